What follows belongs to an exercise in optimizing a design on an open flow for a short achievable clock period and few clock cycles; a production flow would make more cautious choices. In this exercise RTL edits were held to simulation tests only and were not proved equivalent to the original. The runs stand in the order in which they began. Some may have run side by side, so a run need not build on the results above it, and the first need not be the original design. Not every run is shown, and edits may drop behaviour that the tests do not exercise. No activity file was given, so power comes from the tool's default toggle rates.

**flow/run.sh**
```bash
#!/bin/bash
# synth_recipe.tcl (not shown) runs the flow's synth.tcl, then flattens the netlist and writes it again
# the make line also repeats each setting of config.mk as NAME=value (left out here)
make -C /OpenROAD-flow-scripts/flow DESIGN_CONFIG=/design/flow/config.mk WORK_HOME=/design/flow/orfs CLKGATE_MAP_FILE= SYNTH_SCRIPT=/design/flow/synth_recipe.tcl finish
```
**flow/constraint.sdc**
```tcl
create_clock -name core_clock -period 6.0 [get_ports {CLK}]
set_input_delay 1.2000 -clock core_clock [delete_from_list [all_inputs] [get_ports {CLK}]]
set_output_delay 1.2000 -clock core_clock [all_outputs]
set_load 0.01 [all_outputs]
```
**flow/design.v**
```verilog
`timescale 1ns / 1ps
module rat_6_arch(
    input [7:0]IN_PORT,
    input CLK,
    output IO_STRB,
    input RESET,
    output [7:0]PORT_ID,
    output [7:0]OUT_PORT,
    output [9:0]PROG_ADDR,
    input [17:0]PROG_IR
    );
    logic C;
    logic Z;
    logic INT;
    logic [4:0]OPCODE_HI_5;
    logic [1:0]OPCODE_LO_2;
    logic RST;
    logic I_SET;
    logic I_CLR;
            logic PC_LD;
            logic PC_INC;
            logic [1:0]PC_MUX_SEL;
            logic [9:0]PC_DIN;
            logic [9:0]PC_COUNT;
            logic ALU_OPY_SEL;
            logic [3:0]ALU_SEL;
            logic [7:0]ALU_DIN;
            logic ALU_C;
            logic ALU_Z;
            logic [7:0]RESULT;
            logic RF_WR;
            logic [1:0]RF_WR_SEL;
            logic [7:0]RF_DIN;
            logic [7:0]DX_OUT;
            logic [7:0]DY_OUT;
            logic SP_LD;
            logic SP_INCR;
            logic SP_DECR;
            logic SCR_WE;
            logic [1:0]SCR_ADDR_SEL;
            logic SCR_DATA_SEL;
    logic FLG_C_SET;
    logic FLG_C_CLR;
    logic FLG_C_LD;
    logic FLG_Z_LD;
    logic FLG_LD_SEL;
    logic FLG_SHAD_LD;
    logic [9:0]STACK;
    logic [7:0]B;
    logic [17:0]IR;
    assign OPCODE_HI_5=IR[17:13];
    assign OPCODE_LO_2=IR[1:0];
    assign OUT_PORT=DX_OUT;
    assign PORT_ID=IR[7:0];
    assign INT=1'b0;
    assign STACK=10'h000;
    assign B=8'h00;
    ProgramCounter pc0(
        .PC_LD(PC_LD),
        .PC_INC(PC_INC),
        .PC_DIN(PC_DIN),
        .RST(RST),
        .CLK(CLK),
        .PC_COUNT(PC_COUNT)
        );
        comb_PC_Mux pc1(
            .FROM_IMMED(IR[12:3]),
            .FROM_STACK(STACK),
            .PC_MUX_SEL(PC_MUX_SEL),
            .MUX_O(PC_DIN)
            ); 
    assign PROG_ADDR=PC_COUNT;
    assign IR=PROG_IR;
    REG_FILE rf0(
        .DIN(RF_DIN),
        .ADRX(IR[12:8]),
        .ADRY(IR[7:3]),
        .RF_WR(RF_WR),
        .CLK(CLK),
        .DX_OUT(DX_OUT),
        .DY_OUT(DY_OUT)
        );
        comb_RF_Mux rf1(
            .RF_WR_SEL(RF_WR_SEL),
            .RESULT(RESULT),
            .SCR_DATA_OUT(STACK[7:0]),
            .B(B),
            .IN_PORT(IN_PORT),
            .DIN(RF_DIN)
            );   
    ALU alu0(
        .SEL(ALU_SEL),
        .A(DX_OUT),
        .B(ALU_DIN),
        .CIN(C),
        .RESULT(RESULT),
        .C(ALU_C),
        .Z(ALU_Z)
        );
        comb_ALU_Mux alu1(
            .ALU_OPY_SEL(ALU_OPY_SEL),
            .DY_OUT(DY_OUT),
            .IR(IR[7:0]),
            .DIN(ALU_DIN)
            );
    Flags fl0(
        .FLG_CLK(CLK),
        .FLG_C_SET(FLG_C_SET),
        .FLG_C_CLR(FLG_C_CLR),
        .FLG_C_LD(FLG_C_LD),
        .FLG_Z_LD(FLG_Z_LD),
        .FLG_LD_SEL(FLG_LD_SEL),
        .FLG_SHAD_LD(FLG_SHAD_LD),
        .FLG_CIN(ALU_C),
        .FLG_ZIN(ALU_Z),
        .FLG_COUT(C),
        .FLG_ZOUT(Z)
        );
    ControlUnit cu0(
        .CLK(CLK),
        .C(C),
        .Z(Z),
        .INT(INT),
        .RESET(RESET),
        .OPCODE_HI_5(OPCODE_HI_5),
        .OPCODE_LO_2(OPCODE_LO_2),
        .I_SET(I_SET),
        .I_CLR(I_CLR),
        .PC_LD(PC_LD),
        .PC_INC(PC_INC),
        .PC_MUX_SEL(PC_MUX_SEL),
        .ALU_OPY_SEL(ALU_OPY_SEL),
        .ALU_SEL(ALU_SEL),
        .RF_WR(RF_WR),
        .RF_WR_SEL(RF_WR_SEL),
        .SP_LD(SP_LD),
        .SP_INCR(SP_INCR),
        .SP_DECR(SP_DECR),
        .SCR_WE(SCR_WE),
        .SCR_ADDR_SEL(SCR_ADDR_SEL),
        .SCR_DATA_SEL(SCR_DATA_SEL),
        .FLG_C_SET(FLG_C_SET),
        .FLG_C_CLR(FLG_C_CLR),
        .FLG_C_LD(FLG_C_LD),
        .FLG_Z_LD(FLG_Z_LD),
        .FLG_LD_SEL(FLG_LD_SEL),
        .FLG_SHAD_LD(FLG_SHAD_LD),
        .RST(RST),
        .IO_STRB(IO_STRB)
    );
endmodule
module comb_PC_Mux(
    input [9:0]FROM_IMMED,
    input [9:0]FROM_STACK,
    input [1:0]PC_MUX_SEL,
    output [9:0]MUX_O
    );
    logic [9:0]T_MUX_O;
    always_comb
    begin
        case (PC_MUX_SEL)
            2'b00:  T_MUX_O <= FROM_IMMED;
            2'b01:  T_MUX_O <= FROM_STACK;
            2'b10:  T_MUX_O <= 10'h3FF;
            default:  T_MUX_O<=10'h000;
        endcase
    end 
    assign MUX_O=T_MUX_O;
endmodule
module comb_RF_Mux(
    input [1:0]RF_WR_SEL,
    input [7:0]RESULT,
    input [7:0]SCR_DATA_OUT,
    input [7:0]B,
    input [7:0]IN_PORT,
    output [7:0]DIN
    );
    logic [7:0]T_DIN;
    always_comb
    begin
        case (RF_WR_SEL)
        2'b00:  T_DIN<=RESULT;
        2'b01:  T_DIN<=SCR_DATA_OUT;
        2'b10:  T_DIN<=B;
        2'b11:  T_DIN<=IN_PORT;
        endcase
    end
    assign DIN=T_DIN;
endmodule
module comb_ALU_Mux(
    input ALU_OPY_SEL,
    input [7:0]DY_OUT,
    input [7:0]IR,
    output [7:0]DIN
    );
    logic [7:0]T_DIN;
    always_comb
    begin
        case (ALU_OPY_SEL)
        1'b0:  T_DIN<=DY_OUT;
        1'b1:  T_DIN<=IR;
        endcase
    end
    assign DIN=T_DIN;
endmodule
module ALU(
    input [3:0]SEL,
    input [7:0]A,
    input [7:0]B,
    input CIN,
    output [7:0]RESULT,
    output C,
    output Z
    );
    logic [8:0]X;
    logic [7:0]T_RESULT;
    logic T_C;
    logic T_Z;
    always_comb
    begin
        case (SEL)
        4'b0000:         
            X<=A+B;
        4'b0001:         
            X<=A+B+CIN;
        4'b0010:         
            X<=A-B;
        4'b0011:         
            X<=A-B-CIN;
        4'b0100:         
            X<=A-B;
        4'b0101:         
            X<=A&B;
        4'b0110:         
            X<=A|B;
        4'b0111:         
            X<=A^B;
        4'b1000:         
            X<=A&B;
        4'b1001:         
            X<={A[7:0],CIN};
        4'b1010:         
            X<={A[0],CIN,A[7:1]};
        4'b1011:         
            X<={A[7],A[6:0],A[7]};
        4'b1100:         
            X<={A[0],A[0],A[7:1]};
        4'b1101:         
            X<={A[0],A[7],A[7:1]};
        4'b1110:         
            X<={CIN,B[7:0]};
        4'b1111:         
            begin 
            X<=8'b0;
            end 
        endcase
            T_RESULT<=X[7:0];          
            T_C<=X[8];
            T_Z<=(X==8'b0); 
    end
    assign RESULT = T_RESULT;
    assign C = T_C;
    assign Z = T_Z;
endmodule
module ProgramCounter(
    input PC_LD,
    input PC_INC,
    input [9:0]PC_DIN,
    input RST,
    input CLK,
    output [9:0]PC_COUNT
    );
    logic [9:0]PC_T_COUNT;
    always_ff @(posedge CLK)
    begin
    if (RST == 1)
        begin
        PC_T_COUNT <= 10'b0;
        end
    else
        begin
        if (PC_LD == 1)
            begin
            PC_T_COUNT <= PC_DIN;
            end
        else if (PC_INC == 1)
            begin
            PC_T_COUNT<=PC_T_COUNT+1'b1;
            end
        end
    end
    assign PC_COUNT = PC_T_COUNT;
endmodule
module REG_FILE(
    input [7:0]DIN,
    input [4:0]ADRX,
    input [4:0]ADRY,
    input RF_WR,
    input CLK,
    output [7:0]DX_OUT,
    output [7:0]DY_OUT
    );
    logic [7:0]ram[0:31];
    always @(posedge CLK)
    begin
        if (RF_WR)
            begin
            ram[ADRX] <= DIN;
            end
    end
        assign DX_OUT = ram[ADRX];
        assign DY_OUT = ram[ADRY];
endmodule
module ControlUnit(
  input CLK,
  input C,
  input Z,
  input INT,
  input RESET,
  input [4:0]OPCODE_HI_5,
  input [1:0]OPCODE_LO_2,
  output logic I_SET,
  output logic I_CLR,
  output logic PC_LD,
  output logic PC_INC,
  output logic [1:0]PC_MUX_SEL,
  output logic ALU_OPY_SEL,
  output logic [3:0]ALU_SEL,
  output logic RF_WR,
  output logic [1:0]RF_WR_SEL,
  output logic SP_LD,
  output logic SP_INCR,
  output logic SP_DECR,
  output logic SCR_WE,
  output logic [1:0]SCR_ADDR_SEL,
  output logic SCR_DATA_SEL,
  output logic FLG_C_SET,
  output logic FLG_C_CLR,
  output logic FLG_C_LD,
  output logic FLG_Z_LD,
  output logic FLG_LD_SEL,
  output logic FLG_SHAD_LD,
  output logic RST,
  output logic IO_STRB
  );
  typedef enum {ST_FETCH, ST_EXEC, ST_INIT} STATES; 
  STATES NS, PS;
  logic [6:0] s_opcode;
  assign s_opcode = {OPCODE_HI_5,OPCODE_LO_2};
  always_ff @ (posedge CLK)
    begin
      if (RESET == 1'b1)
        PS <= ST_INIT;
      else
        PS <= NS;
    end
  always_comb
    begin
        I_SET<=1'b0;
        I_CLR<=1'b0;
        PC_LD<=1'b0;
        PC_INC<=1'b0;
        PC_MUX_SEL<=2'b00;
        ALU_OPY_SEL<=1'b0;
        ALU_SEL<=4'h0;
        RF_WR<=1'b0;
        RF_WR_SEL<=2'b00;
        SP_LD<=1'b0;
        SP_INCR<=1'b0;
        SP_DECR<=1'b0;
        SCR_WE<=1'b0;
        SCR_ADDR_SEL<=2'b00;
        SCR_DATA_SEL<=1'b0;
        FLG_C_SET<=1'b0;
        FLG_C_CLR<=1'b0;
        FLG_C_LD<=1'b0;
        FLG_Z_LD<=1'b0;
        FLG_LD_SEL<=1'b0;
        FLG_SHAD_LD<=1'b0;
        RST<=1'b0;
        IO_STRB<=1'b0;
      case (PS)
        ST_INIT: begin       
          NS     <= ST_FETCH;
          RST	 <= 1'b1;
        end
        ST_FETCH: begin     
            NS <= ST_EXEC;   
            PC_INC<=1'b1;   
        end
        ST_EXEC: begin       
            NS <= ST_FETCH;
          case (s_opcode)
            7'b0000100:
            begin
            RF_WR<=1'b1;
            ALU_SEL<=4'b0000;
            FLG_C_LD<=1'b1;
            FLG_Z_LD<=1'b1;
            end
            7'b1010000,7'b1010001,7'b1010010,7'b1010011:
            begin
            RF_WR<=1'b1;
            ALU_SEL<=4'b0000;
            ALU_OPY_SEL<=1'b1;
            FLG_C_LD<=1'b1;
            FLG_Z_LD<=1'b1;
            end
            7'b0000101:
            begin
            RF_WR<=1'b1;
            ALU_SEL<=4'b0001;
            FLG_C_LD<=1'b1;
            FLG_Z_LD<=1'b1;
            end
            7'b1010100,7'b1010101,7'b1010110,7'b1010111:
            begin
            RF_WR<=1'b1;
            ALU_SEL<=4'b0001;
            ALU_OPY_SEL<=1'b1;
            FLG_C_LD<=1'b1;
            FLG_Z_LD<=1'b1;
            end
            7'b0000000:
            begin
            RF_WR<=1'b1;
            ALU_SEL<=4'b0101;
            FLG_C_LD<=1'b1;
            FLG_Z_LD<=1'b1;
            end
            7'b1000000,7'b1000001,7'b1000010,7'b1000011:
            begin
            RF_WR<=1'b1;
            ALU_SEL<=4'b0101;
            ALU_OPY_SEL<=1'b1;
            FLG_C_LD<=1'b1;
            FLG_Z_LD<=1'b1;
            end
            7'b0100100:
            begin
            RF_WR<=1'b1;
            ALU_SEL<=4'b1101;
            FLG_C_LD<=1'b1;
            FLG_Z_LD<=1'b1;
            end
            7'b0010101:
            begin
            if (C==1'b0)
                begin
                PC_LD<=1'b1;
                end
            end
            7'b0010100:
            begin
            if (C==1'b1)
                begin
                PC_LD<=1'b1;
                end
            end
            7'b0010010:
            begin
            if (Z==1'b1)
                begin
                PC_LD<=1'b1;
                end
            end
            7'b0010000:
            begin
            PC_LD<=1'b1;
            end
            7'b0010011:
            begin
            if (Z==1'b0)
                begin
                PC_LD<=1'b1;
                end
            end
			7'b0110000:
			begin
			FLG_C_CLR<=1'b1;
			end
			7'b0001000:
			begin
			ALU_SEL<=4'b0100;
			FLG_C_LD<=1'b1;
            FLG_Z_LD<=1'b1;
			end
			7'b1100000,7'b1100001,7'b1100010,7'b1100011:
			begin
            ALU_SEL<=4'b0100;
            ALU_OPY_SEL<=1'b1;
            FLG_C_LD<=1'b1;
            FLG_Z_LD<=1'b1;
            end
			7'b0000010:
            begin
            RF_WR<=1'b1;
            ALU_SEL<=4'b0111;
            FLG_C_CLR<=1'b1;
            FLG_Z_LD<=1'b1;
            end
            7'b1001000,7'b1001001,7'b1001010,7'b1001011:
            begin
		    RF_WR<=1'b1;
            ALU_SEL<=4'b0111;
            ALU_OPY_SEL<=1'b1;
            FLG_C_LD<=1'b1;
            FLG_Z_LD<=1'b1;
			end
			7'b1100100,7'b1100101,7'b1100110,7'b1100111:
			begin
			RF_WR<=1'b1;
			RF_WR_SEL<=2'b11;
			end
			7'b0100000:
			begin
			RF_WR<=1'b1;
			ALU_SEL<=4'b1001;
			FLG_C_LD<=1'b1;
            FLG_Z_LD<=1'b1;
			end
			7'b0100001:
			begin
			RF_WR<=1'b1;
            ALU_SEL<=4'b1010;
            FLG_C_LD<=1'b1;
            FLG_Z_LD<=1'b1;
           end
			7'b0001001:
			begin
            RF_WR<=1'b1;
            ALU_SEL<=4'b1110;
			end
            7'b1101100,7'b1101101,7'b1101110,7'b1101111:
            begin
            RF_WR<=1'b1;
            ALU_SEL<=4'b1110;
            ALU_OPY_SEL<=1'b1;
            end
            7'b0000001:
            begin
            RF_WR<=1'b1;
            ALU_SEL<=4'b0110;
            FLG_C_LD<=1'b1;
            FLG_Z_LD<=1'b1;
            end
            7'b1000100,7'b1000101,7'b1000110,7'b1000111:
            begin
            RF_WR<=1'b1;
            ALU_SEL<=4'b0110;
            ALU_OPY_SEL<=1'b1;
            FLG_C_LD<=1'b1;
            FLG_Z_LD<=1'b1;
            end
            7'b1101000,7'b1101001,7'b1101010,7'b1101011:
            begin
            IO_STRB<=1'b1;
            end
            7'b0100010:
            begin
            RF_WR<=1'b1;
            ALU_SEL<=4'b1011;
            FLG_C_LD<=1'b1;
            FLG_Z_LD<=1'b1;
            end
            7'b0100011:
            begin
            RF_WR<=1'b1;
            ALU_SEL<=4'b1100;
            FLG_C_LD<=1'b1;
            FLG_Z_LD<=1'b1;
            end
            7'b0110001:
            begin
            FLG_C_SET<=1'b1;
            end
            7'b0000110:
            begin
            RF_WR<=1'b1;
            ALU_SEL<=4'b0010;
            FLG_C_LD<=1'b1;
            FLG_Z_LD<=1'b1;
            end
            7'b1011000,7'b1011001,7'b1011010,7'b1011011:
            begin
            RF_WR<=1'b1;
            ALU_SEL<=4'b0010;
            ALU_OPY_SEL<=1'b1;
            FLG_C_LD<=1'b1;
            FLG_Z_LD<=1'b1;
            end
            7'b0000111:
            begin
            RF_WR<=1'b1;
            ALU_SEL<=4'b0011;
            FLG_C_LD<=1'b1;
            FLG_Z_LD<=1'b1;
            end
            7'b1011100,7'b1011101,7'b1011110,7'b1011111:
            begin
            RF_WR<=1'b1;
            ALU_SEL<=4'b0011;
            ALU_OPY_SEL<=1'b1;
            FLG_C_LD<=1'b1;
            FLG_Z_LD<=1'b1;
            end
            7'b0000011:
            begin
            ALU_SEL<=4'b1000;
            FLG_C_LD<=1'b1;
            FLG_Z_LD<=1'b1;
            end
            7'b1001100,7'b1001101,7'b1001110,7'b1001111:
            begin
            ALU_SEL<=4'b1000;
            ALU_OPY_SEL<=1'b1;
            FLG_C_LD<=1'b1;
            FLG_Z_LD<=1'b1;
            end
            default:           
              begin
              RST <= 1'b0;
              end
          endcase
        end
        default:           
          NS <= ST_INIT;
      endcase
    end
endmodule
module Flags(
		input FLG_CLK,
		input FLG_C_SET,
		input FLG_C_CLR,
		input FLG_C_LD,
		input FLG_Z_LD,
		input FLG_LD_SEL,
		input FLG_SHAD_LD,
		input FLG_CIN,
		input FLG_ZIN,
		output FLG_COUT,
		output FLG_ZOUT);
	logic s_cin, s_zin, r_cout, r_zout, r_c_shad, r_z_shad;
	always_comb
	begin
		if (FLG_LD_SEL == 1'b0) 
			s_zin = FLG_ZIN;
		else
			s_zin = r_z_shad;
	end
	always_comb
	begin
		if (FLG_LD_SEL == 1'b0) 
			s_cin = FLG_CIN;
		else
			s_cin = r_c_shad;
	end
	always_ff @ (posedge FLG_CLK)
	begin
		if (FLG_Z_LD == 1'b1)
			r_zout <= s_zin;
	end
	always_ff @ (posedge FLG_CLK)
	begin
		if (FLG_C_CLR == 1'b1)
			r_cout <= 1'b0;
		else if (FLG_C_SET == 1'b1)
			r_cout <= 1'b1;
		else if (FLG_C_LD == 1'b1)
			r_cout <= s_cin;
	end
	always_ff @ (posedge FLG_CLK)
	begin
		if (FLG_SHAD_LD == 1'b1)
			r_z_shad <= r_zout;
	end
	always_ff @ (posedge FLG_CLK)
	begin
		if (FLG_SHAD_LD == 1'b1)
			r_c_shad <= r_cout;
	end
	assign FLG_COUT = r_cout;
	assign FLG_ZOUT = r_zout;
endmodule
```
**flow/config.mk**
```make
export PLATFORM = sky130hd
export DESIGN_NAME = rat_6_arch
export DESIGN_NICKNAME = rat_6_arch
export VERILOG_FILES = /design/flow/design.v
export SDC_FILE = /design/flow/constraint.sdc
export NUM_CORES = 4
export LEC_CHECK = 0
export CAP_MARGIN = 20
export CORE_MARGIN = 2
export CORE_UTILIZATION = 40
export SLEW_MARGIN = 20
```
==> impl_metrics.py, run 1 <==
metrics = {
    "status": {
        "outcome": "timing/DRC/antenna clean",
    },
    "worst_setup_path": {
        "cpMaxStageDelayCell": "mux4_2",
        "regToRegSetupSlack_ns": 0.91,
        "path_cells": "buf_4 -> buf_12 -> buf_4 -> mux4_2 -> mux4_2 -> mux2i_2 -> o21ai_0 -> inv_1 -> ha_1 -> o21ai_0 -> a21oi_1 -> o31a_1 -> nor3_1 -> nand2_1 -> or3_1 -> nand2_1 -> o22ai_1 -> or3_1 -> mux2_2 -> buf_12",
        "path_class": "input port to flip-flop",
        "crit_start": "PROG_IR[3]",
        "crit_family": "multiplexers",
        "cp_max_fo": 32,
        "critPathLaunchType": "input port",
        "required_ns": 6.27,
        "r2r_end": "rf0.ram[3][7]",
        "path_buf_inv": 5,
        "reg2reg_depth": 20,
        "worst_ep_arrival_time_ns": 6.04,
        "cp_slowest_stage_delay_ns": 0.57,
        "r2r_start": "rf0.ram[21][0]",
        "worstSetupEndpointType": "flip-flop",
    },
    "global_routing": {
        "grt_use_total_pct": 27.5,
        "antenna_found_initial": 0,
        "grt_pass1_wl_um": 82000,
        "grt_max_degree": 33,
        "grt_pass1_vias": 12127,
        "grt_overflow_total": 0,
    },
    "hold_path": {
        "hold_path_class": "flip-flop to flip-flop",
        "min_path_cells": 2,
        "hold_start": "pc0.PC_T_COUNT[3]",
        "min_to": "pc0.PC_T_COUNT[3]",
    },
    "timing": {
        "rsz0062_at_grt": "false",
        "setup_slack_ns": 0.234,
        "clock.fmax_mhz": 173,
        "period_needed_ns": 5.77,
        "final_hold_viol_count": 0,
        "skew_ns": 0.0313,
        "worstMarginPinSlew_ns": 0.909,
        "final.period_utilization_pct": 96.1,
        "final-max-slew-violation-count": 0,
        "slew_headroom_pct": 39.2,
        "setup_viol": 0,
    },
    "placed_design": {
        "gp_congestion": 1.01,
        "placed_cell_area_mm2": 0.0188,
        "dp_hpwl_um": 42900,
        "io_buffers": 54,
        "dp_slack_ns": -0.369,
    },
    "synthesis": {
        "syn_area_mm2": 0.0156,
        "synth-async-reset-ratio_pct": 0,
        "synth_cell_types": 75,
        "synth_compound_area_share_pct": 10.2,
        "avgSynthCellArea_um2": 12.4,
        "synth-seq-area-share_pct": 51.1,
        "yosys.area_share.simple_pct": 11.9,
        "netlist_instances": 1259,
        "yosys_register_bits": 270,
        "netlist_top_cells_area": "edfxtp_1, mux4_2, mux2i_1",
        "synth_xor_area_share_pct": 1.18,
        "ys.flop_type": "edfxtp_1",
        "yosys.area_share.adder_pct": 2.58,
        "synth_top_cell_by_area": "edfxtp_1",
        "synth_edf_count": 257,
        "synth_top_family_by_area": "multiplexers",
        "synthTopCellsByCount": "edfxtp_1, mux2i_1, nor2_1",
        "synth_top_area_share_pct": 49.5,
        "synthMuxAreaShare_pct": 19.4,
        "synth.most_common_cell": "edfxtp_1",
        "yosys_warnings": 8,
    },
    "run": {
        "cap_violations": 0,
    },
    "clock_network": {
        "hold_buffers": 0,
        "clock_latency_ns": 0.56,
        "cts_setup_buffers": 0,
        "htreeDepth": 1,
        "cts_buffers": 28,
        "clk_pin_slew_ns": 0.06,
        "cts.repair.resized": 0,
        "clockBufferDepth": 3,
        "cts_root_buffer": "clkbuf_16",
        "cts_tree": "done",
        "clock-sinks": 270,
    },
    "routing": {
        "ant_nets": 0,
        "vias_per_cell": 6.08,
        "wl_per_cell_um": 27.2,
        "drc_errors": 0,
        "drtIter0Drc": 1470,
        "first_pass_iters": 7,
        "drt_wl_total_um": 56600,
        "dr_total_vias": 12641,
    },
    "pwr": {
        "peakVddDrop_v": 0.000259,
        "pwr_density_cell_mw_per_mm2": 293,
        "p_leak_nw": 7.30,
        "p_int_mw": 4.09,
        "clkPwrFrac_pct": 31.3,
        "sw_frac_of_total_pct": 29.3,
        "pwr-share-comb_pct": 28.3,
        "p_sw_mw": 1.70,
        "p_seq_share_pct": 40.3,
    },
    "floorplan": {
        "num_rows": 72,
        "die_w_um": 201,
        "dieArea_mm2": 0.0406,
        "core_mm2": 0.0386,
        "io_pins": 55,
        "initial_utilization_pct": 40.5,
        "die_y_um": 201,
    },
    "finish": {
        "drive_above_1_share_pct": 28.4,
        "fin_area_mm2": 0.0197,
        "nets": 1600,
        "diodes": 0,
        "nFillCells": 3476,
        "area_growth_syn_to_layout_pct": 26.5,
    },
}
[layout by cell type, fill, tap and decap left out, drive strengths merged, types with 7 or more instances in the layout]
cell type | synthesis | layout
nand2 | 74 | 74
dfxtp | 13 | 13
xnor2 | 13 | 13
a22oi | 9 | 9
or3 | 10 | 10
a31oi | 14 | 14
inv | 38 | 39
nand2b | 7 | 7
clkinv | 1 | 12
nand4 | 13 | 13
mux4 | 70 | 70
nand3 | 29 | 29
nor3 | 25 | 25
xor2 | 8 | 8
a211oi | 12 | 12
nand3b | 9 | 9
o22ai | 83 | 83
buf | 42 | 296
or3b | 7 | 7
nor2b | 14 | 14
and3 | 8 | 8
ha | 29 | 29
clkdlybuf4s50 | 0 | 50
a21oi | 33 | 33
nor2 | 85 | 85
mux2 | 9 | 9
edfxtp | 257 | 257
mux2i | 134 | 134
nor4 | 27 | 27
clkbuf | 52 | 33
o21ai | 40 | 40
[worst register-to-register path, delay by kind of cell (launching register included)]
| family | cells | cell delay [ns] |
|---|---|---|
| AOI/OAI and AO/OA | 4 | 0.60 |
| adders and majority gates | 2 | 0.46 |
| buffers and inverters | 3 | 0.38 |
| DFF | 1 | 0.38 |
| muxes | 3 | 1.44 |
| and+or+nand+nor | 8 | 1.54 |
[worst max path at each step]
stage                      to  slack [ns]  cells past startpoint
5_1_grt         rf0.ram[3][7]        0.01                     19
3_3_place_gp   rf0.ram[11][7]       -0.37                     20
6_report        rf0.ram[3][7]        0.23                     20
4_1_cts         rf0.ram[3][7]        0.19                     20
3_5_place_dp   rf0.ram[11][6]       -0.37                     19
2_1_floorplan   rf0.ram[0][4]        0.04                     17
[stage by stage]
stage | power [mW] | std cells | hold slack (ns) | utilization, % | setup TNS, ns
finish | 5.79 | 2080 | 0.519 | 51.2 | 0
global route | 5.99 | 2080 | 0.540 | 51.2 | 0
CTS | 5.78 | 2080 | 0.516 | 51.2 | 0
detailed placement | 4.00 | 2029 | 0.506 | 48.7 | -42.67
global placement | 3.98 | 2029 | 0.503 | 48.7 | -42.71
floorplan | 3.13 | 1259 | 0.512 | - | 0
[state kept, by name, indices dropped and copies added (netlist names)]
signal	count
fl0.r_cout	1
pc0.PC_T_COUNT	10
cu0.PS	2
fl0.r_zout	1
rf0.ram	256
[metal layers]
layer	GRT usage (%)	up-vias	share of wire, %
met4	9.24	0	3.7
met5	0	-	0
met2	45.9	673	48
met3	3.58	101	8.4
li1	-	5563	-
met1	37.0	6304	40
[area by class of cell]
class | instances | area (µm²) | share of cell area (%)
tap | 518 | 648 | 3.28
sequential | 270 | 7980 | 40.4
clock inverter | 18 | 234 | 1.19
multi-input combinational | 856 | 7070 | 35.8
timing repair buffer | 346 | 2930 | 14.9
clock buffer | 33 | 719 | 3.65
inverter | 39 | 146 | 0.742
[power groups by stage]
| stage | logic (mW) | clock network [mW] | registers, mW |
|---|---|---|---|
| 5_1_grt | 1.75 | 1.90 | 2.33 |
| 2_1_floorplan | 0.753 | 0 | 2.38 |
| 3_3_place_gp | 1.61 | 0 | 2.37 |
| 3_5_place_dp | 1.63 | 0 | 2.37 |
| 4_1_cts | 1.63 | 1.82 | 2.33 |
| 6_report | 1.64 | 1.81 | 2.33 |
[cell families (layout without fill, tap and decap cells)]
family | Yosys count | count (layout)
multiplexers | 213 | 213
adder cells (fa/ha/maj) | 31 | 31
XOR/XNOR | 21 | 21
AND/OR/NAND/NOR | 349 | 349
buffers and inverters | 133 | 436
AO/OA/AOI/OAI | 242 | 242
flip-flops | 270 | 270
Testbench counts, summed over its fixed seeds: cycles 20,620.
==> inputs of run 2 (changes only) <==
==> flow/design.v (replaced) <==
`timescale 1ns / 1ps
module rat_6_arch(
    input [7:0]IN_PORT,
    input CLK,
    output IO_STRB,
    input RESET,
    output [7:0]PORT_ID,
    output [7:0]OUT_PORT,
    output [9:0]PROG_ADDR,
    input [17:0]PROG_IR
    );
    logic [9:0] pc;           
    logic       dv;           
    logic [7:0] rf [0:31];    
    logic       C, Z;         
    logic       e_wr;         
    logic [4:0] e_rd;
    logic [7:0] e_a, e_b;     
    logic       e_arith;      
    logic       e_sub;        
    logic       e_cin1, e_cinc, e_cinn;    
    logic       e_and, e_or, e_xor, e_movb, e_in;
    logic       e_lsl, e_lsr, e_rol, e_ror, e_asr;
    logic       e_ldc, e_ldz, e_clc, e_sec;
    logic       strb_q;
    logic [7:0] port_q, out_q;
    assign PROG_ADDR = pc;
    assign IO_STRB   = strb_q;
    assign PORT_ID   = port_q;
    assign OUT_PORT  = out_q;
    logic       cin, co;
    logic [7:0] sum;
    logic [7:0] w;            
    logic       x8;           
    logic       zx;           
    logic       c_nx, z_nx;
    always_comb begin
        cin = e_cin1 | (e_cinc & C) | (e_cinn & ~C);
        {co, sum} = {1'b0, e_a} + {1'b0, e_b} + {8'h00, cin};
        w  = ({8{e_arith}} & sum)
           | ({8{e_and}}   & (e_a & e_b))
           | ({8{e_or}}    & (e_a | e_b))
           | ({8{e_xor}}   & (e_a ^ e_b))
           | ({8{e_movb}}  & e_b)
           | ({8{e_in}}    & IN_PORT)
           | ({8{e_lsl}}   & {e_a[6:0], C})
           | ({8{e_lsr}}   & {C, e_a[7:1]})
           | ({8{e_rol}}   & {e_a[6:0], e_a[7]})
           | ({8{e_ror}}   & {e_a[0], e_a[7:1]})
           | ({8{e_asr}}   & {e_a[7], e_a[7:1]});
        x8 = (e_arith & (co ^ e_sub))
           | (e_lsl & e_a[7])
           | ((e_lsr | e_ror | e_asr) & e_a[0])
           | (e_rol & e_a[7]);
        zx = (w == 8'h00) & ~x8;
        c_nx = e_clc ? 1'b0 : e_sec ? 1'b1 : e_ldc ? x8 : C;
        z_nx = e_ldz ? zx : Z;
    end
    always_ff @(posedge CLK) begin
        C <= c_nx;
        Z <= z_nx;
        if (e_wr) rf[e_rd] <= w;
    end
    logic [4:0] hi;
    logic [1:0] lo;
    logic [4:0] rx, ry;
    logic [7:0] imm;
    assign hi  = PROG_IR[17:13];
    assign lo  = PROG_IR[1:0];
    assign rx  = PROG_IR[12:8];
    assign ry  = PROG_IR[7:3];
    assign imm = PROG_IR[7:0];
    logic rr_lg, rr_ar, rr_cmp, rr_mov;        
    logic im, im_lg, im_ar, im_cmp, im_mov, im_in, im_out;
    logic [2:0] f;                             
    logic sh, sh_lsl, sh_lsr, sh_rol, sh_ror, sh_asr;
    logic br, br_n, br_eq, br_ne, br_cs, br_cc;
    logic op_clc, op_sec;
    logic alu2, is_cmp, is_mov;
    always_comb begin
        im     = hi[4];
        rr_lg  = (hi == 5'b00000);
        rr_ar  = (hi == 5'b00001);
        rr_cmp = (hi == 5'b00010) & (lo == 2'b00);
        rr_mov = (hi == 5'b00010) & (lo == 2'b01);
        im_lg  = (hi[4:2] == 3'b100);
        im_ar  = (hi[4:2] == 3'b101);
        im_cmp = (hi == 5'b11000);
        im_in  = (hi == 5'b11001);
        im_out = (hi == 5'b11010);
        im_mov = (hi == 5'b11011);
        f      = im ? hi[2:0] : {hi[0], lo};
        alu2   = rr_lg | rr_ar | im_lg | im_ar;   
        is_cmp = rr_cmp | im_cmp;
        is_mov = rr_mov | im_mov;
        sh     = (hi == 5'b01000) | ((hi == 5'b01001) & (lo == 2'b00));
        sh_lsl = (hi == 5'b01000) & (lo == 2'b00);
        sh_lsr = (hi == 5'b01000) & (lo == 2'b01);
        sh_rol = (hi == 5'b01000) & (lo == 2'b10);
        sh_ror = (hi == 5'b01000) & (lo == 2'b11);
        sh_asr = (hi == 5'b01001) & (lo == 2'b00);
        br_n   = (hi == 5'b00100) & (lo == 2'b00);
        br_eq  = (hi == 5'b00100) & (lo == 2'b10);
        br_ne  = (hi == 5'b00100) & (lo == 2'b11);
        br_cs  = (hi == 5'b00101) & (lo == 2'b00);
        br_cc  = (hi == 5'b00101) & (lo == 2'b01);
        op_clc = (hi == 5'b01100) & (lo == 2'b00);
        op_sec = (hi == 5'b01100) & (lo == 2'b01);
    end
    logic [7:0] a_nx, b_nx;
    logic       inv_b;
    always_comb begin
        a_nx = (e_wr && e_rd == rx) ? w : rf[rx];
        b_nx = im ? imm : ((e_wr && e_rd == ry) ? w : rf[ry]);
        inv_b = ((alu2 & f[2] & f[1]) | is_cmp);    
    end
    logic take;
    always_comb begin
        take = dv & (br_n | (br_eq & z_nx) | (br_ne & ~z_nx) | (br_cs & c_nx) | (br_cc & ~c_nx));
    end
    always_ff @(posedge CLK) begin
        if (RESET) begin
            pc <= 10'd0;
            dv <= 1'b0;
        end else begin
            pc <= take ? PROG_IR[12:3] : pc + 10'd1;
            dv <= ~take;
        end
    end
    always_ff @(posedge CLK) begin
        e_a <= a_nx;
        e_b <= b_nx ^ {8{inv_b}};
        e_rd <= rx;
        e_arith <= (alu2 & f[2]) | is_cmp;
        e_sub   <= (alu2 & f[2] & f[1]) | is_cmp;
        e_cin1  <= ((alu2 & f[2] & f[1] & ~f[0]) | is_cmp);    
        e_cinc  <= (alu2 & f[2] & ~f[1] & f[0]);               
        e_cinn  <= (alu2 & f[2] & f[1] & f[0]);                
        e_and   <= alu2 & (f == 3'b000 || f == 3'b011);
        e_or    <= alu2 & (f == 3'b001);
        e_xor   <= alu2 & (f == 3'b010);
        e_movb  <= is_mov;
        e_in    <= im_in;
        e_lsl   <= sh_lsl;
        e_lsr   <= sh_lsr;
        e_rol   <= sh_rol;
        e_ror   <= sh_ror;
        e_asr   <= sh_asr;
        if (RESET || !dv) begin
            e_wr  <= 1'b0;
            e_ldc <= 1'b0;
            e_ldz <= 1'b0;
            e_clc <= 1'b0;
            e_sec <= 1'b0;
        end else begin
            e_wr  <= (alu2 & (f != 3'b011)) | is_mov | im_in | sh;
            e_ldc <= alu2 | is_cmp | sh;
            e_ldz <= alu2 | is_cmp | sh;
            e_clc <= op_clc;
            e_sec <= op_sec;
        end
    end
    always_ff @(posedge CLK) begin
        strb_q <= ~RESET & dv & im_out;
        port_q <= imm;
        out_q  <= a_nx;
    end
endmodule
==> run 2 against run 1 <==
  * Combinational power fell by 55%
  * Global-route usage fell by 4.1 points
  * First-iteration DRC count fell by 34%
  * Non-clock buffer count fell by 257
  * Sequential power rose by 8%
  * Synthesized cell count fell by 15%
  * Worst setup slack improved by 0.072 ns
  * Fmax rose by 1.3%
  * Clock power rose by 17%
  * Critical path type is now flip-flop to flip-flop
  * Highest routed layer unchanged
==> impl_metrics.py, run 2 <==
metrics = {
    "status": {
        "outcome": "timing/DRC/antenna clean",
    },
    "routing": {
        "first_pass_iters": 5,
        "drc_errors": 0,
        "drtIter0Drc": 963,
        "wl_per_cell_um": 27.6,
        "drt_wl_total_um": 45600,
        "ant_nets": 0,
        "dr_total_vias": 9935,
        "vias_per_cell": 6.02,
    },
    "synthesis": {
        "synth.most_common_cell": "edfxtp_1",
        "avgSynthCellArea_um2": 14.4,
        "synth-async-reset-ratio_pct": 0,
        "yosys_register_bits": 310,
        "synth_edf_count": 256,
        "synth_cell_types": 60,
        "synth-seq-area-share_pct": 57.1,
        "synthTopCellsByCount": "edfxtp_1, mux2i_1, mux4_2",
        "netlist_top_cells_area": "edfxtp_1, mux4_2, mux2i_1",
        "synth_top_cell_by_area": "edfxtp_1",
        "ys.flop_type": "edfxtp_1",
        "yosys_warnings": 1,
        "netlist_instances": 1067,
        "synth_top_area_share_pct": 50.0,
        "syn_area_mm2": 0.0154,
    },
    "timing": {
        "slew_headroom_pct": 32.7,
        "setup_tns_ns": 0,
        "setup_slack_ns": 0.306,
        "period_needed_ns": 5.69,
        "final-max-slew-violation-count": 0,
        "clock.fmax_mhz": 176,
        "final.period_utilization_pct": 94.9,
        "skew_ns": 0.0316,
        "rsz0062_at_grt": "false",
        "hold_ws_ns": 0.410,
        "worstMarginPinSlew_ns": 1.01,
        "setup_viol": 0,
        "final_hold_viol_count": 0,
    },
    "placed_design": {
        "dp_slack_ns": 0.397,
        "io_buffers": 54,
        "dp_hpwl_um": 32200,
        "dp.cells": 1587,
        "gp_congestion": 0.956,
    },
    "worst_setup_path": {
        "path_class": "flip-flop to flip-flop",
        "critPathLaunchType": "flip-flop",
        "worstSetupEndpointType": "flip-flop",
        "cpMaxStageDelayCell": "dfxtp_1",
        "cp_max_fo": 25,
        "path_cells": "or4b_2 -> o22ai_1 -> nor4_2 -> nand2_1 -> inv_1 -> fa_1 -> fa_1 -> nor2b_1 -> o2111ai_1 -> a31oi_1 -> mux2i_1 -> nor4_1 -> nand4_1 -> or4_4 -> nor4_2 -> a2111oi_4 -> buf_4 -> mux2_4",
        "regToRegSetupSlack_ns": 0.31,
        "cp_slowest_stage_delay_ns": 0.86,
        "required_ns": 6.40,
        "worst_ep_arrival_time_ns": 6.09,
    },
    "global_routing": {
        "grt_use_total_pct": 23.3,
        "grt_max_degree": 47,
        "grt_overflow_total": 0,
        "grt_pass1_wl_um": 66200,
        "antenna_found_initial": 0,
        "grt_pass1_vias": 9712,
    },
    "floorplan": {
        "initial_utilization_pct": 40.7,
        "die_y_um": 200,
        "io_pins": 55,
        "core_mm2": 0.0378,
        "dieArea_mm2": 0.0400,
        "die_w_um": 200,
        "num_rows": 71,
    },
    "pwr": {
        "pwr_density_cell_mw_per_mm2": 305,
        "peakVddDrop_v": 0.000200,
        "finalPower_mw": 5.38,
        "p_leak_nw": 6.19,
    },
    "finish": {
        "nets": 1161,
        "drive_above_1_share_pct": 18.6,
        "multi_input_area_mm2": 0.00611,
        "largest_reg_flops": 256,
        "layout_commonest_cell": "edfxtp_1",
        "regMostFlops": "rf",
        "top_regs": "rf x256, pc x10",
        "area_growth_syn_to_layout_pct": 14.7,
        "regArea_mm2": 0.00877,
        "final_cell_mix": "edfxtp_1, mux2i_1, mux4_2",
        "nFillCells": 3343,
        "layout.cells.non_filler": 1651,
    },
    "clock_network": {
        "hold_buffers": 0,
        "cts_tree": "done",
        "cts_setup_buffers": 0,
        "cts_buffers": 35,
        "cts.repair.resized": 0,
        "cts_root_buffer": "clkbuf_16",
        "clock_latency_ns": 0.53,
        "clockBufferDepth": 3,
        "clock-sinks": 310,
        "htreeDepth": 2,
        "clk_pin_slew_ns": 0.06,
    },
    "run": {
        "cap_violations": 0,
    },
    "hold_path": {
        "hold_path_class": "flip-flop to flip-flop",
    },
}
==> run 2: final cells by class <==
| class | count | area share (%) |
|---|---|---|
| diodes | 1 | 0.0142 |
| flip-flops and latches | 310 | 49.8 |
| well taps | 511 | 3.63 |
| clock buffers | 45 | 5.67 |
| clock inverters | 17 | 0.816 |
| repair buffers | 89 | 4.91 |
| inverters | 25 | 0.532 |
| multi-input cells | 653 | 34.7 |
==> run 2: kinds of logic (layout without fill, tap and decap cells) <==
group	count (synthesis)	count (layout)	synth area share, %
adders and majority gates	19	19	1.64
DFF	310	310	57.1
and+or+nand+nor	223	223	8.10
muxes	227	227	21.6
other	0	1	0
AOI/OAI and AO/OA	158	158	6.64
buffers and inverters	104	176	3.50
xor gates and xnor gates	26	26	1.48
==> run 2: stage by stage <==
step / utilization (%) / area [µm²]
after floorplan: - / 15400
after global placement: 43.6 / 16500
after detailed placement: 43.6 / 16500
after CTS: 46.6 / 17600
after global routing: 46.7 / 17600
final: 46.7 / 17600
==> run 2: final timing paths <==
path	startpoint	to	depth (start not counted)
max reg2reg	e_rd[3]	pc[2]	18
min reg2reg	e_clc	C	1
min	e_clc	C	1
max	e_rd[3]	pc[2]	18
==> run 2: metal layers <==
layer / up-vias / routed length [µm] / GRT usage, %
met5: - / 0 / 0
met4: 0 / 1530 / 8.31
met3: 87 / 3750 / 4.47
met2: 451 / 21600 / 37.5
met1: 5069 / 18700 / 31.7
li1: 4328 / - / -
==> run 2: critical path, delay by kind of cell, from the launching register on <==
family / cells / cell delay (ns)
adders and majority gates: 2 / 0.89
DFF: 1 / 0.86
and+or+nand+nor: 8 / 2.40
AOI/OAI and AO/OA: 4 / 0.68
muxes: 2 / 0.43
buffers and inverters: 2 / 0.29
==> run 2: power breakdown <==
| group | total, mW | internal (mW) | switching, mW |
|---|---|---|---|
| Sequential | 2.52 | 2.48 | 0.0329 |
| Clock | 2.12 | 1.27 | 0.855 |
| Combinational | 0.746 | 0.266 | 0.479 |
Testbench counts for the RTL of run 2, summed over its fixed seeds: cycles 11,731.
==> inputs of run 3 (changes only) <==
--- a/flow/design.v
+++ b/flow/design.v
@@ -11,7 +11,7 @@
     );
     logic [9:0] pc;           
     logic       dv;           
-    logic [7:0] rf [0:31];    
+    logic [31:0][7:0] rf;     
     logic       C, Z;         
     logic       e_wr;         
     logic [4:0] e_rd;
@@ -34,13 +34,37 @@
     logic       x8;           
     logic       zx;           
     logic       c_nx, z_nx;
+    logic [7:0] p, g, k;       
+    logic [8:0] cy;            
+    logic [7:0] gg, pp;        
     always_comb begin
         cin = e_cin1 | (e_cinc & C) | (e_cinn & ~C);
-        {co, sum} = {1'b0, e_a} + {1'b0, e_b} + {8'h00, cin};
+        p = e_a ^ e_b;
+        g = e_a & e_b;
+        k = e_a | e_b;
+        begin : ks
+            logic [7:0] g1, p1, g2, p2;
+            for (int i = 0; i < 8; i++) begin
+                g1[i] = (i >= 1) ? (g[i] | (p[i] & g[i-1])) : g[i];
+                p1[i] = (i >= 1) ? (p[i] & p[i-1]) : p[i];
+            end
+            for (int i = 0; i < 8; i++) begin
+                g2[i] = (i >= 2) ? (g1[i] | (p1[i] & g1[i-2])) : g1[i];
+                p2[i] = (i >= 2) ? (p1[i] & p1[i-2]) : p1[i];
+            end
+            for (int i = 0; i < 8; i++) begin
+                gg[i] = (i >= 4) ? (g2[i] | (p2[i] & g2[i-4])) : g2[i];
+                pp[i] = (i >= 4) ? (p2[i] & p2[i-4]) : p2[i];
+            end
+        end
+        cy[0] = cin;
+        for (int i = 0; i < 8; i++) cy[i+1] = gg[i] | (pp[i] & cin);
+        co  = cy[8];
+        sum = p ^ cy[7:0];
         w  = ({8{e_arith}} & sum)
-           | ({8{e_and}}   & (e_a & e_b))
-           | ({8{e_or}}    & (e_a | e_b))
-           | ({8{e_xor}}   & (e_a ^ e_b))
+           | ({8{e_and}}   & g)
+           | ({8{e_or}}    & k)
+           | ({8{e_xor}}   & p)
            | ({8{e_movb}}  & e_b)
            | ({8{e_in}}    & IN_PORT)
            | ({8{e_lsl}}   & {e_a[6:0], C})
@@ -52,14 +76,20 @@
            | (e_lsl & e_a[7])
            | ((e_lsr | e_ror | e_asr) & e_a[0])
            | (e_rol & e_a[7]);
-        zx = (w == 8'h00) & ~x8;
+        zx = (e_arith & (p[0] == cin) & (p[7:1] == k[6:0]) & (k[7] == e_sub))
+           | (e_and & (g == 8'h00))
+           | (e_or  & (k == 8'h00))
+           | (e_xor & (p == 8'h00))
+           | ((e_lsl | e_lsr) & (e_a == 8'h00) & ~C)
+           | ((e_rol | e_ror | e_asr) & (e_a == 8'h00));
         c_nx = e_clc ? 1'b0 : e_sec ? 1'b1 : e_ldc ? x8 : C;
         z_nx = e_ldz ? zx : Z;
     end
     always_ff @(posedge CLK) begin
         C <= c_nx;
         Z <= z_nx;
-        if (e_wr) rf[e_rd] <= w;
+        for (int i = 0; i < 32; i++)
+            if (e_wr && e_rd == i) rf[i] <= w;
     end
     logic [4:0] hi;
     logic [1:0] lo;
--- a/flow/config.mk
+++ b/flow/config.mk
@@ -5,7 +5,9 @@
 export SDC_FILE = /design/flow/constraint.sdc
 export NUM_CORES = 4
 export LEC_CHECK = 0
+export ABC_CLOCK_PERIOD_IN_PS = 1500
 export CAP_MARGIN = 20
 export CORE_MARGIN = 2
 export CORE_UTILIZATION = 40
+export SETUP_SLACK_MARGIN = 4
 export SLEW_MARGIN = 20
==> run 3 against run 2 <==
  * Sequential power about the same
  * Area after synthesis increased by 2.4%
  * Largest cell class unchanged
  * Routed wire length is 13% higher
  * Largest power group unchanged
  * Total power rose by 9.4%
  * Global-route usage rose by 1.2 points
  * Sequential cell count up 8
  * Register-to-register slack gained 2.9 ns
  * Critical path depth fell by 5
  * Core utilization up 7.1 points
  * Non-clock buffer count is 106 higher
  * Clock-buffer cell count up 9
  * Worst hold slack better by 0.14 ns
==> impl_metrics.py, run 3 <==
metrics = {
    "synthesis": {
        "syn_area_mm2": 0.0157,
        "synth.most_common_cell": "edfxtp_1",
        "synth-seq-area-share_pct": 56.8,
        "synthTopCellsByCount": "edfxtp_1, mux4_2, nor2_1",
        "ys.flop_type": "edfxtp_1",
        "yosys_register_bits": 318,
        "synth_top_area_share_pct": 48.9,
        "synth_edf_count": 256,
        "netlist_top_cells_area": "edfxtp_1, mux4_2, dfxtp_1",
        "netlist_instances": 1025,
        "synth-async-reset-ratio_pct": 0,
        "avgSynthCellArea_um2": 15.3,
        "yosys_warnings": 1,
        "synth_cell_types": 63,
        "synth_top_cell_by_area": "edfxtp_1",
    },
    "worst_setup_path": {
        "path_class": "input port to flip-flop",
        "reg2reg_depth": 8,
        "regToRegSetupSlack_ns": 3.17,
        "cpMaxStageDelayCell": "mux4_2",
        "path_buf_inv": 6,
        "crit_family": "buffers and inverters",
        "required_ns": 6.38,
        "cp_slowest_stage_delay_ns": 0.42,
        "crit_start": "PROG_IR[3]",
        "cp_max_fo": 5,
        "path_cells": "buf_16 -> buf_12 -> buf_12 -> buf_16 -> buf_8 -> buf_4 -> mux4_2 -> a22oi_2 -> nand3_1 -> o21ai_2 -> nor4_1 -> nor2_1 -> o2111ai_1",
        "endpoint": "e_b[5]",
        "r2r_end": "pc[8]",
        "r2r_start": "e_b[2]",
        "worst_ep_arrival_time_ns": 3.23,
        "worstSetupEndpointType": "flip-flop",
        "cp.depth": 13,
        "critPathLaunchType": "input port",
    },
    "timing": {
        "period_needed_ns": 2.85,
        "clock.fmax_mhz": 351,
        "slew_headroom_pct": 36.5,
        "final_hold_viol_count": 0,
        "final-max-slew-violation-count": 0,
        "rsz0062_at_grt": "true",
        "setup_viol": 0,
        "setup_tns_ns": 0,
        "skew_ns": 0.0275,
        "worstMarginPinSlew_ns": 0.949,
        "final.period_utilization_pct": 47.5,
    },
    "clock_network": {
        "clk_pin_slew_ns": 0.06,
        "cts_tree": "done",
        "htreeDepth": 2,
        "clockBufferDepth": 3,
        "cts_buffers": 35,
        "clock_latency_ns": 0.54,
        "cts_root_buffer": "clkbuf_16",
        "hold_buffers": 0,
        "clock-sinks": 318,
    },
    "routing": {
        "drc_errors": 0,
        "vias_per_cell": 6.24,
        "ant_nets": 0,
        "drtIter0Drc": 1321,
        "drt_wl_total_um": 51700,
        "dr_total_vias": 10832,
        "first_pass_iters": 8,
        "wl_per_cell_um": 29.8,
    },
    "pwr": {
        "peakVddDrop_v": 0.000195,
        "pwr_density_cell_mw_per_mm2": 283,
        "finalPower_mw": 5.89,
        "p_leak_nw": 7.18,
    },
    "global_routing": {
        "grt_max_degree": 35,
        "grt_pass1_vias": 10493,
        "grt_pass1_wl_um": 72600,
        "antenna_found_initial": 4,
        "grt_use_total_pct": 24.6,
        "grt_overflow_total": 0,
    },
    "floorplan": {
        "die_w_um": 202,
        "initial_utilization_pct": 40.6,
        "num_rows": 72,
        "die_y_um": 202,
        "dieArea_mm2": 0.0409,
        "core_mm2": 0.0387,
        "io_pins": 55,
    },
    "placed_design": {
        "gp_congestion": 0.901,
        "placed_cell_area_mm2": 0.0169,
        "dp.cells": 1529,
        "io_buffers": 54,
        "dp_hpwl_um": 27800,
    },
    "finish": {
        "regMostFlops": "rf",
        "nets": 1236,
        "area_growth_syn_to_layout_pct": 32.3,
        "largest_reg_flops": 256,
        "drive_above_1_share_pct": 47.5,
        "nFillCells": 3109,
        "top_regs": "rf x256, pc x10",
        "layout.cells.non_filler": 1736,
        "fin_area_mm2": 0.0208,
        "final_cell_mix": "edfxtp_1, mux4_2, buf_6",
        "fin_util_pct": 53.7,
        "layout_commonest_cell": "edfxtp_1",
    },
    "hold_path": {
        "hold_path_class": "flip-flop to flip-flop",
    },
    "run": {
        "cap_violations": 0,
    },
    "status": {
        "outcome": "timing/DRC/antenna clean",
    },
}
[run 3: cell types whose count changed in the layout (fill, tap and decap cells not counted), moves of 17 or more]
| cell | previous run | this run |
|---|---|---|
| nor2_2 | 0 | 21 |
| o22ai_1 | 67 | 1 |
| buf_4 | 31 | 59 |
| nor2_4 | 0 | 17 |
| mux2i_1 | 137 | 7 |
| nor4_1 | 23 | 6 |
| mux4_2 | 80 | 154 |
| buf_16 | 1 | 21 |
| dfxtp_1 | 53 | 33 |
| nor2_1 | 65 | 38 |
| buf_6 | 0 | 63 |
| clkdlybuf4s50_1 | 52 | 6 |
[run 3: what timing repair did]
| action | in CTS | in global routing |
|---|---|---|
| setup buffers | 71 | 35 |
| resized for setup | 392 | 107 |
| hold endpoints to repair | 0 | 0 |
| pin swaps | 45 | 41 |
| gates cloned | 31 | 4 |
| endpoints found under the setup margin | 511 | 510 |
[run 3: cell type report]
class	count	area [µm²]	area share, %
flip-flops and latches	318	9000	43.3
inverters	30	119	0.571
clock buffers	54	1040	4.99
clock inverters	10	90.1	0.433
diodes	2	5.00	0.0240
well taps	518	648	3.11
multi-input cells	608	7410	35.6
repair buffers	195	2490	12.0
repair inverters	1	7.51	0.0361
[run 3: worst min path at each step]
stage | start | end | cells past startpoint
6_report | dv | e_ldz | 2
5_1_grt | Z | Z | 2
4_1_cts | dv | e_ldz | 2
3_5_place_dp | Z | Z | 2
3_3_place_gp | Z | Z | 2
2_1_floorplan | Z | Z | 2
[run 3: metal layers]
layer / wire, µm / track usage [%] / vias to the layer above
met4: 1790 / 8.00 / 4
met1: 19900 / 32.9 / 5573
met5: 90 / 0 / -
met3: 5740 / 7.24 / 120
li1: - / - / 4499
met2: 24200 / 38.6 / 636
[run 3: through the flow]
step	setup WS, ns	hold WS [ns]
after detailed placement	1.77	0.518
after global routing	3.10	0.612
after floorplan	2.93	0.491
after CTS	3.18	0.555
final	3.15	0.553
after global placement	1.85	0.508
[run 3: cell families (layout without fill, tap and decap cells)]
group	after synthesis	after routing	synth area share, %
adder cells (fa/ha/maj)	19	19	1.56
XOR/XNOR	37	37	2.06
other	0	2	0
AND/OR/NAND/NOR	248	256	7.79
buffers and inverters	111	290	2.77
AO/OA/AOI/OAI	117	121	5.39
flip-flops	318	318	56.8
multiplexers	175	175	23.7
[run 3: report_power, final]
part / internal [mW] / leakage, nW / switching [mW]
logic: 0.564 / 3.76 / 0.660
registers: 2.50 / 2.87 / 0.0471
clock network: 1.24 / 0.560 / 0.872
[run 3: worst min-delay path, cell delays in order (launching register included)]
cell and delay, ns:
dfxtp_1 0.31, nand2b_1 0.14, a21oi_1 0.05
Testbench counts for the RTL of run 3, summed over its fixed seeds: cycles 11,731.
==> inputs of run 4 (changes only) <==
==> flow/design.v (replaced) <==
`timescale 1ns / 1ps
module rat_6_arch(
    input [7:0]IN_PORT,
    input CLK,
    output IO_STRB,
    input RESET,
    output [7:0]PORT_ID,
    output [7:0]OUT_PORT,
    output [9:0]PROG_ADDR,
    input [17:0]PROG_IR
    );
    logic [9:0]       pc;         
    logic             dv;         
    logic [31:0][7:0] rf;         
    logic             C, Z;       
    logic       e_wr;             
    logic [4:0] e_rd;
    logic [7:0] e_a, e_b;         
    logic [7:0] e_bs;             
    logic       e_arith, e_sub, e_cin;    
    logic       e_and, e_or, e_xor, e_movb, e_in;
    logic       e_lsl, e_lsr, e_rol, e_ror, e_asr;
    logic       e_ldc, e_ldz, e_clc, e_sec;
    logic       w_wr;
    logic [4:0] w_rd;
    logic [7:0] w_q;
    logic       strb_q;
    logic [7:0] port_q, out_q;
    assign PROG_ADDR = pc;
    assign IO_STRB   = strb_q;
    assign PORT_ID   = port_q;
    assign OUT_PORT  = out_q;
    logic [7:0] w;                
    logic       co, x8o, zl;      
    rat_alu alu (
        .a(e_a), .b(e_b), .bs(e_bs), .C(C), .in_port(IN_PORT),
        .arith(e_arith), .sub(e_sub), .cin(e_cin),
        .f_and(e_and), .f_or(e_or), .f_xor(e_xor), .movb(e_movb), .f_in(e_in),
        .lsl(e_lsl), .lsr(e_lsr), .rol(e_rol), .ror(e_ror), .asr(e_asr),
        .w(w), .co(co), .x8o(x8o), .zl(zl));
    always_ff @(posedge CLK) begin
        w_wr <= e_wr;
        w_rd <= e_rd;
        w_q  <= w;
        for (int i = 0; i < 32; i++)
            if (w_wr && w_rd == i) rf[i] <= w_q;
    end
    logic [4:0] hi;
    logic [1:0] lo;
    logic [4:0] rx, ry;
    logic [7:0] imm;
    assign hi  = PROG_IR[17:13];
    assign lo  = PROG_IR[1:0];
    assign rx  = PROG_IR[12:8];
    assign ry  = PROG_IR[7:3];
    assign imm = PROG_IR[7:0];
    logic rr_lg, rr_ar, rr_cmp, rr_mov;
    logic im, im_lg, im_ar, im_cmp, im_mov, im_in, im_out;
    logic [2:0] f;                
    logic sh, sh_lsl, sh_lsr, sh_rol, sh_ror, sh_asr;
    logic br_n, br_eq, br_ne, br_cs, br_cc;
    logic op_clc, op_sec;
    logic alu2, is_cmp, is_mov, inv_b;
    always_comb begin
        im     = hi[4];
        rr_lg  = (hi == 5'b00000);
        rr_ar  = (hi == 5'b00001);
        rr_cmp = (hi == 5'b00010) & (lo == 2'b00);
        rr_mov = (hi == 5'b00010) & (lo == 2'b01);
        im_lg  = (hi[4:2] == 3'b100);
        im_ar  = (hi[4:2] == 3'b101);
        im_cmp = (hi == 5'b11000);
        im_in  = (hi == 5'b11001);
        im_out = (hi == 5'b11010);
        im_mov = (hi == 5'b11011);
        f      = im ? hi[2:0] : {hi[0], lo};
        alu2   = rr_lg | rr_ar | im_lg | im_ar;
        is_cmp = rr_cmp | im_cmp;
        is_mov = rr_mov | im_mov;
        sh_lsl = (hi == 5'b01000) & (lo == 2'b00);
        sh_lsr = (hi == 5'b01000) & (lo == 2'b01);
        sh_rol = (hi == 5'b01000) & (lo == 2'b10);
        sh_ror = (hi == 5'b01000) & (lo == 2'b11);
        sh_asr = (hi == 5'b01001) & (lo == 2'b00);
        sh     = sh_lsl | sh_lsr | sh_rol | sh_ror | sh_asr;
        br_n   = (hi == 5'b00100) & (lo == 2'b00);
        br_eq  = (hi == 5'b00100) & (lo == 2'b10);
        br_ne  = (hi == 5'b00100) & (lo == 2'b11);
        br_cs  = (hi == 5'b00101) & (lo == 2'b00);
        br_cc  = (hi == 5'b00101) & (lo == 2'b01);
        op_clc = (hi == 5'b01100) & (lo == 2'b00);
        op_sec = (hi == 5'b01100) & (lo == 2'b01);
        inv_b  = (alu2 & f[2] & f[1]) | is_cmp;    
    end
    logic [7:0] a_rf, b_rf, a_nx, b_nx, bs_nx;
    logic       efx, efy;
    logic       wfx, wfy;
    rat_rdport rpa (.rf(rf), .adr(rx), .q(a_rf));
    rat_rdport rpb (.rf(rf), .adr(ry), .q(b_rf));
    always_comb begin
        efx = e_wr && (e_rd == rx);
        efy = e_wr && (e_rd == ry) && !im;
        wfx = w_wr && (w_rd == rx);
        wfy = w_wr && (w_rd == ry);
    end
    rat_bypass bpa (.sel_w(efx), .w(w), .sel_i(1'b0), .i(8'h00), .sel_q(wfx), .wq(w_q),
                    .r(a_rf), .inv(1'b0), .q(a_nx), .qs());
    rat_bypass bpb (.sel_w(efy), .w(w), .sel_i(im), .i(imm), .sel_q(wfy), .wq(w_q),
                    .r(b_rf), .inv(inv_b), .q(b_nx), .qs(bs_nx));
    logic [9:0] pc_nx, pc_inc;
    logic       dv_nx, c_nx, z_nx, cin_nx;
    assign pc_inc = pc + 10'd1;
    rat_brsel brs (
        .reset(RESET), .dv(dv),
        .br_n(br_n), .br_eq(br_eq), .br_ne(br_ne), .br_cs(br_cs), .br_cc(br_cc),
        .C(C), .Z(Z), .ldc(e_ldc), .ldz(e_ldz), .clc(e_clc), .sec(e_sec),
        .arith(e_arith), .sub(e_sub), .co(co), .x8o(x8o), .zl(zl),
        .cin1((alu2 & f[2] & f[1] & ~f[0]) | is_cmp),      
        .cinc(alu2 & f[2] & ~f[1] & f[0]),                 
        .cinn(alu2 & f[2] & f[1] & f[0]),                  
        .tgt(PROG_IR[12:3]), .inc(pc_inc),
        .pc_nx(pc_nx), .dv_nx(dv_nx), .c_nx(c_nx), .z_nx(z_nx), .cin_nx(cin_nx));
    always_ff @(posedge CLK) begin
        pc <= pc_nx;
        dv <= dv_nx;
        C  <= c_nx;
        Z  <= z_nx;
        e_cin <= cin_nx;
    end
    always_ff @(posedge CLK) begin
        e_a  <= a_nx;
        e_b  <= b_nx;
        e_bs <= bs_nx;
        e_rd <= rx;
        e_arith <= (alu2 & f[2]) | is_cmp;
        e_sub   <= inv_b;
        e_and   <= alu2 & (f == 3'b000 || f == 3'b011);
        e_or    <= alu2 & (f == 3'b001);
        e_xor   <= alu2 & (f == 3'b010);
        e_movb  <= is_mov;
        e_in    <= im_in;
        e_lsl   <= sh_lsl;
        e_lsr   <= sh_lsr;
        e_rol   <= sh_rol;
        e_ror   <= sh_ror;
        e_asr   <= sh_asr;
        if (RESET || !dv) begin
            e_wr  <= 1'b0;
            e_ldc <= 1'b0;
            e_ldz <= 1'b0;
            e_clc <= 1'b0;
            e_sec <= 1'b0;
        end else begin
            e_wr  <= (alu2 & (f != 3'b011)) | is_mov | im_in | sh;
            e_ldc <= alu2 | is_cmp | sh;
            e_ldz <= alu2 | is_cmp | sh;
            e_clc <= op_clc;
            e_sec <= op_sec;
        end
    end
    always_ff @(posedge CLK) begin
        strb_q <= ~RESET & dv & im_out;
        port_q <= imm;
        out_q  <= a_nx;
    end
endmodule
module rat_rdport (
    input  [31:0][7:0] rf,
    input  [4:0]       adr,
    output [7:0]       q
    );
    logic [3:0] s0;
    logic [7:0] s1;
    logic [7:0][7:0] grp;
    always_comb begin
        for (int j = 0; j < 4; j++) s0[j] = (adr[1:0] == j);
        for (int j = 0; j < 8; j++) s1[j] = (adr[4:2] == j);
    end
    for (genvar gi = 0; gi < 8; gi++) begin : g4
        rat_sel4 s4 (.d0(rf[4*gi]), .d1(rf[4*gi+1]), .d2(rf[4*gi+2]), .d3(rf[4*gi+3]),
                     .s(s0), .q(grp[gi]));
    end
    rat_sel8 s8 (.d(grp), .s(s1), .q(q));
endmodule
module rat_sel4 (
    input  [7:0] d0, d1, d2, d3,
    input  [3:0] s,
    output [7:0] q
    );
    assign q = ({8{s[0]}} & d0) | ({8{s[1]}} & d1) | ({8{s[2]}} & d2) | ({8{s[3]}} & d3);
endmodule
module rat_sel8 (
    input  [7:0][7:0] d,
    input  [7:0]      s,
    output logic [7:0] q
    );
    always_comb begin
        q = 8'h00;
        for (int j = 0; j < 8; j++) q = q | ({8{s[j]}} & d[j]);
    end
endmodule
module rat_bypass (
    input              sel_w,
    input  [7:0]       w,
    input              sel_i,
    input  [7:0]       i,
    input              sel_q,
    input  [7:0]       wq,
    input  [7:0]       r,
    input              inv,
    output [7:0]       q,
    output [7:0]       qs
    );
    logic [7:0] o, o_s, rs;
    logic       sel_o;
    rat_opmux om (.sel_w(sel_w), .w(w), .sel_i(sel_i), .i(i), .sel_q(sel_q), .wq(wq),
                  .inv(inv), .q(o), .qs(o_s), .sel(sel_o));
    rat_xor #(8) xr (.a(r), .b({8{inv}}), .y(rs));
    rat_mux2 m0 (.s(sel_o), .d1(o), .d0(r), .q(q));
    rat_mux2 m1 (.s(sel_o), .d1(o_s), .d0(rs), .q(qs));
endmodule
module rat_opmux (
    input              sel_w,
    input  [7:0]       w,
    input              sel_i,
    input  [7:0]       i,
    input              sel_q,
    input  [7:0]       wq,
    input              inv,
    output logic [7:0] q,
    output logic [7:0] qs,
    output logic       sel
    );
    always_comb begin
        q   = sel_i ? i : sel_w ? w : wq;
        qs  = q ^ {8{inv}};
        sel = sel_i | sel_w | sel_q;
    end
endmodule
module rat_mux2 (
    input        s,
    input  [7:0] d1,
    input  [7:0] d0,
    output [7:0] q
    );
    assign q = s ? d1 : d0;
endmodule
module rat_brsel (
    input              reset,
    input              dv,
    input              br_n, br_eq, br_ne, br_cs, br_cc,
    input              C, Z,
    input              ldc, ldz, clc, sec,
    input              arith, sub, co, x8o, zl,
    input              cin1, cinc, cinn,        
    input  [9:0]       tgt,
    input  [9:0]       inc,
    output [9:0]       pc_nx,
    output             dv_nx,
    output             c_nx,
    output             z_nx,
    output             cin_nx
    );
    logic       c1, c0, z1, z0, tc1, tc0, tz1, tz0, tz, k1, k0, d1, d0;
    logic [9:0] tgt_r, inc_r, pa1, pa0, pb;
    always_comb begin
        c1 = ~clc & (sec | (ldc ? (arith ? ~sub : x8o) : C));
        c0 = ~clc & (sec | (ldc ? (arith ?  sub : x8o) : C));
        z1 = ldz | Z;
        z0 = ~ldz & Z;
        tc1 = dv & ((br_cs & c1) | (br_cc & ~c1));
        tc0 = dv & ((br_cs & c0) | (br_cc & ~c0));
        tz1 = dv & (br_n | (br_eq & z1) | (br_ne & ~z1));
        tz0 = dv & (br_n | (br_eq & z0) | (br_ne & ~z0));
        k1 = cin1 | (cinc & c1) | (cinn & ~c1);
        k0 = cin1 | (cinc & c0) | (cinn & ~c0);
        d1 = ~reset & ~tc1;
        d0 = ~reset & ~tc0;
        tgt_r = reset ? 10'd0 : tgt;
        inc_r = reset ? 10'd0 : inc;
        pa1 = tc1 ? tgt_r : inc_r;
        pa0 = tc0 ? tgt_r : inc_r;
    end
    rat_mux #(1)  mc (.s(co), .d1(c1), .d0(c0), .q(c_nx));
    rat_mux #(1)  mz (.s(zl), .d1(z1), .d0(z0), .q(z_nx));
    rat_mux #(1)  mk (.s(co), .d1(k1), .d0(k0), .q(cin_nx));
    rat_mux #(1)  mt (.s(zl), .d1(tz1), .d0(tz0), .q(tz));
    rat_mux #(10) mp (.s(co), .d1(pa1), .d0(pa0), .q(pb));
    rat_mux #(10) mq (.s(tz), .d1(tgt_r), .d0(pb), .q(pc_nx));
    rat_dvsel     md (.tz(tz), .co(co), .d1(d1), .d0(d0), .reset(reset), .q(dv_nx));
endmodule
module rat_dvsel (
    input  tz, co, d1, d0, reset,
    output q
    );
    assign q = ~tz & (co ? d1 : d0) & ~reset;
endmodule
module rat_mux #(parameter int W = 1) (
    input          s,
    input  [W-1:0] d1,
    input  [W-1:0] d0,
    output [W-1:0] q
    );
    assign q = s ? d1 : d0;
endmodule
module rat_alu (
    input  [7:0]       a, b, bs,
    input              C,
    input  [7:0]       in_port,
    input              arith, sub, cin,
    input              f_and, f_or, f_xor, movb, f_in,
    input              lsl, lsr, rol, ror, asr,
    output [7:0]       w,
    output logic       co,       
    output logic       x8o,      
    output logic       zl        
    );
    logic       za;
    logic [7:0] p, g, k, sum, zt, zt_b, wo;
    logic [8:0] cy;
    logic       zo, xo;
    assign g = a & bs;
    assign k = a | bs;
    rat_xor #(8) x_p (.a(a), .b(bs), .y(p));
    rat_carry    cc  (.p(p), .g(g), .cin(cin), .cy(cy));
    rat_xor #(8) x_s (.a(p), .b(cy[7:0]), .y(sum));
    assign zt_b = ~{k[6:0], cin};
    rat_xor #(8) x_z (.a(p), .b(zt_b), .y(zt));
    rat_wother   wot (.a(a), .b(b), .p(p), .g(g), .k(k), .C(C), .in_port(in_port),
                      .f_and(f_and), .f_or(f_or), .f_xor(f_xor), .movb(movb), .f_in(f_in),
                      .lsl(lsl), .lsr(lsr), .rol(rol), .ror(ror), .asr(asr),
                      .w(wo), .x8(xo), .zx(zo));
    rat_wsel     wse (.arith(arith), .sum(sum), .wo(wo), .w(w));
    always_comb begin
        co = cy[8];
        za = arith & (&zt) & (sub ? k[7] : ~k[7]);
        x8o = xo;
        zl = za | zo;
    end
endmodule
module rat_carry (
    input  [7:0]       p, g,
    input              cin,
    output logic [8:0] cy
    );
    logic [7:0] g1, p1, g2, p2, gg, pp;
    always_comb begin
        for (int i = 0; i < 8; i++) begin
            g1[i] = (i >= 1) ? (g[i] | (p[i] & g[i-1])) : g[i];
            p1[i] = (i >= 1) ? (p[i] & p[i-1]) : p[i];
        end
        for (int i = 0; i < 8; i++) begin
            g2[i] = (i >= 2) ? (g1[i] | (p1[i] & g1[i-2])) : g1[i];
            p2[i] = (i >= 2) ? (p1[i] & p1[i-2]) : p1[i];
        end
        for (int i = 0; i < 8; i++) begin
            gg[i] = (i >= 4) ? (g2[i] | (p2[i] & g2[i-4])) : g2[i];
            pp[i] = (i >= 4) ? (p2[i] & p2[i-4]) : p2[i];
        end
        cy[0] = cin;
        for (int i = 0; i < 8; i++) cy[i+1] = gg[i] | (pp[i] & cin);
    end
endmodule
module rat_wother (
    input  [7:0]       a, b, p, g, k,
    input              C,
    input  [7:0]       in_port,
    input              f_and, f_or, f_xor, movb, f_in,
    input              lsl, lsr, rol, ror, asr,
    output logic [7:0] w,
    output logic       x8,
    output logic       zx
    );
    always_comb begin
        w  = ({8{f_and}} & g)
           | ({8{f_or}}  & k)
           | ({8{f_xor}} & p)
           | ({8{movb}}  & b)
           | ({8{f_in}}  & in_port)
           | ({8{lsl}}   & {a[6:0], C})
           | ({8{lsr}}   & {C, a[7:1]})
           | ({8{rol}}   & {a[6:0], a[7]})
           | ({8{ror}}   & {a[0], a[7:1]})
           | ({8{asr}}   & {a[7], a[7:1]});
        x8 = (lsl & a[7])
           | ((lsr | ror | asr) & a[0])
           | (rol & a[7]);
        zx = (f_and & (g == 8'h00))
           | (f_or  & (k == 8'h00))
           | (f_xor & (p == 8'h00))
           | ((lsl | lsr) & (a == 8'h00) & ~C)
           | ((rol | ror | asr) & (a == 8'h00));
    end
endmodule
module rat_wsel (
    input        arith,
    input  [7:0] sum,
    input  [7:0] wo,
    output [7:0] w
    );
    assign w = ({8{arith}} & sum) | wo;
endmodule
module rat_xor #(parameter int W = 8) (
    input  [W-1:0] a,
    input  [W-1:0] b,
    output [W-1:0] y
    );
    assign y = a ^ b;
endmodule
--- a/flow/config.mk
+++ b/flow/config.mk
@@ -11,3 +11,5 @@
 export CORE_UTILIZATION = 40
 export SETUP_SLACK_MARGIN = 4
 export SLEW_MARGIN = 20
+export SYNTH_HIERARCHICAL = 1
+export SYNTH_MINIMUM_KEEP_SIZE = 0
==> run 4 against run 3 <==
  * Still clean
  * Core utilization fell by 1.6 points
  * Critical path depth fell by 2
  * Die area rose by 14%
  * Area after synthesis rose by 14%
  * Worst setup slack improved by 0.12 ns
  * Register-to-register slack improved by 0.27 ns
  * Sequential power rose by 12%
  * Clock skew fell by 0.0065 ns
  * Non-clock buffer count rose by 43
  * Largest cell class unchanged
==> impl_metrics.py, run 4 <==
metrics = {
    "placed_design": {
        "io_buffers": 54,
        "dp_hpwl_um": 35200,
        "gp_congestion": 0.910,
    },
    "routing": {
        "drt_wl_total_um": 62400,
        "first_pass_iters": 10,
        "dr_total_vias": 13928,
        "wl_met2_um": 29400,
        "ant_nets": 0,
        "top_layer": "met4",
        "vias_per_cell": 6.16,
        "dr_wl_met3_um": 5400,
        "drtIter0Drc": 1682,
        "wl_met1_um": 24500,
        "drc_errors": 0,
        "wl_per_cell_um": 27.6,
    },
    "finish": {
        "fin_util_pct": 52.1,
        "largest_reg_flops": 256,
        "nets": 1666,
        "layout_commonest_cell": "edfxtp_1",
        "nFillCells": 3682,
        "drive_above_1_share_pct": 43.0,
        "area_growth_syn_to_layout_pct": 28.2,
        "final_cell_mix": "edfxtp_1, a22oi_2, nand2_1",
        "top_regs": "rf x256, pc x10",
        "regMostFlops": "rf",
    },
    "timing": {
        "worstMarginPinSlew_ns": 1.02,
        "skew_ns": 0.0210,
        "setup_viol": 0,
        "final_hold_viol_count": 0,
        "slew_headroom_pct": 31.9,
        "final-max-slew-violation-count": 0,
        "final.period_utilization_pct": 45.5,
        "period_needed_ns": 2.73,
        "rsz0062_at_grt": "true",
        "setup_tns_ns": 0,
        "clock.fmax_mhz": 366,
    },
    "global_routing": {
        "grt_max_degree": 35,
        "grt_pass1_vias": 13705,
        "grt_use_total_pct": 25.7,
        "antenna_found_initial": 1,
        "grt_pass1_wl_um": 89800,
        "grt_overflow_total": 0,
    },
    "worst_setup_path": {
        "cp_max_fo": 7,
        "worst_ep_arrival_time_ns": 3.18,
        "required_ns": 6.45,
        "reg2reg_depth": 11,
        "critPathLaunchType": "input port",
        "worstSetupEndpointType": "flip-flop",
        "path_class": "input port to flip-flop",
    },
    "clock_network": {
        "hold_buffers": 0,
        "clock_latency_ns": 0.57,
        "htreeDepth": 2,
        "clock-sinks": 338,
        "clk_pin_slew_ns": 0.06,
        "cts_root_buffer": "clkbuf_16",
        "cts_tree": "done",
        "clockBufferDepth": 3,
        "cts_buffers": 38,
    },
    "floorplan": {
        "die_y_um": 216,
        "num_rows": 77,
        "initial_utilization_pct": 40.6,
        "io_pins": 55,
        "die_w_um": 216,
        "core_mm2": 0.0443,
        "dieArea_mm2": 0.0467,
    },
    "pwr": {
        "sw_frac_of_total_pct": 29.0,
        "peakVddDrop_v": 0.000225,
        "p_seq_share_pct": 43.9,
        "p_sw_mw": 1.88,
        "pwr_density_cell_mw_per_mm2": 281,
        "pwr-share-comb_pct": 20.7,
        "p_leak_nw": 8.36,
        "p_int_mw": 4.60,
        "clkPwrFrac_pct": 35.3,
    },
    "hold_path": {
        "hold_path_class": "flip-flop to flip-flop",
        "min_path_cells": 0,
    },
    "status": {
        "outcome": "timing/DRC/antenna clean",
    },
    "synthesis": {
        "yosys_warnings": 14,
        "syn_area_mm2": 0.0180,
        "avgSynthCellArea_um2": 12.4,
        "netlist_instances": 1456,
    },
    "run": {
        "cap_violations": 0,
    },
}
[run 4: cell type report]
class                      instances  area [µm²]  share of cell area [%]
timing repair buffer             238        2870                    12.4
sequential                       338        9410                    40.8
tap                              592         741                    3.21
multi-input combinational        996        8770                    38.0
clock inverter                    20         171                   0.742
antenna                            1        2.50                  0.0108
clock buffer                      50        1030                    4.45
inverter                          25        96.3                   0.417
[run 4: what timing repair did]
| action | 4_1_cts | 5_1_grt |
|---|---|---|
| resized for setup | 534 | 73 |
| pin swaps | 126 | 79 |
| endpoints found under the setup margin | 285 | 261 |
| setup buffers | 110 | 18 |
| cloned | 25 | 5 |
[run 4: power by group through the flow]
stage	sequential, mW	combinational (mW)	clock [mW]
after floorplan	2.84	0.661	0
after CTS	2.84	1.26	2.31
after global placement	2.88	0.939	0
after global routing	2.86	1.40	2.40
final	2.85	1.34	2.29
after detailed placement	2.88	0.950	0
[run 4: worst max-delay path, cell delays in order]
cell       delay (ns)
buf_16           0.12
buf_12           0.14
xnor2_4          0.11
nand4_1          0.18
nor4b_4          0.33
buf_4            0.19
clkbuf_16        0.14
mux2i_1          0.18
o21ai_1          0.13
xor2_1           0.18
mux2_4           0.26
[run 4: metrics by stage]
| step | instances | power [mW] | setup WS (ns) | cell area [µm²] | hold WS [ns] |
|---|---|---|---|---|---|
| floorplan | 1471 | 3.50 | 3.06 | 18200 | 0.345 |
| detailed placement | 2031 | 3.83 | 1.43 | 18600 | 0.366 |
| finish | 2260 | 6.48 | 3.27 | 23100 | 0.415 |
| CTS | 2236 | 6.41 | 3.40 | 22500 | 0.400 |
| global route | 2259 | 6.66 | 3.19 | 23100 | 0.429 |
| global placement | 2029 | 3.82 | 1.49 | 18600 | 0.373 |
[run 4: worst paths after layout]
kind | startpoint | end | slack [ns]
setup reg to reg | e_a[0] | e_bs[6] | 3.44
setup / recovery | PROG_IR[4] | e_bs[4] | 3.27
hold / removal | e_rd[3] | w_rd[3] | 0.41
hold reg to reg | e_rd[3] | w_rd[3] | 0.41
[run 4: per-layer routing]
metal  GRT usage (%)  vias up
li1                -     5971
met1            32.4     7018
met2            41.8      740
met3            6.13      199
met4            12.4        0
met5               0        -
Testbench counts for the RTL of run 4, summed over its fixed seeds: cycles 11,731.
==> inputs of run 5 (changes only) <==
--- a/flow/design.v
+++ b/flow/design.v
@@ -15,8 +15,8 @@
     logic             C, Z;       
     logic       e_wr;             
     logic [4:0] e_rd;
-    logic [7:0] e_a, e_b;         
-    logic [7:0] e_bs;             
+    logic [7:0] e_an, e_bn;       
+    logic [7:0] e_bsn;            
     logic       e_arith, e_sub, e_cin;    
     logic       e_and, e_or, e_xor, e_movb, e_in;
     logic       e_lsl, e_lsr, e_rol, e_ror, e_asr;
@@ -25,15 +25,15 @@
     logic [4:0] w_rd;
     logic [7:0] w_q;
     logic       strb_q;
-    logic [7:0] port_q, out_q;
+    logic [7:0] port_q, out_qn;
     assign PROG_ADDR = pc;
     assign IO_STRB   = strb_q;
     assign PORT_ID   = port_q;
-    assign OUT_PORT  = out_q;
+    assign OUT_PORT  = ~out_qn;
     logic [7:0] w;                
     logic       co, x8o, zl;      
     rat_alu alu (
-        .a(e_a), .b(e_b), .bs(e_bs), .C(C), .in_port(IN_PORT),
+        .an(e_an), .bn(e_bn), .bsn(e_bsn), .C(C), .in_port(IN_PORT),
         .arith(e_arith), .sub(e_sub), .cin(e_cin),
         .f_and(e_and), .f_or(e_or), .f_xor(e_xor), .movb(e_movb), .f_in(e_in),
         .lsl(e_lsl), .lsr(e_lsr), .rol(e_rol), .ror(e_ror), .asr(e_asr),
@@ -58,7 +58,6 @@
     logic im, im_lg, im_ar, im_cmp, im_mov, im_in, im_out;
     logic [2:0] f;                
     logic sh, sh_lsl, sh_lsr, sh_rol, sh_ror, sh_asr;
-    logic br_n, br_eq, br_ne, br_cs, br_cc;
     logic op_clc, op_sec;
     logic alu2, is_cmp, is_mov, inv_b;
     always_comb begin
@@ -83,36 +82,28 @@
         sh_ror = (hi == 5'b01000) & (lo == 2'b11);
         sh_asr = (hi == 5'b01001) & (lo == 2'b00);
         sh     = sh_lsl | sh_lsr | sh_rol | sh_ror | sh_asr;
-        br_n   = (hi == 5'b00100) & (lo == 2'b00);
-        br_eq  = (hi == 5'b00100) & (lo == 2'b10);
-        br_ne  = (hi == 5'b00100) & (lo == 2'b11);
-        br_cs  = (hi == 5'b00101) & (lo == 2'b00);
-        br_cc  = (hi == 5'b00101) & (lo == 2'b01);
         op_clc = (hi == 5'b01100) & (lo == 2'b00);
         op_sec = (hi == 5'b01100) & (lo == 2'b01);
         inv_b  = (alu2 & f[2] & f[1]) | is_cmp;    
     end
-    logic [7:0] a_rf, b_rf, a_nx, b_nx, bs_nx;
+    logic [7:0] a_rf, b_rf, a_nxn, b_nxn, bs_nxn;
     logic       efx, efy;
     logic       wfx, wfy;
     rat_rdport rpa (.rf(rf), .adr(rx), .q(a_rf));
     rat_rdport rpb (.rf(rf), .adr(ry), .q(b_rf));
-    always_comb begin
-        efx = e_wr && (e_rd == rx);
-        efy = e_wr && (e_rd == ry) && !im;
-        wfx = w_wr && (w_rd == rx);
-        wfy = w_wr && (w_rd == ry);
-    end
-    rat_bypass bpa (.sel_w(efx), .w(w), .sel_i(1'b0), .i(8'h00), .sel_q(wfx), .wq(w_q),
-                    .r(a_rf), .inv(1'b0), .q(a_nx), .qs());
-    rat_bypass bpb (.sel_w(efy), .w(w), .sel_i(im), .i(imm), .sel_q(wfy), .wq(w_q),
-                    .r(b_rf), .inv(inv_b), .q(b_nx), .qs(bs_nx));
+    logic       sox, soy;
+    rat_fwd fwd (.rx(rx), .ry(ry), .hi4(hi[4]), .e_wr(e_wr), .e_rd(e_rd), .w_wr(w_wr), .w_rd(w_rd),
+                 .efx(efx), .efy(efy), .wfx(wfx), .wfy(wfy), .sox(sox), .soy(soy));
+    rat_bypass bpa (.sel_w(efx), .w(w), .sel_i(1'b0), .i(8'h00), .sel_q(wfx), .wq(w_q), .sel_o(sox),
+                    .r(a_rf), .inv(1'b0), .qn(a_nxn), .qsn());
+    rat_bypass bpb (.sel_w(efy), .w(w), .sel_i(im), .i(imm), .sel_q(wfy), .wq(w_q), .sel_o(soy),
+                    .r(b_rf), .inv(inv_b), .qn(b_nxn), .qsn(bs_nxn));
     logic [9:0] pc_nx, pc_inc;
     logic       dv_nx, c_nx, z_nx, cin_nx;
     assign pc_inc = pc + 10'd1;
     rat_brsel brs (
         .reset(RESET), .dv(dv),
-        .br_n(br_n), .br_eq(br_eq), .br_ne(br_ne), .br_cs(br_cs), .br_cc(br_cc),
+        .hi(hi), .lo(lo),
         .C(C), .Z(Z), .ldc(e_ldc), .ldz(e_ldz), .clc(e_clc), .sec(e_sec),
         .arith(e_arith), .sub(e_sub), .co(co), .x8o(x8o), .zl(zl),
         .cin1((alu2 & f[2] & f[1] & ~f[0]) | is_cmp),      
@@ -128,9 +119,9 @@
         e_cin <= cin_nx;
     end
     always_ff @(posedge CLK) begin
-        e_a  <= a_nx;
-        e_b  <= b_nx;
-        e_bs <= bs_nx;
+        e_an  <= a_nxn;
+        e_bn  <= b_nxn;
+        e_bsn <= bs_nxn;
         e_rd <= rx;
         e_arith <= (alu2 & f[2]) | is_cmp;
         e_sub   <= inv_b;
@@ -161,7 +152,7 @@
     always_ff @(posedge CLK) begin
         strb_q <= ~RESET & dv & im_out;
         port_q <= imm;
-        out_q  <= a_nx;
+        out_qn <= a_nxn;
     end
 endmodule
 module rat_rdport (
@@ -171,16 +162,16 @@
     );
     logic [3:0] s0;
     logic [7:0] s1;
-    logic [7:0][7:0] grp;
+    logic [3:0][7:0] grp;
     always_comb begin
         for (int j = 0; j < 4; j++) s0[j] = (adr[1:0] == j);
         for (int j = 0; j < 8; j++) s1[j] = (adr[4:2] == j);
     end
-    for (genvar gi = 0; gi < 8; gi++) begin : g4
-        rat_sel4 s4 (.d0(rf[4*gi]), .d1(rf[4*gi+1]), .d2(rf[4*gi+2]), .d3(rf[4*gi+3]),
-                     .s(s0), .q(grp[gi]));
+    for (genvar l = 0; l < 4; l++) begin : g8
+        rat_sel8 s8 (.d({rf[28+l], rf[24+l], rf[20+l], rf[16+l], rf[12+l], rf[8+l], rf[4+l], rf[l]}),
+                     .s(s1), .q(grp[l]));
     end
-    rat_sel8 s8 (.d(grp), .s(s1), .q(q));
+    rat_sel4 s4 (.d0(grp[0]), .d1(grp[1]), .d2(grp[2]), .d3(grp[3]), .s(s0), .q(q));
 endmodule
 module rat_sel4 (
     input  [7:0] d0, d1, d2, d3,
@@ -199,6 +190,24 @@
         for (int j = 0; j < 8; j++) q = q | ({8{s[j]}} & d[j]);
     end
 endmodule
+module rat_fwd (
+    input  [4:0] rx, ry,
+    input        hi4,             
+    input        e_wr,
+    input  [4:0] e_rd,
+    input        w_wr,
+    input  [4:0] w_rd,
+    output logic efx, efy, wfx, wfy, sox, soy
+    );
+    always_comb begin
+        efx = e_wr && (e_rd == rx);
+        efy = e_wr && (e_rd == ry) && !hi4;
+        wfx = w_wr && (w_rd == rx);
+        wfy = w_wr && (w_rd == ry);
+        sox = efx | wfx;
+        soy = efy | wfy | hi4;
+    end
+endmodule
 module rat_bypass (
     input              sel_w,
     input  [7:0]       w,
@@ -206,18 +215,18 @@
     input  [7:0]       i,
     input              sel_q,
     input  [7:0]       wq,
+    input              sel_o,    
     input  [7:0]       r,
     input              inv,
-    output [7:0]       q,
-    output [7:0]       qs
+    output [7:0]       qn,       
+    output [7:0]       qsn       
     );
     logic [7:0] o, o_s, rs;
-    logic       sel_o;
     rat_opmux om (.sel_w(sel_w), .w(w), .sel_i(sel_i), .i(i), .sel_q(sel_q), .wq(wq),
-                  .inv(inv), .q(o), .qs(o_s), .sel(sel_o));
+                  .inv(inv), .q(o), .qs(o_s));
     rat_xor #(8) xr (.a(r), .b({8{inv}}), .y(rs));
-    rat_mux2 m0 (.s(sel_o), .d1(o), .d0(r), .q(q));
-    rat_mux2 m1 (.s(sel_o), .d1(o_s), .d0(rs), .q(qs));
+    rat_mux2n m1 (.s(sel_o), .d1(o), .d0(r), .q(qn));
+    rat_mux2n m2 (.s(sel_o), .d1(o_s), .d0(rs), .q(qsn));
 endmodule
 module rat_opmux (
     input              sel_w,
@@ -228,15 +237,21 @@
     input  [7:0]       wq,
     input              inv,
     output logic [7:0] q,
-    output logic [7:0] qs,
-    output logic       sel
+    output logic [7:0] qs
     );
     always_comb begin
         q   = sel_i ? i : sel_w ? w : wq;
         qs  = q ^ {8{inv}};
-        sel = sel_i | sel_w | sel_q;
     end
 endmodule
+module rat_mux2n (
+    input        s,
+    input  [7:0] d1,
+    input  [7:0] d0,
+    output [7:0] q
+    );
+    assign q = ~(s ? d1 : d0);
+endmodule
 module rat_mux2 (
     input        s,
     input  [7:0] d1,
@@ -248,7 +263,8 @@
 module rat_brsel (
     input              reset,
     input              dv,
-    input              br_n, br_eq, br_ne, br_cs, br_cc,
+    input  [4:0]       hi,
+    input  [1:0]       lo,
     input              C, Z,
     input              ldc, ldz, clc, sec,
     input              arith, sub, co, x8o, zl,
@@ -263,7 +279,13 @@
     );
     logic       c1, c0, z1, z0, tc1, tc0, tz1, tz0, tz, k1, k0, d1, d0;
     logic [9:0] tgt_r, inc_r, pa1, pa0, pb;
+    logic       br_n, br_eq, br_ne, br_cs, br_cc;
     always_comb begin
+        br_n   = (hi == 5'b00100) & (lo == 2'b00);
+        br_eq  = (hi == 5'b00100) & (lo == 2'b10);
+        br_ne  = (hi == 5'b00100) & (lo == 2'b11);
+        br_cs  = (hi == 5'b00101) & (lo == 2'b00);
+        br_cc  = (hi == 5'b00101) & (lo == 2'b01);
         c1 = ~clc & (sec | (ldc ? (arith ? ~sub : x8o) : C));
         c0 = ~clc & (sec | (ldc ? (arith ?  sub : x8o) : C));
         z1 = ldz | Z;
@@ -304,7 +326,7 @@
     assign q = s ? d1 : d0;
 endmodule
 module rat_alu (
-    input  [7:0]       a, b, bs,
+    input  [7:0]       an, bn, bsn,      
     input              C,
     input  [7:0]       in_port,
     input              arith, sub, cin,
@@ -316,12 +338,14 @@
     output logic       zl        
     );
     logic       za;
-    logic [7:0] p, g, k, sum, zt, zt_b, wo;
+    logic [7:0] a, b, p, g, k, sum, zt, zt_b, wo;
     logic [8:0] cy;
     logic       zo, xo;
-    assign g = a & bs;
-    assign k = a | bs;
-    rat_xor #(8) x_p (.a(a), .b(bs), .y(p));
+    assign a = ~an;
+    assign b = ~bn;
+    assign g = ~(an | bsn);
+    assign k = ~(an & bsn);
+    rat_xor #(8) x_p (.a(an), .b(bsn), .y(p));
     rat_carry    cc  (.p(p), .g(g), .cin(cin), .cy(cy));
     rat_xor #(8) x_s (.a(p), .b(cy[7:0]), .y(sum));
     assign zt_b = ~{k[6:0], cin};
==> run 5 against run 4 <==
  * Still clean on timing, DRC and antenna
  * Critical path depth shrank 1
  * Cell area shrank 2.8%
  * Cell count shrank 5.8%
  * Combinational power is essentially flat
  * Area after synthesis shrank 5.3%
  * Sequential cell count is the same
==> impl_metrics.py, run 5 <==
metrics = {
    "status": {
        "outcome": "timing/DRC/antenna clean",
    },
    "finish": {
        "top_regs": "rf x256, pc x10",
        "nets": 1590,
        "largest_reg_flops": 256,
        "fin_util_pct": 53.4,
        "nFillCells": 3389,
        "multi_input_area_mm2": 0.00809,
        "area_growth_syn_to_layout_pct": 31.6,
        "regArea_mm2": 0.00941,
        "regMostFlops": "rf",
        "drive_above_1_share_pct": 40.5,
        "layout_commonest_cell": "edfxtp_1",
        "final_cell_mix": "edfxtp_1, a22oi_1, a22oi_2",
        "layout.cells.non_filler": 2129,
    },
    "worst_setup_path": {
        "cp_max_fo": 8,
        "cp_slowest_stage_delay_ns": 0.36,
        "worstSetupEndpointType": "flip-flop",
        "crit_top_cell": "buf_12",
        "path_buf_inv": 3,
        "reg2reg_depth": 9,
        "required_ns": 6.47,
        "path_class": "input port to flip-flop",
        "cp.depth": 10,
        "path_cells": "buf_16 -> nor3b_4 -> buf_12 -> buf_12 -> a22oi_1 -> nand4_1 -> a22oi_2 -> nand2_2 -> xor2_1 -> mux2i_1",
        "cpMaxStageDelayCell": "a22oi_2",
        "worst_ep_arrival_time_ns": 2.96,
        "crit_family": "simple AND/OR/NAND/NOR gates",
        "critPathLaunchType": "input port",
    },
    "floorplan": {
        "initial_utilization_pct": 40.6,
        "dieArea_mm2": 0.0443,
        "die_w_um": 210,
        "die_y_um": 210,
        "num_rows": 75,
        "core_mm2": 0.0420,
        "io_pins": 55,
    },
    "synthesis": {
        "syn_area_mm2": 0.0171,
        "avgSynthCellArea_um2": 12.5,
        "netlist_instances": 1365,
        "yosys_warnings": 15,
    },
    "timing": {
        "hold_ws_ns": 0.427,
        "clock.fmax_mhz": 401,
        "final-max-slew-violation-count": 0,
        "worstMarginPinSlew_ns": 0.750,
        "final.period_utilization_pct": 41.5,
        "period_needed_ns": 2.49,
        "final_hold_viol_count": 0,
        "slew_headroom_pct": 50.0,
        "setup_tns_ns": 0,
        "skew_ns": 0.0190,
        "setup_viol": 0,
        "rsz0062_at_grt": "true",
    },
    "global_routing": {
        "grt_pass1_wl_um": 87800,
        "grt_use_total_pct": 26.8,
        "grt_overflow_total": 0,
        "grt_max_degree": 35,
        "grt_pass1_vias": 13312,
        "antenna_found_initial": 1,
    },
    "placed_design": {
        "io_buffers": 54,
        "dp.cells": 1883,
        "gp_congestion": 0.924,
        "dp_hpwl_um": 32900,
    },
    "clock_network": {
        "clockBufferDepth": 3,
        "clock-sinks": 338,
        "clk_pin_slew_ns": 0.06,
        "htreeDepth": 2,
        "clock_latency_ns": 0.54,
        "cts_buffers": 37,
        "cts_tree": "done",
        "cts_root_buffer": "clkbuf_16",
    },
    "pwr": {
        "pwr_density_cell_mw_per_mm2": 289,
        "p_int_mw": 4.67,
        "pwr-share-comb_pct": 20.6,
        "peakVddDrop_v": 0.000156,
        "p_leak_nw": 8.07,
        "sw_frac_of_total_pct": 28.0,
        "clkPwrFrac_pct": 36.5,
        "p_seq_share_pct": 43.0,
        "p_sw_mw": 1.81,
    },
    "routing": {
        "wl_per_cell_um": 29.1,
        "dr_total_vias": 13771,
        "ant_nets": 0,
        "first_pass_iters": 8,
        "drc_errors": 0,
        "drt_wl_total_um": 61900,
        "vias_per_cell": 6.47,
        "drtIter0Drc": 1954,
    },
    "hold_path": {
        "hold_path_class": "flip-flop to flip-flop",
        "min_path_cells": 0,
    },
    "run": {
        "cap_violations": 0,
    },
}
[run 5: metrics by stage]
stage,total power [mW],instance area (µm²),worst slack [ns]
floorplan,3.40,17300,3.26
global placement,3.69,17700,1.71
detailed placement,3.71,17700,1.69
CTS,6.30,21300,3.58
global route,6.66,22400,3.49
finish,6.48,22400,3.51
[run 5: area by class of cell]
class | instances | share of cell area, %
Clock buffer | 42 | 4.21
Inverter | 48 | 0.825
Clock inverter | 25 | 1.32
Sequential cell | 338 | 41.9
Antenna cell | 1 | 0.0111
Tap cell | 539 | 3.00
Multi-Input combinational cell | 906 | 36.0
Timing Repair Buffer | 230 | 12.7
[run 5: power groups by stage]
stage	combinational (mW)	clock [mW]	sequential, mW
final	1.33	2.36	2.79
after global routing	1.39	2.48	2.79
after CTS	1.14	2.38	2.78
after detailed placement	0.896	0	2.81
after global placement	0.881	0	2.81
after floorplan	0.584	0	2.82
[run 5: per-layer routing]
layer	track usage (%)	part of all wire, %
met1	35.2	38
met2	41.8	45
met3	5.33	11
met4	15.2	6.3
met5	0	0
[run 5: final timing paths]
check                  end        from  slack (ns)
setup / recovery  e_bsn[2]  PROG_IR[7]        3.51
hold / removal     w_rd[1]     e_rd[1]        0.43
setup reg to reg     pc[4]       e_lsr        3.55
hold reg to reg    w_rd[1]     e_rd[1]        0.43
[run 5: what timing repair did]
action	CTS	global route
hold buffers	0	0
buffers inserted	80	59
gates cloned	35	4
endpoints found under the setup margin	292	219
gates resized for setup	520	140
pin swaps	113	102
Testbench counts for the RTL of run 5, summed over its fixed seeds: cycles 11,731.
==> inputs of run 6 (changes only) <==
--- a/flow/design.v
+++ b/flow/design.v
@@ -278,7 +278,7 @@
     output             cin_nx
     );
     logic       c1, c0, z1, z0, tc1, tc0, tz1, tz0, tz, k1, k0, d1, d0;
-    logic [9:0] tgt_r, inc_r, pa1, pa0, pb;
+    logic [9:0] tgt_r, inc_r;
     logic       br_n, br_eq, br_ne, br_cs, br_cc;
     always_comb begin
         br_n   = (hi == 5'b00100) & (lo == 2'b00);
@@ -300,22 +300,22 @@
         d0 = ~reset & ~tc0;
         tgt_r = reset ? 10'd0 : tgt;
         inc_r = reset ? 10'd0 : inc;
-        pa1 = tc1 ? tgt_r : inc_r;
-        pa0 = tc0 ? tgt_r : inc_r;
     end
     rat_mux #(1)  mc (.s(co), .d1(c1), .d0(c0), .q(c_nx));
     rat_mux #(1)  mz (.s(zl), .d1(z1), .d0(z0), .q(z_nx));
     rat_mux #(1)  mk (.s(co), .d1(k1), .d0(k0), .q(cin_nx));
     rat_mux #(1)  mt (.s(zl), .d1(tz1), .d0(tz0), .q(tz));
-    rat_mux #(10) mp (.s(co), .d1(pa1), .d0(pa0), .q(pb));
-    rat_mux #(10) mq (.s(tz), .d1(tgt_r), .d0(pb), .q(pc_nx));
-    rat_dvsel     md (.tz(tz), .co(co), .d1(d1), .d0(d0), .reset(reset), .q(dv_nx));
+    logic tc, take;
+    rat_mux #(1)  mtc (.s(co), .d1(tc1), .d0(tc0), .q(tc));
+    rat_or        mtk (.a(tz), .b(tc), .q(take));
+    rat_mux #(10) mq (.s(take), .d1(tgt_r), .d0(inc_r), .q(pc_nx));
+    assign dv_nx = ~take & ~reset;
 endmodule
-module rat_dvsel (
-    input  tz, co, d1, d0, reset,
+module rat_or (
+    input  a, b,
     output q
     );
-    assign q = ~tz & (co ? d1 : d0) & ~reset;
+    assign q = a | b;
 endmodule
 module rat_mux #(parameter int W = 1) (
     input          s,
==> run 6 against run 5 <==
  * Non-clock buffer count fell by 59
  * Largest cell class unchanged
  * Critical endpoint is now e_bsn[5]
  * First-iteration DRC count rose by 1.2%
  * Clock power fell by 2%
  * Fmax fell by 5.8%
==> impl_metrics.py, run 6 <==
metrics = {
    "status": {
        "outcome": "timing/DRC/antenna clean",
    },
    "placed_design": {
        "gp_congestion": 0.916,
        "dp.cells": 1838,
        "dp_slack_ns": 1.79,
        "placed_cell_area_mm2": 0.0173,
        "dp_hpwl_um": 31500,
        "io_buffers": 54,
    },
    "timing": {
        "final_hold_viol_count": 0,
        "period_needed_ns": 2.65,
        "worstMarginPinSlew_ns": 0.727,
        "setup_viol": 0,
        "slew_headroom_pct": 51.4,
        "setup_slack_ns": 3.35,
        "final.period_utilization_pct": 44.1,
        "skew_ns": 0.0271,
        "clock.fmax_mhz": 378,
        "rsz0062_at_grt": "true",
        "setup_tns_ns": 0,
        "hold_ws_ns": 0.385,
        "final-max-slew-violation-count": 0,
    },
    "synthesis": {
        "netlist_instances": 1322,
        "syn_area_mm2": 0.0166,
        "yosys_warnings": 15,
        "avgSynthCellArea_um2": 12.6,
    },
    "floorplan": {
        "dieArea_mm2": 0.0431,
        "die_y_um": 208,
        "die_w_um": 208,
        "num_rows": 74,
        "initial_utilization_pct": 40.6,
        "io_pins": 55,
        "core_mm2": 0.0409,
    },
    "routing": {
        "dr_total_vias": 12921,
        "ant_nets": 0,
        "first_pass_iters": 7,
        "drt_wl_total_um": 56300,
        "vias_per_cell": 6.39,
        "drc_errors": 0,
        "drtIter0Drc": 1978,
        "wl_per_cell_um": 27.9,
    },
    "finish": {
        "layout.cells.non_filler": 2021,
        "multi_input_area_mm2": 0.00756,
        "drive_above_1_share_pct": 36.9,
        "layout_commonest_cell": "edfxtp_1",
        "regArea_mm2": 0.00940,
        "fin_area_mm2": 0.0210,
        "diodes": 0,
        "area_growth_syn_to_layout_pct": 26.4,
        "regMostFlops": "rf",
        "top_regs": "rf x256, pc x10",
        "fin_util_pct": 51.2,
        "largest_reg_flops": 256,
        "nFillCells": 3430,
        "nets": 1488,
        "final_cell_mix": "edfxtp_1, a22oi_1, a22oi_2",
    },
    "worst_setup_path": {
        "r2r_start": "e_an[5]",
        "critPathLaunchType": "input port",
        "path_class": "input port to flip-flop",
        "required_ns": 6.45,
        "cp_max_fo": 8,
        "path_cells": "buf_12 -> buf_12 -> nor3b_4 -> buf_12 -> buf_12 -> a22oi_2 -> nand4_1 -> a22oi_2 -> nand2_2 -> xor2_1 -> mux2i_1",
        "worstSetupEndpointType": "flip-flop",
        "cpMaxStageDelayCell": "a22oi_2",
        "crit_top_cell": "buf_12",
        "path_buf_inv": 4,
        "cp_slowest_stage_delay_ns": 0.39,
        "crit_start": "PROG_IR[7]",
        "worst_ep_arrival_time_ns": 3.10,
        "crit_family": "buffers and inverters",
    },
    "global_routing": {
        "grt_max_degree": 40,
        "grt_pass1_vias": 12574,
        "antenna_found_initial": 1,
        "grt_use_total_pct": 25.2,
        "grt_pass1_wl_um": 82200,
        "grt_overflow_total": 0,
    },
    "pwr": {
        "peakVddDrop_v": 0.000235,
        "pwr_density_cell_mw_per_mm2": 295,
        "p_leak_nw": 7.22,
        "finalPower_mw": 6.19,
    },
    "run": {
        "cap_violations": 0,
    },
    "clock_network": {
        "cts_buffers": 38,
        "clockBufferDepth": 3,
        "clock_latency_ns": 0.54,
        "clock-sinks": 338,
        "cts_root_buffer": "clkbuf_16",
        "htreeDepth": 2,
        "cts_tree": "done",
        "clk_pin_slew_ns": 0.06,
    },
    "hold_path": {
        "hold_path_class": "flip-flop to flip-flop",
        "hold_start": "e_wr",
    },
}
## run 6: routing by layer
metal	share of wire, %	vias to the layer above	GRT usage (%)
li1	-	5492	-
met1	38	6263	33.1
met2	45	959	39.7
met3	11	205	5.34
met4	5.3	2	12.6
met5	0.023	-	0
## run 6: power breakdown
group / leakage (nW) / internal (mW) / switching, mW
Sequential: 3.03 / 2.67 / 0.0835
Combinational: 3.56 / 0.446 / 0.666
Clock: 0.620 / 1.37 / 0.953
## run 6: final cells by class
| cell class | count | area share, % |
|---|---|---|
| Timing Repair Buffer | 171 | 9.30 |
| Inverter | 38 | 0.716 |
| Tap cell | 532 | 3.17 |
| Clock inverter | 23 | 1.01 |
| Sequential cell | 338 | 44.8 |
| Clock buffer | 47 | 4.95 |
| Multi-Input combinational cell | 872 | 36.0 |
## run 6: path summary, 6_finish.rpt
kind / endpoint / slack (ns) / cells past startpoint
worst max-delay path: e_bsn[5] / 3.35 / 11
worst min-delay path: w_wr / 0.39 / 0
worst max register to register: pc[9] / 3.41 / 8
worst min register to register: w_wr / 0.39 / 0
## run 6: what timing repair did
| item | 4_1_cts | 5_1_grt |
|---|---|---|
| pin swaps | 105 | 42 |
| hold buffers | 0 | 0 |
| setup buffers | 69 | 18 |
| setup endpoints to repair | 284 | 192 |
| hold endpoints to repair | 0 | 0 |
| resized for setup | 515 | 93 |
| gates cloned | 26 | 0 |
## run 6: worst register-to-register path, stage by stage (launching register included)
cell and delay (ns):
dfxtp_4 0.37, inv_2 0.06, or4_4 0.53, a211o_1 0.29, nand4_1 0.08, a21o_1 0.19
mux2_4 0.33, or2_4 0.32, mux2_4 0.31
Testbench counts for the RTL of run 6, summed over its fixed seeds: cycles 11,731.
==> inputs of run 7 (changes only) <==
--- a/flow/design.v
+++ b/flow/design.v
@@ -98,9 +98,36 @@
                     .r(a_rf), .inv(1'b0), .qn(a_nxn), .qsn());
     rat_bypass bpb (.sel_w(efy), .w(w), .sel_i(im), .i(imm), .sel_q(wfy), .wq(w_q), .sel_o(soy),
                     .r(b_rf), .inv(inv_b), .qn(b_nxn), .qsn(bs_nxn));
-    logic [9:0] pc_nx, pc_inc;
-    logic       dv_nx, c_nx, z_nx, cin_nx;
+    logic [9:0] pc_nx, pc_inc, seq;
+    logic       dv_nx, c_nx, z_nx, cin_nx, take, hit, pr;
     assign pc_inc = pc + 10'd1;
+    logic       btb_v;
+    logic [9:0] btb_tag, btb_tgt;
+    logic       pred_d;             
+    logic [9:0] fall_d, addr_d;     
+    logic       u_take, u_pr;       
+    logic [9:0] u_addr, u_tgt;
+    assign hit = btb_v & (pc == btb_tag);
+    assign seq = hit ? btb_tgt : pc_inc;
+    assign pr  = dv & pred_d;
+    always_ff @(posedge CLK) begin
+        pred_d <= hit;
+        fall_d <= pc_inc;
+        addr_d <= pc;
+        u_take <= take;
+        u_pr   <= pr;
+        u_addr <= addr_d;
+        u_tgt  <= PROG_IR[12:3];
+        if (RESET) begin
+            btb_v <= 1'b0;
+        end else if (u_take & ~u_pr) begin
+            btb_v   <= 1'b1;
+            btb_tag <= u_addr;
+            btb_tgt <= u_tgt;
+        end else if (~u_take & u_pr) begin
+            btb_v <= 1'b0;
+        end
+    end
     rat_brsel brs (
         .reset(RESET), .dv(dv),
         .hi(hi), .lo(lo),
@@ -109,8 +136,8 @@
         .cin1((alu2 & f[2] & f[1] & ~f[0]) | is_cmp),      
         .cinc(alu2 & f[2] & ~f[1] & f[0]),                 
         .cinn(alu2 & f[2] & f[1] & f[0]),                  
-        .tgt(PROG_IR[12:3]), .inc(pc_inc),
-        .pc_nx(pc_nx), .dv_nx(dv_nx), .c_nx(c_nx), .z_nx(z_nx), .cin_nx(cin_nx));
+        .tgt(PROG_IR[12:3]), .seq(seq), .fall(fall_d), .pr(pr),
+        .pc_nx(pc_nx), .dv_nx(dv_nx), .take(take), .c_nx(c_nx), .z_nx(z_nx), .cin_nx(cin_nx));
     always_ff @(posedge CLK) begin
         pc <= pc_nx;
         dv <= dv_nx;
@@ -270,15 +297,18 @@
     input              arith, sub, co, x8o, zl,
     input              cin1, cinc, cinn,        
     input  [9:0]       tgt,
-    input  [9:0]       inc,
+    input  [9:0]       seq,                     
+    input  [9:0]       fall,                    
+    input              pr,                      
     output [9:0]       pc_nx,
     output             dv_nx,
+    output             take,
     output             c_nx,
     output             z_nx,
     output             cin_nx
     );
-    logic       c1, c0, z1, z0, tc1, tc0, tz1, tz0, tz, k1, k0, d1, d0;
-    logic [9:0] tgt_r, inc_r;
+    logic       c1, c0, z1, z0, tc1, tc0, tz1, tz0, tz, k1, k0, d1, d0, prr, nprr, tc;
+    logic [9:0] tgt_r, seq_r, fall_r, pt, pn;
     logic       br_n, br_eq, br_ne, br_cs, br_cc;
     always_comb begin
         br_n   = (hi == 5'b00100) & (lo == 2'b00);
@@ -296,20 +326,24 @@
         tz0 = dv & (br_n | (br_eq & z0) | (br_ne & ~z0));
         k1 = cin1 | (cinc & c1) | (cinn & ~c1);
         k0 = cin1 | (cinc & c0) | (cinn & ~c0);
-        d1 = ~reset & ~tc1;
-        d0 = ~reset & ~tc0;
-        tgt_r = reset ? 10'd0 : tgt;
-        inc_r = reset ? 10'd0 : inc;
+        prr  = ~reset & pr;
+        nprr = ~reset & ~pr;
+        d1 = tc1 ? prr : nprr;
+        d0 = tc0 ? prr : nprr;
+        tgt_r  = reset ? 10'd0 : tgt;
+        seq_r  = reset ? 10'd0 : seq;
+        fall_r = reset ? 10'd0 : fall;
+        pt = pr ? seq_r : tgt_r;        
+        pn = pr ? fall_r : seq_r;       
     end
     rat_mux #(1)  mc (.s(co), .d1(c1), .d0(c0), .q(c_nx));
     rat_mux #(1)  mz (.s(zl), .d1(z1), .d0(z0), .q(z_nx));
     rat_mux #(1)  mk (.s(co), .d1(k1), .d0(k0), .q(cin_nx));
     rat_mux #(1)  mt (.s(zl), .d1(tz1), .d0(tz0), .q(tz));
-    logic tc, take;
     rat_mux #(1)  mtc (.s(co), .d1(tc1), .d0(tc0), .q(tc));
     rat_or        mtk (.a(tz), .b(tc), .q(take));
-    rat_mux #(10) mq (.s(take), .d1(tgt_r), .d0(inc_r), .q(pc_nx));
-    assign dv_nx = ~take & ~reset;
+    rat_mux #(10) mq (.s(take), .d1(pt), .d0(pn), .q(pc_nx));
+    rat_mux #(1)  md (.s(take), .d1(prr), .d0(nprr), .q(dv_nx));
 endmodule
 module rat_or (
     input  a, b,
==> run 7 against run 6 <==
  * Still clean
  * Cell count increased by 12%
  * Worst setup slack better by 0.079 ns
  * Critical path depth fell by 3
  * Non-clock buffer count is 60 higher
  * Routed wire length grew 15%
==> impl_metrics.py, run 7 <==
metrics = {
    "placed_design": {
        "gp_congestion": 0.873,
        "dp.cells": 2022,
        "dp_hpwl_um": 33900,
        "io_buffers": 54,
        "dp_slack_ns": 1.66,
        "placed_cell_area_mm2": 0.0192,
    },
    "worst_setup_path": {
        "worstSetupEndpointType": "flip-flop",
        "regToRegSetupSlack_ns": 3.43,
        "cp_max_fo": 6,
        "worst_ep_arrival_time_ns": 3.01,
        "cpMaxStageDelayCell": "or4_4",
        "crit_family": "simple AND/OR/NAND/NOR gates",
        "r2r_start": "e_an[2]",
        "path_cells": "inv_2 -> or4_4 -> a211o_1 -> nand4_1 -> a21o_1 -> mux2_4 -> or2_4 -> mux2_4",
        "crit_top_cell": "mux2_4",
        "critPathLaunchType": "flip-flop",
        "r2r_end": "pc[2]",
        "path_class": "flip-flop to flip-flop",
        "reg2reg_depth": 8,
        "required_ns": 6.44,
        "path_buf_inv": 1,
        "cp_slowest_stage_delay_ns": 0.50,
    },
    "pwr": {
        "peakVddDrop_v": 0.000210,
        "sw_frac_of_total_pct": 27.5,
        "pwr_density_cell_mw_per_mm2": 291,
        "p_seq_share_pct": 45.5,
        "p_leak_nw": 8.33,
        "clkPwrFrac_pct": 36.3,
        "p_int_mw": 5.06,
        "pwr-share-comb_pct": 18.2,
        "p_sw_mw": 1.92,
    },
    "timing": {
        "final_hold_viol_count": 0,
        "rsz0062_at_grt": "true",
        "final.period_utilization_pct": 42.8,
        "hold_ws_ns": 0.321,
        "setup_tns_ns": 0,
        "slew_headroom_pct": 48.3,
        "setup_viol": 0,
        "worstMarginPinSlew_ns": 0.771,
        "skew_ns": 0.0236,
        "setup_slack_ns": 3.43,
        "final-max-slew-violation-count": 0,
        "clock.fmax_mhz": 390,
        "period_needed_ns": 2.57,
    },
    "floorplan": {
        "die_y_um": 218,
        "die_w_um": 218,
        "num_rows": 78,
        "dieArea_mm2": 0.0476,
        "core_mm2": 0.0454,
        "initial_utilization_pct": 40.4,
        "io_pins": 55,
    },
    "finish": {
        "diodes": 0,
        "layout_commonest_cell": "edfxtp_1",
        "fin_area_mm2": 0.0240,
        "regMostFlops": "rf",
        "drive_above_1_share_pct": 37.7,
        "final_cell_mix": "edfxtp_1, a22oi_1, a22oi_2",
        "nets": 1668,
        "area_growth_syn_to_layout_pct": 30.6,
        "layout.cells.non_filler": 2269,
        "largest_reg_flops": 256,
    },
    "status": {
        "outcome": "timing/DRC/antenna clean",
    },
    "clock_network": {
        "cts_tree": "done",
        "cts_buffers": 42,
        "clockBufferDepth": 3,
        "clock_latency_ns": 0.57,
        "clk_pin_slew_ns": 0.06,
        "cts_root_buffer": "clkbuf_16",
        "htreeDepth": 2,
        "clock-sinks": 392,
        "hold_buffers": 0,
    },
    "synthesis": {
        "netlist_instances": 1441,
        "yosys_warnings": 15,
        "syn_area_mm2": 0.0184,
        "avgSynthCellArea_um2": 12.7,
    },
    "routing": {
        "vias_per_cell": 6.34,
        "drt_wl_total_um": 64700,
        "drc_errors": 0,
        "drtIter0Drc": 2070,
        "wl_per_cell_um": 28.5,
        "ant_nets": 0,
        "dr_total_vias": 14390,
        "first_pass_iters": 8,
    },
    "hold_path": {
        "hold_path_class": "flip-flop to flip-flop",
        "hold_start": "addr_d[9]",
        "min_path_cells": 0,
        "min_to": "u_addr[9]",
    },
    "global_routing": {
        "grt_pass1_vias": 13745,
        "grt_overflow_total": 0,
        "grt_use_total_pct": 26.4,
        "grt_max_degree": 40,
        "grt_pass1_wl_um": 92400,
        "antenna_found_initial": 0,
    },
    "run": {
        "cap_violations": 0,
    },
}
-- run 7: power groups by stage --
stage	logic, mW	clock network (mW)	registers [mW]
2_1_floorplan	0.577	0	3.23
3_3_place_gp	0.897	0	3.21
3_5_place_dp	0.907	0	3.21
4_1_cts	1.13	2.55	3.16
5_1_grt	1.34	2.68	3.18
6_report	1.27	2.53	3.17
-- run 7: area by class of cell --
cell class | instances | area (µm²)
Multi-Input combinational cell | 933 | 8200
Clock buffer | 57 | 1170
Tap cell | 600 | 751
Inverter | 38 | 160
Fill cell | 3697 | 21400
Clock inverter | 18 | 150
Sequential cell | 392 | 10700
Timing Repair Buffer | 231 | 2830
-- run 7: repair_timing --
action / in CTS / in global routing
cloned: 32 / 3
pin swaps: 108 / 84
gates resized for setup: 554 / 95
setup buffers: 83 / 54
setup endpoints to repair: 331 / 266
endpoints found under the hold margin: 0 / 0
-- run 7: worst max-delay path by stage --
stage	from	to	slack (ns)	depth (start not counted)
finish	e_an[2]	pc[2]	3.43	8
global route	e_an[5]	pc[2]	3.37	9
CTS	e_lsr	dv	3.43	9
detailed placement	PROG_IR[7]	e_bsn[1]	1.66	9
global placement	PROG_IR[7]	e_bsn[1]	1.74	9
floorplan	PROG_IR[1]	pc[0]	3.32	8
-- run 7: metrics by stage --
stage	total power, mW	utilization [%]
finish	6.98	52.8
global route	7.19	52.8
CTS	6.85	50.6
detailed placement	4.11	42.3
global placement	4.10	42.3
floorplan	3.80	-
-- run 7: metal layers --
layer  global-route usage, %  wire (µm)  vias up
met5                       0          0        -
met4                    13.5       4100        0
met3                    6.35       7510      269
met2                    40.6      28600     1065
met1                    34.7      24400     7030
li1                        -          -     6026
-- run 7: worst reg2reg max path, stage by stage (launching register included) --
cell	delay (ns)
dfxtp_4	0.39
inv_2	0.07
or4_4	0.50
a211o_1	0.28
nand4_1	0.08
a21o_1	0.14
mux2_4	0.35
or2_4	0.34
mux2_4	0.32
Testbench counts for the RTL of run 7, summed over its fixed seeds: cycles 11,492.
==> inputs of run 8 (changes only) <==
==> flow/design.v: back to that of run 5 <==
--- a/flow/config.mk
+++ b/flow/config.mk
@@ -9,6 +9,8 @@
 export CAP_MARGIN = 20
 export CORE_MARGIN = 2
 export CORE_UTILIZATION = 40
+export GPL_ROUTABILITY_DRIVEN = 0
+export PLACE_DENSITY = 0.7
 export SETUP_SLACK_MARGIN = 4
 export SLEW_MARGIN = 20
 export SYNTH_HIERARCHICAL = 1
==> run 8 against run 7 <==
  * Sequential share of layout area down 0.40 points
  * Via count down 5.7%
  * Still clean on timing, DRC and antenna
  * Synthesized cell count down 5.3%
  * Sequential cell count down 54
  * Critical path type is now input port to flip-flop
  * Sequential power down 12%
  * Worst setup slack better by 0.032 ns
  * Area after synthesis down 7.1%
  * Routed wire length down 13%
  * Clock skew down 0.0059 ns
  * Die area down 7.0%
  * Cell area down 11%
  * Worst hold slack better by 0.087 ns
  * Largest power group unchanged
==> impl_metrics.py, run 8 <==
metrics = {
    "hold_path": {
        "min_path_cells": 0,
        "hold_start": "e_rd[4]",
        "hold_path_class": "flip-flop to flip-flop",
    },
    "finish": {
        "largest_reg_flops": 256,
        "fin_area_mm2": 0.0212,
        "diodes": 0,
        "final_cell_mix": "edfxtp_1, a22oi_1, a22oi_2",
        "top_regs": "rf x256, pc x10",
        "area_growth_syn_to_layout_pct": 24.6,
        "drive_above_1_share_pct": 35.5,
        "nets": 1535,
        "layout_commonest_cell": "edfxtp_1",
        "regMostFlops": "rf",
    },
    "routing": {
        "drt_wl_total_um": 56600,
        "vias_per_cell": 6.55,
        "drc_errors": 0,
        "ant_nets": 0,
        "dr_total_vias": 13576,
        "first_pass_iters": 9,
        "drtIter0Drc": 2315,
        "wl_per_cell_um": 27.3,
    },
    "synthesis": {
        "syn_area_mm2": 0.0171,
        "netlist_instances": 1365,
        "avgSynthCellArea_um2": 12.5,
        "yosys_warnings": 15,
    },
    "timing": {
        "worstMarginPinSlew_ns": 0.790,
        "setup_slack_ns": 3.46,
        "clock.fmax_mhz": 394,
        "final-max-slew-violation-count": 0,
        "setup_viol": 0,
        "final.period_utilization_pct": 42.3,
        "skew_ns": 0.0177,
        "slew_headroom_pct": 47.4,
        "setup_tns_ns": 0,
        "final_hold_viol_count": 0,
        "rsz0062_at_grt": "true",
        "period_needed_ns": 2.54,
    },
    "worst_setup_path": {
        "worst_ep_arrival_time_ns": 2.99,
        "required_ns": 6.46,
        "worstSetupEndpointType": "flip-flop",
        "cpMaxStageDelayCell": "nor4b_4",
        "path_cells": "buf_12 -> buf_12 -> xnor2_2 -> nand4_1 -> nor4b_4 -> buf_4 -> buf_6 -> mux2i_1 -> o21ai_2 -> xor2_1 -> mux2i_1",
        "critPathLaunchType": "input port",
        "path_buf_inv": 4,
        "crit_family": "buffers and inverters",
        "crit_start": "PROG_IR[7]",
        "path_class": "input port to flip-flop",
        "cp_max_fo": 5,
        "r2r_start": "e_an[0]",
        "cp_slowest_stage_delay_ns": 0.29,
        "cp.depth": 11,
        "reg2reg_depth": 12,
    },
    "pwr": {
        "pwr_density_cell_mw_per_mm2": 299,
        "p_leak_nw": 7.56,
        "peakVddDrop_v": 0.000184,
        "finalPower_mw": 6.34,
    },
    "placed_design": {
        "dp_slack_ns": 1.60,
        "io_buffers": 54,
        "dp_hpwl_um": 31900,
        "placed_cell_area_mm2": 0.0177,
    },
    "floorplan": {
        "initial_utilization_pct": 40.6,
        "io_pins": 55,
        "core_mm2": 0.0420,
        "dieArea_mm2": 0.0443,
        "die_y_um": 210,
        "num_rows": 75,
        "die_w_um": 210,
    },
    "clock_network": {
        "htreeDepth": 2,
        "clock_latency_ns": 0.54,
        "clock-sinks": 338,
        "clockBufferDepth": 3,
        "cts_tree": "done",
        "cts_buffers": 37,
        "cts_root_buffer": "clkbuf_16",
        "hold_buffers": 0,
        "clk_pin_slew_ns": 0.06,
    },
    "global_routing": {
        "grt_pass1_vias": 12949,
        "antenna_found_initial": 1,
        "grt_max_degree": 35,
        "grt_pass1_wl_um": 81300,
        "grt_overflow_total": 0,
        "grt_use_total_pct": 24.4,
    },
    "run": {
        "cap_violations": 0,
    },
    "status": {
        "outcome": "timing/DRC/antenna clean",
    },
}
[run 8: final timing paths]
kind | to | slack (ns)
max | e_bsn[7] | 3.46
min | w_rd[4] | 0.41
max reg2reg | e_bsn[6] | 3.46
min reg2reg | w_rd[4] | 0.41
[run 8: area by class of cell]
type	instances	area (µm²)
flip-flops and latches	338	9400
repair buffers	176	1910
clock buffers	44	973
fillers	3478	20800
multi-input cells	905	7830
clock inverters	24	274
inverters	48	185
well taps	539	674
[run 8: where the power goes]
part	switching [mW]	internal [mW]	total, mW
sequential	0.114	2.67	2.79
clock	0.960	1.39	2.35
combinational	0.693	0.514	1.21
[run 8: metrics by stage]
stage / hold slack, ns / instances / util, %
floorplan: 0.336 / 1379 / -
global placement: 0.363 / 1882 / 42.0
detailed placement: 0.370 / 1882 / 42.0
CTS: 0.414 / 2048 / 49.1
global route: 0.420 / 2074 / 50.5
finish: 0.408 / 2074 / 50.5
[run 8: per-layer routing]
layer	wire (µm)	up-vias	global-route usage [%]
met5	0	-	0
met4	2790	0	11.2
met3	7040	187	5.68
met2	25500	1130	38.3
met1	21200	6613	32.2
li1	-	5646	-
[run 8: timing repair]
action,in CTS,in global routing
pin swaps,67,36
setup buffers,76,21
gates resized for setup,465,87
cloned,22,5
endpoints found under the setup margin,261,282
Testbench counts for the RTL of run 8, summed over its fixed seeds: cycles 11,731.
==> inputs of run 9 (changes only) <==
--- a/flow/design.v
+++ b/flow/design.v
@@ -86,7 +86,7 @@
         op_sec = (hi == 5'b01100) & (lo == 2'b01);
         inv_b  = (alu2 & f[2] & f[1]) | is_cmp;    
     end
-    logic [7:0] a_rf, b_rf, a_nxn, b_nxn, bs_nxn;
+    logic [7:0] a_rf, b_rf, a_nxn, b_nxn, bs_nxn, o_nxn;
     logic       efx, efy;
     logic       wfx, wfy;
     rat_rdport rpa (.rf(rf), .adr(rx), .q(a_rf));
@@ -95,12 +95,39 @@
     rat_fwd fwd (.rx(rx), .ry(ry), .hi4(hi[4]), .e_wr(e_wr), .e_rd(e_rd), .w_wr(w_wr), .w_rd(w_rd),
                  .efx(efx), .efy(efy), .wfx(wfx), .wfy(wfy), .sox(sox), .soy(soy));
     rat_bypass bpa (.sel_w(efx), .w(w), .sel_i(1'b0), .i(8'h00), .sel_q(wfx), .wq(w_q), .sel_o(sox),
-                    .r(a_rf), .inv(1'b0), .qn(a_nxn), .qsn());
+                    .r(a_rf), .inv(1'b0), .qn(a_nxn), .qn2(o_nxn), .qsn());
     rat_bypass bpb (.sel_w(efy), .w(w), .sel_i(im), .i(imm), .sel_q(wfy), .wq(w_q), .sel_o(soy),
-                    .r(b_rf), .inv(inv_b), .qn(b_nxn), .qsn(bs_nxn));
-    logic [9:0] pc_nx, pc_inc;
-    logic       dv_nx, c_nx, z_nx, cin_nx;
+                    .r(b_rf), .inv(inv_b), .qn(b_nxn), .qn2(), .qsn(bs_nxn));
+    logic [9:0] pc_nx, pc_inc, seq;
+    logic       dv_nx, c_nx, z_nx, cin_nx, take, hit, pr;
     assign pc_inc = pc + 10'd1;
+    logic       btb_v;
+    logic [9:0] btb_tag, btb_tgt;
+    logic       pred_d;             
+    logic [9:0] fall_d, addr_d;     
+    logic       u_take, u_pr;       
+    logic [9:0] u_addr, u_tgt;
+    assign hit = btb_v & (pc == btb_tag);
+    assign seq = hit ? btb_tgt : pc_inc;
+    assign pr  = dv & pred_d;
+    always_ff @(posedge CLK) begin
+        pred_d <= hit;
+        fall_d <= pc_inc;
+        addr_d <= pc;
+        u_take <= take;
+        u_pr   <= pr;
+        u_addr <= addr_d;
+        u_tgt  <= PROG_IR[12:3];
+        if (RESET) begin
+            btb_v <= 1'b0;
+        end else if (u_take & ~u_pr) begin
+            btb_v   <= 1'b1;
+            btb_tag <= u_addr;
+            btb_tgt <= u_tgt;
+        end else if (~u_take & u_pr) begin
+            btb_v <= 1'b0;
+        end
+    end
     rat_brsel brs (
         .reset(RESET), .dv(dv),
         .hi(hi), .lo(lo),
@@ -109,8 +136,8 @@
         .cin1((alu2 & f[2] & f[1] & ~f[0]) | is_cmp),      
         .cinc(alu2 & f[2] & ~f[1] & f[0]),                 
         .cinn(alu2 & f[2] & f[1] & f[0]),                  
-        .tgt(PROG_IR[12:3]), .inc(pc_inc),
-        .pc_nx(pc_nx), .dv_nx(dv_nx), .c_nx(c_nx), .z_nx(z_nx), .cin_nx(cin_nx));
+        .tgt(PROG_IR[12:3]), .seq(seq), .fall(fall_d), .pr(pr),
+        .pc_nx(pc_nx), .dv_nx(dv_nx), .take(take), .c_nx(c_nx), .z_nx(z_nx), .cin_nx(cin_nx));
     always_ff @(posedge CLK) begin
         pc <= pc_nx;
         dv <= dv_nx;
@@ -152,7 +179,7 @@
     always_ff @(posedge CLK) begin
         strb_q <= ~RESET & dv & im_out;
         port_q <= imm;
-        out_qn <= a_nxn;
+        out_qn <= o_nxn;
     end
 endmodule
 module rat_rdport (
@@ -219,6 +246,7 @@
     input  [7:0]       r,
     input              inv,
     output [7:0]       qn,       
+    output [7:0]       qn2,      
     output [7:0]       qsn       
     );
     logic [7:0] o, o_s, rs;
@@ -226,6 +254,7 @@
                   .inv(inv), .q(o), .qs(o_s));
     rat_xor #(8) xr (.a(r), .b({8{inv}}), .y(rs));
     rat_mux2n m1 (.s(sel_o), .d1(o), .d0(r), .q(qn));
+    rat_mux2n m3 (.s(sel_o), .d1(o), .d0(r), .q(qn2));
     rat_mux2n m2 (.s(sel_o), .d1(o_s), .d0(rs), .q(qsn));
 endmodule
 module rat_opmux (
@@ -270,15 +299,18 @@
     input              arith, sub, co, x8o, zl,
     input              cin1, cinc, cinn,        
     input  [9:0]       tgt,
-    input  [9:0]       inc,
+    input  [9:0]       seq,                     
+    input  [9:0]       fall,                    
+    input              pr,                      
     output [9:0]       pc_nx,
     output             dv_nx,
+    output             take,
     output             c_nx,
     output             z_nx,
     output             cin_nx
     );
-    logic       c1, c0, z1, z0, tc1, tc0, tz1, tz0, tz, k1, k0, d1, d0;
-    logic [9:0] tgt_r, inc_r, pa1, pa0, pb;
+    logic       c1, c0, z1, z0, tc1, tc0, tz1, tz0, tz, k1, k0, d1, d0, prr, nprr, tc;
+    logic [9:0] tgt_r, seq_r, fall_r, pt, pn;
     logic       br_n, br_eq, br_ne, br_cs, br_cc;
     always_comb begin
         br_n   = (hi == 5'b00100) & (lo == 2'b00);
@@ -296,26 +328,30 @@
         tz0 = dv & (br_n | (br_eq & z0) | (br_ne & ~z0));
         k1 = cin1 | (cinc & c1) | (cinn & ~c1);
         k0 = cin1 | (cinc & c0) | (cinn & ~c0);
-        d1 = ~reset & ~tc1;
-        d0 = ~reset & ~tc0;
-        tgt_r = reset ? 10'd0 : tgt;
-        inc_r = reset ? 10'd0 : inc;
-        pa1 = tc1 ? tgt_r : inc_r;
-        pa0 = tc0 ? tgt_r : inc_r;
+        prr  = ~reset & pr;
+        nprr = ~reset & ~pr;
+        d1 = tc1 ? prr : nprr;
+        d0 = tc0 ? prr : nprr;
+        tgt_r  = reset ? 10'd0 : tgt;
+        seq_r  = reset ? 10'd0 : seq;
+        fall_r = reset ? 10'd0 : fall;
+        pt = pr ? seq_r : tgt_r;        
+        pn = pr ? fall_r : seq_r;       
     end
     rat_mux #(1)  mc (.s(co), .d1(c1), .d0(c0), .q(c_nx));
     rat_mux #(1)  mz (.s(zl), .d1(z1), .d0(z0), .q(z_nx));
     rat_mux #(1)  mk (.s(co), .d1(k1), .d0(k0), .q(cin_nx));
     rat_mux #(1)  mt (.s(zl), .d1(tz1), .d0(tz0), .q(tz));
-    rat_mux #(10) mp (.s(co), .d1(pa1), .d0(pa0), .q(pb));
-    rat_mux #(10) mq (.s(tz), .d1(tgt_r), .d0(pb), .q(pc_nx));
-    rat_dvsel     md (.tz(tz), .co(co), .d1(d1), .d0(d0), .reset(reset), .q(dv_nx));
+    rat_mux #(1)  mtc (.s(co), .d1(tc1), .d0(tc0), .q(tc));
+    rat_or        mtk (.a(tz), .b(tc), .q(take));
+    rat_mux #(10) mq (.s(take), .d1(pt), .d0(pn), .q(pc_nx));
+    rat_mux #(1)  md (.s(take), .d1(prr), .d0(nprr), .q(dv_nx));
 endmodule
-module rat_dvsel (
-    input  tz, co, d1, d0, reset,
+module rat_or (
+    input  a, b,
     output q
     );
-    assign q = ~tz & (co ? d1 : d0) & ~reset;
+    assign q = a | b;
 endmodule
 module rat_mux #(parameter int W = 1) (
     input          s,
@@ -340,7 +376,7 @@
     logic       za;
     logic [7:0] a, b, p, g, k, sum, zt, zt_b, wo;
     logic [8:0] cy;
-    logic       zo, xo;
+    logic       xo;
     assign a = ~an;
     assign b = ~bn;
     assign g = ~(an | bsn);
@@ -353,13 +389,14 @@
     rat_wother   wot (.a(a), .b(b), .p(p), .g(g), .k(k), .C(C), .in_port(in_port),
                       .f_and(f_and), .f_or(f_or), .f_xor(f_xor), .movb(movb), .f_in(f_in),
                       .lsl(lsl), .lsr(lsr), .rol(rol), .ror(ror), .asr(asr),
-                      .w(wo), .x8(xo), .zx(zo));
+                      .w(wo), .x8(xo));
     rat_wsel     wse (.arith(arith), .sum(sum), .wo(wo), .w(w));
+    rat_zdet     zd  (.an(an), .p(p), .g(g), .k(k), .zt(zt), .C(C), .arith(arith), .sub(sub),
+                      .f_and(f_and), .f_or(f_or), .f_xor(f_xor),
+                      .lsl(lsl), .lsr(lsr), .rol(rol), .ror(ror), .asr(asr), .zl(zl));
     always_comb begin
         co = cy[8];
-        za = arith & (&zt) & (sub ? k[7] : ~k[7]);
         x8o = xo;
-        zl = za | zo;
     end
 endmodule
 module rat_carry (
@@ -392,8 +429,7 @@
     input              f_and, f_or, f_xor, movb, f_in,
     input              lsl, lsr, rol, ror, asr,
     output logic [7:0] w,
-    output logic       x8,
-    output logic       zx
+    output logic       x8
     );
     always_comb begin
         w  = ({8{f_and}} & g)
@@ -409,11 +445,20 @@
         x8 = (lsl & a[7])
            | ((lsr | ror | asr) & a[0])
            | (rol & a[7]);
-        zx = (f_and & (g == 8'h00))
+    end
+endmodule
+module rat_zdet (
+    input  [7:0] an, p, g, k, zt,
+    input        C, arith, sub, f_and, f_or, f_xor, lsl, lsr, rol, ror, asr,
+    output logic zl
+    );
+    always_comb begin
+        zl = (arith & (&zt) & (sub ? k[7] : ~k[7]))
+           | (f_and & (g == 8'h00))
            | (f_or  & (k == 8'h00))
            | (f_xor & (p == 8'h00))
-           | ((lsl | lsr) & (a == 8'h00) & ~C)
-           | ((rol | ror | asr) & (a == 8'h00));
+           | ((lsl | lsr) & (an == 8'hff) & ~C)
+           | ((rol | ror | asr) & (an == 8'hff));
     end
 endmodule
 module rat_wsel (
--- a/flow/config.mk
+++ b/flow/config.mk
@@ -9,8 +9,6 @@
 export CAP_MARGIN = 20
 export CORE_MARGIN = 2
 export CORE_UTILIZATION = 40
-export GPL_ROUTABILITY_DRIVEN = 0
-export PLACE_DENSITY = 0.7
 export SETUP_SLACK_MARGIN = 4
 export SLEW_MARGIN = 20
 export SYNTH_HIERARCHICAL = 1
==> run 9 against run 8 <==
  * Synthesized cell count is 6.3% higher
  * Cell count is 9.3% higher
  * Largest power group unchanged
  * Clock skew is 0.0079 ns higher
  * Clock power is 14% higher
  * Core utilization is 1.9 points higher
  * Critical path depth is 2 lower
==> impl_metrics.py, run 9 <==
metrics = {
    "routing": {
        "drt_wl_total_um": 63200,
        "ant_nets": 0,
        "wl_per_cell_um": 27.9,
        "drtIter0Drc": 2124,
        "vias_per_cell": 6.30,
        "dr_total_vias": 14273,
        "first_pass_iters": 9,
        "drc_errors": 0,
    },
    "timing": {
        "clock.fmax_mhz": 379,
        "final.period_utilization_pct": 44.0,
        "setup_tns_ns": 0,
        "slew_headroom_pct": 49.1,
        "rsz0062_at_grt": "true",
        "final_hold_viol_count": 0,
        "worstMarginPinSlew_ns": 0.763,
        "final-max-slew-violation-count": 0,
        "setup_slack_ns": 3.36,
        "skew_ns": 0.0256,
        "setup_viol": 0,
        "period_needed_ns": 2.64,
    },
    "finish": {
        "nets": 1661,
        "largest_reg_flops": 256,
        "final_cell_mix": "edfxtp_1, a22oi_1, buf_4",
        "nFillCells": 3742,
        "area_growth_syn_to_layout_pct": 28.8,
        "drive_above_1_share_pct": 36.0,
        "regMostFlops": "rf",
        "diodes": 0,
        "layout_commonest_cell": "edfxtp_1",
    },
    "placed_design": {
        "gp_congestion": 0.942,
        "dp_hpwl_um": 34000,
        "dp_slack_ns": 1.51,
        "io_buffers": 54,
    },
    "worst_setup_path": {
        "cpMaxStageDelayCell": "dfxtp_4",
        "crit_family": "compound AO/OA/AOI/OAI gates",
        "worst_ep_arrival_time_ns": 3.11,
        "path_class": "flip-flop to flip-flop",
        "cp_slowest_stage_delay_ns": 0.41,
        "cp.depth": 9,
        "crit_start": "e_an[0]",
        "path_cells": "xor2_4 -> a211oi_2 -> o21bai_2 -> a2111oi_4 -> buf_4 -> o31ai_4 -> mux2_4 -> or2_4 -> mux2_4",
        "reg2reg_depth": 9,
        "critPathLaunchType": "flip-flop",
        "crit_top_cell": "mux2_4",
        "cp_max_fo": 6,
        "path_buf_inv": 1,
        "required_ns": 6.47,
        "r2r_start": "e_an[0]",
        "worstSetupEndpointType": "flip-flop",
    },
    "clock_network": {
        "clk_pin_slew_ns": 0.06,
        "htreeDepth": 2,
        "cts_root_buffer": "clkbuf_16",
        "clock_latency_ns": 0.59,
        "cts_tree": "done",
        "clock-sinks": 400,
        "clockBufferDepth": 3,
        "cts_buffers": 44,
    },
    "pwr": {
        "pwr_density_cell_mw_per_mm2": 301,
        "peakVddDrop_v": 0.000215,
        "p_leak_nw": 8.29,
    },
    "global_routing": {
        "antenna_found_initial": 0,
        "grt_pass1_wl_um": 91100,
        "grt_overflow_total": 0,
        "grt_pass1_vias": 13594,
        "grt_max_degree": 44,
        "grt_use_total_pct": 25.8,
    },
    "floorplan": {
        "die_w_um": 219,
        "initial_utilization_pct": 40.7,
        "dieArea_mm2": 0.0482,
        "die_y_um": 219,
        "num_rows": 78,
        "io_pins": 55,
        "core_mm2": 0.0456,
    },
    "synthesis": {
        "yosys_warnings": 16,
        "avgSynthCellArea_um2": 12.8,
        "syn_area_mm2": 0.0186,
        "netlist_instances": 1451,
    },
    "hold_path": {
        "hold_start": "addr_d[1]",
        "min_path_cells": 0,
        "hold_path_class": "flip-flop to flip-flop",
    },
    "run": {
        "cap_violations": 0,
    },
    "status": {
        "outcome": "timing/DRC/antenna clean",
    },
}
run 9: cell count changes in the layout (fill, tap and decap cells not counted), sizes merged, moves of 15 or more:
cell	delta
nand2b	-20
buf	+36
dfxtp	+42
inv	-15
clkbuf	+18
edfxtp	+20
nor2	+19
run 9: through the flow:
| step | instance area, µm² | power, mW | std cells | utilization [%] | hold WS, ns |
|---|---|---|---|---|---|
| 5_1_grt | 23900 | 7.40 | 2266 | 52.5 | 0.330 |
| 4_1_cts | 23100 | 7.07 | 2229 | 50.7 | 0.326 |
| 3_5_place_dp | 19400 | 4.18 | 2030 | 42.5 | 0.312 |
| 3_3_place_gp | 19300 | 4.18 | 2030 | 42.5 | 0.310 |
| 6_report | 23900 | 7.19 | 2266 | 52.5 | 0.325 |
| 2_1_floorplan | 18800 | 3.87 | 1465 | - | 0.310 |
run 9: area by class of cell:
class | instances | area [µm²] | area share [%]
clock buffers | 63 | 1300 | 5.44
clock inverters | 18 | 134 | 0.560
inverters | 35 | 139 | 0.581
multi-input cells | 938 | 8150 | 34.1
flip-flops and latches | 400 | 10900 | 45.4
well taps | 600 | 751 | 3.14
repair buffers | 212 | 2580 | 10.8
run 9: what timing repair did:
action	CTS	global route
hold buffers	0	0
buffers inserted	89	34
gates resized for setup	523	97
pin swaps	102	66
setup endpoints to repair	345	265
gates cloned	29	3
run 9: worst paths after layout:
check | end | slack (ns)
hold / removal | u_addr[1] | 0.33
setup / recovery | pc[1] | 3.36
setup reg to reg | pc[1] | 3.36
hold reg to reg | u_addr[1] | 0.33
run 9: worst register-to-register path, delay by kind of cell (launching register included):
family / cells / cell delay, ns
and+or+nand+nor: 1 / 0.32
DFF: 1 / 0.41
xor gates and xnor gates: 1 / 0.21
muxes: 2 / 0.69
buffers and inverters: 1 / 0.16
AOI/OAI and AO/OA: 4 / 0.77
run 9: power by group:
group	total (mW)	switching [mW]	internal (mW)	leakage, nW
registers	3.31	0.176	3.13	3.56
clock network	2.68	1.12	1.56	0.708
logic	1.20	0.671	0.533	4.01
run 9: per-layer routing:
| metal | global-route usage [%] | share of wire [%] |
|---|---|---|
| met1 | 34.5 | 39 |
| met2 | 39.6 | 45 |
| met3 | 6.51 | 12 |
| met5 | 0 | 0 |
| met4 | 11.3 | 4.4 |
Testbench counts for the RTL of run 9, summed over its fixed seeds: cycles 11,492.
==> inputs of run 10 (changes only) <==
--- a/flow/design.v
+++ b/flow/design.v
@@ -89,8 +89,16 @@
     logic [7:0] a_rf, b_rf, a_nxn, b_nxn, bs_nxn, o_nxn;
     logic       efx, efy;
     logic       wfx, wfy;
-    rat_rdport rpa (.rf(rf), .adr(rx), .q(a_rf));
-    rat_rdport rpb (.rf(rf), .adr(ry), .q(b_rf));
+    logic [31:0][3:0] rf_lo, rf_hi;
+    always_comb
+        for (int j = 0; j < 32; j++) begin
+            rf_lo[j] = rf[j][3:0];
+            rf_hi[j] = rf[j][7:4];
+        end
+    rat_rdport rpa0 (.rf(rf_lo), .adr(rx), .q(a_rf[3:0]));
+    rat_rdport rpa1 (.rf(rf_hi), .adr(rx), .q(a_rf[7:4]));
+    rat_rdport rpb0 (.rf(rf_lo), .adr(ry), .q(b_rf[3:0]));
+    rat_rdport rpb1 (.rf(rf_hi), .adr(ry), .q(b_rf[7:4]));
     logic       sox, soy;
     rat_fwd fwd (.rx(rx), .ry(ry), .hi4(hi[4]), .e_wr(e_wr), .e_rd(e_rd), .w_wr(w_wr), .w_rd(w_rd),
                  .efx(efx), .efy(efy), .wfx(wfx), .wfy(wfy), .sox(sox), .soy(soy));
@@ -183,13 +191,13 @@
     end
 endmodule
 module rat_rdport (
-    input  [31:0][7:0] rf,
+    input  [31:0][3:0] rf,
     input  [4:0]       adr,
-    output [7:0]       q
+    output [3:0]       q
     );
     logic [3:0] s0;
     logic [7:0] s1;
-    logic [3:0][7:0] grp;
+    logic [3:0][3:0] grp;
     always_comb begin
         for (int j = 0; j < 4; j++) s0[j] = (adr[1:0] == j);
         for (int j = 0; j < 8; j++) s1[j] = (adr[4:2] == j);
@@ -201,20 +209,20 @@
     rat_sel4 s4 (.d0(grp[0]), .d1(grp[1]), .d2(grp[2]), .d3(grp[3]), .s(s0), .q(q));
 endmodule
 module rat_sel4 (
-    input  [7:0] d0, d1, d2, d3,
+    input  [3:0] d0, d1, d2, d3,
     input  [3:0] s,
-    output [7:0] q
+    output [3:0] q
     );
-    assign q = ({8{s[0]}} & d0) | ({8{s[1]}} & d1) | ({8{s[2]}} & d2) | ({8{s[3]}} & d3);
+    assign q = ({4{s[0]}} & d0) | ({4{s[1]}} & d1) | ({4{s[2]}} & d2) | ({4{s[3]}} & d3);
 endmodule
 module rat_sel8 (
-    input  [7:0][7:0] d,
+    input  [7:0][3:0] d,
     input  [7:0]      s,
-    output logic [7:0] q
+    output logic [3:0] q
     );
     always_comb begin
-        q = 8'h00;
-        for (int j = 0; j < 8; j++) q = q | ({8{s[j]}} & d[j]);
+        q = 4'h0;
+        for (int j = 0; j < 8; j++) q = q | ({4{s[j]}} & d[j]);
     end
 endmodule
 module rat_fwd (
==> run 10 against run 9 <==
  * Core utilization increased by 2.0 points
  * Sequential cell count unchanged
  * Worst hold slack better by 0.00085 ns
  * Register-to-register slack better by 0.05 ns
  * Non-clock buffer count increased by 14
  * First-iteration DRC count decreased by 2.4%
  * Largest cell class unchanged
  * Largest power group unchanged
==> impl_metrics.py, run 10 <==
metrics = {
    "worst_setup_path": {
        "cp_max_fo": 5,
        "required_ns": 6.50,
        "worst_ep_arrival_time_ns": 3.11,
        "cp_slowest_stage_delay_ns": 0.43,
        "path_class": "input port to flip-flop",
        "worstSetupEndpointType": "flip-flop",
        "path_cells": "buf_12 -> buf_12 -> xnor2_4 -> nand4_1 -> nor4b_4 -> buf_6 -> mux2i_1 -> o21ai_2 -> xor2_1 -> mux2i_1",
        "critPathLaunchType": "input port",
        "cpMaxStageDelayCell": "nor4b_4",
    },
    "finish": {
        "final_cell_mix": "edfxtp_1, a22oi_1, buf_4",
        "drive_above_1_share_pct": 35.2,
        "layout.cells.non_filler": 2288,
        "nets": 1692,
        "regMostFlops": "rf",
        "area_growth_syn_to_layout_pct": 34.4,
        "layout_commonest_cell": "edfxtp_1",
        "fin_area_mm2": 0.0240,
        "largest_reg_flops": 256,
        "nFillCells": 3586,
        "fin_util_pct": 54.5,
    },
    "clock_network": {
        "cts_tree": "done",
        "cts_root_buffer": "clkbuf_16",
        "cts_buffers": 42,
        "clockBufferDepth": 3,
        "clock_latency_ns": 0.59,
        "clk_pin_slew_ns": 0.06,
        "clock-sinks": 400,
        "hold_buffers": 0,
        "htreeDepth": 2,
    },
    "pwr": {
        "sw_frac_of_total_pct": 27.1,
        "p_seq_share_pct": 45.5,
        "p_int_mw": 5.18,
        "pwr_density_cell_mw_per_mm2": 296,
        "finalPower_mw": 7.11,
        "p_leak_nw": 8.40,
        "clkPwrFrac_pct": 36.6,
        "pwr-share-comb_pct": 17.9,
        "p_sw_mw": 1.93,
        "peakVddDrop_v": 0.000207,
    },
    "placed_design": {
        "gp_congestion": 0.907,
        "dp_slack_ns": 1.73,
        "dp.cells": 2047,
        "dp_hpwl_um": 35700,
        "io_buffers": 54,
        "placed_cell_area_mm2": 0.0194,
    },
    "routing": {
        "wl_per_cell_um": 27.0,
        "ant_nets": 0,
        "drc_errors": 0,
        "first_pass_iters": 9,
        "dr_total_vias": 14272,
        "drtIter0Drc": 2074,
        "vias_per_cell": 6.24,
        "drt_wl_total_um": 61900,
    },
    "timing": {
        "period_needed_ns": 2.61,
        "final_hold_viol_count": 0,
        "worstMarginPinSlew_ns": 0.714,
        "skew_ns": 0.0278,
        "final-max-slew-violation-count": 0,
        "clock.fmax_mhz": 383,
        "final.period_utilization_pct": 43.5,
        "setup_viol": 0,
        "hold_ws_ns": 0.326,
        "slew_headroom_pct": 52.4,
        "setup_tns_ns": 0,
        "rsz0062_at_grt": "true",
        "setup_slack_ns": 3.39,
    },
    "synthesis": {
        "avgSynthCellArea_um2": 12.7,
        "yosys_warnings": 16,
        "syn_area_mm2": 0.0179,
        "netlist_instances": 1403,
    },
    "hold_path": {
        "hold_path_class": "flip-flop to flip-flop",
    },
    "global_routing": {
        "gr-usage-met1_pct": 33.3,
        "grt_use_total_pct": 26.1,
        "grt_overflow_total": 0,
        "grt-busiest-layer": "met2",
        "grt_pass1_vias": 14142,
        "grt_max_degree": 44,
        "grt_pass1_wl_um": 90500,
        "grt_use_met2_pct": 43.0,
        "grt.met3_usage_pct": 4.85,
        "antenna_found_initial": 1,
    },
    "floorplan": {
        "dieArea_mm2": 0.0464,
        "num_rows": 77,
        "io_pins": 55,
        "initial_utilization_pct": 40.5,
        "core_mm2": 0.0441,
        "die_y_um": 215,
        "die_w_um": 215,
    },
    "run": {
        "cap_violations": 0,
    },
    "status": {
        "outcome": "timing/DRC/antenna clean",
    },
}
-- run 10: final timing paths --
path,start,to,slack [ns],cells past startpoint
worst max-delay path,PROG_IR[7],e_bsn[6],3.39,10
worst min-delay path,addr_d[6],u_addr[6],0.33,0
worst max register to register,e_an[5],pc[3],3.41,9
worst min register to register,addr_d[6],u_addr[6],0.33,0
-- run 10: critical path: cells and delay by family --
kind	cells	cell delay (ns)
buffers and inverters	3	0.47
AOI/OAI and AO/OA	1	0.10
muxes	2	0.45
and+or+nand+nor	2	0.58
xor gates and xnor gates	2	0.28
-- run 10: power groups by stage --
| stage | combinational (mW) | sequential [mW] | clock, mW |
|---|---|---|---|
| 6_report | 1.27 | 3.23 | 2.60 |
| 5_1_grt | 1.34 | 3.24 | 2.75 |
| 4_1_cts | 1.16 | 3.22 | 2.64 |
| 3_5_place_dp | 0.906 | 3.26 | 0 |
| 3_3_place_gp | 0.894 | 3.26 | 0 |
| 2_1_floorplan | 0.536 | 3.29 | 0 |
-- run 10: area by class of cell --
| class | instances | area [µm²] | share of cell area [%] |
|---|---|---|---|
| Sequential cell | 400 | 10900 | 45.3 |
| Multi-Input combinational cell | 957 | 8180 | 34.0 |
| Timing Repair Buffer | 226 | 2720 | 11.3 |
| Clock buffer | 52 | 1190 | 4.97 |
| Tap cell | 592 | 741 | 3.08 |
| Clock inverter | 24 | 176 | 0.734 |
| Inverter | 35 | 139 | 0.578 |
| Antenna cell | 2 | 5.00 | 0.0208 |
-- run 10: timing repair --
item,4_1_cts,5_1_grt
gates cloned,28,1
pin swaps,79,35
endpoints found under the hold margin,0,0
endpoints found under the setup margin,314,261
resized for setup,520,87
setup buffers,108,26
-- run 10: layer usage --
metal,up-vias,part of all wire [%]
met2,892,47
met4,2,4.8
met5,-,0.018
met1,7024,39
met3,206,8.9
li1,6148,-
Testbench counts for the RTL of run 10, summed over its fixed seeds: cycles 11,492.
==> inputs of run 11 (changes only) <==
--- a/flow/design.v
+++ b/flow/design.v
@@ -106,36 +106,9 @@
                     .r(a_rf), .inv(1'b0), .qn(a_nxn), .qn2(o_nxn), .qsn());
     rat_bypass bpb (.sel_w(efy), .w(w), .sel_i(im), .i(imm), .sel_q(wfy), .wq(w_q), .sel_o(soy),
                     .r(b_rf), .inv(inv_b), .qn(b_nxn), .qn2(), .qsn(bs_nxn));
-    logic [9:0] pc_nx, pc_inc, seq;
-    logic       dv_nx, c_nx, z_nx, cin_nx, take, hit, pr;
+    logic [9:0] pc_nx, pc_inc;
+    logic       dv_nx, c_nx, z_nx, cin_nx;
     assign pc_inc = pc + 10'd1;
-    logic       btb_v;
-    logic [9:0] btb_tag, btb_tgt;
-    logic       pred_d;             
-    logic [9:0] fall_d, addr_d;     
-    logic       u_take, u_pr;       
-    logic [9:0] u_addr, u_tgt;
-    assign hit = btb_v & (pc == btb_tag);
-    assign seq = hit ? btb_tgt : pc_inc;
-    assign pr  = dv & pred_d;
-    always_ff @(posedge CLK) begin
-        pred_d <= hit;
-        fall_d <= pc_inc;
-        addr_d <= pc;
-        u_take <= take;
-        u_pr   <= pr;
-        u_addr <= addr_d;
-        u_tgt  <= PROG_IR[12:3];
-        if (RESET) begin
-            btb_v <= 1'b0;
-        end else if (u_take & ~u_pr) begin
-            btb_v   <= 1'b1;
-            btb_tag <= u_addr;
-            btb_tgt <= u_tgt;
-        end else if (~u_take & u_pr) begin
-            btb_v <= 1'b0;
-        end
-    end
     rat_brsel brs (
         .reset(RESET), .dv(dv),
         .hi(hi), .lo(lo),
@@ -144,8 +117,8 @@
         .cin1((alu2 & f[2] & f[1] & ~f[0]) | is_cmp),      
         .cinc(alu2 & f[2] & ~f[1] & f[0]),                 
         .cinn(alu2 & f[2] & f[1] & f[0]),                  
-        .tgt(PROG_IR[12:3]), .seq(seq), .fall(fall_d), .pr(pr),
-        .pc_nx(pc_nx), .dv_nx(dv_nx), .take(take), .c_nx(c_nx), .z_nx(z_nx), .cin_nx(cin_nx));
+        .tgt(PROG_IR[12:3]), .inc(pc_inc),
+        .pc_nx(pc_nx), .dv_nx(dv_nx), .c_nx(c_nx), .z_nx(z_nx), .cin_nx(cin_nx));
     always_ff @(posedge CLK) begin
         pc <= pc_nx;
         dv <= dv_nx;
@@ -307,18 +280,15 @@
     input              arith, sub, co, x8o, zl,
     input              cin1, cinc, cinn,        
     input  [9:0]       tgt,
-    input  [9:0]       seq,                     
-    input  [9:0]       fall,                    
-    input              pr,                      
+    input  [9:0]       inc,
     output [9:0]       pc_nx,
     output             dv_nx,
-    output             take,
     output             c_nx,
     output             z_nx,
     output             cin_nx
     );
-    logic       c1, c0, z1, z0, tc1, tc0, tz1, tz0, tz, k1, k0, d1, d0, prr, nprr, tc;
-    logic [9:0] tgt_r, seq_r, fall_r, pt, pn;
+    logic       c1, c0, z1, z0, tc1, tc0, tz1, tz0, tz, k1, k0, d1, d0;
+    logic [9:0] tgt_r, inc_r, pa1, pa0, pb;
     logic       br_n, br_eq, br_ne, br_cs, br_cc;
     always_comb begin
         br_n   = (hi == 5'b00100) & (lo == 2'b00);
@@ -336,30 +306,26 @@
         tz0 = dv & (br_n | (br_eq & z0) | (br_ne & ~z0));
         k1 = cin1 | (cinc & c1) | (cinn & ~c1);
         k0 = cin1 | (cinc & c0) | (cinn & ~c0);
-        prr  = ~reset & pr;
-        nprr = ~reset & ~pr;
-        d1 = tc1 ? prr : nprr;
-        d0 = tc0 ? prr : nprr;
-        tgt_r  = reset ? 10'd0 : tgt;
-        seq_r  = reset ? 10'd0 : seq;
-        fall_r = reset ? 10'd0 : fall;
-        pt = pr ? seq_r : tgt_r;        
-        pn = pr ? fall_r : seq_r;       
+        d1 = ~reset & ~tc1;
+        d0 = ~reset & ~tc0;
+        tgt_r = reset ? 10'd0 : tgt;
+        inc_r = reset ? 10'd0 : inc;
+        pa1 = tc1 ? tgt_r : inc_r;
+        pa0 = tc0 ? tgt_r : inc_r;
     end
     rat_mux #(1)  mc (.s(co), .d1(c1), .d0(c0), .q(c_nx));
     rat_mux #(1)  mz (.s(zl), .d1(z1), .d0(z0), .q(z_nx));
     rat_mux #(1)  mk (.s(co), .d1(k1), .d0(k0), .q(cin_nx));
     rat_mux #(1)  mt (.s(zl), .d1(tz1), .d0(tz0), .q(tz));
-    rat_mux #(1)  mtc (.s(co), .d1(tc1), .d0(tc0), .q(tc));
-    rat_or        mtk (.a(tz), .b(tc), .q(take));
-    rat_mux #(10) mq (.s(take), .d1(pt), .d0(pn), .q(pc_nx));
-    rat_mux #(1)  md (.s(take), .d1(prr), .d0(nprr), .q(dv_nx));
+    rat_mux #(10) mp (.s(co), .d1(pa1), .d0(pa0), .q(pb));
+    rat_mux #(10) mq (.s(tz), .d1(tgt_r), .d0(pb), .q(pc_nx));
+    rat_dvsel     md (.tz(tz), .co(co), .d1(d1), .d0(d0), .reset(reset), .q(dv_nx));
 endmodule
-module rat_or (
-    input  a, b,
+module rat_dvsel (
+    input  tz, co, d1, d0, reset,
     output q
     );
-    assign q = a | b;
+    assign q = ~tz & (co ? d1 : d0) & ~reset;
 endmodule
 module rat_mux #(parameter int W = 1) (
     input          s,
==> run 11 against run 10 <==
  * Routed wire length shrank 6.4%
  * Highest routed layer is now met4
  * Critical path type is now flip-flop to flip-flop
  * Global-route usage shrank 0.38 points
  * Largest cell class unchanged
  * Cell area is 7.4% lower
  * Core utilization down 0.091 points
  * Largest power group unchanged
  * Clock skew fell by 0.010 ns
==> impl_metrics.py, run 11 <==
metrics = {
    "timing": {
        "final_hold_viol_count": 0,
        "setup_viol": 0,
        "setup_slack_ns": 3.55,
        "final.period_utilization_pct": 40.9,
        "rsz0062_at_grt": "true",
        "skew_ns": 0.0178,
        "clock.fmax_mhz": 408,
        "period_needed_ns": 2.45,
        "worstMarginPinSlew_ns": 0.728,
        "final-max-slew-violation-count": 0,
        "slew_headroom_pct": 51.4,
        "setup_tns_ns": 0,
    },
    "placed_design": {
        "dp_slack_ns": 1.42,
        "gp_congestion": 0.943,
        "dp_hpwl_um": 33500,
        "dp.cells": 1917,
        "placed_cell_area_mm2": 0.0180,
        "io_buffers": 54,
    },
    "finish": {
        "top_regs": "rf x256, pc x10",
        "final_cell_mix": "edfxtp_1, a22oi_1, buf_4",
        "largest_reg_flops": 256,
        "regMostFlops": "rf",
        "layout_commonest_cell": "edfxtp_1",
        "nFillCells": 3392,
        "nets": 1598,
        "regArea_mm2": 0.00957,
        "drive_above_1_share_pct": 35.5,
        "multi_input_area_mm2": 0.00806,
        "area_growth_syn_to_layout_pct": 33.8,
        "diodes": 0,
        "layout.cells.non_filler": 2131,
        "fin_area_mm2": 0.0223,
    },
    "pwr": {
        "p_int_mw": 4.76,
        "clkPwrFrac_pct": 37.4,
        "peakVddDrop_v": 0.000188,
        "sw_frac_of_total_pct": 27.4,
        "p_seq_share_pct": 43.6,
        "pwr_density_cell_mw_per_mm2": 295,
        "p_leak_nw": 7.98,
        "finalPower_mw": 6.56,
        "p_sw_mw": 1.80,
        "pwr-share-comb_pct": 19.0,
    },
    "routing": {
        "vias_per_cell": 6.34,
        "dr_total_vias": 13511,
        "drt_wl_total_um": 57900,
        "drc_errors": 0,
        "wl_per_cell_um": 27.2,
        "first_pass_iters": 7,
        "ant_nets": 0,
        "drtIter0Drc": 2094,
    },
    "clock_network": {
        "clk_pin_slew_ns": 0.06,
        "clockBufferDepth": 3,
        "htreeDepth": 2,
        "clock_latency_ns": 0.57,
        "cts_tree": "done",
        "clock-sinks": 346,
        "hold_buffers": 0,
        "cts_buffers": 39,
        "cts_root_buffer": "clkbuf_16",
    },
    "synthesis": {
        "syn_area_mm2": 0.0166,
        "avgSynthCellArea_um2": 12.4,
        "yosys_warnings": 16,
        "netlist_instances": 1336,
    },
    "worst_setup_path": {
        "path_class": "flip-flop to flip-flop",
        "critPathLaunchType": "flip-flop",
        "cp_max_fo": 6,
        "worstSetupEndpointType": "flip-flop",
        "required_ns": 6.44,
        "worst_ep_arrival_time_ns": 2.89,
    },
    "global_routing": {
        "grt_overflow_total": 0,
        "grt_use_total_pct": 25.7,
        "grt_pass1_vias": 13122,
        "antenna_found_initial": 0,
        "grt_pass1_wl_um": 84100,
        "grt_max_degree": 35,
    },
    "floorplan": {
        "io_pins": 55,
        "initial_utilization_pct": 40.6,
        "num_rows": 74,
        "core_mm2": 0.0409,
        "die_y_um": 208,
        "dieArea_mm2": 0.0432,
        "die_w_um": 208,
    },
    "hold_path": {
        "hold_path_class": "flip-flop to flip-flop",
    },
    "run": {
        "cap_violations": 0,
    },
    "status": {
        "outcome": "timing/DRC/antenna clean",
    },
}
run 11: worst max-delay path, cell delays in order (launching register included):
cell and delay [ns]:
dfxtp_2 0.32, or3_4 0.39, a22o_4 0.24, nand2b_4 0.09, a311oi_4 0.09, buf_6 0.15
mux2_4 0.37, mux2i_1 0.15, mux2_4 0.28, mux2_4 0.27
run 11: path summary, 6_finish.rpt:
| path | startpoint | slack [ns] | depth (start not counted) | endpoint |
|---|---|---|---|---|
| min reg2reg | e_wr | 0.41 | 0 | w_wr |
| max reg2reg | e_asr | 3.55 | 9 | pc[9] |
| min | e_wr | 0.41 | 0 | w_wr |
| max | e_asr | 3.55 | 9 | pc[9] |
run 11: area by class of cell:
cell class	count	share of cell area, %
Sequential cell	346	43.0
Timing Repair Buffer	203	11.2
Clock inverter	28	1.41
Inverter	42	0.709
Clock buffer	43	4.45
Multi-Input combinational cell	937	36.2
Tap cell	532	2.99
run 11: repair_timing:
item / 4_1_cts / 5_1_grt
gates cloned: 19 / 6
pin swaps: 73 / 54
endpoints found under the setup margin: 289 / 222
resized for setup: 479 / 97
setup buffers: 98 / 20
run 11: per-layer routing:
| metal | vias up | track usage [%] | share of wire (%) |
|---|---|---|---|
| met1 | 6654 | 33.2 | 39 |
| met3 | 173 | 5.58 | 9.3 |
| met4 | 0 | 8.78 | 4.0 |
| met2 | 825 | 42.7 | 48 |
| li1 | 5859 | - | - |
| met5 | - | 0 | 0 |
run 11: power by group through the flow:
stage	Clock, mW	Sequential (mW)	Combinational (mW)
after global placement	0	2.88	0.880
after global routing	2.57	2.87	1.32
after detailed placement	0	2.88	0.889
final	2.45	2.86	1.25
after CTS	2.48	2.85	1.14
after floorplan	0	2.88	0.551
run 11: per-stage QoR:
| stage | util [%] | hold slack, ns |
|---|---|---|
| 3_5_place_dp | 44.0 | 0.383 |
| 4_1_cts | 52.7 | 0.389 |
| 6_report | 54.4 | 0.410 |
| 2_1_floorplan | - | 0.336 |
| 3_3_place_gp | 44.0 | 0.386 |
| 5_1_grt | 54.4 | 0.423 |
Testbench counts for the RTL of run 11, summed over its fixed seeds: cycles 11,731.
==> inputs of run 12 (changes only) <==
--- a/flow/design.v
+++ b/flow/design.v
@@ -100,15 +100,46 @@
     rat_rdport rpb0 (.rf(rf_lo), .adr(ry), .q(b_rf[3:0]));
     rat_rdport rpb1 (.rf(rf_hi), .adr(ry), .q(b_rf[7:4]));
     logic       sox, soy;
-    rat_fwd fwd (.rx(rx), .ry(ry), .hi4(hi[4]), .e_wr(e_wr), .e_rd(e_rd), .w_wr(w_wr), .w_rd(w_rd),
-                 .efx(efx), .efy(efy), .wfx(wfx), .wfy(wfy), .sox(sox), .soy(soy));
+    rat_eq2 fex (.a1(e_rd), .b1(rx), .en1(e_wr), .a2(5'd0), .b2(5'd0), .en2(1'b0), .f(1'b0), .q(efx));
+    rat_eq2 fey (.a1(e_rd), .b1(ry), .en1(e_wr & ~hi[4]), .a2(5'd0), .b2(5'd0), .en2(1'b0), .f(1'b0), .q(efy));
+    rat_eq2 fwx (.a1(w_rd), .b1(rx), .en1(w_wr), .a2(5'd0), .b2(5'd0), .en2(1'b0), .f(1'b0), .q(wfx));
+    rat_eq2 fwy (.a1(w_rd), .b1(ry), .en1(w_wr), .a2(5'd0), .b2(5'd0), .en2(1'b0), .f(1'b0), .q(wfy));
+    rat_eq2 fox (.a1(e_rd), .b1(rx), .en1(e_wr), .a2(w_rd), .b2(rx), .en2(w_wr), .f(1'b0), .q(sox));
+    rat_eq2 foy (.a1(e_rd), .b1(ry), .en1(e_wr), .a2(w_rd), .b2(ry), .en2(w_wr), .f(hi[4]), .q(soy));
     rat_bypass bpa (.sel_w(efx), .w(w), .sel_i(1'b0), .i(8'h00), .sel_q(wfx), .wq(w_q), .sel_o(sox),
                     .r(a_rf), .inv(1'b0), .qn(a_nxn), .qn2(o_nxn), .qsn());
     rat_bypass bpb (.sel_w(efy), .w(w), .sel_i(im), .i(imm), .sel_q(wfy), .wq(w_q), .sel_o(soy),
                     .r(b_rf), .inv(inv_b), .qn(b_nxn), .qn2(), .qsn(bs_nxn));
-    logic [9:0] pc_nx, pc_inc;
-    logic       dv_nx, c_nx, z_nx, cin_nx;
+    logic [9:0] pc_nx, pc_inc, seq;
+    logic       dv_nx, c_nx, z_nx, cin_nx, take, hit, pr;
     assign pc_inc = pc + 10'd1;
+    logic       btb_v;
+    logic [9:0] btb_tag, btb_tgt;
+    logic       pred_d;             
+    logic [9:0] fall_d, addr_d;     
+    logic       u_take, u_pr;       
+    logic [9:0] u_addr, u_tgt;
+    assign hit = btb_v & (pc == btb_tag);
+    assign seq = hit ? btb_tgt : pc_inc;
+    assign pr  = dv & pred_d;
+    always_ff @(posedge CLK) begin
+        pred_d <= hit;
+        fall_d <= pc_inc;
+        addr_d <= pc;
+        u_take <= take;
+        u_pr   <= pr;
+        u_addr <= addr_d;
+        u_tgt  <= PROG_IR[12:3];
+        if (RESET) begin
+            btb_v <= 1'b0;
+        end else if (u_take & ~u_pr) begin
+            btb_v   <= 1'b1;
+            btb_tag <= u_addr;
+            btb_tgt <= u_tgt;
+        end else if (~u_take & u_pr) begin
+            btb_v <= 1'b0;
+        end
+    end
     rat_brsel brs (
         .reset(RESET), .dv(dv),
         .hi(hi), .lo(lo),
@@ -117,8 +148,8 @@
         .cin1((alu2 & f[2] & f[1] & ~f[0]) | is_cmp),      
         .cinc(alu2 & f[2] & ~f[1] & f[0]),                 
         .cinn(alu2 & f[2] & f[1] & f[0]),                  
-        .tgt(PROG_IR[12:3]), .inc(pc_inc),
-        .pc_nx(pc_nx), .dv_nx(dv_nx), .c_nx(c_nx), .z_nx(z_nx), .cin_nx(cin_nx));
+        .tgt(PROG_IR[12:3]), .seq(seq), .fall(fall_d), .pr(pr),
+        .pc_nx(pc_nx), .dv_nx(dv_nx), .take(take), .c_nx(c_nx), .z_nx(z_nx), .cin_nx(cin_nx));
     always_ff @(posedge CLK) begin
         pc <= pc_nx;
         dv <= dv_nx;
@@ -198,23 +229,12 @@
         for (int j = 0; j < 8; j++) q = q | ({4{s[j]}} & d[j]);
     end
 endmodule
-module rat_fwd (
-    input  [4:0] rx, ry,
-    input        hi4,             
-    input        e_wr,
-    input  [4:0] e_rd,
-    input        w_wr,
-    input  [4:0] w_rd,
-    output logic efx, efy, wfx, wfy, sox, soy
+module rat_eq2 (
+    input  [4:0] a1, b1, a2, b2,
+    input        en1, en2, f,
+    output       q
     );
-    always_comb begin
-        efx = e_wr && (e_rd == rx);
-        efy = e_wr && (e_rd == ry) && !hi4;
-        wfx = w_wr && (w_rd == rx);
-        wfy = w_wr && (w_rd == ry);
-        sox = efx | wfx;
-        soy = efy | wfy | hi4;
-    end
+    assign q = f | (en1 & (a1 == b1)) | (en2 & (a2 == b2));
 endmodule
 module rat_bypass (
     input              sel_w,
@@ -280,15 +300,18 @@
     input              arith, sub, co, x8o, zl,
     input              cin1, cinc, cinn,        
     input  [9:0]       tgt,
-    input  [9:0]       inc,
+    input  [9:0]       seq,                     
+    input  [9:0]       fall,                    
+    input              pr,                      
     output [9:0]       pc_nx,
     output             dv_nx,
+    output             take,
     output             c_nx,
     output             z_nx,
     output             cin_nx
     );
-    logic       c1, c0, z1, z0, tc1, tc0, tz1, tz0, tz, k1, k0, d1, d0;
-    logic [9:0] tgt_r, inc_r, pa1, pa0, pb;
+    logic       c1, c0, z1, z0, tc1, tc0, tz1, tz0, tz, k1, k0, d1, d0, prr, nprr, tc;
+    logic [9:0] tgt_r, seq_r, fall_r, pt, pn;
     logic       br_n, br_eq, br_ne, br_cs, br_cc;
     always_comb begin
         br_n   = (hi == 5'b00100) & (lo == 2'b00);
@@ -306,26 +329,39 @@
         tz0 = dv & (br_n | (br_eq & z0) | (br_ne & ~z0));
         k1 = cin1 | (cinc & c1) | (cinn & ~c1);
         k0 = cin1 | (cinc & c0) | (cinn & ~c0);
-        d1 = ~reset & ~tc1;
-        d0 = ~reset & ~tc0;
-        tgt_r = reset ? 10'd0 : tgt;
-        inc_r = reset ? 10'd0 : inc;
-        pa1 = tc1 ? tgt_r : inc_r;
-        pa0 = tc0 ? tgt_r : inc_r;
+        prr  = ~reset & pr;
+        nprr = ~reset & ~pr;
+        d1 = tc1 ? prr : nprr;
+        d0 = tc0 ? prr : nprr;
+        tgt_r  = reset ? 10'd0 : tgt;
+        seq_r  = reset ? 10'd0 : seq;
+        fall_r = reset ? 10'd0 : fall;
+        pt = pr ? seq_r : tgt_r;        
+        pn = pr ? fall_r : seq_r;       
     end
     rat_mux #(1)  mc (.s(co), .d1(c1), .d0(c0), .q(c_nx));
     rat_mux #(1)  mz (.s(zl), .d1(z1), .d0(z0), .q(z_nx));
     rat_mux #(1)  mk (.s(co), .d1(k1), .d0(k0), .q(cin_nx));
-    rat_mux #(1)  mt (.s(zl), .d1(tz1), .d0(tz0), .q(tz));
-    rat_mux #(10) mp (.s(co), .d1(pa1), .d0(pa0), .q(pb));
-    rat_mux #(10) mq (.s(tz), .d1(tgt_r), .d0(pb), .q(pc_nx));
-    rat_dvsel     md (.tz(tz), .co(co), .d1(d1), .d0(d0), .reset(reset), .q(dv_nx));
+    for (genvar i = 0; i < 10; i++) begin : pb
+        rat_pcb b (.co(co), .zl(zl), .tc1(tc1), .tc0(tc0), .tz1(tz1), .tz0(tz0),
+                   .t(pt[i]), .n(pn[i]), .q(pc_nx[i]));
+    end
+    rat_pcb bd (.co(co), .zl(zl), .tc1(tc1), .tc0(tc0), .tz1(tz1), .tz0(tz0),
+                .t(prr), .n(nprr), .q(dv_nx));
+    rat_pcb bt (.co(co), .zl(zl), .tc1(tc1), .tc0(tc0), .tz1(tz1), .tz0(tz0),
+                .t(1'b1), .n(1'b0), .q(take));
+endmodule
+module rat_or (
+    input  a, b,
+    output q
+    );
+    assign q = a | b;
 endmodule
-module rat_dvsel (
-    input  tz, co, d1, d0, reset,
+module rat_pcb (
+    input  co, zl, tc1, tc0, tz1, tz0, t, n,
     output q
     );
-    assign q = ~tz & (co ? d1 : d0) & ~reset;
+    assign q = ((zl ? tz1 : tz0) | (co ? tc1 : tc0)) ? t : n;
 endmodule
 module rat_mux #(parameter int W = 1) (
     input          s,
==> run 12 against run 11 <==
  * Sequential share of layout area is 0.54 points lower
  * Sequential power is 14% higher
  * Clock power is 13% higher
  * Largest power group unchanged
==> impl_metrics.py, run 12 <==
metrics = {
    "status": {
        "outcome": "timing/DRC/antenna clean",
    },
    "worst_setup_path": {
        "path_buf_inv": 5,
        "crit_top_cell": "buf_12",
        "cp_max_fo": 7,
        "required_ns": 6.49,
        "path_class": "input port to flip-flop",
        "cpMaxStageDelayCell": "a22oi_2",
        "worst_ep_arrival_time_ns": 3.09,
        "cp_slowest_stage_delay_ns": 0.23,
        "path_cells": "buf_12 -> buf_12 -> buf_16 -> nor3b_4 -> buf_4 -> buf_6 -> a22oi_1 -> nand4_1 -> a22oi_2 -> nand2_2 -> xor2_1 -> mux2i_1",
        "worstSetupEndpointType": "flip-flop",
        "critPathLaunchType": "input port",
        "crit_family": "buffers and inverters",
    },
    "clock_network": {
        "cts_root_buffer": "clkbuf_16",
        "clk_pin_slew_ns": 0.06,
        "htreeDepth": 2,
        "cts_buffers": 43,
        "clock_latency_ns": 0.60,
        "hold_buffers": 0,
        "cts_tree": "done",
        "clockBufferDepth": 3,
        "clock-sinks": 400,
    },
    "synthesis": {
        "netlist_instances": 1470,
        "avgSynthCellArea_um2": 12.5,
        "syn_area_mm2": 0.0184,
        "yosys_warnings": 15,
    },
    "routing": {
        "drc_errors": 0,
        "top_layer": "met4",
        "drt_wl_total_um": 65300,
        "first_pass_iters": 7,
        "wl_per_cell_um": 27.0,
        "wl_met1_um": 24500,
        "ant_nets": 0,
        "vias_per_cell": 6.30,
        "drtIter0Drc": 2342,
        "dr_total_vias": 15268,
        "wl_met2_um": 30300,
        "dr_wl_met3_um": 6290,
    },
    "timing": {
        "final-max-slew-violation-count": 0,
        "clock.fmax_mhz": 385,
        "setup_slack_ns": 3.40,
        "setup_tns_ns": 0,
        "worstMarginPinSlew_ns": 0.768,
        "setup_viol": 0,
        "slew_headroom_pct": 48.8,
        "rsz0062_at_grt": "true",
        "period_needed_ns": 2.60,
        "final.period_utilization_pct": 43.3,
        "final_hold_viol_count": 0,
        "skew_ns": 0.0252,
    },
    "pwr": {
        "pwr_density_cell_mw_per_mm2": 295,
        "p_seq_share_pct": 43.1,
        "p_sw_mw": 2.10,
        "peakVddDrop_v": 0.000204,
        "sw_frac_of_total_pct": 27.8,
        "pwr-share-comb_pct": 20.0,
        "p_leak_nw": 9.19,
        "clkPwrFrac_pct": 36.8,
        "p_int_mw": 5.46,
    },
    "finish": {
        "regMostFlops": "rf",
        "largest_reg_flops": 256,
        "nets": 1821,
        "drive_above_1_share_pct": 37.5,
        "area_growth_syn_to_layout_pct": 39.4,
        "final_cell_mix": "edfxtp_1, a22oi_1, buf_4",
        "layout.cells.non_filler": 2423,
        "diodes": 0,
        "layout_commonest_cell": "edfxtp_1",
    },
    "run": {
        "cap_violations": 0,
    },
    "floorplan": {
        "initial_utilization_pct": 40.5,
        "io_pins": 55,
        "num_rows": 78,
        "core_mm2": 0.0454,
        "die_w_um": 218,
        "dieArea_mm2": 0.0477,
        "die_y_um": 218,
    },
    "placed_design": {
        "dp.cells": 2145,
        "gp_congestion": 0.884,
        "io_buffers": 54,
        "dp_hpwl_um": 36700,
        "dp_slack_ns": 1.69,
    },
    "global_routing": {
        "grt_max_degree": 35,
        "grt_pass1_wl_um": 94200,
        "antenna_found_initial": 0,
        "grt_use_total_pct": 26.7,
        "grt_pass1_vias": 14811,
        "grt_overflow_total": 0,
    },
    "hold_path": {
        "hold_path_class": "flip-flop to flip-flop",
    },
}
[run 12: area by class of cell]
class / instances / area (µm²)
clock inverter: 25 / 268
timing repair buffer: 260 / 3210
clock buffer: 52 / 1200
tap: 600 / 751
multi-input combinational: 1052 / 9170
sequential: 400 / 10900
fill: 3594 / 19800
inverter: 34 / 128
[run 12: metrics by stage]
stage / utilization [%] / total power [mW] / hold slack (ns) / instance area, µm²
floorplan: - / 3.95 / 0.310 / 18900
global placement: 44.2 / 4.31 / 0.310 / 20100
finish: 56.4 / 7.56 / 0.325 / 25600
CTS: 54.2 / 7.42 / 0.326 / 24600
detailed placement: 44.2 / 4.32 / 0.313 / 20100
global route: 56.4 / 7.79 / 0.331 / 25600
[run 12: worst paths after layout]
| check | startpoint | end | slack, ns | cells after the start |
|---|---|---|---|---|
| worst max-delay path | PROG_IR[5] | e_bsn[4] | 3.40 | 12 |
| worst max register to register | e_bsn[2] | dv | 3.50 | 10 |
| worst min register to register | addr_d[7] | u_addr[7] | 0.32 | 0 |
| worst min-delay path | addr_d[7] | u_addr[7] | 0.32 | 0 |
[run 12: power by group through the flow]
stage | sequential (mW) | clock, mW | combinational [mW]
after global placement | 3.29 | 0 | 1.01
after global routing | 3.27 | 2.93 | 1.59
after floorplan | 3.33 | 0 | 0.620
after CTS | 3.25 | 2.81 | 1.36
after detailed placement | 3.30 | 0 | 1.02
final | 3.26 | 2.78 | 1.51
[run 12: timing repair]
item | 4_1_cts | 5_1_grt
cloned | 31 | 1
setup buffers | 125 | 44
resized for setup | 558 | 131
endpoints found under the setup margin | 336 | 326
pin swaps | 145 | 84
[run 12: per-layer routing]
layer	global-route usage (%)	up-vias
li1	-	6476
met1	33.2	7497
met2	42.7	1017
met3	6.01	278
met4	15.3	0
met5	0	-
[run 12: worst reg2reg max path, stage by stage (launching register included)]
cell and delay, ns:
dfxtp_4 0.36, xor2_2 0.18, buf_4 0.15, xor2_1 0.14, nand2_1 0.15, nor4_4 0.08, buf_4 0.15, or4_4 0.61
mux2i_1 0.18, nand2_1 0.08, mux2_4 0.29
Testbench counts for the RTL of run 12, summed over its fixed seeds: cycles 11,492.
==> inputs of run 13 (changes only) <==
--- a/flow/design.v
+++ b/flow/design.v
@@ -110,36 +110,9 @@
                     .r(a_rf), .inv(1'b0), .qn(a_nxn), .qn2(o_nxn), .qsn());
     rat_bypass bpb (.sel_w(efy), .w(w), .sel_i(im), .i(imm), .sel_q(wfy), .wq(w_q), .sel_o(soy),
                     .r(b_rf), .inv(inv_b), .qn(b_nxn), .qn2(), .qsn(bs_nxn));
-    logic [9:0] pc_nx, pc_inc, seq;
-    logic       dv_nx, c_nx, z_nx, cin_nx, take, hit, pr;
+    logic [9:0] pc_nx, pc_inc;
+    logic       dv_nx, c_nx, z_nx, cin_nx;
     assign pc_inc = pc + 10'd1;
-    logic       btb_v;
-    logic [9:0] btb_tag, btb_tgt;
-    logic       pred_d;             
-    logic [9:0] fall_d, addr_d;     
-    logic       u_take, u_pr;       
-    logic [9:0] u_addr, u_tgt;
-    assign hit = btb_v & (pc == btb_tag);
-    assign seq = hit ? btb_tgt : pc_inc;
-    assign pr  = dv & pred_d;
-    always_ff @(posedge CLK) begin
-        pred_d <= hit;
-        fall_d <= pc_inc;
-        addr_d <= pc;
-        u_take <= take;
-        u_pr   <= pr;
-        u_addr <= addr_d;
-        u_tgt  <= PROG_IR[12:3];
-        if (RESET) begin
-            btb_v <= 1'b0;
-        end else if (u_take & ~u_pr) begin
-            btb_v   <= 1'b1;
-            btb_tag <= u_addr;
-            btb_tgt <= u_tgt;
-        end else if (~u_take & u_pr) begin
-            btb_v <= 1'b0;
-        end
-    end
     rat_brsel brs (
         .reset(RESET), .dv(dv),
         .hi(hi), .lo(lo),
@@ -148,8 +121,8 @@
         .cin1((alu2 & f[2] & f[1] & ~f[0]) | is_cmp),      
         .cinc(alu2 & f[2] & ~f[1] & f[0]),                 
         .cinn(alu2 & f[2] & f[1] & f[0]),                  
-        .tgt(PROG_IR[12:3]), .seq(seq), .fall(fall_d), .pr(pr),
-        .pc_nx(pc_nx), .dv_nx(dv_nx), .take(take), .c_nx(c_nx), .z_nx(z_nx), .cin_nx(cin_nx));
+        .tgt(PROG_IR[12:3]), .inc(pc_inc),
+        .pc_nx(pc_nx), .dv_nx(dv_nx), .c_nx(c_nx), .z_nx(z_nx), .cin_nx(cin_nx));
     always_ff @(posedge CLK) begin
         pc <= pc_nx;
         dv <= dv_nx;
@@ -300,18 +273,15 @@
     input              arith, sub, co, x8o, zl,
     input              cin1, cinc, cinn,        
     input  [9:0]       tgt,
-    input  [9:0]       seq,                     
-    input  [9:0]       fall,                    
-    input              pr,                      
+    input  [9:0]       inc,
     output [9:0]       pc_nx,
     output             dv_nx,
-    output             take,
     output             c_nx,
     output             z_nx,
     output             cin_nx
     );
-    logic       c1, c0, z1, z0, tc1, tc0, tz1, tz0, tz, k1, k0, d1, d0, prr, nprr, tc;
-    logic [9:0] tgt_r, seq_r, fall_r, pt, pn;
+    logic       c1, c0, z1, z0, tc1, tc0, tz1, tz0, tz, k1, k0, d1, d0;
+    logic [9:0] tgt_r, inc_r;
     logic       br_n, br_eq, br_ne, br_cs, br_cc;
     always_comb begin
         br_n   = (hi == 5'b00100) & (lo == 2'b00);
@@ -329,33 +299,20 @@
         tz0 = dv & (br_n | (br_eq & z0) | (br_ne & ~z0));
         k1 = cin1 | (cinc & c1) | (cinn & ~c1);
         k0 = cin1 | (cinc & c0) | (cinn & ~c0);
-        prr  = ~reset & pr;
-        nprr = ~reset & ~pr;
-        d1 = tc1 ? prr : nprr;
-        d0 = tc0 ? prr : nprr;
-        tgt_r  = reset ? 10'd0 : tgt;
-        seq_r  = reset ? 10'd0 : seq;
-        fall_r = reset ? 10'd0 : fall;
-        pt = pr ? seq_r : tgt_r;        
-        pn = pr ? fall_r : seq_r;       
+        d1 = ~reset & ~tc1;
+        d0 = ~reset & ~tc0;
+        tgt_r = reset ? 10'd0 : tgt;
+        inc_r = reset ? 10'd0 : inc;
     end
     rat_mux #(1)  mc (.s(co), .d1(c1), .d0(c0), .q(c_nx));
     rat_mux #(1)  mz (.s(zl), .d1(z1), .d0(z0), .q(z_nx));
     rat_mux #(1)  mk (.s(co), .d1(k1), .d0(k0), .q(cin_nx));
     for (genvar i = 0; i < 10; i++) begin : pb
         rat_pcb b (.co(co), .zl(zl), .tc1(tc1), .tc0(tc0), .tz1(tz1), .tz0(tz0),
-                   .t(pt[i]), .n(pn[i]), .q(pc_nx[i]));
+                   .t(tgt_r[i]), .n(inc_r[i]), .q(pc_nx[i]));
     end
     rat_pcb bd (.co(co), .zl(zl), .tc1(tc1), .tc0(tc0), .tz1(tz1), .tz0(tz0),
-                .t(prr), .n(nprr), .q(dv_nx));
-    rat_pcb bt (.co(co), .zl(zl), .tc1(tc1), .tc0(tc0), .tz1(tz1), .tz0(tz0),
-                .t(1'b1), .n(1'b0), .q(take));
-endmodule
-module rat_or (
-    input  a, b,
-    output q
-    );
-    assign q = a | b;
+                .t(1'b0), .n(~reset), .q(dv_nx));
 endmodule
 module rat_pcb (
     input  co, zl, tc1, tc0, tz1, tz0, t, n,
==> run 13 against run 12 <==
  * Fmax is 4.9% higher
  * Clock power is 19% lower
  * Non-clock buffer count is 17 lower
  * Synthesized cell count is 7.8% lower
  * Worst setup slack better by 0.12 ns
  * Register-to-register slack better by 0.03 ns
  * Clock-buffer cell count is 1 higher
  * Critical path depth is 1 lower
  * Total power is 13% lower
  * First-iteration DRC count is 24% lower
  * Largest power group unchanged
  * Largest cell class unchanged
==> impl_metrics.py, run 13 <==
metrics = {
    "placed_design": {
        "gp_congestion": 0.944,
        "dp_hpwl_um": 34700,
        "dp.cells": 1964,
        "io_buffers": 54,
        "placed_cell_area_mm2": 0.0183,
    },
    "finish": {
        "regMostFlops": "rf",
        "layout_commonest_cell": "edfxtp_1",
        "top_regs": "rf x256, pc x10",
        "nFillCells": 3269,
        "final_cell_mix": "edfxtp_1, a22oi_1, buf_4",
        "layout.cells.non_filler": 2214,
        "fin_util_pct": 56.2,
        "largest_reg_flops": 256,
        "drive_above_1_share_pct": 37.2,
        "fin_area_mm2": 0.0230,
        "area_growth_syn_to_layout_pct": 38.3,
        "diodes": 0,
        "nets": 1681,
    },
    "floorplan": {
        "die_w_um": 208,
        "num_rows": 74,
        "io_pins": 55,
        "dieArea_mm2": 0.0432,
        "core_mm2": 0.0409,
        "initial_utilization_pct": 40.7,
        "die_y_um": 208,
    },
    "worst_setup_path": {
        "worst_ep_arrival_time_ns": 2.92,
        "required_ns": 6.45,
        "worstSetupEndpointType": "flip-flop",
        "cp_max_fo": 6,
        "critPathLaunchType": "flip-flop",
        "path_class": "flip-flop to flip-flop",
    },
    "pwr": {
        "p_int_mw": 4.66,
        "clkPwrFrac_pct": 34.6,
        "peakVddDrop_v": 0.000163,
        "p_leak_nw": 8.26,
        "pwr-share-comb_pct": 21.2,
        "sw_frac_of_total_pct": 28.8,
        "p_seq_share_pct": 44.2,
        "p_sw_mw": 1.88,
        "pwr_density_cell_mw_per_mm2": 284,
    },
    "timing": {
        "setup_tns_ns": 0,
        "skew_ns": 0.0204,
        "worstMarginPinSlew_ns": 0.731,
        "final_hold_viol_count": 0,
        "setup_viol": 0,
        "hold_ws_ns": 0.403,
        "rsz0062_at_grt": "true",
        "slew_headroom_pct": 51.2,
        "final-max-slew-violation-count": 0,
        "final.period_utilization_pct": 41.2,
        "clock.fmax_mhz": 404,
        "period_needed_ns": 2.47,
    },
    "clock_network": {
        "cts_root_buffer": "clkbuf_16",
        "clock-sinks": 346,
        "cts_buffers": 38,
        "clockBufferDepth": 3,
        "cts_tree": "done",
        "htreeDepth": 2,
        "hold_buffers": 0,
        "clock_latency_ns": 0.57,
        "clk_pin_slew_ns": 0.06,
    },
    "routing": {
        "drtIter0Drc": 1788,
        "ant_nets": 0,
        "drt_wl_total_um": 60800,
        "wl_per_cell_um": 27.5,
        "vias_per_cell": 6.36,
        "dr_total_vias": 14078,
        "first_pass_iters": 6,
        "drc_errors": 0,
    },
    "run": {
        "cap_violations": 0,
    },
    "global_routing": {
        "grt_max_degree": 35,
        "grt_pass1_vias": 13674,
        "grt_pass1_wl_um": 87900,
        "grt_use_total_pct": 26.9,
        "grt_overflow_total": 0,
        "antenna_found_initial": 0,
    },
    "synthesis": {
        "yosys_warnings": 15,
        "avgSynthCellArea_um2": 12.3,
        "syn_area_mm2": 0.0166,
        "netlist_instances": 1355,
    },
    "hold_path": {
        "hold_path_class": "flip-flop to flip-flop",
    },
    "status": {
        "outcome": "timing/DRC/antenna clean",
    },
}
==> run 13: timing repair <==
action | 4_1_cts | 5_1_grt
resized for setup | 507 | 116
setup buffers | 129 | 28
pin swaps | 122 | 75
gates cloned | 21 | 2
endpoints found under the setup margin | 299 | 274
==> run 13: power by group through the flow <==
| stage | combinational [mW] | sequential (mW) | clock, mW |
|---|---|---|---|
| 2_1_floorplan | 0.581 | 2.90 | 0 |
| 3_3_place_gp | 0.909 | 2.91 | 0 |
| 3_5_place_dp | 0.916 | 2.92 | 0 |
| 4_1_cts | 1.24 | 2.89 | 2.28 |
| 5_1_grt | 1.45 | 2.90 | 2.38 |
| 6_report | 1.39 | 2.89 | 2.26 |
==> run 13: cell type report <==
| class | count | area (µm²) | area share [%] |
|---|---|---|---|
| Clock buffer | 53 | 1060 | 4.59 |
| Timing Repair Buffer | 243 | 2970 | 12.9 |
| Tap cell | 532 | 666 | 2.89 |
| Multi-Input combinational cell | 990 | 8480 | 36.8 |
| Clock inverter | 17 | 129 | 0.560 |
| Inverter | 33 | 124 | 0.538 |
| Sequential cell | 346 | 9580 | 41.7 |
==> run 13: final timing paths <==
| check | from | end | cells past startpoint | slack [ns] |
|---|---|---|---|---|
| worst max-delay path | e_bsn[0] | pc[4] | 11 | 3.53 |
| worst min register to register | e_wr | w_wr | 0 | 0.40 |
| worst max register to register | e_bsn[0] | pc[4] | 11 | 3.53 |
| worst min-delay path | e_wr | w_wr | 0 | 0.40 |
==> run 13: worst max-delay path: stages, from the launching register on <==
cell	delay, ns
dfxtp_4	0.36
xor2_4	0.19
buf_6	0.12
a211oi_4	0.23
o21bai_4	0.11
a2111oi_4	0.31
o31ai_4	0.12
buf_6	0.16
buf_12	0.15
mux2i_1	0.15
nand2_1	0.13
mux2_4	0.31
==> run 13: metrics by stage <==
| stage | setup WS (ns) | power (mW) |
|---|---|---|
| 3_5_place_dp | 1.73 | 3.83 |
| 3_3_place_gp | 1.76 | 3.82 |
| 2_1_floorplan | 3.01 | 3.48 |
| 4_1_cts | 3.57 | 6.41 |
| 6_report | 3.53 | 6.54 |
| 5_1_grt | 3.44 | 6.73 |
==> run 13: per-layer routing <==
layer,routed length [µm],vias up,global-route usage (%)
met3,5250,231,4.85
li1,-,6022,-
met5,0,-,0
met1,22600,6903,33.3
met2,29100,922,44.1
met4,3920,0,16.0
Testbench counts for the RTL of run 13, summed over its fixed seeds: cycles 11,731.
==> inputs of run 14 (changes only) <==
--- a/flow/design.v
+++ b/flow/design.v
@@ -84,8 +84,8 @@
         sh     = sh_lsl | sh_lsr | sh_rol | sh_ror | sh_asr;
         op_clc = (hi == 5'b01100) & (lo == 2'b00);
         op_sec = (hi == 5'b01100) & (lo == 2'b01);
-        inv_b  = (alu2 & f[2] & f[1]) | is_cmp;    
     end
+    rat_invb ivb (.hi(hi), .lo(lo), .inv_b(inv_b));
     logic [7:0] a_rf, b_rf, a_nxn, b_nxn, bs_nxn, o_nxn;
     logic       efx, efy;
     logic       wfx, wfy;
@@ -282,21 +282,13 @@
     );
     logic       c1, c0, z1, z0, tc1, tc0, tz1, tz0, tz, k1, k0, d1, d0;
     logic [9:0] tgt_r, inc_r;
-    logic       br_n, br_eq, br_ne, br_cs, br_cc;
+    rat_tk tk (.dv(dv), .hi(hi), .lo(lo), .c1(c1), .c0(c0), .z1(z1), .z0(z0),
+               .tc1(tc1), .tc0(tc0), .tz1(tz1), .tz0(tz0));
     always_comb begin
-        br_n   = (hi == 5'b00100) & (lo == 2'b00);
-        br_eq  = (hi == 5'b00100) & (lo == 2'b10);
-        br_ne  = (hi == 5'b00100) & (lo == 2'b11);
-        br_cs  = (hi == 5'b00101) & (lo == 2'b00);
-        br_cc  = (hi == 5'b00101) & (lo == 2'b01);
         c1 = ~clc & (sec | (ldc ? (arith ? ~sub : x8o) : C));
         c0 = ~clc & (sec | (ldc ? (arith ?  sub : x8o) : C));
         z1 = ldz | Z;
         z0 = ~ldz & Z;
-        tc1 = dv & ((br_cs & c1) | (br_cc & ~c1));
-        tc0 = dv & ((br_cs & c0) | (br_cc & ~c0));
-        tz1 = dv & (br_n | (br_eq & z1) | (br_ne & ~z1));
-        tz0 = dv & (br_n | (br_eq & z0) | (br_ne & ~z0));
         k1 = cin1 | (cinc & c1) | (cinn & ~c1);
         k0 = cin1 | (cinc & c0) | (cinn & ~c0);
         d1 = ~reset & ~tc1;
@@ -314,6 +306,36 @@
     rat_pcb bd (.co(co), .zl(zl), .tc1(tc1), .tc0(tc0), .tz1(tz1), .tz0(tz0),
                 .t(1'b0), .n(~reset), .q(dv_nx));
 endmodule
+module rat_invb (
+    input  [4:0] hi,
+    input  [1:0] lo,
+    output       inv_b
+    );
+    assign inv_b = (hi[4:1] == 4'b1011)                           
+                 | (hi == 5'b11000)                               
+                 | ((hi == 5'b00001) & (lo[1] == 1'b1))           
+                 | ((hi == 5'b00010) & (lo == 2'b00));            
+endmodule
+module rat_tk (
+    input        dv,
+    input  [4:0] hi,
+    input  [1:0] lo,
+    input        c1, c0, z1, z0,
+    output logic tc1, tc0, tz1, tz0
+    );
+    logic br_n, br_eq, br_ne, br_cs, br_cc;
+    always_comb begin
+        br_n   = (hi == 5'b00100) & (lo == 2'b00);
+        br_eq  = (hi == 5'b00100) & (lo == 2'b10);
+        br_ne  = (hi == 5'b00100) & (lo == 2'b11);
+        br_cs  = (hi == 5'b00101) & (lo == 2'b00);
+        br_cc  = (hi == 5'b00101) & (lo == 2'b01);
+        tc1 = dv & ((br_cs & c1) | (br_cc & ~c1));
+        tc0 = dv & ((br_cs & c0) | (br_cc & ~c0));
+        tz1 = dv & (br_n | (br_eq & z1) | (br_ne & ~z1));
+        tz0 = dv & (br_n | (br_eq & z0) | (br_ne & ~z0));
+    end
+endmodule
 module rat_pcb (
     input  co, zl, tc1, tc0, tz1, tz0, t, n,
     output q
==> run 14 against run 13 <==
  * Routed wire length decreased by 5.6%
  * Largest power group unchanged
  * Non-clock buffer count down 36
  * Sequential power decreased by 1%
  * Combinational power shrank 4%
==> impl_metrics.py, run 14 <==
metrics = {
    "clock_network": {
        "clock_latency_ns": 0.58,
        "hold_buffers": 0,
        "cts_root_buffer": "clkbuf_16",
        "clockBufferDepth": 3,
        "htreeDepth": 2,
        "clk_pin_slew_ns": 0.06,
        "clock-sinks": 346,
        "cts_buffers": 39,
        "cts_tree": "done",
    },
    "timing": {
        "final-max-slew-violation-count": 0,
        "worstMarginPinSlew_ns": 0.702,
        "skew_ns": 0.0277,
        "period_needed_ns": 2.47,
        "setup_tns_ns": 0,
        "final_hold_viol_count": 0,
        "final.period_utilization_pct": 41.2,
        "setup_viol": 0,
        "slew_headroom_pct": 53.2,
        "clock.fmax_mhz": 405,
        "rsz0062_at_grt": "true",
    },
    "worst_setup_path": {
        "required_ns": 6.45,
        "cp_max_fo": 6,
        "worstSetupEndpointType": "flip-flop",
        "critPathLaunchType": "flip-flop",
        "path_class": "flip-flop to flip-flop",
        "worst_ep_arrival_time_ns": 2.92,
    },
    "finish": {
        "largest_reg_flops": 256,
        "top_regs": "rf x256, pc x10",
        "area_growth_syn_to_layout_pct": 33.9,
        "final_cell_mix": "edfxtp_1, a22oi_1, buf_4",
        "fin_util_pct": 54.4,
        "regMostFlops": "rf",
        "diodes": 0,
        "nets": 1650,
        "layout_commonest_cell": "edfxtp_1",
        "drive_above_1_share_pct": 33.6,
    },
    "global_routing": {
        "grt_pass1_vias": 13140,
        "grt_pass1_wl_um": 83200,
        "antenna_found_initial": 0,
        "grt_overflow_total": 0,
        "grt_max_degree": 44,
        "grt_use_total_pct": 25.6,
    },
    "routing": {
        "wl_per_cell_um": 26.3,
        "dr_total_vias": 13655,
        "drt_wl_total_um": 57400,
        "drc_errors": 0,
        "ant_nets": 0,
        "drtIter0Drc": 1952,
        "first_pass_iters": 10,
        "vias_per_cell": 6.26,
    },
    "synthesis": {
        "netlist_instances": 1359,
        "syn_area_mm2": 0.0167,
        "avgSynthCellArea_um2": 12.3,
        "yosys_warnings": 16,
    },
    "pwr": {
        "pwr_density_cell_mw_per_mm2": 292,
        "clkPwrFrac_pct": 36.0,
        "p_int_mw": 4.67,
        "peakVddDrop_v": 0.000169,
        "p_seq_share_pct": 43.6,
        "p_sw_mw": 1.85,
        "sw_frac_of_total_pct": 28.3,
        "p_leak_nw": 7.99,
        "pwr-share-comb_pct": 20.4,
    },
    "floorplan": {
        "core_mm2": 0.0410,
        "io_pins": 55,
        "dieArea_mm2": 0.0433,
        "die_w_um": 208,
        "initial_utilization_pct": 40.6,
        "die_y_um": 208,
        "num_rows": 74,
    },
    "hold_path": {
        "hold_path_class": "flip-flop to flip-flop",
    },
    "placed_design": {
        "dp_hpwl_um": 34100,
        "io_buffers": 54,
        "gp_congestion": 0.919,
    },
    "status": {
        "outcome": "timing/DRC/antenna clean",
    },
    "run": {
        "cap_violations": 0,
    },
}
## run 14: power groups by stage
| stage | registers, mW | clock network [mW] | logic (mW) |
|---|---|---|---|
| global placement | 2.87 | 0 | 0.959 |
| CTS | 2.84 | 2.37 | 1.19 |
| detailed placement | 2.87 | 0 | 0.967 |
| finish | 2.85 | 2.35 | 1.33 |
| floorplan | 2.90 | 0 | 0.580 |
| global route | 2.86 | 2.48 | 1.41 |
## run 14: path summary, 6_finish.rpt
path / cells after the start / endpoint / from / slack, ns
hold / removal: 0 / w_wr / e_wr / 0.42
hold reg to reg: 0 / w_wr / e_wr / 0.42
setup / recovery: 10 / pc[8] / e_bsn[1] / 3.53
setup reg to reg: 10 / pc[8] / e_bsn[1] / 3.53
## run 14: layer usage
layer	GRT usage (%)	vias up	share of wire [%]
met5	0	-	0
met4	13.3	0	5.2
met3	4.18	191	9.1
met2	41.2	813	46
met1	33.4	6716	39
li1	-	5935	-
## run 14: cell type report
cell class	instances	area, µm²
inverter	30	113
fill	3367	18700
sequential	346	9560
clock inverter	21	201
tap	532	666
clock buffer	50	1040
timing repair buffer	207	2370
multi-input combinational	997	8370
## run 14: through the flow
| step | cells | hold slack, ns | total power, mW | setup slack, ns | area (µm²) |
|---|---|---|---|---|---|
| 2_1_floorplan | 1398 | 0.373 | 3.48 | 3.28 | 17300 |
| 3_3_place_gp | 1966 | 0.415 | 3.83 | 1.58 | 18300 |
| 3_5_place_dp | 1966 | 0.404 | 3.84 | 1.61 | 18300 |
| 4_1_cts | 2146 | 0.421 | 6.40 | 3.55 | 21600 |
| 5_1_grt | 2183 | 0.450 | 6.75 | 3.41 | 22300 |
| 6_report | 2183 | 0.422 | 6.52 | 3.53 | 22300 |
## run 14: timing repair
item,in CTS,in global routing
gates resized for setup,451,92
setup buffers,97,32
gates cloned,12,5
pin swaps,96,67
endpoints found under the setup margin,306,260
## run 14: critical path, stage by stage (launching register included)
cell,delay [ns]
dfxtp_4,0.41
xor2_4,0.23
o21ai_2,0.10
o21bai_4,0.24
a2111oi_4,0.08
buf_4,0.17
o31ai_4,0.32
clkbuf_16,0.23
mux2i_1,0.18
nand2_1,0.09
mux2_4,0.29
Testbench counts for the RTL of run 14, summed over its fixed seeds: cycles 11,731.
==> inputs of run 15 (changes only) <==
--- a/flow/design.v
+++ b/flow/design.v
@@ -282,13 +282,21 @@
     );
     logic       c1, c0, z1, z0, tc1, tc0, tz1, tz0, tz, k1, k0, d1, d0;
     logic [9:0] tgt_r, inc_r;
-    rat_tk tk (.dv(dv), .hi(hi), .lo(lo), .c1(c1), .c0(c0), .z1(z1), .z0(z0),
-               .tc1(tc1), .tc0(tc0), .tz1(tz1), .tz0(tz0));
+    logic       br_n, br_eq, br_ne, br_cs, br_cc;
     always_comb begin
+        br_n   = (hi == 5'b00100) & (lo == 2'b00);
+        br_eq  = (hi == 5'b00100) & (lo == 2'b10);
+        br_ne  = (hi == 5'b00100) & (lo == 2'b11);
+        br_cs  = (hi == 5'b00101) & (lo == 2'b00);
+        br_cc  = (hi == 5'b00101) & (lo == 2'b01);
         c1 = ~clc & (sec | (ldc ? (arith ? ~sub : x8o) : C));
         c0 = ~clc & (sec | (ldc ? (arith ?  sub : x8o) : C));
         z1 = ldz | Z;
         z0 = ~ldz & Z;
+        tc1 = dv & ((br_cs & c1) | (br_cc & ~c1));
+        tc0 = dv & ((br_cs & c0) | (br_cc & ~c0));
+        tz1 = dv & (br_n | (br_eq & z1) | (br_ne & ~z1));
+        tz0 = dv & (br_n | (br_eq & z0) | (br_ne & ~z0));
         k1 = cin1 | (cinc & c1) | (cinn & ~c1);
         k0 = cin1 | (cinc & c0) | (cinn & ~c0);
         d1 = ~reset & ~tc1;
@@ -316,26 +324,6 @@
                  | ((hi == 5'b00001) & (lo[1] == 1'b1))           
                  | ((hi == 5'b00010) & (lo == 2'b00));            
 endmodule
-module rat_tk (
-    input        dv,
-    input  [4:0] hi,
-    input  [1:0] lo,
-    input        c1, c0, z1, z0,
-    output logic tc1, tc0, tz1, tz0
-    );
-    logic br_n, br_eq, br_ne, br_cs, br_cc;
-    always_comb begin
-        br_n   = (hi == 5'b00100) & (lo == 2'b00);
-        br_eq  = (hi == 5'b00100) & (lo == 2'b10);
-        br_ne  = (hi == 5'b00100) & (lo == 2'b11);
-        br_cs  = (hi == 5'b00101) & (lo == 2'b00);
-        br_cc  = (hi == 5'b00101) & (lo == 2'b01);
-        tc1 = dv & ((br_cs & c1) | (br_cc & ~c1));
-        tc0 = dv & ((br_cs & c0) | (br_cc & ~c0));
-        tz1 = dv & (br_n | (br_eq & z1) | (br_ne & ~z1));
-        tz0 = dv & (br_n | (br_eq & z0) | (br_ne & ~z0));
-    end
-endmodule
 module rat_pcb (
     input  co, zl, tc1, tc0, tz1, tz0, t, n,
     output q
==> run 15 against run 14 <==
  * Clock power up 7%
  * Clock-buffer cell count down 3
  * Sequential cell count unchanged
  * Area after synthesis up 0.16%
  * Cell count grew 0.55%
  * Critical endpoint is now e_bsn[0]
  * Largest cell class unchanged
  * Largest power group unchanged
  * Highest routed layer unchanged
==> impl_metrics.py, run 15 <==
metrics = {
    "worst_setup_path": {
        "regToRegSetupSlack_ns": 3.53,
        "r2r_end": "pc[1]",
        "reg2reg_depth": 10,
        "critPathLaunchType": "input port",
        "worstSetupEndpointType": "flip-flop",
        "path_class": "input port to flip-flop",
        "cp_slowest_stage_delay_ns": 0.25,
        "cpMaxStageDelayCell": "a22oi_2",
        "path_buf_inv": 6,
        "worst_ep_arrival_time_ns": 2.99,
        "crit_top_cell": "buf_6",
        "required_ns": 6.48,
        "crit_family": "buffers and inverters",
        "r2r_start": "e_an[0]",
        "path_cells": "buf_12 -> buf_12 -> buf_6 -> buf_6 -> nor3_4 -> buf_6 -> clkbuf_16 -> a22oi_1 -> nand4_1 -> a22oi_2 -> nand2_2 -> xor2_1 -> mux2i_1",
        "cp_max_fo": 8,
    },
    "timing": {
        "period_needed_ns": 2.51,
        "setup_slack_ns": 3.49,
        "final_hold_viol_count": 0,
        "worstMarginPinSlew_ns": 0.805,
        "setup_viol": 0,
        "skew_ns": 0.0208,
        "rsz0062_at_grt": "true",
        "clock.fmax_mhz": 399,
        "final-max-slew-violation-count": 0,
        "setup_tns_ns": 0,
        "hold_ws_ns": 0.448,
        "slew_headroom_pct": 46.3,
        "final.period_utilization_pct": 41.8,
    },
    "hold_path": {
        "hold_start": "e_wr",
        "min_to": "w_wr",
        "hold_path_class": "flip-flop to flip-flop",
        "min_path_cells": 0,
    },
    "clock_network": {
        "hold_buffers": 0,
        "cts_root_buffer": "clkbuf_16",
        "clock_latency_ns": 0.58,
        "clockBufferDepth": 3,
        "cts_buffers": 39,
        "htreeDepth": 2,
        "clock-sinks": 346,
        "clk_pin_slew_ns": 0.06,
        "cts_tree": "done",
    },
    "synthesis": {
        "netlist_instances": 1359,
        "yosys_warnings": 15,
        "avgSynthCellArea_um2": 12.3,
        "syn_area_mm2": 0.0167,
    },
    "routing": {
        "drc_errors": 0,
        "ant_nets": 0,
        "dr_total_vias": 14118,
        "first_pass_iters": 6,
        "drt_wl_total_um": 61500,
        "drtIter0Drc": 2170,
        "wl_per_cell_um": 28.0,
        "vias_per_cell": 6.43,
    },
    "floorplan": {
        "initial_utilization_pct": 40.7,
        "die_w_um": 208,
        "num_rows": 74,
        "die_y_um": 208,
        "core_mm2": 0.0410,
        "io_pins": 55,
        "dieArea_mm2": 0.0434,
    },
    "finish": {
        "fin_util_pct": 56.0,
        "final_cell_mix": "edfxtp_1, a22oi_1, buf_4",
        "fin_area_mm2": 0.0230,
        "diodes": 0,
        "layout_commonest_cell": "edfxtp_1",
        "area_growth_syn_to_layout_pct": 37.5,
        "top_regs": "rf x256, pc x10",
        "nFillCells": 3235,
        "nets": 1661,
        "regMostFlops": "rf",
        "drive_above_1_share_pct": 36.0,
        "layout.cells.non_filler": 2195,
        "largest_reg_flops": 256,
    },
    "pwr": {
        "pwr_density_cell_mw_per_mm2": 294,
        "sw_frac_of_total_pct": 28.5,
        "peakVddDrop_v": 0.000233,
        "pwr-share-comb_pct": 20.1,
        "p_leak_nw": 8.21,
        "p_seq_share_pct": 42.7,
        "p_int_mw": 4.83,
        "clkPwrFrac_pct": 37.2,
        "finalPower_mw": 6.76,
        "p_sw_mw": 1.93,
    },
    "placed_design": {
        "placed_cell_area_mm2": 0.0184,
        "dp_slack_ns": 1.64,
        "io_buffers": 54,
        "dp.cells": 1972,
        "dp_hpwl_um": 34500,
        "gp_congestion": 0.926,
    },
    "global_routing": {
        "grt_overflow_total": 0,
        "antenna_found_initial": 0,
        "grt_pass1_wl_um": 88800,
        "grt_pass1_vias": 13748,
        "grt_use_total_pct": 27.4,
        "grt_max_degree": 44,
    },
    "run": {
        "cap_violations": 0,
    },
    "status": {
        "outcome": "timing/DRC/antenna clean",
    },
}
[run 15: metal layers]
layer / up-vias / wire length [µm] / global-route usage (%)
met5: - / 0 / 0
met4: 0 / 3960 / 14.7
met3: 281 / 6210 / 6.16
met2: 952 / 29100 / 45.0
met1: 6905 / 22200 / 33.6
li1: 5980 / - / -
[run 15: how the worst max path moves through the flow]
stage,start,to,cells past startpoint
2_1_floorplan,PROG_IR[13],e_bsn[0],6
4_1_cts,PROG_IR[5],e_bsn[3],10
5_1_grt,e_bsn[0],pc[5],10
3_5_place_dp,PROG_IR[6],e_bsn[5],8
6_report,PROG_IR[5],e_bsn[0],13
3_3_place_gp,PROG_IR[6],e_bsn[7],8
[run 15: area by class of cell]
class                      count  area, µm²  share of cell area [%]
multi-input combinational    998       8600                    37.4
clock inverter                25        287                    1.25
sequential                   346       9580                    41.7
inverter                      31        116                   0.507
tap                          532        666                    2.90
clock buffer                  47       1050                    4.56
timing repair buffer         216       2670                    11.6
[run 15: power by group through the flow]
stage	Sequential, mW	Combinational, mW	Clock, mW
3_3_place_gp	2.90	0.935	0
6_report	2.89	1.36	2.51
5_1_grt	2.90	1.43	2.63
2_1_floorplan	2.90	0.585	0
3_5_place_dp	2.90	0.943	0
4_1_cts	2.88	1.25	2.52
[run 15: worst reg2reg max path: cells and delay by family (launching register included)]
| family | cells | cell delay, ns |
|---|---|---|
| buf+inv | 2 | 0.35 |
| flops | 1 | 0.42 |
| xor+xnor | 1 | 0.25 |
| simple gates | 1 | 0.11 |
| compound gates | 4 | 0.68 |
| mux | 2 | 0.53 |
[run 15: timing repair]
item                                    4_1_cts  5_1_grt
endpoints found under the setup margin      310      265
resized for setup                           499      103
gates cloned                                 23        3
pin swaps                                   130       64
setup buffers                               105       20
Testbench counts for the RTL of run 15, summed over its fixed seeds: cycles 11,731.
==> inputs of run 16 (changes only) <==
==> flow/design.v: back to that of run 11 <==
--- a/flow/config.mk
+++ b/flow/config.mk
@@ -8,7 +8,7 @@
 export ABC_CLOCK_PERIOD_IN_PS = 1500
 export CAP_MARGIN = 20
 export CORE_MARGIN = 2
-export CORE_UTILIZATION = 40
+export CORE_UTILIZATION = 55
 export SETUP_SLACK_MARGIN = 4
 export SLEW_MARGIN = 20
 export SYNTH_HIERARCHICAL = 1
==> run 16 against run 15 <==
  * Still clean on timing, DRC and antenna
  * Routed wire length fell by 11%
  * Sequential share of layout area rose by 2.4 points
  * Die area fell by 27%
  * Area after synthesis fell by 0.43%
==> impl_metrics.py, run 16 <==
metrics = {
    "status": {
        "outcome": "timing/DRC/antenna clean",
    },
    "timing": {
        "clock.fmax_mhz": 396,
        "period_needed_ns": 2.53,
        "worstMarginPinSlew_ns": 0.884,
        "final_hold_viol_count": 0,
        "slew_headroom_pct": 40.9,
        "setup_tns_ns": 0,
        "skew_ns": 0.0279,
        "setup_viol": 0,
        "rsz0062_at_grt": "true",
        "setup_slack_ns": 3.47,
        "final.period_utilization_pct": 42.1,
        "final-max-slew-violation-count": 0,
    },
    "clock_network": {
        "cts_root_buffer": "clkbuf_16",
        "cts_tree": "done",
        "hold_buffers": 0,
        "cts_buffers": 36,
        "clockBufferDepth": 3,
        "clk_pin_slew_ns": 0.06,
        "clock_latency_ns": 0.54,
        "htreeDepth": 2,
        "clock-sinks": 346,
    },
    "floorplan": {
        "dieArea_mm2": 0.0316,
        "initial_utilization_pct": 55.9,
        "core_mm2": 0.0297,
        "io_pins": 55,
        "die_y_um": 178,
        "die_w_um": 178,
        "num_rows": 63,
    },
    "global_routing": {
        "antenna_found_initial": 0,
        "grt_pass1_wl_um": 80100,
        "grt_overflow_total": 0,
        "grt_pass1_vias": 12908,
        "grt_use_total_pct": 34.4,
        "grt_max_degree": 35,
    },
    "routing": {
        "vias_per_cell": 6.86,
        "drt_wl_total_um": 54900,
        "dr_total_vias": 13491,
        "wl_per_cell_um": 27.9,
        "drtIter0Drc": 1938,
        "ant_nets": 0,
        "first_pass_iters": 9,
        "drc_errors": 0,
    },
    "pwr": {
        "clkPwrFrac_pct": 35.2,
        "p_seq_share_pct": 44.9,
        "p_int_mw": 4.55,
        "p_leak_nw": 7.78,
        "finalPower_mw": 6.29,
        "p_sw_mw": 1.75,
        "pwr_density_cell_mw_per_mm2": 291,
        "peakVddDrop_v": 0.000252,
        "pwr-share-comb_pct": 19.9,
        "sw_frac_of_total_pct": 27.7,
    },
    "worst_setup_path": {
        "path_cells": "buf_12 -> buf_8 -> and3b_4 -> a22oi_2 -> nand4_1 -> a22oi_2 -> nand2_1 -> xor2_1 -> mux2i_1",
        "path_buf_inv": 2,
        "worst_ep_arrival_time_ns": 2.93,
        "cp_max_fo": 15,
        "crit_top_cell": "a22oi_2",
        "crit_family": "simple AND/OR/NAND/NOR gates",
        "cp_slowest_stage_delay_ns": 0.28,
        "cpMaxStageDelayCell": "and3b_4",
        "critPathLaunchType": "input port",
        "required_ns": 6.40,
        "worstSetupEndpointType": "flip-flop",
        "path_class": "input port to flip-flop",
    },
    "synthesis": {
        "netlist_instances": 1336,
        "yosys_warnings": 16,
        "avgSynthCellArea_um2": 12.4,
        "syn_area_mm2": 0.0166,
    },
    "placed_design": {
        "io_buffers": 54,
        "dp_hpwl_um": 32400,
        "gp_congestion": 0.914,
        "dp_slack_ns": 1.52,
        "placed_cell_area_mm2": 0.0178,
    },
    "run": {
        "cap_violations": 0,
    },
    "finish": {
        "fin_area_mm2": 0.0216,
        "drive_above_1_share_pct": 33.4,
        "layout_commonest_cell": "edfxtp_1",
        "nets": 1578,
        "nFillCells": 1998,
        "largest_reg_flops": 256,
        "area_growth_syn_to_layout_pct": 30.1,
        "top_regs": "rf x256, pc x10",
        "regMostFlops": "rf",
        "fin_util_pct": 72.8,
        "final_cell_mix": "edfxtp_1, a22oi_1, buf_4",
    },
    "hold_path": {
        "hold_path_class": "flip-flop to flip-flop",
    },
}
## run 16: changes by cell type in the layout (fill, tap and decap cells not counted), moves of 13 or more
cell      previous run  this run
a22oi_1            216       238
a22oi_2             76        54
conb_1              41        15
dfxtp_4             19         6
mux2_4              14        29
nand2b_1             8        26
nor2_4              29        13
nor2b_1             36        16
xor2_1              66        47
## run 16: final timing paths
kind | slack, ns | endpoint | startpoint | depth (start not counted)
min reg2reg | 0.41 | w_wr | e_wr | 0
max | 3.47 | e_bsn[5] | PROG_IR[5] | 9
min | 0.41 | w_wr | e_wr | 0
max reg2reg | 3.50 | pc[8] | e_bsn[1] | 11
## run 16: cell type report
type                            instances  area [µm²]  area share (%)
Sequential cell                       346        9550            44.1
Clock buffer                           45         955            4.41
Clock inverter                         21         199           0.920
Tap cell                              390         488            2.26
Inverter                               42         158           0.729
Antenna cell                            1        2.50          0.0116
Multi-Input combinational cell        930        7950            36.8
Timing Repair Buffer                  193        2330            10.8
## run 16: routing by layer
layer	routed length (µm)	share of wire, %	vias to the layer above	global-route usage (%)
met3	5260	9.6	157	6.53
met1	21400	39	6626	46.1
li1	-	-	5793	-
met5	0	0	-	0
met4	2400	4.4	0	15.4
met2	25800	47	915	54.6
## run 16: metrics by stage
| stage | hold WS, ns | cells |
|---|---|---|
| 6_report | 0.411 | 1968 |
| 5_1_grt | 0.411 | 1967 |
| 4_1_cts | 0.397 | 1953 |
| 3_5_place_dp | 0.383 | 1776 |
| 3_3_place_gp | 0.379 | 1775 |
| 2_1_floorplan | 0.336 | 1350 |
## run 16: power groups by stage
stage	Combinational, mW	Clock, mW	Sequential, mW
floorplan	0.551	0	2.88
global placement	0.911	0	2.85
detailed placement	0.918	0	2.85
CTS	1.16	2.22	2.82
global route	1.32	2.33	2.83
finish	1.25	2.22	2.83
## run 16: worst register-to-register path, cell delays in order, from the launching register on
cell	delay (ns)
dfxtp_4	0.42
xor2_4	0.20
o21ai_1	0.12
o21bai_2	0.18
buf_6	0.14
a2111oi_4	0.04
buf_4	0.17
o31ai_4	0.26
buf_4	0.16
buf_12	0.13
mux2_4	0.30
mux2_4	0.26
## run 16: timing repair
item,in CTS,in global routing
setup buffers,97,13
pin swaps,89,37
endpoints found under the setup margin,204,256
gates cloned,14,1
gates resized for setup,447,93
Testbench counts for the RTL of run 16, summed over its fixed seeds: cycles 11,731.
==> inputs of run 17 (changes only) <==
==> flow/design.v: back to that of run 14 <==
==> run 17 against run 16 <==
  * Still clean on timing, DRC and antenna
  * Total power up 5.3%
  * Register-to-register slack gained 0.04 ns
  * Cell area up 5.4%
  * Synthesized cell count rose by 1.7%
  * Worst hold slack better by 0.048 ns
  * Non-clock buffer count grew 32
  * Critical path type unchanged
==> impl_metrics.py, run 17 <==
metrics = {
    "synthesis": {
        "avgSynthCellArea_um2": 12.3,
        "netlist_instances": 1359,
        "yosys_warnings": 16,
        "syn_area_mm2": 0.0167,
    },
    "routing": {
        "first_pass_iters": 9,
        "ant_nets": 0,
        "wl_per_cell_um": 29.2,
        "vias_per_cell": 7.05,
        "top_layer": "met5",
        "drc_errors": 0,
        "dr_total_vias": 14575,
        "dr_wl_met3_um": 7460,
        "wl_met1_um": 21500,
        "wl_met2_um": 27200,
        "drt_wl_total_um": 60300,
        "drtIter0Drc": 2267,
    },
    "finish": {
        "area_growth_syn_to_layout_pct": 36.8,
        "nets": 1677,
        "drive_above_1_share_pct": 36.6,
        "diodes": 0,
        "fin_area_mm2": 0.0228,
        "top_regs": "rf x256, pc x10",
        "regMostFlops": "rf",
        "layout_commonest_cell": "edfxtp_1",
        "final_cell_mix": "edfxtp_1, a22oi_1, buf_4",
        "largest_reg_flops": 256,
    },
    "clock_network": {
        "clockBufferDepth": 3,
        "clk_pin_slew_ns": 0.06,
        "clock_latency_ns": 0.56,
        "cts_tree": "done",
        "clock-sinks": 346,
        "cts_root_buffer": "clkbuf_16",
        "hold_buffers": 0,
        "htreeDepth": 2,
        "cts_buffers": 38,
    },
    "global_routing": {
        "grt_pass1_vias": 13517,
        "grt_overflow_total": 0,
        "antenna_found_initial": 1,
        "grt_use_total_pct": 36.8,
        "grt_pass1_wl_um": 85700,
        "grt_max_degree": 35,
    },
    "placed_design": {
        "dp_hpwl_um": 33400,
        "io_buffers": 54,
        "placed_cell_area_mm2": 0.0182,
        "gp_congestion": 0.960,
    },
    "worst_setup_path": {
        "required_ns": 6.44,
        "crit_top_cell": "a22oi_1",
        "cp_slowest_stage_delay_ns": 0.25,
        "cpMaxStageDelayCell": "a22oi_1",
        "r2r_start": "e_bsn[0]",
        "r2r_end": "e_bsn[5]",
        "path_cells": "buf_12 -> buf_16 -> buf_6 -> and3_4 -> buf_4 -> a22oi_1 -> nand4_1 -> a22oi_1 -> nand2_2 -> mux2i_1",
        "regToRegSetupSlack_ns": 3.54,
        "worstSetupEndpointType": "flip-flop",
        "reg2reg_depth": 11,
        "crit_start": "PROG_IR[12]",
        "endpoint": "e_an[0]",
        "worst_ep_arrival_time_ns": 2.94,
        "path_class": "input port to flip-flop",
        "critPathLaunchType": "input port",
        "cp_max_fo": 7,
    },
    "pwr": {
        "p_leak_nw": 8.28,
        "finalPower_mw": 6.63,
        "peakVddDrop_v": 0.000313,
        "pwr_density_cell_mw_per_mm2": 291,
    },
    "timing": {
        "setup_viol": 0,
        "final_hold_viol_count": 0,
        "hold_ws_ns": 0.460,
        "rsz0062_at_grt": "true",
        "clock.fmax_mhz": 400,
        "slew_headroom_pct": 36.8,
        "final-max-slew-violation-count": 0,
        "final.period_utilization_pct": 41.7,
        "period_needed_ns": 2.50,
        "skew_ns": 0.0360,
        "worstMarginPinSlew_ns": 0.945,
        "setup_tns_ns": 0,
    },
    "floorplan": {
        "core_mm2": 0.0297,
        "die_y_um": 178,
        "die_w_um": 178,
        "num_rows": 63,
        "dieArea_mm2": 0.0317,
        "io_pins": 55,
        "initial_utilization_pct": 56.1,
    },
    "hold_path": {
        "hold_path_class": "flip-flop to flip-flop",
    },
    "run": {
        "cap_violations": 0,
    },
    "status": {
        "outcome": "timing/DRC/antenna clean",
    },
}
==> run 17: layout make-up <==
| type | count | area [µm²] |
|---|---|---|
| inverters | 30 | 113 |
| repair buffers | 225 | 2670 |
| fillers | 1781 | 6910 |
| clock inverters | 19 | 220 |
| well taps | 390 | 488 |
| multi-input cells | 1007 | 8670 |
| flip-flops and latches | 346 | 9580 |
| clock buffers | 50 | 1070 |
==> run 17: through the flow <==
stage	cells	setup WS [ns]	utilization, %
detailed placement	1826	1.59	61.1
global placement	1826	1.70	61.1
CTS	2035	3.57	74.2
finish	2067	3.50	76.7
global route	2067	3.45	76.7
floorplan	1398	3.28	-
==> run 17: how the worst min path moves through the flow <==
stage,from,endpoint,slack [ns],cells after the start
finish,e_rd[1],w_rd[1],0.46,0
global route,e_rd[1],w_rd[1],0.47,0
CTS,e_rd[1],w_rd[1],0.46,0
detailed placement,e_wr,w_wr,0.42,0
global placement,e_wr,w_wr,0.42,0
floorplan,e_wr,w_wr,0.37,0
==> run 17: timing repair <==
action                                  CTS  global route
buffers inserted                        108            28
resized for setup                       504           108
cloned                                   32             4
pin swaps                               121            85
hold endpoints to repair                  0             0
endpoints found under the setup margin  226           219
==> run 17: where the power goes <==
group / total, mW / internal [mW] / switching (mW)
registers: 2.86 / 2.75 / 0.107
logic: 1.36 / 0.574 / 0.791
clock network: 2.41 / 1.43 / 0.975
total: 6.63 / 4.75 / 1.87
==> run 17: metal layers <==
layer  up-vias  global-route usage [%]
met5         -                       0
met1      6986                    48.2
met2      1218                    57.8
met4         2                    18.6
li1       6048                       -
met3       321                    8.21
==> run 17: worst max-delay path, delay by kind of cell <==
family / cells / cell delay, ns
simple gates: 3 / 0.54
compound gates: 2 / 0.46
buf+inv: 4 / 0.58
mux: 1 / 0.16
Testbench counts for the RTL of run 17, summed over its fixed seeds: cycles 11,731.

==> static timing again, ports no longer ideal <==
Ports are ideal in the flow. The routed layouts listed here were re-timed in OpenROAD. Step 1: set_driving_cell puts a clkbuf_16 on CLK and a buf_2 on each other input, an assumption about the parent block. Step 2 also shifts input and output timing later by t, the mid clock arrival at the registers, as if the neighbouring blocks saw the same clock. Slacks: ideal / step 1 / step 2; pairs: ideal / step 1.
| run | t, ns | setup WS [ns] | hold WS [ns] | slew at the worst register clock pin (ns) |
|---|---|---|---|---|
| run 1 | 0.597 | 0.234 / 0.260 / -0.337 | 0.519 / 0.519 / 0.519 | 0.07 / 0.07 |
| run 2 | 0.567 | 0.306 / 0.306 / 0.306 | 0.410 / 0.410 / 0.410 | 0.07 / 0.07 |
| run 3 | 0.578 | 3.149 / 3.009 / 2.431 | 0.553 / 0.553 / 0.553 | 0.06 / 0.06 |
| run 4 | 0.609 | 3.269 / 3.258 / 2.649 | 0.415 / 0.415 / 0.415 | 0.06 / 0.06 |
| run 5 | 0.588 | 3.508 / 3.396 / 2.808 | 0.427 / 0.427 / 0.427 | 0.07 / 0.07 |
| run 6 | 0.579 | 3.354 / 3.358 / 2.779 | 0.385 / 0.385 / 0.385 | 0.07 / 0.07 |
| run 7 | 0.617 | 3.433 / 3.398 / 2.790 | 0.321 / 0.321 / 0.321 | 0.07 / 0.07 |
| run 8 | 0.589 | 3.465 / 3.417 / 2.827 | 0.408 / 0.408 / 0.408 | 0.06 / 0.06 |
| run 9 | 0.625 | 3.359 / 3.342 / 2.718 | 0.325 / 0.325 / 0.325 | 0.07 / 0.07 |
| run 10 | 0.637 | 3.391 / 3.401 / 2.764 | 0.326 / 0.326 / 0.326 | 0.07 / 0.07 |
| run 11 | 0.614 | 3.549 / 3.534 / 2.920 | 0.410 / 0.410 / 0.410 | 0.07 / 0.07 |
| run 12 | 0.641 | 3.403 / 3.415 / 2.774 | 0.325 / 0.325 / 0.325 | 0.07 / 0.07 |
| run 13 | 0.617 | 3.525 / 3.525 / 2.934 | 0.403 / 0.403 / 0.403 | 0.07 / 0.07 |
| run 14 | 0.620 | 3.530 / 3.510 / 2.890 | 0.422 / 0.422 / 0.422 | 0.06 / 0.06 |
| run 15 | 0.624 | 3.494 / 3.487 / 2.863 | 0.448 / 0.448 / 0.448 | 0.07 / 0.07 |
| run 16 | 0.583 | 3.472 / 3.452 / 2.869 | 0.411 / 0.411 / 0.411 | 0.07 / 0.07 |
| run 17 | 0.596 | 3.500 / 3.444 / 2.848 | 0.460 / 0.460 / 0.460 | 0.07 / 0.07 |
Met with ideal ports but missed after step 2: setup timing in run 1. The setup slack of run 3, which loses most, moves by -0.140 ns with the drivers and by -0.718 ns with both steps.
